From an optimization exercise on the open Yosys and OpenROAD flow, aimed at small area and a short achievable clock period; shortcuts taken in it are not production practice.
RTL that was checked went through simulation tests only; none was proved equivalent to the original.
Order is by start time. A run may have started before the one above it ended, and the first run may already hold edits.
The series may have gaps, and a smaller design here may also do less where the tests do not look.
Function not checked in runs 3, 5, 6, 13, 18, 23 and 30: the RTL went through the layout flow alone.

==> flow/design.v <==
module t2c_maze_explorer (
    input clk,
    input rst_n,
    input left,
    mid,
    right,   
    output reg [2:0] move
);
  parameter IDLE = 3'b000;
  parameter START = 3'b001;
  parameter MOVE = 3'b010;
  parameter DECIDE = 3'b011;
  parameter STOP = 3'b000;
  parameter FORWARD = 3'b001;
  parameter LEFT = 3'b010;
  parameter RIGHT = 3'b011;
  parameter U_TURN = 3'b100;
  reg [2:0] state, next_state;
  reg [1:0] flag;
  reg [80:0] mark;   
  function mk;
    input [3:0] x, y;
    begin
      if (x < 9 && y < 9) mk = mark[x*9+y];
      else mk = 1'b1;
    end
  endfunction
  reg [1:0] dirn;   
  reg [3:0] x_pos, y_pos, prev_x, prev_y;
  reg signed [3:0] dir_x[3:0], dir_y[3:0];
  reg [1:0] ways_blocked, ways;
  reg block;
  reg flag2;
  always @(posedge clk or negedge rst_n) begin
    if (!rst_n) begin
      state <= IDLE;
      mark <= 81'd0;   
      mark[4*9+8] <= 1;
      move <= STOP;
      dirn <= 2'b00;
      x_pos <= 4;
      y_pos <= 8;
      prev_x <= 4;
      prev_y <= 8;
      flag <= 0;
      flag2 <= 0;
    end else begin
      flag  <= flag + 1;
      state <= next_state;
      if (state == START) begin
        move <= STOP;
      end else if (state == DECIDE) begin
        prev_x <= x_pos;
        prev_y <= y_pos;
        if (mk(prev_x, prev_y) && block) begin
          if (x_pos < 9 && y_pos < 9) mark[x_pos*9+y_pos] <= 1;
        end
        flag <= 0;
        if (x_pos == 4 && y_pos == 0) begin
          if (!flag2) begin
            flag2 <= 1;
            if ((!left + !mid + !right == 1)) begin
              x_pos <= x_pos + dir_x[3];
              y_pos <= y_pos + dir_y[3];
              dirn  <= (dirn + 2) % 4;
              move  <= U_TURN;
            end else if (!left && dirn != 1 && !mk(x_pos+dir_x[0], y_pos+dir_y[0])) begin
              x_pos <= x_pos + dir_x[0];
              y_pos <= y_pos + dir_y[0];
              dirn  <= (dirn + 3) % 4;
              move  <= LEFT;
            end else if ( !mid && dirn != 0 && !mk(x_pos+dir_x[1], y_pos+dir_y[1])) begin
              x_pos <= x_pos + dir_x[1];
              y_pos <= y_pos + dir_y[1];
              move  <= FORWARD;
            end else if ( !right && dirn != 3 && !mk(x_pos+dir_x[2], y_pos+dir_y[2])) begin
              x_pos <= x_pos + dir_x[2];
              y_pos <= y_pos + dir_y[2];
              dirn  <= (dirn + 1) % 4;
              move  <= RIGHT;
            end
          end else if (!left && (x_pos + dir_x[0] == 4) && (y_pos + dir_y[0] == -1)) begin
            x_pos <= x_pos + dir_x[0];
            y_pos <= y_pos + dir_y[0];
            dirn  <= (dirn + 3) % 4;
            move  <= LEFT;
          end else if (!mid && (x_pos + dir_x[1] == 4) && (y_pos + dir_y[1] == -1)) begin
            x_pos <= x_pos + dir_x[1];
            y_pos <= y_pos + dir_y[1];
            move  <= FORWARD;
          end else if (!right && (x_pos + dir_x[2] == 4) && (y_pos + dir_y[2] == -1)) begin
            x_pos <= x_pos + dir_x[2];
            y_pos <= y_pos + dir_y[2];
            dirn  <= (dirn + 1) % 4;
            move  <= RIGHT;
          end else if (!left && !mk(x_pos+dir_x[0], y_pos+dir_y[0])) begin
            x_pos <= x_pos + dir_x[0];
            y_pos <= y_pos + dir_y[0];
            dirn  <= (dirn + 3) % 4;
            move  <= LEFT;
          end else if (!mid && !mk(x_pos+dir_x[1], y_pos+dir_y[1])) begin
            x_pos <= x_pos + dir_x[1];
            y_pos <= y_pos + dir_y[1];
            move  <= FORWARD;
          end else if (!right && !mk(x_pos+dir_x[2], y_pos+dir_y[2])) begin
            x_pos <= x_pos + dir_x[2];
            y_pos <= y_pos + dir_y[2];
            dirn  <= (dirn + 1) % 4;
            move  <= RIGHT;
          end
        end else if (!left && !mk(x_pos+dir_x[0], y_pos+dir_y[0])) begin
          x_pos <= x_pos + dir_x[0];
          y_pos <= y_pos + dir_y[0];
          dirn  <= (dirn + 3) % 4;
          move  <= LEFT;
        end else if (!mid && !mk(x_pos+dir_x[1], y_pos+dir_y[1])) begin
          x_pos <= x_pos + dir_x[1];
          y_pos <= y_pos + dir_y[1];
          move  <= FORWARD;
        end else if (!right && !mk(x_pos+dir_x[2], y_pos+dir_y[2])) begin
          x_pos <= x_pos + dir_x[2];
          y_pos <= y_pos + dir_y[2];
          dirn  <= (dirn + 1) % 4;
          move  <= RIGHT;
        end else begin
          x_pos <= x_pos + dir_x[3];
          y_pos <= y_pos + dir_y[3];
          if (x_pos < 9 && y_pos < 9) mark[x_pos*9+y_pos] <= 1;
          dirn <= (dirn + 2) % 4;
          move <= U_TURN;
        end
      end
    end
  end
  always @(*) begin
    case (dirn)
      2'b00: begin
        dir_x[0] = -1;
        dir_y[0] = 0;
        dir_x[1] = 0;
        dir_y[1] = -1;
        dir_x[2] = 1;
        dir_y[2] = 0;
        dir_x[3] = 0;
        dir_y[3] = 1;
      end
      2'b01: begin
        dir_x[0] = 0;
        dir_y[0] = -1;
        dir_x[1] = 1;
        dir_y[1] = 0;
        dir_x[2] = 0;
        dir_y[2] = 1;
        dir_x[3] = -1;
        dir_y[3] = 0;
      end
      2'b10: begin
        dir_x[0] = 1;
        dir_y[0] = 0;
        dir_x[1] = 0;
        dir_y[1] = 1;
        dir_x[2] = -1;
        dir_y[2] = 0;
        dir_x[3] = 0;
        dir_y[3] = -1;
      end
      2'b11: begin
        dir_x[0] = 0;
        dir_y[0] = 1;
        dir_x[1] = -1;
        dir_y[1] = 0;
        dir_x[2] = 0;
        dir_y[2] = -1;
        dir_x[3] = 1;
        dir_y[3] = 0;
      end
    endcase
    ways_blocked=(!left && mk(x_pos+dir_x[0], y_pos+dir_y[0])) +
    (!mid && mk(x_pos+dir_x[1], y_pos+dir_y[1])) + (!right && mk(x_pos+dir_x[2], y_pos+dir_y[2]));
    ways = !left + !mid + !right;
    block = (ways_blocked + 1 == ways);
    next_state = IDLE;
    case (state)
      IDLE: begin
        next_state = START;
      end
      START: begin
        if (flag == 2'b01) begin
          next_state = DECIDE;
        end else begin
          next_state = START;
        end
      end
      MOVE: begin
        next_state = DECIDE;
      end
      DECIDE: begin
        next_state = MOVE;
      end
    endcase
  end
endmodule
==> flow/run.sh <==
#!/bin/bash
# synth_recipe.tcl (not shown) runs the flow's synth.tcl, then flattens the netlist and writes it again
# the make line also repeats each setting of config.mk as NAME=value (left out here)
make -C /OpenROAD-flow-scripts/flow DESIGN_CONFIG=/design/flow/config.mk WORK_HOME=/design/flow/orfs CLKGATE_MAP_FILE= SYNTH_SCRIPT=/design/flow/synth_recipe.tcl finish
==> flow/config.mk <==
export PLATFORM = sky130hd
export DESIGN_NAME = t2c_maze_explorer
export DESIGN_NICKNAME = t2c_maze_explorer
export VERILOG_FILES = /design/flow/design.v
export SDC_FILE = /design/flow/constraint.sdc
export NUM_CORES = 4
export LEC_CHECK = 0
export CAP_MARGIN = 20
export CORE_MARGIN = 2
export CORE_UTILIZATION = 40
export SLEW_MARGIN = 20
==> flow/constraint.sdc <==
create_clock -name core_clock -period 9.0 [get_ports {clk}]
set_input_delay 1.8000 -clock core_clock [delete_from_list [all_inputs] [get_ports {clk}]]
set_output_delay 1.8000 -clock core_clock [all_outputs]
set_load 0.01 [all_outputs]
==> run_results.csv, run 1 <==
group,metric,value,unit
cts,clkTransAtPathRegs,0.09,ns
global_route,grt_first_pass_wirelength,51300,um
cts,cts_hold_buf,0,
cells_and_area,design_area,0.0111,sq mm
place,routabilityCongestion,0.943,
yosys,synth_top_area_share,24.2,%
critical_path,worstPathArrival,8.73,ns
yosys,synth_edf_count,0,
floorplanning,initial_utilization,40.5,%
critical_path,r2r_slack,0.56,ns
cells_and_area,diodes,0,
cells_and_area,fin_nets,1105,
yosys,synth_common_cells,"dfrtp_1, ha_1, mux4_2",
place,hpwl,24500,um
cts,clock-sinks,107,
detailed_routing,drt_iter0_drc,937,
yosys,ys_ff_latch,107,
yosys,yosysWarnings,3,
detailed_routing,drt_first_pass_iters,5,
detailed_routing,drc,0,
place,dp_cells,1316,
cts,h-tree-depth,3,
global_route,gr-usage-met1,33.7,%
yosys,yosys.area.top_type,"dfrtp_1",
floorplanning,die-area,0.0276,sq mm
global_route,antenna_found_initial,0,
detailed_routing,ant_nets,0,
sta,period_needed,8.44,ns
critical_path,crit_required,9.29,ns
sta,relSlewSlack,23.5,%
cts,clk-insertion-delay-late,0.37,ns
detailed_routing,routed_wl,32300,um
critical_path,critPathMaxFanout,11,
sta,fin_crit_sh,93.7,%
floorplanning,coreArea,0.0260,sq mm
sta,hold_violations,0,
critical_path,max_stage_delay,0.77,ns
global_route,use_met2,37.3,%
sta,whs,0.428,ns
critical_path,crit_type,"reg2reg",
global_route,grt_start_max_net_pins,73,
cts,cts_buffers,9,
yosys,netlist_top_cells_area,"dfrtp_1, mux4_2, ha_1, a21o_1, fa_1",
sta,slew_viol_final,0,
global_route,grt_pass1_vias,8548,
cts,cts_setup_buffers,0,
sta,finalClockSkew,0.0151,ns
min_path,hold_class,"reg2reg",
cts,cts_tree,"built",
global_route,grt_use_met3,4.41,%
critical_path,critPathSlowestCell,"or4_1",
critical_path,critical-path-top-delay-family,"adder cells",
sta,tightest_slew,1.15,ns
floorplanning,fp.dieW,166,um
sta,setup_viol,0,
cts,cts_buffer_depth,2,
sta,rsz0062_at_grt,"no",
cells_and_area,fin_cells,1332,
critical_path,critPathCaptureType,"register",
sta,fin_tns_setup,0,ns
global_route,track_usage,23.8,%
yosys,synth_seq_area_share,25.5,%
cells_and_area,area_growth,5.81,%
yosys,synth_flop_cell,"dfrtp_1",
yosys,syn-num-nets,1118,
cells_and_area,num-fill-cells,2522,
detailed_routing,wl_per_cell,24.2,um
yosys,async_flop_share,100,%
yosys,netlist_area,0.0105,sq mm
critical_path,crit_path_start_kind,"register",
yosys,synthCells,1005,
outcome,status,"complete, no violations",
floorplanning,rows,59,
floorplanning,io-pin-count,8,
place,place_area,0.0108,sq mm
cts,cts_root_buffer,"clkbuf_16",
yosys,ys_types,83,
sta,fmax,0.119,GHz
cells_and_area,drive_above_1_share,14.8,%
yosys,synth.most_common_cell,"dfrtp_1",
place,port_buffers,7,
critical_path,cpMostUsedCell,"ha_1",
yosys,syn_avg_cell_area,10.5,sq um
detailed_routing,vias_per_cell,6.41,
floorplanning,die_h,166,um
global_route,overflow,0,
cts,cts_resized,0,
run,drv_cap,0,
critical_path,critPathBufInv,4,
detailed_routing,dr_total_vias,8534,
global_route,top_usage_layer,"met2",
-- stage by stage --
stage                     util (%)  setup slack (ns)
after detailed placement      41.7             0.422
after global routing          42.9            0.0181
after floorplan                  -              2.18
after global placement        41.7             0.604
final                         42.9             0.563
after CTS                     42.9             0.345
-- cells by family (layout without fill, tap and decap cells) --
family / Yosys count / in the layout / synth area share [%]
AOI/OAI and AO/OA: 272 / 272 / 18.5
DFF: 107 / 107 / 25.5
adders and majority gates: 108 / 108 / 14.0
and+or+nand+nor: 244 / 244 / 12.0
buffers and inverters: 110 / 102 / 5.08
muxes: 118 / 118 / 21.1
xor gates and xnor gates: 46 / 46 / 3.97
-- final timing paths --
path / start / to / cells after the start
min in group asynchronous: rst_n / mark[40] / 1
setup reg to reg: dirn[1] / mark[26] / 30
hold reg to reg: flag[0] / flag[0] / 1
setup / recovery: dirn[1] / mark[26] / 30
max in group asynchronous: rst_n / prev_y[2] / 2
hold / removal: flag[0] / flag[0] / 1
-- worst register-to-register path: cells and delay by family (launching register included) --
kind | cells | cell delay, ns
AOI/OAI and AO/OA | 8 | 1.69
xor gates and xnor gates | 3 | 1.23
adders and majority gates | 8 | 2.43
buffers and inverters | 4 | 0.61
DFF | 1 | 0.47
muxes | 2 | 0.46
and+or+nand+nor | 5 | 1.46
-- per-layer routing --
layer	up-vias	part of all wire [%]
li1	3818	-
met1	4272	44
met2	385	46
met3	59	7.8
met4	0	2.6
met5	-	0
-- state kept, by name (all words and copies together), names as in the netlist --
register / count
x_pos: 4
dirn: 2
prev_y: 4
flag2: 1
prev_x: 4
move: 3
flag: 2
mark: 81
y_pos: 4
state: 2
-- layout make-up --
class,instances,area (sq um),share of cell area (%)
clock buffers,10,239,2.14
clock inverters,6,62.6,0.561
inverters,65,244,2.19
multi-input cells,788,7320,65.7
flip-flops and latches,107,2680,24.1
well taps,335,419,3.76
repair buffers,21,173,1.55
-- layout by cell type (no fill, tap or decap), drive strengths merged, types with 7 or more instances in the layout --
| master | count |
|---|---|
| a31oi | 12 |
| mux2i | 29 |
| a21oi | 42 |
| a211oi | 8 |
| nor3 | 12 |
| or3 | 7 |
| xor2 | 24 |
| o31ai | 7 |
| buf | 15 |
| nand4 | 10 |
| xnor2 | 22 |
| mux2 | 8 |
| a21o | 55 |
| fa | 16 |
| nand3 | 53 |
| clkbuf | 10 |
| ha | 92 |
| nor2 | 40 |
| mux4 | 81 |
| o21bai | 38 |
| o21ai | 36 |
| a22oi | 8 |
| nand2 | 59 |
| inv | 68 |
| nor2b | 16 |
| dfrtp | 102 |
| and3 | 11 |
Power of run 1 is not shown: default switching activity piles up to over one toggle a cycle in this logic, so the estimate is an artifact.
==> inputs of run 2 (changes only) <==
==> flow/design.v (replaced) <==
module t2c_maze_explorer (
    input clk,
    input rst_n,
    input left,
    mid,
    right,   
    output reg [2:0] move
);
  localparam STOP = 3'b000;
  localparam FORWARD = 3'b001;
  localparam LEFT = 3'b010;
  localparam RIGHT = 3'b011;
  localparam U_TURN = 3'b100;
  reg [1:0] st;         
  reg [3:0] x_pos, y_pos;
  reg [1:0] dirn;       
  reg flag2;
  reg cm;               
  reg pm;               
  reg mL, mF, mR, mB;   
  wire [80:0] mark;     
  wire idle = (st == 2'b00);
  wire decide = (st == 2'b10);
  wire [8:0] xh, yh;    
  genvar gi, gj;
  generate
    for (gi = 0; gi < 9; gi = gi + 1) begin : g_dec
      assign xh[gi] = (x_pos == gi);
      assign yh[gi] = (y_pos == gi);
    end
  endgenerate
  wire [8:0] col_y;     
  wire [8:0] row_x;     
  generate
    for (gi = 0; gi < 9; gi = gi + 1) begin : g_pl
      wire [8:0] a, b;
      for (gj = 0; gj < 9; gj = gj + 1) begin : g_t
        assign a[gj] = mark[gi*9+gj] & yh[gj];
        assign b[gj] = mark[gj*9+gi] & xh[gj];
      end
      assign col_y[gi] = |a;
      assign row_x[gi] = |b;
    end
  endgenerate
  wire x_out = ~|xh;
  wire y_out = ~|yh;
  wire mE = y_out | (|(col_y[8:1] & xh[7:0])) | (x_pos >= 4'd8 && x_pos != 4'd15) |
            (x_pos == 4'd15 && col_y[0]);
  wire mW = y_out | (|(col_y[7:0] & xh[8:1])) | (x_pos == 4'd0) | (x_pos >= 4'd10) |
            (x_pos == 4'd9 && col_y[8]);
  wire mS = x_out | (|(row_x[8:1] & yh[7:0])) | (y_pos >= 4'd8 && y_pos != 4'd15) |
            (y_pos == 4'd15 && row_x[0]);
  wire mN = x_out | (|(row_x[7:0] & yh[8:1])) | (y_pos == 4'd0) | (y_pos >= 4'd10) |
            (y_pos == 4'd9 && row_x[8]);
  wire [3:0] nb = {mW, mS, mE, mN};
  always @(posedge clk) begin
    mF <= nb[dirn];
    mR <= nb[dirn+2'd1];
    mB <= nb[dirn+2'd2];
    mL <= nb[dirn+2'd3];
  end
  wire fL = ~left & ~mL;
  wire fF = ~mid & ~mF;
  wire fR = ~right & ~mR;
  wire nofree = ~fL & ~fF & ~fR;
  wire block = (fL ^ fF ^ fR) & ~(fL & fF & fR);
  wire ways1 = (~left ^ ~mid ^ ~right) & ~(~left & ~mid & ~right);
  wire at40 = (x_pos == 4'd4) && (y_pos == 4'd0);
  reg go;               
  reg [1:0] turn;       
  always @(*) begin
    go = 1'b1;
    turn = 2'd2;
    if (at40 && !flag2) begin
      if (ways1) turn = 2'd2;
      else if (fL && dirn != 2'd1) turn = 2'd3;
      else if (fF && dirn != 2'd0) turn = 2'd0;
      else if (fR && dirn != 2'd3) turn = 2'd1;
      else go = 1'b0;
    end else begin
      if (fL) turn = 2'd3;
      else if (fF) turn = 2'd0;
      else if (fR) turn = 2'd1;
      else if (at40) go = 1'b0;
    end
  end
  wire we = (pm & block) | (nofree & ~at40);
  wire [1:0] nd = dirn + turn;
  wire [2:0] mv = (turn == 2'd0) ? FORWARD : (turn == 2'd1) ? RIGHT :
                  (turn == 2'd2) ? U_TURN : LEFT;
  always @(posedge clk or negedge rst_n) begin
    if (!rst_n) begin
      st <= 2'b00;
      move <= STOP;
      dirn <= 2'd0;
      x_pos <= 4'd4;
      y_pos <= 4'd8;
      flag2 <= 1'b0;
      cm <= 1'b1;
      pm <= 1'b1;
    end else begin
      st <= {st[1] | st[0], ~st[0]};
      if (decide) begin
        pm <= cm | we;
        if (at40) flag2 <= 1'b1;
        if (go) begin
          move <= mv;
          dirn <= nd;
          cm <= (turn == 2'd2) ? mB : 1'b0;
          case (nd)
            2'd0: y_pos <= y_pos - 4'd1;
            2'd1: x_pos <= x_pos + 4'd1;
            2'd2: y_pos <= y_pos + 4'd1;
            2'd3: x_pos <= x_pos - 4'd1;
          endcase
        end
      end
    end
  end
  wire [8:0] wr = xh & {9{we & decide}};
  generate
    for (gi = 0; gi < 9; gi = gi + 1) begin : g_wi
      for (gj = 0; gj < 9; gj = gj + 1) begin : g_wj
        if (gi == 4 && gj == 8) begin : g_start
          assign mark[gi*9+gj] = 1'b1;
        end else begin : g_cell
          reg m;
          always @(posedge clk) m <= (m & ~idle) | (wr[gi] & yh[gj]);
          assign mark[gi*9+gj] = m;
        end
      end
    end
  endgenerate
endmodule
==> run_results.csv, run 2 <==
group,metric,value,unit
yosys,synth_edf_count,0,
detailed_routing,drt_first_pass_iters,8,
place,port_buffers,7,
cts,clock-sinks,102,
sta,setup_viol,0,
yosys,syn-num-nets,688,
detailed_routing,drc,0,
critical_path,critPathSlowestCell,"clkdlybuf4s50_1",
cts,cts_buffers,9,
detailed_routing,wl_per_cell,23.1,um
sta,fin_tns_setup,0,ns
floorplanning,fp.dieW,121,um
cells_and_area,num-fill-cells,1379,
min_path,min-delay-start,"mB",
cells_and_area,fin_nets,667,
sta,rsz0062_at_grt,"no",
global_route,grt_pass1_vias,5038,
critical_path,critical-path-top-delay-family,"simple AND/OR/NAND/NOR gates",
min_path,hold_class,"reg2reg",
detailed_routing,drt_iter0_drc,573,
global_route,grt_start_max_net_pins,75,
cts,clk-insertion-delay-late,0.36,ns
floorplanning,coreArea,0.0133,sq mm
cts,cts_setup_buffers,0,
run,drv_cap,0,
yosys,synth_flop_cell,"dfxtp_1",
global_route,track_usage,26.6,%
sta,finalClockSkew,0.0126,ns
yosys,ys_types,67,
place,hpwl,13100,um
cells_and_area,layout_common_cells,"nand2_1, o21ai_0, dfxtp_1",
critical_path,path_depth,11,
sta,period_needed,4.65,ns
yosys,synth_top_area_share,30.5,%
cells_and_area,drive_above_1_share,6.47,%
critical_path,worst-r2r-cell-count,13,
yosys,synth_seq_area_share,38.8,%
cells_and_area,diodes,0,
cts,cts_buffer_depth,2,
yosys,netlist_area,0.00551,sq mm
place,routabilityCongestion,0.987,
detailed_routing,ant_nets,0,
cts,cts_root_buffer,"clkbuf_16",
yosys,syn_avg_cell_area,8.27,sq um
cts,cts_tree,"built",
cells_and_area,layout_commonest_cell,"nand2_1",
cells_and_area,reg.largest.list,"g_wi.g_wj.g_cell.m: 80 flops, x_pos: 4 flops, y_pos: 4 flops",
yosys,synthCells,666,
critical_path,crit_path_start_kind,"input pin",
critical_path,worstPathArrival,4.92,ns
yosys,async_flop_share,17.6,%
yosys,synth_common_cells,"nand2_1, o21ai_0, dfxtp_1",
cells_and_area,final_util,44.5,%
floorplanning,die_h,121,um
yosys,ys_ff_latch,102,
cells_and_area,top_register,"g_wi.g_wj.g_cell.m",
critical_path,path_cells,"clkdlybuf4s50_1 > or2_2 > o31ai_1 > nand2_1 > a21boi_0 > ha_1 > xnor2_1 > xnor2_2 > or4_1 > a211oi_2 > xnor2_1",
sta,tightest_slew,1.08,ns
detailed_routing,routed_wl,19000,um
sta,hold_violations,0,
global_route,grt_first_pass_wirelength,29300,um
cts,cts_resized,0,
critical_path,worstReg2RegStart,"y_pos[1]",
cells_and_area,area_growth,7.86,%
detailed_routing,vias_per_cell,6.48,
yosys,netlist_top_cells_area,"dfxtp_1, o21ai_0, nand2_1, dfrtp_1, a22oi_1",
critical_path,critPathBufInv,1,
critical_path,max_stage_delay,0.52,ns
floorplanning,initial_utilization,41.3,%
critical_path,crit_required,9.27,ns
min_path,whs_path_depth,2,
critical_path,cp-startpoint,"right",
outcome,status,"complete, no violations",
critical_path,critPathCaptureType,"register",
cells_and_area,regArea,0.00214,sq mm
sta,relSlewSlack,28.0,%
cts,clkTransAtPathRegs,0.06,ns
global_route,overflow,0,
detailed_routing,dr_total_vias,5343,
sta,slew_viol_final,0,
yosys,yosys.area.top_type,"dfxtp_1",
global_route,antenna_found_initial,0,
cts,h-tree-depth,3,
sta,fin_crit_sh,51.6,%
yosys,yosysWarnings,1,
cts,cts_hold_buf,0,
floorplanning,io-pin-count,8,
critical_path,cpMostUsedCell,"xnor2_1",
sta,fmax,0.215,GHz
yosys,synth.most_common_cell,"nand2_1",
critical_path,critPathMaxFanout,9,
cells_and_area,largest_reg_flops,80,
floorplanning,rows,42,
floorplanning,die-area,0.0147,sq mm
critical_path,crit_type,"in2reg",
cells_and_area,multi_input_area,0.00309,sq mm
## run 2: changes by cell type after synthesis, sizes merged, moves of 23 or more
cell	before	now
nand2	59	108
o21bai	38	1
mux4	81	0
a21o	55	1
xor2	24	1
a21oi	42	17
dfrtp	102	14
nand3	53	16
inv	64	27
dfxtp	0	84
ha	92	17
o21ai	36	91
## run 2: path summary, 6_finish.rpt
| kind | to | slack [ns] |
|---|---|---|
| worst max-delay path | x_pos[3] | 4.35 |
| worst min register to register | cm | 0.43 |
| worst min-delay path | cm | 0.43 |
| worst max register to register | x_pos[3] | 4.95 |
| min in group asynchronous | dirn[1] | 1.95 |
| max in group asynchronous | dirn[0] | 6.52 |
## run 2: stage by stage
step | instances | area, sq um | hold slack, ns | setup slack (ns)
finish | 825 | 5940 | 0.426 | 4.35
floorplan | 666 | 5510 | 0.375 | 4.96
global route | 825 | 5940 | 0.454 | 4.13
CTS | 825 | 5940 | 0.424 | 4.31
detailed placement | 810 | 5670 | 0.407 | 3.96
global placement | 810 | 5670 | 0.391 | 3.93
## run 2: metal layers
metal	vias up	share of wire, %	GRT usage [%]
li1	2405	-	-
met1	2560	42	34.2
met2	307	46	41.8
met3	71	8.1	6.30
met4	0	4.5	12.7
met5	-	0	0
## run 2: worst register-to-register path, delay by kind of cell (launching register included)
| kind | cells | cell delay [ns] |
|---|---|---|
| xor gates and xnor gates | 3 | 0.51 |
| AOI/OAI and AO/OA | 3 | 0.89 |
| buffers and inverters | 2 | 0.42 |
| and+or+nand+nor | 3 | 1.27 |
| adders and majority gates | 2 | 0.43 |
| DFF | 1 | 0.46 |
## run 2: cell type report
cell class / count / area share (%)
flip-flops and latches: 102 / 36.0
inverters: 27 / 1.71
repair buffers: 14 / 2.06
clock inverters: 4 / 0.485
multi-input cells: 491 / 52.0
clock buffers: 11 / 4.09
well taps: 176 / 3.71
## run 2: cells by family (layout without fill, tap and decap cells)
kind of cell,count (synthesis),in the layout,synth area share [%]
simple gates,204,204,17.1
buf+inv,73,56,5.27
compound gates,235,235,28.4
xor+xnor,10,10,1.73
fa+ha+maj,17,17,3.86
flops,102,102,38.8
mux,25,25,4.77
Power of run 2 is not shown: the default activity estimate is doubtful for this run.
==> inputs of run 3 (changes only) <==
--- a/flow/design.v
+++ b/flow/design.v
@@ -8,7 +8,2 @@
 );
-  localparam STOP = 3'b000;
-  localparam FORWARD = 3'b001;
-  localparam LEFT = 3'b010;
-  localparam RIGHT = 3'b011;
-  localparam U_TURN = 3'b100;
   reg [1:0] st;         
@@ -18,7 +13,8 @@
   reg cm;               
+  reg bm;               
   reg pm;               
-  reg mL, mF, mR, mB;   
+  reg mL, mF, mR;       
   wire [80:0] mark;     
-  wire idle = (st == 2'b00);
-  wire decide = (st == 2'b10);
+  wire idle = ~st[1] & ~st[0];
+  wire decide = st[1] & ~st[0];
   wire [8:0] xh, yh;    
@@ -58,3 +54,2 @@
     mR <= nb[dirn+2'd1];
-    mB <= nb[dirn+2'd2];
     mL <= nb[dirn+2'd3];
@@ -64,28 +59,22 @@
   wire fR = ~right & ~mR;
-  wire nofree = ~fL & ~fF & ~fR;
+  wire nof = ~fL & ~fF & ~fR;
   wire block = (fL ^ fF ^ fR) & ~(fL & fF & fR);
-  wire ways1 = (~left ^ ~mid ^ ~right) & ~(~left & ~mid & ~right);
+  wire ways1 = ~(left ^ mid ^ right) & (left | mid | right);   
   wire at40 = (x_pos == 4'd4) && (y_pos == 4'd0);
-  reg go;               
-  reg [1:0] turn;       
-  always @(*) begin
-    go = 1'b1;
-    turn = 2'd2;
-    if (at40 && !flag2) begin
-      if (ways1) turn = 2'd2;
-      else if (fL && dirn != 2'd1) turn = 2'd3;
-      else if (fF && dirn != 2'd0) turn = 2'd0;
-      else if (fR && dirn != 2'd3) turn = 2'd1;
-      else go = 1'b0;
-    end else begin
-      if (fL) turn = 2'd3;
-      else if (fF) turn = 2'd0;
-      else if (fR) turn = 2'd1;
-      else if (at40) go = 1'b0;
-    end
-  end
-  wire we = (pm & block) | (nofree & ~at40);
-  wire [1:0] nd = dirn + turn;
-  wire [2:0] mv = (turn == 2'd0) ? FORWARD : (turn == 2'd1) ? RIGHT :
-                  (turn == 2'd2) ? U_TURN : LEFT;
+  wire uf = at40 & ~flag2 & ways1;    
+  wire sL = ~uf & fL;
+  wire sF = ~uf & ~fL & fF;
+  wire sR = ~uf & ~fL & ~fF & fR;
+  wire sU = uf | (nof & ~at40);
+  wire go = sL | sF | sR | sU;
+  wire we = (pm & block) | (nof & ~at40);
+  wire [3:0] xp = x_pos + 4'd1, xm = x_pos - 4'd1;
+  wire [3:0] yp = y_pos + 4'd1, ym = y_pos - 4'd1;
+  wire [1:0] dL = dirn + 2'd3, dR = dirn + 2'd1, dU = dirn + 2'd2;
+  wire [7:0] nxt[0:3];
+  assign nxt[0] = {x_pos, ym};
+  assign nxt[1] = {xp, y_pos};
+  assign nxt[2] = {x_pos, yp};
+  assign nxt[3] = {xm, y_pos};
+  wire [7:0] pL = nxt[dL], pF = nxt[dirn], pR = nxt[dR], pU = nxt[dU];
   always @(posedge clk or negedge rst_n) begin
@@ -93,3 +82,3 @@
       st <= 2'b00;
-      move <= STOP;
+      move <= 3'd0;
       dirn <= 2'd0;
@@ -99,2 +88,3 @@
       cm <= 1'b1;
+      bm <= 1'b1;
       pm <= 1'b1;
@@ -106,11 +96,7 @@
         if (go) begin
-          move <= mv;
-          dirn <= nd;
-          cm <= (turn == 2'd2) ? mB : 1'b0;
-          case (nd)
-            2'd0: y_pos <= y_pos - 4'd1;
-            2'd1: x_pos <= x_pos + 4'd1;
-            2'd2: y_pos <= y_pos + 4'd1;
-            2'd3: x_pos <= x_pos - 4'd1;
-          endcase
+          move <= {sU, sL | sR, sF | sR};
+          dirn <= ({2{sL}} & dL) | ({2{sF}} & dirn) | ({2{sR}} & dR) | ({2{sU}} & dU);
+          {x_pos, y_pos} <= ({8{sL}} & pL) | ({8{sF}} & pF) | ({8{sR}} & pR) | ({8{sU}} & pU);
+          bm <= cm | we;
+          cm <= sU & bm;
         end
@@ -119,3 +105,5 @@
   end
-  wire [8:0] wr = xh & {9{we & decide}};
+  wire [8:0] wa = xh & {9{decide & pm}};
+  wire [8:0] wb = xh & {9{decide & ~at40}};
+  wire [8:0] wr = (wa & {9{block}}) | (wb & {9{nof}});
   generate
==> run_results.csv, run 3 <==
group,metric,value,unit
cts,cts_hold_buf,0,
critical_path,crit_path_start_kind,"input pin",
sta,fin_tns_setup,0,ns
critical_path,worstPathArrival,4.91,ns
global_route,antenna_found_initial,0,
sta,tightest_slew,0.975,ns
cells_and_area,area_growth,6.26,%
detailed_routing,drt_iter0_drc,967,
detailed_routing,drt_first_pass_iters,10,
cells_and_area,layout_common_cells,"nand2_1, o21ai_0, dfxtp_1",
sta,hold_violations,0,
floorplanning,fp.dieW,132,um
cts,cts_root_buffer,"clkbuf_16",
critical_path,critPathMaxFanout,12,
cts,cts_resized,0,
yosys,yosysWarnings,1,
cts,h-tree-depth,3,
yosys,synth_common_cells,"nand2_1, o21ai_0, dfxtp_1",
sta,finalClockSkew,0.0130,ns
yosys,synth_seq_area_share,32.8,%
detailed_routing,routed_wl,23600,um
cts,clock-sinks,102,
global_route,grt_pass1_vias,6321,
yosys,syn_avg_cell_area,7.69,sq um
global_route,grt_start_max_net_pins,79,
floorplanning,initial_utilization,41.0,%
global_route,overflow,0,
yosys,netlist_area,0.00654,sq mm
sta,fin_crit_sh,51.9,%
cts,clkTransAtPathRegs,0.07,ns
yosys,synth_flop_cell,"dfxtp_1",
outcome,status,"complete, no violations",
cells_and_area,layout_commonest_cell,"nand2_1",
sta,fmax,0.214,GHz
floorplanning,die-area,0.0174,sq mm
detailed_routing,wl_per_cell,23.0,um
sta,rsz0062_at_grt,"no",
yosys,synth_edf_count,0,
critical_path,critPathCaptureType,"register",
cells_and_area,num-fill-cells,1654,
cts,cts_tree,"built",
place,port_buffers,7,
sta,period_needed,4.67,ns
detailed_routing,drc,0,
critical_path,crit_required,9.24,ns
sta,relSlewSlack,35.0,%
cts,cts_buffer_depth,2,
cells_and_area,largest_reg_flops,80,
sta,setup_viol,0,
sta,slew_viol_final,0,
cts,cts_buffers,9,
yosys,synth_top_area_share,25.4,%
min_path,hold_class,"reg2reg",
cts,clk-insertion-delay-late,0.37,ns
yosys,netlist_top_cells_area,"dfxtp_1, o21ai_0, nand2_1, a22oi_1, dfrtp_1",
yosys,synth.most_common_cell,"nand2_1",
cts,cts_setup_buffers,0,
floorplanning,rows,46,
place,hpwl,15600,um
global_route,grt_first_pass_wirelength,36800,um
floorplanning,die_h,132,um
floorplanning,io-pin-count,8,
critical_path,crit_type,"in2reg",
place,routabilityCongestion,0.934,
yosys,ys_ff_latch,102,
yosys,async_flop_share,18.6,%
global_route,track_usage,26.5,%
run,drv_cap,0,
cells_and_area,reg.largest.list,"g_wi.g_wj.g_cell.m: 80 flops, x_pos: 4 flops, y_pos: 4 flops",
cells_and_area,fin_nets,827,
detailed_routing,ant_nets,0,
cells_and_area,top_register,"g_wi.g_wj.g_cell.m",
yosys,syn-num-nets,875,
yosys,synthCells,850,
detailed_routing,dr_total_vias,6880,
cells_and_area,diodes,0,
floorplanning,coreArea,0.0159,sq mm
yosys,ys_types,68,
cells_and_area,drive_above_1_share,5.95,%
yosys,yosys.area.top_type,"dfxtp_1",
detailed_routing,vias_per_cell,6.73,
run 3: cell count changes after synthesis, sizes merged, moves of 8 or more:
cell and delta:
a211oi +9, buf +23, nand2 +11, nand3 +9, nor2 +10, mux2 -8
a22oi +21, clkbuf +10, o21ai +17, a21oi +37, nor3 +19, a221oi +14
run 3: worst max-delay path: stages:
cell and delay (ns):
clkdlybuf4s50_1 0.48, inv_1 0.05, ha_1 0.29, or3_1 0.42, a2111oi_4 0.40, or3_1 0.55, inv_1 0.14, a21oi_1 0.26
o31ai_1 0.14, a221o_1 0.38
run 3: final timing paths:
| path | depth (start not counted) | slack [ns] | from | end |
|---|---|---|---|---|
| max in group asynchronous | 2 | 6.76 | rst_n | bm |
| worst min register to register | 2 | 0.47 | move[1] | move[1] |
| worst max register to register | 10 | 5.20 | y_pos[0] | x_pos[0] |
| worst min-delay path | 2 | 0.47 | move[1] | move[1] |
| worst max-delay path | 10 | 4.33 | left | x_pos[0] |
| min in group asynchronous | 1 | 1.72 | rst_n | x_pos[3] |
run 3: final cells by class:
cell class / instances / area [sq um] / area share, %
repair buffers: 20 / 175 / 2.52
inverters: 28 / 105 / 1.51
well taps: 216 / 270 / 3.89
clock inverters: 7 / 91.3 / 1.32
clock buffers: 9 / 225 / 3.24
multi-input cells: 641 / 3930 / 56.6
flip-flops and latches: 102 / 2140 / 30.9
run 3: cell families after synthesis:
group / after synthesis / share of synthesized area, %
AOI/OAI and AO/OA: 338 / 34.3
xor gates and xnor gates: 3 / 0.402
muxes: 16 / 2.49
DFF: 102 / 32.8
and+or+nand+nor: 264 / 19.1
adders and majority gates: 20 / 3.83
buffers and inverters: 107 / 7.03
run 3: per-stage QoR:
| step | utilization, % | hold slack [ns] | setup slack (ns) | instances | area (sq um) |
|---|---|---|---|---|---|
| detailed placement | 41.5 | 0.462 | 4.01 | 1006 | 6610 |
| floorplan | - | 0.432 | 5.14 | 850 | 6540 |
| finish | 43.6 | 0.473 | 4.33 | 1023 | 6940 |
| CTS | 43.5 | 0.475 | 4.39 | 1022 | 6930 |
| global placement | 41.5 | 0.457 | 4.09 | 1006 | 6610 |
| global route | 43.6 | 0.505 | 4.18 | 1023 | 6940 |
run 3: metal layers:
layer,vias to the layer above,track usage (%),wire length (um)
met5,-,0,0
met4,0,12.2,837
met3,73,4.73,2040
met2,418,41.4,10800
met1,3297,35.6,9910
li1,3092,-,-
Power of run 3 is not shown: the default activity estimate is doubtful for this run.
==> inputs of run 4 (changes only) <==
==> flow/design.v: back to that of run 2 <==
--- a/flow/config.mk
+++ b/flow/config.mk
@@ -10,2 +10,3 @@
 export CORE_UTILIZATION = 40
+export SETUP_SLACK_MARGIN = 5
 export SLEW_MARGIN = 20
==> run_results.csv, run 4 <==
group,metric,value,unit
yosys,netlist_area,0.00551,sq mm
critical_path,worstReg2RegStart,"y_pos[0]",
critical_path,crit_type,"in2reg",
sta,period_needed,3.92,ns
cts,cts_root_buffer,"clkbuf_16",
cells_and_area,fin_nets,672,
sta,fmax,0.255,GHz
cells_and_area,largest_reg_flops,80,
yosys,syn_avg_cell_area,8.27,sq um
yosys,netlist_top_cells_area,"dfxtp_1, o21ai_0, nand2_1, dfrtp_1, a22oi_1",
sta,rsz0062_at_grt,"yes",
cells_and_area,layout_commonest_cell,"nand2_1",
cells_and_area,num-fill-cells,1349,
cells_and_area,diodes,0,
cts,cts_buffers,9,
sta,relSlewSlack,31.4,%
global_route,antenna_found_initial,0,
detailed_routing,drt_first_pass_iters,5,
cts,clock-sinks,102,
place,routabilityCongestion,0.967,
critical_path,r2r_slack,5.27,ns
yosys,synth_edf_count,0,
sta,slew_viol_final,0,
cells_and_area,top_register,"g_wi.g_wj.g_cell.m",
detailed_routing,routed_wl,18900,um
critical_path,crit_path_start_kind,"input pin",
yosys,synth_common_cells,"nand2_1, o21ai_0, dfxtp_1",
cts,h-tree-depth,3,
critical_path,rr_endpoint,"x_pos[3]",
global_route,grt_start_max_net_pins,41,
yosys,synthCells,666,
cells_and_area,reg.largest.list,"g_wi.g_wj.g_cell.m: 80 flops, x_pos: 4 flops, y_pos: 4 flops",
detailed_routing,dr_total_vias,5332,
detailed_routing,wl_per_cell,22.8,um
yosys,synth_top_area_share,30.5,%
cts,clkTransAtPathRegs,0.07,ns
cts,cts_buffer_depth,2,
detailed_routing,vias_per_cell,6.42,
floorplanning,die_h,121,um
yosys,yosys.area.top_type,"dfxtp_1",
yosys,synth_flop_cell,"dfxtp_1",
sta,hold_violations,0,
floorplanning,die-area,0.0147,sq mm
place,hpwl,12900,um
global_route,grt_first_pass_wirelength,29200,um
min_path,hold_class,"reg2reg",
critical_path,crit_required,9.27,ns
min_path,hold_end,"cm",
min_path,min-delay-start,"mB",
yosys,syn-num-nets,688,
detailed_routing,drt_iter0_drc,722,
sta,fin_tns_setup,0,ns
run,drv_cap,0,
cells_and_area,area_growth,12.0,%
floorplanning,initial_utilization,41.3,%
yosys,synth.most_common_cell,"nand2_1",
cells_and_area,layout_common_cells,"nand2_1, dfxtp_1, o21ai_0",
global_route,overflow,0,
critical_path,critPathMaxFanout,9,
yosys,ys_types,67,
global_route,track_usage,26.2,%
detailed_routing,drc,0,
cells_and_area,drive_above_1_share,10.7,%
floorplanning,coreArea,0.0133,sq mm
sta,fin_crit_sh,43.5,%
sta,setup_viol,0,
min_path,whs_path_depth,2,
outcome,status,"complete, no violations",
global_route,grt_pass1_vias,5071,
floorplanning,rows,42,
yosys,async_flop_share,17.6,%
floorplanning,fp.dieW,121,um
critical_path,worst-r2r-cell-count,12,
sta,finalClockSkew,0.0109,ns
yosys,synth_seq_area_share,38.8,%
sta,tightest_slew,1.00,ns
critical_path,worstPathArrival,4.19,ns
detailed_routing,ant_nets,0,
yosys,yosysWarnings,1,
yosys,ys_ff_latch,102,
cts,clk-insertion-delay-late,0.36,ns
critical_path,critPathCaptureType,"register",
place,port_buffers,7,
floorplanning,io-pin-count,8,
cts,cts_tree,"built",
==> run 4: cell count changes after synthesis, sizes merged, moves of 10 or more <==
cell and change:
buf -23, a221oi -14, a22oi -21, nor3 -19, nor2 -10, clkbuf -10, o21ai -17, nand2 -11
a21oi -37
==> run 4: cell families (layout without fill, tap and decap cells) <==
kind of cell | after synthesis | in the layout | share of synthesized area, %
XOR/XNOR | 10 | 10 | 1.73
flip-flops | 102 | 102 | 38.8
AO/OA/AOI/OAI | 235 | 235 | 28.4
adder cells (fa/ha/maj) | 17 | 17 | 3.86
AND/OR/NAND/NOR | 204 | 204 | 17.1
buffers and inverters | 73 | 61 | 5.27
multiplexers | 25 | 25 | 4.77
==> run 4: timing repair <==
action,in CTS,in global routing
pin swaps,6,4
setup endpoints to repair,86,74
hold buffers,0,0
resized for setup,21,37
setup buffers,4,2
==> run 4: stage by stage <==
| step | utilization [%] | worst slack (ns) | instances | hold WS, ns | area [sq um] |
|---|---|---|---|---|---|
| floorplan | - | 5.03 | 666 | 0.375 | 5520 |
| global placement | 42.4 | 4.13 | 808 | 0.389 | 5670 |
| detailed placement | 42.6 | 4.08 | 809 | 0.412 | 5690 |
| CTS | 45.6 | 5.00 | 828 | 0.424 | 6080 |
| global route | 46.2 | 4.94 | 830 | 0.466 | 6160 |
| finish | 46.2 | 5.08 | 830 | 0.420 | 6160 |
==> run 4: area by class of cell <==
class	count	area (sq um)	area share (%)
Clock buffer	10	229	3.71
Clock inverter	5	56.3	0.913
Inverter	27	101	1.64
Multi-Input combinational cell	491	3230	52.4
Sequential cell	102	2140	34.7
Tap cell	176	220	3.57
Timing Repair Buffer	19	188	3.04
==> run 4: critical path, cell delays in order <==
cell and delay [ns]:
clkdlybuf4s15_1 0.21, or2_1 0.30, ha_1 0.34, nor4_2 0.29, a21oi_1 0.07, nor2b_1 0.17
a31oi_1 0.11, nor2_4 0.27, buf_4 0.19, nand3_2 0.18, o21ai_0 0.26
==> run 4: per-layer routing <==
metal  track usage [%]  part of all wire (%)  up-vias
li1                  -                     -     2419
met1              34.5                    41     2570
met2              41.7                    45      285
met3              5.12                   9.6       58
met4              11.8                   4.1        0
met5                 0                     0        -
==> run 4: how the worst max path moves through the flow <==
stage / startpoint / endpoint / slack [ns] / cells after the start
finish: left / g_wi[3].g_wj[7].g_cell.m / 5.08 / 11
global route: left / g_wi[3].g_wj[7].g_cell.m / 4.94 / 11
CTS: right / x_pos[3] / 5.00 / 11
detailed placement: right / x_pos[3] / 4.08 / 11
global placement: mid / g_wi[3].g_wj[6].g_cell.m / 4.13 / 10
floorplan: left / x_pos[3] / 5.03 / 12
Power of run 4 is not shown: the default activity estimate is doubtful for this run.
==> inputs of run 5 (changes only) <==
==> flow/design.v (replaced) <==
module t2c_maze_explorer (
    input clk,
    input rst_n,
    input left,
    mid,
    right,   
    output reg [2:0] move
);
  reg [1:0] st;         
  reg [3:0] x_pos, y_pos;
  reg [1:0] dirn;       
  reg flag2;
  reg cm;               
  reg bm;               
  reg pm;               
  reg mL, mF, mR;       
  wire [80:0] mark;     
  wire idle = ~st[1] & ~st[0];
  wire decide = st[1] & ~st[0];
  wire [15:0] xa, ya;   
  genvar gi, gj;
  generate
    for (gi = 0; gi < 16; gi = gi + 1) begin : g_dec
      assign xa[gi] = (x_pos == gi);
      assign ya[gi] = (y_pos == gi);
    end
  endgenerate
  wire [8:0] xh = xa[8:0], yh = ya[8:0];
  wire [8:0] col_y;     
  wire [8:0] row_x;     
  generate
    for (gi = 0; gi < 9; gi = gi + 1) begin : g_pl
      wire [8:0] a, b;
      for (gj = 0; gj < 9; gj = gj + 1) begin : g_t
        assign a[gj] = mark[gi*9+gj] & yh[gj];
        assign b[gj] = mark[gj*9+gi] & xh[gj];
      end
      assign col_y[gi] = |a;
      assign row_x[gi] = |b;
    end
  endgenerate
  wire x_out = |xa[15:9];
  wire y_out = |ya[15:9];
  wire mE = y_out | (|(col_y[8:1] & xa[7:0])) | (|xa[14:8]) | (xa[15] & col_y[0]);
  wire mW = y_out | (|(col_y[8:0] & xa[9:1])) | xa[0] | (|xa[15:10]);
  wire mS = x_out | (|(row_x[8:1] & ya[7:0])) | (|ya[14:8]) | (ya[15] & row_x[0]);
  wire mN = x_out | (|(row_x[8:0] & ya[9:1])) | ya[0] | (|ya[15:10]);
  always @(posedge clk) begin
    case (dirn)
      2'd0: {mL, mF, mR} <= {mW, mN, mE};
      2'd1: {mL, mF, mR} <= {mN, mE, mS};
      2'd2: {mL, mF, mR} <= {mE, mS, mW};
      default: {mL, mF, mR} <= {mS, mW, mN};
    endcase
  end
  wire fL = ~left & ~mL;
  wire fF = ~mid & ~mF;
  wire fR = ~right & ~mR;
  wire nof = ~fL & ~fF & ~fR;
  wire block = (fL ^ fF ^ fR) & ~(fL & fF & fR);
  wire ways1 = ~(left ^ mid ^ right) & (left | mid | right);   
  wire at40 = xa[4] & ya[0];
  wire uf = at40 & ~flag2 & ways1;    
  wire sL = ~uf & fL;
  wire sF = ~uf & ~fL & fF;
  wire sR = ~uf & ~fL & ~fF & fR;
  wire sU = uf | (nof & ~at40);
  wire go = sL | sF | sR | sU;
  wire we = (pm & block) | (nof & ~at40);
  wire [1:0] turn = {sU | sL, sR | sL};
  wire [1:0] nd = {dirn[1] ^ turn[1] ^ (dirn[0] & turn[0]), dirn[0] ^ turn[0]};
  wire [3:0] xp = {x_pos[3] ^ (&x_pos[2:0]), x_pos[2] ^ (&x_pos[1:0]), x_pos[1] ^ x_pos[0], ~x_pos[0]};
  wire [3:0] xm = {x_pos[3] ^ ~(|x_pos[2:0]), x_pos[2] ^ ~(|x_pos[1:0]), x_pos[1] ^ ~x_pos[0], ~x_pos[0]};
  wire [3:0] yp = {y_pos[3] ^ (&y_pos[2:0]), y_pos[2] ^ (&y_pos[1:0]), y_pos[1] ^ y_pos[0], ~y_pos[0]};
  wire [3:0] ym = {y_pos[3] ^ ~(|y_pos[2:0]), y_pos[2] ^ ~(|y_pos[1:0]), y_pos[1] ^ ~y_pos[0], ~y_pos[0]};
  always @(posedge clk or negedge rst_n) begin
    if (!rst_n) begin
      st <= 2'b00;
      move <= 3'd0;
      dirn <= 2'd0;
      x_pos <= 4'd4;
      y_pos <= 4'd8;
      flag2 <= 1'b0;
      cm <= 1'b1;
      bm <= 1'b1;
      pm <= 1'b1;
    end else begin
      st <= {st[1] | st[0], ~st[0]};
      if (decide) begin
        pm <= cm | we;
        if (at40) flag2 <= 1'b1;
        if (go) begin
          move <= {sU, sL | sR, sF | sR};
          dirn <= nd;
          bm <= cm | we;
          cm <= sU & bm;
          case (nd)
            2'd0: y_pos <= ym;
            2'd1: x_pos <= xp;
            2'd2: y_pos <= yp;
            default: x_pos <= xm;
          endcase
        end
      end
    end
  end
  wire [8:0] wr = xh & {9{decide & we}};
  generate
    for (gi = 0; gi < 9; gi = gi + 1) begin : g_wi
      for (gj = 0; gj < 9; gj = gj + 1) begin : g_wj
        if (gi == 4 && gj == 8) begin : g_start
          assign mark[gi*9+gj] = 1'b1;
        end else begin : g_cell
          reg m_n;   
          always @(posedge clk) m_n <= (m_n | idle) & ~(wr[gi] & yh[gj]);
          assign mark[gi*9+gj] = ~m_n;
        end
      end
    end
  endgenerate
endmodule
==> flow/flow/run.sh (new file) <==
#!/bin/bash
# Own layout flow: the standard flow, except that the synthesised netlist
# comes from the same synthesis script with a different ABC mapping script
# (flow/area.abc) and without the adder-cell mapping.  Registers (names and
# cell types) are those of the standard synthesis; this is checked below.
set -euo pipefail
W=$PWD
F=$W/flow
R=$W/orfs/results/$FLOW_PLATFORM/t2c_maze_explorer/base

bash standard.sh synth > $W/log_std_synth.txt 2>&1
cp $R/1_2_yosys.v $W/std_1_2_yosys.v

# 2. own synthesis in a separate ORFS work folder
MY_ABC_SCRIPT=$F/area.abc make -C $FLOW_HOME DESIGN_CONFIG=$W/config.mk WORK_HOME=$W/own \
  CLKGATE_MAP_FILE= SYNTH_SCRIPT=$F/mysynth.tcl synth > $W/log_own_synth.txt 2>&1
OWN=$W/own/results/$FLOW_PLATFORM/t2c_maze_explorer/base/1_2_yosys.v

regs() { grep -E '^ *sky130_fd_sc_hd__(df|ed|sd)[a-z]*_[0-9]+ ' "$1" | awk '{print $1, $2}' | sed 's/_[0-9]* / /' | sort; }
regs $R/1_2_yosys.v > $W/regs_std.txt
regs $OWN > $W/regs_own.txt
if cmp -s $W/regs_std.txt $W/regs_own.txt; then
  cp $OWN $R/1_2_yosys.v
  echo "own synthesis used" > $W/log_synth_choice.txt
else
  echo "register mismatch; keeping the standard synthesis" > $W/log_synth_choice.txt
fi

# 3. the rest of the standard flow on that netlist
bash standard.sh > $W/log_flow.txt 2>&1
==> flow/flow/area.abc (new file) <==
strash; dch -f; amap; topo
==> flow/flow/mysynth.tcl (new file) <==
proc synth {args} { yosys synth -nofsm -noshare {*}$args }
set ::env(ADDER_MAP_FILE) ""
proc abc {args} {
  set i [lsearch -exact $args -script]
  if {$i >= 0} {
    if {[info exists ::env(MY_ABC_SCRIPT)] && $::env(MY_ABC_SCRIPT) ne ""} {
      set args [lreplace $args $i [expr {$i+1}] -script $::env(MY_ABC_SCRIPT)]
    } else {
      set args [lreplace $args $i [expr {$i+1}]]
    }
  }
  if {[info exists ::env(MY_ABC_NOD)]} {
    set j [lsearch -exact $args -D]
    if {$j >= 0} { set args [lreplace $args $j [expr {$j+1}]] }
  }
  puts "my abc: $args"
  yosys abc {*}$args
}
source $::env(SCRIPTS_DIR)/synth.tcl
# left out here: clear keep_hierarchy, flatten, clean up, hide names made inside functions, write 1_2_yosys.v
==> flow/standard.sh (new file) <==
#!/bin/bash
# synth_recipe.tcl (not shown) runs the flow's synth.tcl, then flattens the netlist and writes it again
# the make line also repeats each setting of config.mk as NAME=value (left out here)
make -C /OpenROAD-flow-scripts/flow DESIGN_CONFIG=/design/flow/config.mk WORK_HOME=/design/flow/orfs CLKGATE_MAP_FILE= SYNTH_SCRIPT=/design/flow/synth_recipe.tcl "${@:-finish}"
removed: flow/run.sh
==> run_results.csv, run 5 <==
group,metric,value,unit
cts,cts_buffer_depth,2,
critical_path,worstPathArrival,4.08,ns
detailed_routing,drt_first_pass_iters,5,
detailed_routing,wl_met2,6270,um
run,drv_cap,0,
detailed_routing,highest_layer,"met4",
cells_and_area,drive_above_1_share,13.1,%
cts,clock-sinks,102,
critical_path,max_stage_delay,0.61,ns
cts,cts_buffers,9,
floorplanning,fp.dieW,111,um
sta,setup_viol,0,
place,routabilityCongestion,0.909,
yosys,syn-num-nets,516,
min_path,min-delay-start,"bm",
floorplanning,rows,38,
cts,clkTransAtPathRegs,0.07,ns
cells_and_area,layout_common_cells,"o22a_1, dfxtp_1, nor2_1",
min_path,hold_class,"reg2reg",
critical_path,cp-startpoint,"y_pos[3]",
detailed_routing,vias_per_cell,6.36,
global_route,antenna_found_initial,0,
critical_path,critical-path-top-delay-family,"simple AND/OR/NAND/NOR gates",
yosys,netlist_area,0.00455,sq mm
yosys,syn_avg_cell_area,8.91,sq um
sta,whs,0.456,ns
place,port_buffers,7,
cts,cts_tree,"built",
global_route,grt_first_pass_wirelength,21700,um
cts,cts_hold_buf,0,
detailed_routing,drt-met1-wl,6260,um
floorplanning,coreArea,0.0110,sq mm
critical_path,path_cells,"clkinv_1 > nand4_1 > buf_4 > o22a_1 > o221ai_1 > nor4_1 > o22ai_1 > nor4_1 > o21ai_0 > nor4_2 > o22ai_1 > a31oi_1 > o21ai_0",
detailed_routing,ant_nets,0,
critical_path,critPathSlowestCell,"nor4_1",
cells_and_area,reg.largest.list,"g_wi.g_wj.g_cell.m_n: 80 flops, x_pos: 4 flops, y_pos: 4 flops",
cts,cts_root_buffer,"clkbuf_16",
sta,slew_viol_final,0,
sta,fmax,0.259,GHz
yosys,synthCells,511,
critical_path,worstReg2RegStart,"y_pos[3]",
floorplanning,initial_utilization,41.4,%
detailed_routing,dr_total_vias,4389,
global_route,grt_pass1_vias,3930,
outcome,status,"complete, no violations",
critical_path,crit_required,9.22,ns
critical_path,crit_type,"reg2reg",
sta,fin_crit_sh,42.8,%
floorplanning,die_h,111,um
cells_and_area,layout_commonest_cell,"o22a_1",
critical_path,critPathBufInv,2,
global_route,track_usage,22.5,%
floorplanning,io-pin-count,8,
cts,h-tree-depth,3,
cells_and_area,fin_nets,550,
cells_and_area,top_register,"g_wi.g_wj.g_cell.m_n",
cells_and_area,area_growth,18.1,%
global_route,overflow,0,
cts,clk-insertion-delay-late,0.36,ns
sta,hold_violations,0,
detailed_routing,drt_iter0_drc,400,
critical_path,critPathMaxFanout,20,
sta,fin_tns_setup,0,ns
global_route,grt_start_max_net_pins,82,
place,hpwl,9390,um
sta,period_needed,3.86,ns
critical_path,crit_path_start_kind,"register",
sta,rsz0062_at_grt,"yes",
cells_and_area,diodes,0,
floorplanning,die-area,0.0122,sq mm
detailed_routing,wl_per_cell,20.2,um
sta,tightest_slew,0.882,ns
cells_and_area,largest_reg_flops,80,
yosys,yosysWarnings,1,
critical_path,critPathCaptureType,"register",
detailed_routing,wl_met3,851,um
sta,finalClockSkew,0.0107,ns
sta,relSlewSlack,41.2,%
detailed_routing,drc,0,
detailed_routing,routed_wl,13900,um
run 5: final timing paths:
check,to,slack [ns],cells past startpoint
worst min register to register,bm,0.46,2
max in group asynchronous,move[1],6.56,1
worst max register to register,mR,5.14,13
worst max-delay path,mR,5.14,13
worst min-delay path,bm,0.46,2
min in group asynchronous,move[2],1.92,1
run 5: metal layers:
layer,vias up,global-route usage (%)
met3,36,5.41
met1,2122,30.5
li1,2078,-
met2,153,34.2
met4,0,9.75
met5,-,0
run 5: metrics by stage:
| step | cells | util, % | area, sq um | setup WS (ns) |
|---|---|---|---|---|
| 2_1_floorplan | 511 | - | 4620 | 4.99 |
| 3_3_place_gp | 664 | 44.7 | 4910 | 4.10 |
| 3_5_place_dp | 664 | 44.7 | 4910 | 3.99 |
| 4_1_cts | 685 | 48.1 | 5280 | 4.92 |
| 5_1_grt | 690 | 49.0 | 5380 | 4.97 |
| 6_report | 690 | 49.0 | 5380 | 5.14 |
run 5: worst register-to-register path, cell delays in order, from the launching register on:
cell	delay [ns]
dfstp_2	0.58
clkinv_1	0.33
nand4_1	0.18
buf_4	0.30
o22a_1	0.17
o221ai_1	0.11
nor4_1	0.61
o22ai_1	0.16
nor4_1	0.28
o21ai_0	0.17
nor4_2	0.43
o22ai_1	0.14
a31oi_1	0.15
o21ai_0	0.11
run 5: final cells by class:
type	instances	area [sq um]
fill	1020	5610
multi-input combinational	371	2410
sequential	102	2140
clock buffer	13	262
timing repair buffer	23	185
tap	140	175
inverter	38	171
clock inverter	3	25.0
run 5: what timing repair did:
action	in CTS	in global routing
pin swaps	1	5
setup buffers	5	5
endpoints found under the setup margin	87	75
gates resized for setup	23	21
Power of run 5 is not shown: the default activity estimate is doubtful for this run.
==> inputs of run 6 (changes only) <==
--- a/flow/flow/run.sh
+++ b/flow/flow/run.sh
@@ -29,2 +29,3 @@
 # 3. the rest of the standard flow on that netlist
+export SETUP_SLACK_MARGIN=6.5
 bash standard.sh > $W/log_flow.txt 2>&1
--- a/flow/config.mk
+++ b/flow/config.mk
@@ -10,3 +10,2 @@
 export CORE_UTILIZATION = 40
-export SETUP_SLACK_MARGIN = 5
 export SLEW_MARGIN = 20
==> run_results.csv, run 6 <==
group,metric,value,unit
cells_and_area,multi_input_area,0.00306,sq mm
floorplanning,die_h,111,um
critical_path,crit_required,9.24,ns
cells_and_area,top_register,"g_wi.g_wj.g_cell.m_n",
critical_path,cpMostUsedCell,"buf_6",
cells_and_area,num-fill-cells,865,
detailed_routing,routed_wl,19000,um
floorplanning,initial_utilization,41.4,%
sta,hold_violations,0,
global_route,track_usage,28.5,%
critical_path,worstPathArrival,4.11,ns
global_route,grt_first_pass_wirelength,27400,um
detailed_routing,wl_per_cell,24.1,um
yosys,syn-num-nets,516,
detailed_routing,drt_iter0_drc,515,
critical_path,critPathSlowestCell,"nor3_2",
outcome,status,"complete, no violations",
cts,cts_root_buffer,"clkbuf_16",
critical_path,critPathMaxFanout,3,
cts,h-tree-depth,3,
critical_path,path_cells,"buf_12 > inv_8 > nand2_4 > o21ai_4 > xor2_1 > o21ai_1 > nor3_2 > clkinv_2 > o21ai_4 > nor3_4 > a21oi_4 > buf_6 > nor2_4 > a21oi_4 > buf_6 > nor2_4 > buf_6 > o22ai_2 > nor2_1 > a21oi_1 > o22ai_1",
cells_and_area,fin_nets,649,
critical_path,path_depth,21,
critical_path,worst-r2r-cell-count,21,
cells_and_area,reg.largest.list,"g_wi.g_wj.g_cell.m_n: 80 flops, x_pos: 4 flops, y_pos: 4 flops",
global_route,grt_pass1_vias,4905,
floorplanning,coreArea,0.0110,sq mm
cts,cts_buffer_depth,2,
floorplanning,rows,38,
place,port_buffers,7,
yosys,syn_avg_cell_area,8.91,sq um
cts,clkTransAtPathRegs,0.07,ns
cells_and_area,layout_common_cells,"o22a_1, dfxtp_1, buf_4",
sta,setup_viol,0,
floorplanning,io-pin-count,8,
cts,cts_hold_buf,0,
cells_and_area,area_growth,52.0,%
detailed_routing,ant_nets,0,
yosys,synthCells,511,
critical_path,max_stage_delay,0.23,ns
detailed_routing,dr_total_vias,5315,
min_path,hold_class,"reg2reg",
run,drv_cap,0,
sta,period_needed,3.87,ns
min_path,whs_path_depth,2,
global_route,grt_start_max_net_pins,82,
cts,clock-sinks,102,
yosys,netlist_area,0.00455,sq mm
cells_and_area,layout_commonest_cell,"o22a_1",
cts,cts_tree,"built",
global_route,antenna_found_initial,0,
sta,relSlewSlack,38.0,%
sta,rsz0062_at_grt,"yes",
sta,finalClockSkew,0.00645,ns
cts,clk-insertion-delay-late,0.36,ns
global_route,overflow,0,
critical_path,crit_type,"in2reg",
cells_and_area,regArea,0.00215,sq mm
cells_and_area,diodes,0,
detailed_routing,vias_per_cell,6.74,
detailed_routing,drt_first_pass_iters,5,
floorplanning,die-area,0.0122,sq mm
sta,fin_crit_sh,43.0,%
critical_path,r2r_slack,5.34,ns
cts,cts_buffers,9,
sta,fmax,0.258,GHz
cells_and_area,largest_reg_flops,80,
critical_path,crit_path_start_kind,"input pin",
critical_path,critPathBufInv,6,
yosys,yosysWarnings,1,
critical_path,critical-path-top-delay-family,"compound AO/OA/AOI/OAI gates",
detailed_routing,drc,0,
sta,whs,0.461,ns
floorplanning,fp.dieW,111,um
sta,slew_viol_final,0,
place,hpwl,9600,um
critical_path,critPathCaptureType,"register",
sta,tightest_slew,0.930,ns
sta,fin_tns_setup,0,ns
cells_and_area,final_util,63.0,%
cells_and_area,drive_above_1_share,40.8,%
place,routabilityCongestion,0.891,
-- run 6: final cells by class --
cell class | count | area share (%)
multi-input cells | 381 | 44.2
repair buffers | 112 | 14.4
clock buffers | 10 | 3.45
clock inverters | 6 | 1.10
well taps | 140 | 2.53
flip-flops and latches | 102 | 31.0
inverters | 38 | 3.26
-- run 6: final timing paths --
kind | to | from
worst max-delay path | y_pos[1] | mid
worst min register to register | bm | bm
min in group asynchronous | y_pos[1] | rst_n
worst max register to register | y_pos[1] | x_pos[0]
worst min-delay path | bm | bm
max in group asynchronous | x_pos[3] | rst_n
-- run 6: worst register-to-register path, cell delays in order, from the launching register on --
cell and delay, ns:
dfrtp_1 0.43, nor2_1 0.30, clkinv_1 0.30, nor3_4 0.36, inv_4 0.14, nor2_2 0.19
clkinv_1 0.12, nor3_2 0.19, clkinv_2 0.14, o21ai_4 0.10, nor3_4 0.07, a21oi_4 0.12
buf_6 0.14, nor2_4 0.05, a21oi_4 0.17, buf_6 0.14, nor2_4 0.04, buf_6 0.11
o22ai_2 0.15, nor2_1 0.06, a21oi_1 0.16, o22ai_1 0.08
-- run 6: per-stage QoR --
stage / setup slack (ns) / instance area, sq um / cells
finish: 5.13 / 6920 / 789
global placement: 4.20 / 5070 / 664
floorplan: 5.14 / 4770 / 511
CTS: 5.40 / 6380 / 752
global route: 4.95 / 6920 / 789
detailed placement: 4.09 / 5070 / 664
-- run 6: metal layers --
metal	GRT usage, %	up-vias	routed length [um]
li1	-	2303	-
met4	13.2	0	1090
met3	8.15	97	1770
met2	45.6	330	8820
met1	35.7	2585	7360
met5	0	-	0
-- run 6: timing repair --
item,in CTS,in global routing
pin swaps,39,27
hold endpoints to repair,0,0
buffers inserted,62,34
gates resized for setup,132,59
endpoints found under the setup margin,117,102
cloned,10,3
Power of run 6 is not shown: the default activity estimate is doubtful for this run.
==> inputs of run 7 (changes only) <==
==> flow/design.v (replaced) <==
module t2c_late (
    input left, mid, right,    
    input mL, mF, mR,          
    input [3:0] dh,            
    input decide,              
    input at40,                
    input sp,                  
    input pm, cm, bm,          
    input [2:0] move,
    input [1:0] dirn, dL, dR, dU,        
    input [3:0] x, xp, xm, y, yp, ym,    
    input [8:0] xh,                      
    output [2:0] move_d,
    output [1:0] dirn_d,
    output [3:0] x_d, y_d,
    output pm_d, bm_d, cm_d,
    output [8:0] wr                      
);
  wire fL = ~left & ~mL;
  wire fF = ~mid & ~mF;
  wire fR = ~right & ~mR;
  wire nof = ~(fL | fF | fR);
  wire block = (fL & ~fF & ~fR) | (~fL & fF & ~fR) | (~fL & ~fF & fR);
  wire uf = sp & ((left & mid & ~right) | (left & ~mid & right) | (~left & mid & right));
  wire sL = decide & ~uf & fL;
  wire sF = decide & ~uf & ~fL & fF;
  wire sR = decide & ~uf & ~fL & ~fF & fR;
  wire sU = decide & (uf | (nof & ~at40));
  wire hold = ~(sL | sF | sR | sU);
  wire selN = dh[0] & sF | dh[1] & sL | dh[2] & sU | dh[3] & sR;
  wire selE = dh[0] & sR | dh[1] & sF | dh[2] & sL | dh[3] & sU;
  wire selS = dh[0] & sU | dh[1] & sR | dh[2] & sF | dh[3] & sL;
  wire selW = dh[0] & sL | dh[1] & sU | dh[2] & sR | dh[3] & sF;
  wire holdx = ~(selE | selW);
  wire holdy = ~(selN | selS);
  wire wm = decide & (pm & block | nof & ~at40);    
  assign move_d = ({3{sL}} & 3'd2) | ({3{sF}} & 3'd1) | ({3{sR}} & 3'd3) | ({3{sU}} & 3'd4) |
                  ({3{hold}} & move);
  assign dirn_d = ({2{sL}} & dL) | ({2{sF}} & dirn) | ({2{sR}} & dR) | ({2{sU}} & dU) |
                  ({2{hold}} & dirn);
  assign x_d = ({4{selE}} & xp) | ({4{selW}} & xm) | ({4{holdx}} & x);
  assign y_d = ({4{selS}} & yp) | ({4{selN}} & ym) | ({4{holdy}} & y);
  assign pm_d = decide ? (cm | wm) : pm;
  assign bm_d = hold ? bm : (cm | wm);
  assign cm_d = hold ? cm : (sU & bm);
  assign wr = xh & {9{wm}};
endmodule
module t2c_maze_explorer (
    input clk,
    input rst_n,
    input left,
    mid,
    right,   
    output reg [2:0] move
);
  reg [1:0] st;         
  reg [3:0] x_pos, y_pos;
  reg [1:0] dirn;       
  reg flag2;
  reg cm;               
  reg bm;               
  reg pm;               
  reg mN, mE, mS, mW;   
  wire [80:0] mark;     
  wire idle = ~st[1] & ~st[0];
  wire decide = st[1] & ~st[0];
  wire [15:0] xa, ya;   
  genvar gi, gj;
  generate
    for (gi = 0; gi < 16; gi = gi + 1) begin : g_dec
      assign xa[gi] = (x_pos == gi);
      assign ya[gi] = (y_pos == gi);
    end
  endgenerate
  wire [8:0] xh = xa[8:0], yh = ya[8:0];
  wire [8:0] col_y;     
  wire [8:0] row_x;     
  generate
    for (gi = 0; gi < 9; gi = gi + 1) begin : g_pl
      wire [8:0] a, b;
      for (gj = 0; gj < 9; gj = gj + 1) begin : g_t
        assign a[gj] = mark[gi*9+gj] & yh[gj];
        assign b[gj] = mark[gj*9+gi] & xh[gj];
      end
      assign col_y[gi] = |a;
      assign row_x[gi] = |b;
    end
  endgenerate
  wire x_out = |xa[15:9];
  wire y_out = |ya[15:9];
  always @(posedge clk) begin
    mE <= y_out | (|(col_y[8:1] & xa[7:0])) | (|xa[14:8]) | (xa[15] & col_y[0]);
    mW <= y_out | (|(col_y[8:0] & xa[9:1])) | xa[0] | (|xa[15:10]);
    mS <= x_out | (|(row_x[8:1] & ya[7:0])) | (|ya[14:8]) | (ya[15] & row_x[0]);
    mN <= x_out | (|(row_x[8:0] & ya[9:1])) | ya[0] | (|ya[15:10]);
  end
  wire [3:0] dh = {dirn == 2'd3, dirn == 2'd2, dirn == 2'd1, dirn == 2'd0};
  wire mL = dh[0] & mW | dh[1] & mN | dh[2] & mE | dh[3] & mS;
  wire mF = dh[0] & mN | dh[1] & mE | dh[2] & mS | dh[3] & mW;
  wire mR = dh[0] & mE | dh[1] & mS | dh[2] & mW | dh[3] & mN;
  wire at40 = xa[4] & ya[0];
  wire sp = at40 & ~flag2;
  wire [3:0] xp = {x_pos[3] ^ (&x_pos[2:0]), x_pos[2] ^ (&x_pos[1:0]), x_pos[1] ^ x_pos[0], ~x_pos[0]};
  wire [3:0] xm = {x_pos[3] ^ ~(|x_pos[2:0]), x_pos[2] ^ ~(|x_pos[1:0]), x_pos[1] ^ ~x_pos[0], ~x_pos[0]};
  wire [3:0] yp = {y_pos[3] ^ (&y_pos[2:0]), y_pos[2] ^ (&y_pos[1:0]), y_pos[1] ^ y_pos[0], ~y_pos[0]};
  wire [3:0] ym = {y_pos[3] ^ ~(|y_pos[2:0]), y_pos[2] ^ ~(|y_pos[1:0]), y_pos[1] ^ ~y_pos[0], ~y_pos[0]};
  wire [1:0] dL = {dirn[1] ^ ~dirn[0], ~dirn[0]};
  wire [1:0] dR = {dirn[1] ^ dirn[0], ~dirn[0]};
  wire [1:0] dU = {~dirn[1], dirn[0]};
  wire [2:0] move_d;
  wire [1:0] dirn_d;
  wire [3:0] x_d, y_d;
  wire pm_d, bm_d, cm_d;
  wire [8:0] wr;
  t2c_late u_late (
      .left(left), .mid(mid), .right(right), .mL(mL), .mF(mF), .mR(mR), .dh(dh),
      .decide(decide), .at40(at40), .sp(sp), .pm(pm), .cm(cm), .bm(bm), .move(move),
      .dirn(dirn), .dL(dL), .dR(dR), .dU(dU), .x(x_pos), .xp(xp), .xm(xm),
      .y(y_pos), .yp(yp), .ym(ym), .xh(xh),
      .move_d(move_d), .dirn_d(dirn_d), .x_d(x_d), .y_d(y_d),
      .pm_d(pm_d), .bm_d(bm_d), .cm_d(cm_d), .wr(wr));
  always @(posedge clk or negedge rst_n) begin
    if (!rst_n) begin
      st <= 2'b00;
      move <= 3'd0;
      dirn <= 2'd0;
      x_pos <= 4'd4;
      y_pos <= 4'd8;
      flag2 <= 1'b0;
      cm <= 1'b1;
      bm <= 1'b1;
      pm <= 1'b1;
    end else begin
      st <= {st[1] | st[0], ~st[0]};
      if (decide && at40) flag2 <= 1'b1;
      move <= move_d;
      dirn <= dirn_d;
      x_pos <= x_d;
      y_pos <= y_d;
      pm <= pm_d;
      bm <= bm_d;
      cm <= cm_d;
    end
  end
  generate
    for (gi = 0; gi < 9; gi = gi + 1) begin : g_wi
      for (gj = 0; gj < 9; gj = gj + 1) begin : g_wj
        if (gi == 4 && gj == 8) begin : g_start
          assign mark[gi*9+gj] = 1'b1;
        end else begin : g_cell
          reg m_n;   
          always @(posedge clk) m_n <= (m_n | idle) & ~(wr[gi] & yh[gj]);
          assign mark[gi*9+gj] = ~m_n;
        end
      end
    end
  endgenerate
endmodule
--- a/flow/flow/run.sh
+++ b/flow/flow/run.sh
@@ -2,5 +2,6 @@
 # Own layout flow: the standard flow, except that the synthesised netlist
-# comes from the same synthesis script with a different ABC mapping script
-# (flow/area.abc) and without the adder-cell mapping.  Registers (names and
-# cell types) are those of the standard synthesis; this is checked below.
+# comes from the same synthesis script with different ABC mapping (see
+# flow/mysynth.tcl and flow/settings.sh) and without the adder-cell mapping.
+# Registers (names and cell types) are those of the standard synthesis; this
+# is checked below, and the standard netlist is used if they differ.
 set -euo pipefail
@@ -9,2 +10,3 @@
 R=$W/orfs/results/$FLOW_PLATFORM/t2c_maze_explorer/base
+source $F/settings.sh
 
@@ -14,3 +16,3 @@
 # 2. own synthesis in a separate ORFS work folder
-MY_ABC_SCRIPT=$F/area.abc make -C $FLOW_HOME DESIGN_CONFIG=$W/config.mk WORK_HOME=$W/own \
+make -C $FLOW_HOME DESIGN_CONFIG=$W/config.mk WORK_HOME=$W/own \
   CLKGATE_MAP_FILE= SYNTH_SCRIPT=$F/mysynth.tcl synth > $W/log_own_synth.txt 2>&1
@@ -29,3 +31,3 @@
 # 3. the rest of the standard flow on that netlist
-export SETUP_SLACK_MARGIN=6.5
+export SETUP_SLACK_MARGIN=$FLOW_SETUP_MARGIN
 bash standard.sh > $W/log_flow.txt 2>&1
--- a/flow/flow/mysynth.tcl
+++ b/flow/flow/mysynth.tcl
@@ -11,5 +11,39 @@
   }
-  if {[info exists ::env(MY_ABC_NOD)]} {
-    set j [lsearch -exact $args -D]
-    if {$j >= 0} { set args [lreplace $args $j [expr {$j+1}]] }
+  set j [lsearch -exact $args -D]
+  if {$j >= 0} { set args [lreplace $args $j [expr {$j+1}]] }
+  if {[info exists ::env(MY_ABC_D)] && $::env(MY_ABC_D) ne ""} {
+    lappend args -D $::env(MY_ABC_D)
+  }
+  if {[info exists ::env(MY_LATE_D)] && $::env(MY_LATE_D) ne ""} {
+    # speed-map the logic cone of the sensor inputs first (up to the flip-flops)
+    set stop {}
+    foreach c [split [string trim [tee -q -s result.string select -list-mod =A:liberty_cell]] "\n"] {
+      if {[regexp {__(df|ed|sd)} $c]} { lappend stop $c }
+    }
+    yosys select -set late {*}$::env(MY_LATE_FROM) %co*:-[join $stop ,]
+    set sargs $args
+    set k [lsearch -exact $sargs -script]
+    if {$k >= 0} { set sargs [lreplace $sargs $k [expr {$k+1}]] }
+    if {[info exists ::env(MY_LATE_SCRIPT)] && $::env(MY_LATE_SCRIPT) ne ""} { lappend sargs -script $::env(MY_LATE_SCRIPT) }
+    set k [lsearch -exact $sargs -D]
+    if {$k >= 0} { set sargs [lreplace $sargs $k [expr {$k+1}]] }
+    lappend sargs -D $::env(MY_LATE_D)
+    puts "my late abc: $sargs"
+    yosys abc {*}$sargs @late
+    yosys select -clear
+  }
+  if {[info exists ::env(MY_KEEP)]} {
+    set kargs $args
+    set k [lsearch -exact $kargs -script]
+    if {$k >= 0} { set kargs [lreplace $kargs $k [expr {$k+1}]] }
+    set k [lsearch -exact $kargs -D]
+    if {$k >= 0} { set kargs [lreplace $kargs $k [expr {$k+1}]] }
+    if {[info exists ::env(MY_KEEP_SCRIPT)] && $::env(MY_KEEP_SCRIPT) ne ""} { lappend kargs -script $::env(MY_KEEP_SCRIPT) }
+    lappend kargs -D $::env(MY_KEEP_D)
+    foreach m $::env(MY_KEEP) {
+      puts "my keep abc ($m): $kargs"
+      yosys abc {*}$kargs $m
+    }
+    yosys abc {*}$args $::env(DESIGN_NAME)
+    return
   }
@@ -18,2 +52,10 @@
 }
+# modules named in MY_KEEP keep their own hierarchy until after ABC, which maps
+# them on their own with yosys's default (delay-driven) script and -D MY_KEEP_D
+proc hierarchy {args} {
+  yosys hierarchy {*}$args
+  if {[info exists ::env(MY_KEEP)]} {
+    foreach m $::env(MY_KEEP) { yosys setattr -mod -set keep_hierarchy 1 $m }
+  }
+}
 source $::env(SCRIPTS_DIR)/synth.tcl
==> flow/flow/settings.sh (new file) <==
# settings for flow/run.sh
export MY_ABC_SCRIPT=$F/area.abc   # ABC script for the design
export MY_KEEP=t2c_late            # module mapped on its own, delay-driven
export MY_KEEP_D=300               # its ABC delay target (ps)
export FLOW_SETUP_MARGIN=6.0       # repair_timing setup margin (ns)
--- a/flow/config.mk
+++ b/flow/config.mk
@@ -9,3 +9,3 @@
 export CORE_MARGIN = 2
-export CORE_UTILIZATION = 40
+export CORE_UTILIZATION = 55
 export SLEW_MARGIN = 20
==> run_results.csv, run 7 <==
group,metric,value,unit
yosys,netlist_top_cells_area,"dfxtp_1, o32a_2, dfrtp_1, o22ai_1, ha_1",
global_route,overflow,0,
cells_and_area,layout_commonest_cell,"dfxtp_1",
cts,cts_buffers,9,
floorplanning,io-pin-count,8,
sta,whs,0.480,ns
cells_and_area,num-fill-cells,679,
cells_and_area,area_growth,30.5,%
sta,fmax,0.312,GHz
cells_and_area,drive_above_1_share,31.6,%
cells_and_area,top_register,"g_wi.g_wj.g_cell.m_n",
critical_path,crit_required,9.30,ns
sta,hold_violations,0,
yosys,synth_common_cells,"dfxtp_1, o32a_2, clkbuf_1",
cells_and_area,largest_reg_flops,80,
yosys,yosysWarnings,1,
floorplanning,coreArea,0.0104,sq mm
yosys,synth_edf_count,0,
cts,cts_buffer_depth,2,
sta,period_needed,3.21,ns
critical_path,critPathMaxFanout,6,
cells_and_area,design_area,0.00768,sq mm
run,drv_cap,0,
critical_path,crit_type,"in2reg",
detailed_routing,vias_per_cell,7.69,
critical_path,critPathSlowestCell,"a31oi_4",
cts,clk-insertion-delay-late,0.42,ns
place,routabilityCongestion,1.01,
cells_and_area,final_util,74.1,%
cells_and_area,fin_nets,671,
yosys,netlist_area,0.00589,sq mm
detailed_routing,ant_nets,0,
critical_path,path_cells,"buf_12 > xnor2_4 > a211oi_4 > buf_6 > a211oi_4 > a32oi_2 > a31oi_4 > o21bai_1 > mux2_4",
global_route,grt_first_pass_wirelength,35000,um
place,port_buffers,7,
critical_path,critPathCaptureType,"register",
yosys,async_flop_share,18.4,%
yosys,synth.most_common_cell,"dfxtp_1",
sta,setup_viol,0,
min_path,hold_class,"reg2reg",
detailed_routing,drt_first_pass_iters,8,
sta,slew_viol_final,0,
cts,clkTransAtPathRegs,0.10,ns
detailed_routing,wl_per_cell,29.5,um
sta,relSlewSlack,35.1,%
cells_and_area,diodes,0,
floorplanning,die_h,107,um
global_route,grt_pass1_vias,5913,
floorplanning,initial_utilization,56.8,%
critical_path,cpMostUsedCell,"a211oi_4",
cells_and_area,reg.largest.list,"g_wi.g_wj.g_cell.m_n: 80 flops, x_pos: 4 flops, y_pos: 4 flops",
cts,cts_tree,"built",
global_route,grt_start_max_net_pins,81,
floorplanning,fp.dieW,107,um
yosys,ys_ff_latch,103,
detailed_routing,routed_wl,23300,um
yosys,synthCells,622,
global_route,antenna_found_initial,1,
yosys,syn-num-nets,643,
cts,h-tree-depth,3,
critical_path,max_stage_delay,0.35,ns
critical_path,worstPathArrival,3.51,ns
detailed_routing,drc,0,
detailed_routing,drt_iter0_drc,1026,
sta,finalClockSkew,0.0141,ns
place,hpwl,13500,um
sta,fin_tns_setup,0,ns
yosys,yosys.area.top_type,"dfxtp_1",
cells_and_area,layout_common_cells,"dfxtp_1, o32a_4, buf_4",
cts,clock-sinks,103,
yosys,synth_flop_cell,"dfxtp_1",
yosys,syn_avg_cell_area,9.47,sq um
floorplanning,rows,37,
sta,fin_crit_sh,35.6,%
sta,tightest_slew,0.970,ns
sta,rsz0062_at_grt,"yes",
cts,cts_root_buffer,"clkbuf_8",
critical_path,crit_path_start_kind,"input pin",
outcome,status,"complete, no violations",
yosys,synth_top_area_share,28.6,%
detailed_routing,dr_total_vias,6085,
place,place_area,0.00653,sq mm
yosys,ys_types,79,
yosys,synth_seq_area_share,36.7,%
floorplanning,die-area,0.0115,sq mm
global_route,track_usage,40.4,%
[run 7: cell count changes in the layout (fill, tap and decap cells not counted), sizes merged, moves of 15 or more]
cell / delta
buf: -41
o22ai: -35
clkinv: -28
o32a: +75
o22a: -77
nand2: +19
nor2: -41
nand2b: +15
ha: +16
[run 7: final timing paths]
path | slack (ns) | endpoint | cells after the start | start
worst max register to register | 5.87 | mW | 7 | y_pos[3]
worst max-delay path | 5.79 | y_pos[1] | 9 | mid
min in group asynchronous | 1.90 | x_pos[0] | 1 | rst_n
worst min register to register | 0.48 | move[1] | 2 | move[1]
worst min-delay path | 0.48 | move[1] | 2 | move[1]
max in group asynchronous | 6.49 | y_pos[1] | 1 | rst_n
[run 7: stage by stage]
step	worst slack [ns]	std cells
2_1_floorplan	5.66	622
3_3_place_gp	4.46	712
3_5_place_dp	4.38	712
4_1_cts	5.79	774
5_1_grt	5.71	791
6_report	5.79	791
[run 7: repair_timing]
action / 4_1_cts / 5_1_grt
hold buffers: 0 / 0
cloned: 6 / 1
setup buffers: 40 / 15
pin swaps: 38 / 9
resized for setup: 69 / 9
endpoints found under the setup margin: 103 / 93
[run 7: cell families (layout without fill, tap and decap cells)]
kind of cell    after synthesis  in the layout  synth area share (%)
compound gates              251            251                  35.6
xor+xnor                      5              5                 0.744
fa+ha+maj                    16             16                  3.40
buf+inv                      84            114                  7.35
flops                       103            103                  36.7
mux                          10             10                  1.78
simple gates                153            156                  14.4
[run 7: layout make-up]
class,instances,area (sq um),share of cell area [%]
Clock buffer,11,153,1.99
Clock inverter,5,45.0,0.586
Timing Repair Buffer,73,820,10.7
Multi-Input combinational cell,438,4230,55.0
Tap cell,136,170,2.21
Inverter,25,101,1.32
Sequential cell,103,2170,28.2
[run 7: worst max-delay path: cells and delay by family]
family	cells	cell delay [ns]
AO/OA/AOI/OAI	5	0.99
multiplexers	1	0.27
buffers and inverters	2	0.25
XOR/XNOR	1	0.17
[run 7: layer usage]
metal  routed length, um  share of wire [%]  GRT usage (%)  up-vias
met1                8750                 38           52.6     2960
li1                    -                  -              -     2522
met2               10500                 45           60.4      472
met5                   0                  0              0        -
met4                1220                5.2           19.7        0
met3                2800                 12           13.2      131
Power of run 7 is not shown: the default activity estimate is doubtful for this run.
==> inputs of run 8 (changes only) <==
==> flow/flow/settings.sh (replaced) <==
# settings for flow/run.sh
export MY_ABC_SCRIPT=$F/area.abc   # ABC script for the design
export FLOW_SETUP_MARGIN=6.0       # repair_timing setup margin (ns)
==> run_results.csv, run 8 <==
group,metric,value,unit
outcome,status,"complete, no violations",
sta,fin_tns_setup,0,ns
cells_and_area,reg.largest.list,"g_wi.g_wj.g_cell.m_n: 80 flops, x_pos: 4 flops, y_pos: 4 flops",
cts,h-tree-depth,3,
sta,fmax,0.300,GHz
cts,cts_tree,"built",
sta,slew_viol_final,0,
floorplanning,die-area,0.00910,sq mm
sta,period_needed,3.34,ns
cts,clkTransAtPathRegs,0.11,ns
yosys,netlist_area,0.00459,sq mm
place,hpwl,9320,um
floorplanning,coreArea,0.00818,sq mm
sta,fin_crit_sh,37.1,%
cts,cts_root_buffer,"clkbuf_8",
detailed_routing,drt_iter0_drc,418,
global_route,overflow,0,
detailed_routing,wl_per_cell,23.1,um
cells_and_area,top_register,"g_wi.g_wj.g_cell.m_n",
cts,cts_buffer_depth,2,
cells_and_area,area_growth,27.8,%
detailed_routing,drt_first_pass_iters,5,
critical_path,crit_path_start_kind,"input pin",
cells_and_area,largest_reg_flops,80,
critical_path,critPathCaptureType,"register",
critical_path,worstPathArrival,3.64,ns
sta,rsz0062_at_grt,"yes",
floorplanning,die_h,95.4,um
cts,clk-insertion-delay-late,0.38,ns
sta,setup_viol,0,
cells_and_area,fin_nets,580,
cells_and_area,final_util,71.8,%
global_route,grt_pass1_vias,4288,
floorplanning,rows,33,
yosys,yosysWarnings,1,
yosys,syn_avg_cell_area,9.12,sq um
global_route,track_usage,33.2,%
floorplanning,initial_utilization,56.2,%
sta,hold_violations,0,
run,drv_cap,0,
cells_and_area,diodes,0,
sta,relSlewSlack,39.9,%
yosys,syn-num-nets,509,
global_route,grt_first_pass_wirelength,22900,um
detailed_routing,vias_per_cell,7.03,
detailed_routing,ant_nets,0,
cells_and_area,drive_above_1_share,24.8,%
floorplanning,io-pin-count,8,
detailed_routing,dr_total_vias,4816,
cts,cts_hold_buf,0,
critical_path,crit_type,"in2reg",
min_path,hold_class,"reg2reg",
global_route,grt_start_max_net_pins,82,
sta,finalClockSkew,0.0155,ns
cts,cts_buffers,9,
detailed_routing,routed_wl,15800,um
floorplanning,fp.dieW,95.4,um
place,port_buffers,7,
critical_path,critPathMaxFanout,4,
yosys,synthCells,504,
detailed_routing,drc,0,
cells_and_area,layout_common_cells,"o22ai_1, dfxtp_1, o22a_1",
sta,tightest_slew,0.899,ns
global_route,antenna_found_initial,0,
cts,clock-sinks,103,
critical_path,crit_required,9.30,ns
place,routabilityCongestion,0.927,
[run 8: cell count changes in the layout (fill, tap and decap cells not counted), sizes merged, moves of 18 or more]
cell	previous run	this run
nor4	3	23
o22a	7	80
o32a	75	0
clkinv	3	34
o22ai	35	88
nand2	37	18
buf	68	50
[run 8: cell type report]
| class | count | area (sq um) |
|---|---|---|
| clock buffers | 10 | 128 |
| fillers | 595 | 2300 |
| repair buffers | 54 | 482 |
| flip-flops and latches | 103 | 2160 |
| inverters | 42 | 200 |
| clock inverters | 6 | 62.6 |
| multi-input cells | 365 | 2700 |
| well taps | 105 | 131 |
[run 8: routing by layer]
metal / vias up / GRT usage, % / wire, um
met5: - / 0 / 0
met4: 0 / 16.0 / 533
met3: 52 / 6.64 / 1190
met2: 257 / 54.2 / 7680
met1: 2323 / 42.2 / 6430
li1: 2184 / - / -
[run 8: final timing paths]
kind / startpoint / end / slack, ns / cells after the start
max: right / y_pos[3] / 5.66 / 12
min in group asynchronous: rst_n / st[1] / 1.92 / 1
max in group asynchronous: rst_n / y_pos[2] / 6.48 / 1
min: bm / bm / 0.49 / 2
min reg2reg: bm / bm / 0.49 / 2
max reg2reg: x_pos[3] / mN / 5.73 / 10
[run 8: through the flow]
stage          cells  hold slack (ns)  cell area [sq um]  setup slack, ns
3_5_place_dp     619            0.476               4930             4.32
2_1_floorplan    504            0.454               4700             5.47
5_1_grt          685            0.520               5870             5.58
3_3_place_gp     619            0.472               4930             4.39
4_1_cts          661            0.490               5490             5.61
6_report         685            0.486               5870             5.66
[run 8: worst max-delay path: stages]
cell and delay, ns:
buf_6 0.10, o21a_1 0.18, a21oi_2 0.14, nor3_2 0.07
or3_4 0.35, nor3_4 0.25, inv_4 0.08, o22ai_2 0.15
a31oi_1 0.08, o21ai_2 0.15, o21ai_0 0.16, o211ai_1 0.12
[run 8: repair_timing]
item | in CTS | in global routing
endpoints found under the setup margin | 102 | 99
setup buffers | 22 | 20
gates cloned | 4 | 3
pin swaps | 23 | 21
gates resized for setup | 65 | 45
Power of run 8 is not shown: the default activity estimate is doubtful for this run.
==> inputs of run 9 (changes only) <==
--- a/flow/design.v
+++ b/flow/design.v
@@ -8,10 +8,11 @@
     input pm, cm, bm,          
-    input [2:0] move,
     input [1:0] dirn, dL, dR, dU,        
-    input [3:0] x, xp, xm, y, yp, ym,    
+    input [3:0] xp, xm, yp, ym,          
     input [8:0] xh,                      
-    output [2:0] move_d,
-    output [1:0] dirn_d,
-    output [3:0] x_d, y_d,
-    output pm_d, bm_d, cm_d,
+    output go,                           
+    output [2:0] move_n,
+    output [1:0] dirn_n,
+    output ex, ey,                       
+    output [3:0] x_n, y_n,
+    output pm_n, bm_n, cm_n,
     output [8:0] wr                      
@@ -36,11 +37,12 @@
   wire wm = decide & (pm & block | nof & ~at40);    
-  assign move_d = ({3{sL}} & 3'd2) | ({3{sF}} & 3'd1) | ({3{sR}} & 3'd3) | ({3{sU}} & 3'd4) |
-                  ({3{hold}} & move);
-  assign dirn_d = ({2{sL}} & dL) | ({2{sF}} & dirn) | ({2{sR}} & dR) | ({2{sU}} & dU) |
-                  ({2{hold}} & dirn);
-  assign x_d = ({4{selE}} & xp) | ({4{selW}} & xm) | ({4{holdx}} & x);
-  assign y_d = ({4{selS}} & yp) | ({4{selN}} & ym) | ({4{holdy}} & y);
-  assign pm_d = decide ? (cm | wm) : pm;
-  assign bm_d = hold ? bm : (cm | wm);
-  assign cm_d = hold ? cm : (sU & bm);
+  assign go = ~hold;
+  assign move_n = ({3{sL}} & 3'd2) | ({3{sF}} & 3'd1) | ({3{sR}} & 3'd3) | ({3{sU}} & 3'd4);
+  assign dirn_n = ({2{sL}} & dL) | ({2{sF}} & dirn) | ({2{sR}} & dR) | ({2{sU}} & dU);
+  assign ex = ~holdx;
+  assign ey = ~holdy;
+  assign x_n = ({4{selE}} & xp) | ({4{selW}} & xm);
+  assign y_n = ({4{selS}} & yp) | ({4{selN}} & ym);
+  assign pm_n = cm | wm;
+  assign bm_n = cm | wm;
+  assign cm_n = sU & bm;
   assign wr = xh & {9{wm}};
@@ -109,6 +111,7 @@
   wire [1:0] dU = {~dirn[1], dirn[0]};
-  wire [2:0] move_d;
-  wire [1:0] dirn_d;
-  wire [3:0] x_d, y_d;
-  wire pm_d, bm_d, cm_d;
+  wire go, ex, ey;
+  wire [2:0] move_n;
+  wire [1:0] dirn_n;
+  wire [3:0] x_n, y_n;
+  wire pm_n, bm_n, cm_n;
   wire [8:0] wr;
@@ -116,7 +119,6 @@
       .left(left), .mid(mid), .right(right), .mL(mL), .mF(mF), .mR(mR), .dh(dh),
-      .decide(decide), .at40(at40), .sp(sp), .pm(pm), .cm(cm), .bm(bm), .move(move),
-      .dirn(dirn), .dL(dL), .dR(dR), .dU(dU), .x(x_pos), .xp(xp), .xm(xm),
-      .y(y_pos), .yp(yp), .ym(ym), .xh(xh),
-      .move_d(move_d), .dirn_d(dirn_d), .x_d(x_d), .y_d(y_d),
-      .pm_d(pm_d), .bm_d(bm_d), .cm_d(cm_d), .wr(wr));
+      .decide(decide), .at40(at40), .sp(sp), .pm(pm), .cm(cm), .bm(bm),
+      .dirn(dirn), .dL(dL), .dR(dR), .dU(dU), .xp(xp), .xm(xm), .yp(yp), .ym(ym), .xh(xh),
+      .go(go), .move_n(move_n), .dirn_n(dirn_n), .ex(ex), .ey(ey), .x_n(x_n), .y_n(y_n),
+      .pm_n(pm_n), .bm_n(bm_n), .cm_n(cm_n), .wr(wr));
   always @(posedge clk or negedge rst_n) begin
@@ -135,9 +137,11 @@
       if (decide && at40) flag2 <= 1'b1;
-      move <= move_d;
-      dirn <= dirn_d;
-      x_pos <= x_d;
-      y_pos <= y_d;
-      pm <= pm_d;
-      bm <= bm_d;
-      cm <= cm_d;
+      if (decide) pm <= pm_n;
+      if (go) begin
+        move <= move_n;
+        dirn <= dirn_n;
+        bm <= bm_n;
+        cm <= cm_n;
+      end
+      if (ex) x_pos <= x_n;
+      if (ey) y_pos <= y_n;
     end
--- a/flow/flow/mysynth.tcl
+++ b/flow/flow/mysynth.tcl
@@ -1,2 +1,12 @@
-proc synth {args} { yosys synth -nofsm -noshare {*}$args }
+proc synth {args} {
+
+  yosys synth -nofsm -noshare {*}$args
+  if {[lsearch -exact $args fine:] >= 0 && [info exists ::env(MY_LATE_OUTS)] && $::env(MY_LATE_OUTS) ne ""} {
+    # mark the cells between the wires MY_LATE_INS and MY_LATE_OUTS
+    yosys select -set lo {*}$::env(MY_LATE_OUTS) %ci*
+    yosys select -set li {*}$::env(MY_LATE_INS) %ci*
+    yosys setattr -set my_late 1 @lo @li %d
+    yosys select -clear
+  }
+}
 set ::env(ADDER_MAP_FILE) ""
@@ -22,3 +32,8 @@
     }
-    yosys select -set late {*}$::env(MY_LATE_FROM) %co*:-[join $stop ,]
+    if {[info exists ::env(MY_LATE_OUTS)] && $::env(MY_LATE_OUTS) ne ""} {
+      yosys select -set late a:my_late
+    } else {
+      yosys select -set late {*}$::env(MY_LATE_FROM) %co*:-[join $stop ,]
+    }
+    yosys tee -o $::env(REPORTS_DIR)/late_stat.txt stat @late
     set sargs $args
==> run_results.csv, run 9 <==
group,metric,value,unit
critical_path,rr_endpoint,"dirn[0]",
critical_path,critPathMaxFanout,5,
critical_path,crit_required,9.25,ns
sta,fin_tns_setup,0,ns
cells_and_area,design_area,0.00620,sq mm
detailed_routing,drt_iter0_drc,565,
detailed_routing,drc,0,
place,routabilityCongestion,0.907,
floorplanning,fp.dieW,95.9,um
critical_path,crit_path_start_kind,"input pin",
floorplanning,rows,33,
critical_path,worst-r2r-cell-count,15,
floorplanning,die-area,0.00919,sq mm
global_route,track_usage,32.5,%
cells_and_area,drive_above_1_share,29.5,%
cts,clk-insertion-delay-late,0.38,ns
detailed_routing,ant_nets,0,
cells_and_area,diodes,0,
critical_path,critical-path-top-delay-family,"simple AND/OR/NAND/NOR gates",
run,drv_cap,0,
cells_and_area,layout_common_cells,"dfxtp_1, o22a_1, nor2_1",
detailed_routing,dr_total_vias,5139,
floorplanning,coreArea,0.00822,sq mm
cts,cts_buffer_depth,2,
sta,fin_crit_sh,38.4,%
outcome,status,"complete, no violations",
sta,hold_violations,0,
cells_and_area,layout_commonest_cell,"dfxtp_1",
global_route,antenna_found_initial,0,
cells_and_area,top_register,"g_wi.g_wj.g_cell.m_n",
sta,tightest_slew,0.877,ns
cells_and_area,fin_nets,624,
place,hpwl,9500,um
detailed_routing,routed_wl,16600,um
critical_path,path_depth,14,
cts,cts_buffers,9,
cts,h-tree-depth,3,
sta,slew_viol_final,0,
detailed_routing,drt_first_pass_iters,6,
critical_path,critPathBufInv,4,
global_route,grt_pass1_vias,4535,
critical_path,r2r_slack,5.65,ns
yosys,syn_avg_cell_area,8.66,sq um
sta,finalClockSkew,0.0122,ns
cts,cts_tree,"built",
detailed_routing,vias_per_cell,7.05,
cells_and_area,largest_reg_flops,80,
critical_path,critPathSlowestCell,"nor4_2",
yosys,netlist_area,0.00464,sq mm
sta,relSlewSlack,41.3,%
floorplanning,io-pin-count,8,
critical_path,max_stage_delay,0.31,ns
critical_path,path_cells,"buf_6 > buf_6 > nor2_2 > o21a_1 > nor4_2 > or2_4 > nor2_4 > inv_4 > nor2_4 > nor3_2 > o21ai_2 > nor2_4 > buf_6 > o21ai_1",
sta,fmax,0.289,GHz
critical_path,worstPathArrival,3.71,ns
sta,setup_viol,0,
cells_and_area,reg.largest.list,"g_wi.g_wj.g_cell.m_n: 80 flops, x_pos: 4 flops, y_pos: 4 flops",
cells_and_area,area_growth,33.6,%
global_route,overflow,0,
critical_path,crit_type,"in2reg",
global_route,grt_first_pass_wirelength,22900,um
critical_path,critPathCaptureType,"register",
critical_path,cp-endpoint,"dirn[0]",
critical_path,cp-startpoint,"mid",
cts,clock-sinks,103,
yosys,synthCells,536,
sta,period_needed,3.46,ns
floorplanning,initial_utilization,56.5,%
place,place_area,0.00495,sq mm
critical_path,worstReg2RegStart,"x_pos[2]",
floorplanning,die_h,95.9,um
place,port_buffers,7,
min_path,hold_class,"reg2reg",
global_route,grt_start_max_net_pins,82,
cts,cts_root_buffer,"clkbuf_8",
yosys,syn-num-nets,541,
detailed_routing,wl_per_cell,22.8,um
sta,rsz0062_at_grt,"yes",
yosys,yosysWarnings,1,
cts,clkTransAtPathRegs,0.10,ns
## run 9: final cells by class
class / instances / area [sq um]
Multi-Input combinational cell: 398 / 2930
Sequential cell: 103 / 2170
Fill cell: 599 / 2010
Timing Repair Buffer: 65 / 562
Inverter: 41 / 221
Tap cell: 105 / 131
Clock buffer: 10 / 128
Clock inverter: 6 / 58.8
Timing Repair inverter: 1 / 5.00
## run 9: worst min path at each step
stage               startpoint  end  cells after the start
finish                      cm   cm                      2
detailed placement          bm   cm                      2
floorplan                   bm   cm                      2
global placement            bm   cm                      2
CTS                         bm   cm                      2
global route                cm   cm                      2
## run 9: through the flow
stage | std cells | hold WS (ns) | util [%] | worst slack [ns]
finish | 729 | 0.504 | 75.5 | 5.54
global route | 729 | 0.529 | 75.5 | 5.45
CTS | 693 | 0.480 | 67.6 | 5.63
detailed placement | 654 | 0.468 | 60.3 | 4.49
global placement | 654 | 0.469 | 60.3 | 4.63
floorplan | 536 | 0.448 | - | 5.52
## run 9: what timing repair did
item	CTS	global route
gates resized for setup	77	95
setup endpoints to repair	103	100
cloned	1	7
hold buffers	0	0
pin swaps	20	28
buffers inserted	22	29
## run 9: routing by layer
metal  up-vias  global-route usage, %  part of all wire (%)
li1       2258                      -                     -
met1      2477                   40.8                    40
met2       333                   53.0                    46
met3        71                   6.66                   9.1
met4         0                   16.3                   4.6
met5         -                      0                     0
## run 9: worst min-delay path, cell delays in order (launching register included)
cell and delay [ns]:
dfstp_2 0.40, nand2_1 0.06, o21ai_1 0.06
Power of run 9 is not shown: the default activity estimate is doubtful for this run.
==> inputs of run 10 (changes only) <==
==> flow/flow/settings.sh (replaced) <==
# settings for flow/run.sh
export MY_ABC_SCRIPT=$F/area.abc   # ABC script for the design
export MY_KEEP=t2c_late            # module mapped on its own, delay-driven
export MY_KEEP_D=300               # its ABC delay target (ps)
export FLOW_SETUP_MARGIN=6.0       # repair_timing setup margin (ns)
export BUFFER_PORTS_ARGS="-buffer_cell sky130_fd_sc_hd__buf_2"   # port buffers
--- a/flow/config.mk
+++ b/flow/config.mk
@@ -9,3 +9,3 @@
 export CORE_MARGIN = 2
-export CORE_UTILIZATION = 55
+export CORE_UTILIZATION = 70
 export SLEW_MARGIN = 20
==> run_results.csv, run 10 <==
group,metric,value,unit
cells_and_area,num-fill-cells,258,
cts,cts_root_buffer,"clkbuf_8",
floorplanning,coreArea,0.00676,sq mm
run,drv_cap,0,
critical_path,max_stage_delay,0.59,ns
global_route,antenna_found_initial,1,
sta,relSlewSlack,42.5,%
floorplanning,fp.dieW,87.4,um
yosys,netlist_area,0.00487,sq mm
critical_path,critPathCaptureType,"register",
detailed_routing,drc,0,
yosys,synthCells,558,
cts,clock-sinks,103,
floorplanning,initial_utilization,72.1,%
global_route,grt_pass1_vias,4942,
cells_and_area,reg.largest.list,"g_wi.g_wj.g_cell.m_n: 80 flops, x_pos: 4 flops, y_pos: 4 flops",
cts,clkTransAtPathRegs,0.09,ns
cts,cts_tree,"built",
sta,period_needed,3.36,ns
critical_path,crit_path_start_kind,"register",
cts,cts_buffers,9,
critical_path,critPathMaxFanout,11,
global_route,grt_start_max_net_pins,82,
critical_path,worstPathArrival,3.56,ns
cells_and_area,top_register,"g_wi.g_wj.g_cell.m_n",
detailed_routing,ant_nets,0,
place,port_buffers,7,
floorplanning,rows,30,
sta,setup_viol,0,
global_route,track_usage,43.8,%
place,hpwl,10400,um
critical_path,crit_type,"reg2reg",
cells_and_area,layout_commonest_cell,"dfxtp_1",
global_route,overflow,0,
critical_path,path_cells,"clkinv_1 > nand2_1 > nor2_1 > inv_2 > o22ai_1 > nor4_2 > o22ai_1 > nor4_2 > clkinv_1 > a2111oi_1 > o21ai_0",
cts,cts_buffer_depth,2,
yosys,yosysWarnings,1,
min_path,hold_class,"reg2reg",
sta,fmax,0.298,GHz
floorplanning,die_h,87.4,um
sta,fin_tns_setup,0,ns
detailed_routing,wl_per_cell,29.5,um
cells_and_area,fin_nets,617,
sta,tightest_slew,0.863,ns
floorplanning,io-pin-count,8,
detailed_routing,drt_first_pass_iters,24,
yosys,syn_avg_cell_area,8.73,sq um
outcome,status,"complete, no violations",
cells_and_area,largest_reg_flops,80,
critical_path,crit_required,9.20,ns
cts,h-tree-depth,3,
detailed_routing,routed_wl,20600,um
yosys,syn-num-nets,563,
cells_and_area,layout_common_cells,"dfxtp_1, o22a_1, o22ai_1",
cts,clk-insertion-delay-late,0.37,ns
sta,slew_viol_final,0,
floorplanning,die-area,0.00764,sq mm
sta,rsz0062_at_grt,"yes",
sta,fin_crit_sh,37.3,%
place,routabilityCongestion,0.995,
sta,hold_violations,0,
detailed_routing,dr_total_vias,5904,
detailed_routing,vias_per_cell,8.47,
cells_and_area,drive_above_1_share,26.6,%
critical_path,critPathSlowestCell,"dfstp_2",
global_route,grt_first_pass_wirelength,25700,um
sta,finalClockSkew,0.0177,ns
cts,cts_hold_buf,0,
detailed_routing,drt_iter0_drc,1579,
cells_and_area,area_growth,26.0,%
==> run 10: layout make-up <==
class / instances / area (sq um) / area share, %
Timing Repair Buffer: 42 / 375 / 6.12
Sequential cell: 103 / 2170 / 35.3
Antenna cell: 1 / 2.50 / 0.0408
Multi-Input combinational cell: 404 / 3050 / 49.7
Clock inverter: 5 / 57.6 / 0.938
Clock buffer: 10 / 128 / 2.08
Inverter: 51 / 251 / 4.10
Tap cell: 80 / 100 / 1.63
Timing Repair inverter: 1 / 5.00 / 0.0815
==> run 10: repair_timing <==
item	4_1_cts	5_1_grt
pin swaps	12	14
gates cloned	1	3
setup endpoints to repair	99	99
buffers inserted	11	18
gates resized for setup	51	87
==> run 10: worst paths after layout <==
path                       slack, ns     start  endpoint  cells past startpoint
setup / recovery                5.64  x_pos[2]        mN                     11
hold reg to reg                 0.52     st[0]     st[0]                      1
min in group asynchronous       1.37     rst_n  y_pos[1]                      1
max in group asynchronous       7.26     rst_n  x_pos[2]                      1
hold / removal                  0.52     st[0]     st[0]                      1
setup reg to reg                5.64  x_pos[2]        mN                     11
==> run 10: through the flow <==
step                setup slack, ns  instance area (sq um)  instances  hold WS [ns]  util, %
finish                         5.64                   6140        697         0.522     90.8
global route                   5.25                   6140        697         0.537     90.8
CTS                            5.91                   5620        675         0.498     83.1
detailed placement             5.11                   5150        648         0.472     76.2
global placement               5.24                   5150        648         0.468     76.2
floorplan                      5.83                   4990        558         0.444        -
==> run 10: per-layer routing <==
layer  part of all wire (%)  track usage, %
met5                      0               0
met4                     11            20.3
met1                     32            54.1
met2                     41            70.0
met3                     16            13.3
==> run 10: worst max-delay path, delay by kind of cell (launching register included) <==
family	cells	cell delay (ns)
AO/OA/AOI/OAI	4	0.94
flip-flops	1	0.59
AND/OR/NAND/NOR	4	1.10
buffers and inverters	3	0.56
Power of run 10 is not shown: the default activity estimate is doubtful for this run.
==> inputs of run 11 (changes only) <==
==> flow/flow/settings.sh (replaced) <==
# settings for flow/run.sh
export MY_ABC_SCRIPT=$F/area.abc   # ABC script for the design
export MY_KEEP=t2c_late            # module mapped on its own, delay-driven
export MY_KEEP_D=300               # its ABC delay target (ps)
export FLOW_SETUP_MARGIN=5.5       # repair_timing setup margin (ns)
--- a/flow/config.mk
+++ b/flow/config.mk
@@ -9,3 +9,3 @@
 export CORE_MARGIN = 2
-export CORE_UTILIZATION = 70
+export CORE_UTILIZATION = 55
 export SLEW_MARGIN = 20
==> run_results.csv, run 11 <==
group,metric,value,unit
outcome,status,"complete, no violations",
critical_path,crit_path_start_kind,"register",
cts,clock-sinks,103,
place,routabilityCongestion,0.955,
critical_path,worstPathArrival,3.67,ns
cts,cts_hold_buf,0,
yosys,syn-num-nets,563,
yosys,netlist_area,0.00487,sq mm
cells_and_area,fin_nets,590,
cells_and_area,layout_commonest_cell,"dfxtp_1",
critical_path,crit_type,"reg2reg",
cells_and_area,area_growth,12.9,%
global_route,overflow,0,
floorplanning,die-area,0.00963,sq mm
cts,cts_root_buffer,"clkbuf_8",
sta,hold_violations,0,
sta,fin_crit_sh,38.3,%
detailed_routing,wl_per_cell,20.9,um
cells_and_area,layout_common_cells,"dfxtp_1, o22a_1, nor2_1",
place,preCtsSetupSlack,4.81,ns
cts,clkTransAtPathRegs,0.10,ns
place,port_buffers,7,
cts,cts_buffers,9,
cts,cts_buffer_depth,2,
cells_and_area,largest_reg_flops,80,
detailed_routing,ant_nets,0,
place,dp_cells,675,
critical_path,critPathMaxFanout,11,
critical_path,cp-endpoint,"mN",
cells_and_area,diodes,0,
global_route,antenna_found_initial,0,
sta,fmax,0.290,GHz
cts,h-tree-depth,3,
min_path,hold_class,"reg2reg",
floorplanning,coreArea,0.00864,sq mm
global_route,track_usage,30.6,%
place,hpwl,9940,um
cells_and_area,reg.largest.list,"g_wi.g_wj.g_cell.m_n: 80 flops, x_pos: 4 flops, y_pos: 4 flops",
floorplanning,io-pin-count,8,
detailed_routing,drt_iter0_drc,456,
sta,tightest_slew,0.896,ns
sta,finalClockSkew,0.0212,ns
floorplanning,die_h,98.1,um
cells_and_area,num-fill-cells,777,
sta,setup_viol,0,
sta,relSlewSlack,40.1,%
critical_path,critPathCaptureType,"register",
detailed_routing,vias_per_cell,6.87,
critical_path,worst-r2r-cell-count,12,
cts,clk-insertion-delay-late,0.38,ns
yosys,synthCells,558,
sta,fin_tns_setup,0,ns
yosys,syn_avg_cell_area,8.73,sq um
global_route,grt_pass1_vias,4452,
critical_path,cp-startpoint,"x_pos[3]",
sta,whs,0.505,ns
global_route,grt_start_max_net_pins,82,
yosys,yosysWarnings,1,
cts,cts_tree,"built",
sta,period_needed,3.45,ns
floorplanning,initial_utilization,56.4,%
global_route,grt_first_pass_wirelength,23600,um
floorplanning,fp.dieW,98.1,um
critical_path,worstReg2RegStart,"x_pos[3]",
critical_path,crit_required,9.22,ns
cells_and_area,fin_cells,698,
detailed_routing,dr_total_vias,4795,
critical_path,r2r_slack,5.55,ns
sta,rsz0062_at_grt,"yes",
sta,fin_ws,5.55,ns
detailed_routing,drc,0,
detailed_routing,routed_wl,14600,um
sta,slew_viol_final,0,
cells_and_area,top_register,"g_wi.g_wj.g_cell.m_n",
cells_and_area,drive_above_1_share,12.0,%
floorplanning,rows,34,
critical_path,rr_endpoint,"mN",
run,drv_cap,0,
detailed_routing,drt_first_pass_iters,5,
run 11: layout make-up:
type,instances,area [sq um],area share (%)
repair buffers,19,160,2.91
clock inverters,6,60.1,1.09
multi-input cells,401,2660,48.3
flip-flops and latches,103,2160,39.3
well taps,108,135,2.46
clock buffers,10,128,2.32
inverters,51,198,3.59
run 11: layer usage:
layer  wire (um)  share of wire (%)  track usage (%)
met5           0                  0                0
met4         360                2.5             10.3
met3        1080                7.4             6.08
met2        6810                 47             47.7
met1        6350                 44             42.8
run 11: worst min path at each step:
stage                  from      end  slack [ns]  cells past startpoint
global placement      flag2    flag2        0.48                      1
detailed placement    flag2    flag2        0.47                      1
global route        move[1]  move[1]        0.53                      1
floorplan             st[0]    st[0]        0.44                      1
CTS                   flag2    flag2        0.50                      1
finish                flag2    flag2        0.51                      1
run 11: through the flow:
step	instance area, sq um	util, %
2_1_floorplan	4870	-
3_3_place_gp	5100	59.0
3_5_place_dp	5100	59.0
4_1_cts	5380	62.3
5_1_grt	5500	63.7
6_report	5500	63.7
run 11: repair_timing:
action / 4_1_cts / 5_1_grt
resized for setup: 22 / 21
buffers inserted: 3 / 4
pin swaps: 5 / 1
setup endpoints to repair: 88 / 80
run 11: critical path, stage by stage, from the launching register on:
cell	delay [ns]
dfrtp_1	0.47
clkinv_1	0.30
nand2_1	0.19
nor2_1	0.11
clkinv_1	0.22
o22a_1	0.18
o221ai_1	0.19
nor4_1	0.42
o22ai_1	0.13
nor4_1	0.34
clkinv_1	0.13
a2111oi_1	0.45
o21ai_0	0.18
Power of run 11 is not shown: the default activity estimate is doubtful for this run.
==> inputs of run 12 (changes only) <==
--- a/flow/flow/settings.sh
+++ b/flow/flow/settings.sh
@@ -4,2 +4,2 @@
 export MY_KEEP_D=300               # its ABC delay target (ps)
-export FLOW_SETUP_MARGIN=5.5       # repair_timing setup margin (ns)
+export FLOW_SETUP_MARGIN=6.5       # repair_timing setup margin (ns)
==> run_results.csv, run 12 <==
group,metric,value,unit
cells_and_area,fin_nets,658,
min_path,hold_class,"reg2reg",
cells_and_area,top_register,"g_wi.g_wj.g_cell.m_n",
cells_and_area,reg.largest.list,"g_wi.g_wj.g_cell.m_n: 80 flops, x_pos: 4 flops, y_pos: 4 flops",
sta,fin_tns_setup,0,ns
place,routabilityCongestion,0.962,
sta,rsz0062_at_grt,"yes",
critical_path,worstPathArrival,3.35,ns
sta,tightest_slew,0.870,ns
min_path,hold_end,"g_wi[0].g_wj[2].g_cell.m_n",
sta,finalClockSkew,0.0165,ns
cts,cts_hold_buf,0,
detailed_routing,routed_wl,17300,um
critical_path,crit_path_start_kind,"input pin",
critical_path,r2r_slack,6.06,ns
detailed_routing,drc,0,
place,hpwl,10200,um
global_route,grt_first_pass_wirelength,26000,um
global_route,grt_start_max_net_pins,82,
cells_and_area,drive_above_1_share,36.6,%
sta,setup_viol,0,
min_path,whs_path_depth,1,
floorplanning,io-pin-count,8,
yosys,syn-num-nets,563,
floorplanning,die_h,98.1,um
place,dp_cells,677,
detailed_routing,vias_per_cell,6.97,
cells_and_area,layout_commonest_cell,"dfxtp_1",
critical_path,crit_required,9.31,ns
floorplanning,initial_utilization,56.4,%
critical_path,critPathCaptureType,"register",
floorplanning,coreArea,0.00864,sq mm
cts,h-tree-depth,3,
cts,cts_buffers,9,
global_route,antenna_found_initial,0,
global_route,grt_pass1_vias,4985,
yosys,synthCells,558,
detailed_routing,ant_nets,0,
yosys,netlist_area,0.00487,sq mm
cts,cts_tree,"built",
critical_path,rr_endpoint,"x_pos[2]",
cts,cts_buffer_depth,2,
detailed_routing,dr_total_vias,5336,
detailed_routing,wl_per_cell,22.5,um
yosys,syn_avg_cell_area,8.73,sq um
global_route,track_usage,33.7,%
cells_and_area,area_growth,36.8,%
global_route,overflow,0,
cells_and_area,largest_reg_flops,80,
place,preCtsSetupSlack,4.67,ns
cells_and_area,diodes,0,
critical_path,crit_type,"in2reg",
floorplanning,die-area,0.00963,sq mm
cts,cts_root_buffer,"clkbuf_8",
critical_path,worstReg2RegStart,"x_pos[1]",
yosys,yosysWarnings,1,
floorplanning,rows,34,
sta,relSlewSlack,41.9,%
sta,hold_violations,0,
sta,fin_ws,5.95,ns
outcome,status,"complete, no violations",
cells_and_area,fin_cells,766,
sta,fin_crit_sh,33.9,%
place,port_buffers,7,
cts,clock-sinks,103,
sta,period_needed,3.05,ns
sta,fmax,0.328,GHz
critical_path,worst-r2r-cell-count,16,
cells_and_area,num-fill-cells,619,
cts,clkTransAtPathRegs,0.11,ns
floorplanning,fp.dieW,98.1,um
critical_path,critPathMaxFanout,8,
detailed_routing,drt_iter0_drc,581,
min_path,min-delay-start,"g_wi[0].g_wj[2].g_cell.m_n",
run,drv_cap,0,
sta,slew_viol_final,0,
cts,clk-insertion-delay-late,0.37,ns
cells_and_area,layout_common_cells,"dfxtp_1, o22a_1, o22ai_1",
detailed_routing,drt_first_pass_iters,5,
-- run 12: changes by cell type in the layout (fill, tap and decap cells not counted), sizes merged --
cell | before | now
buf | 12 | 80
inv | 11 | 22
clkinv | 45 | 35
clkdlybuf4s50 | 4 | 0
clkinvlp | 1 | 5
dlygate4sd2 | 2 | 0
nand2 | 24 | 25
-- run 12: cell type report --
class / count / area [sq um] / area share [%]
sequential: 103 / 2170 / 32.5
tap: 108 / 135 / 2.03
timing repair inverter: 5 / 21.3 / 0.319
clock inverter: 6 / 43.8 / 0.657
multi-input combinational: 402 / 3160 / 47.4
clock buffer: 10 / 128 / 1.91
inverter: 51 / 280 / 4.20
timing repair buffer: 81 / 727 / 10.9
-- run 12: metal layers --
metal,wire (um),global-route usage [%]
met3,1620,6.16
met1,6550,42.7
met2,8030,53.8
met5,0,0
met4,1060,19.9
-- run 12: stage by stage --
stage          hold WS [ns]  area [sq um]  util (%)
2_1_floorplan         0.444          5000         -
3_3_place_gp          0.460          5230      60.6
3_5_place_dp          0.476          5230      60.6
4_1_cts               0.501          6110      70.7
5_1_grt               0.535          6670      77.2
6_report              0.520          6670      77.2
-- run 12: worst max-delay path, stage by stage --
cell and delay, ns:
buf_12 0.12, and3_4 0.20, o31a_4 0.32, buf_4 0.15, nand3_2 0.08, o2111ai_4 0.11, or2_1 0.27, inv_4 0.12
nor2_1 0.06, a21oi_1 0.14
-- run 12: timing repair --
item,4_1_cts,5_1_grt
resized for setup,136,92
setup endpoints to repair,104,117
buffers inserted,40,27
pin swaps,30,73
cloned,4,2
-- run 12: worst max-delay path by stage --
stage,startpoint,endpoint,depth (start not counted),slack (ns)
global route,mid,y_pos[0],10,5.90
global placement,mid,x_pos[0],9,4.81
floorplan,mid,x_pos[2],8,5.83
detailed placement,mid,x_pos[1],9,4.67
finish,mid,x_pos[2],10,5.95
CTS,mid,y_pos[3],10,5.95
Power of run 12 is not shown: the default activity estimate is doubtful for this run.
==> inputs of run 13 (changes only) <==
--- a/flow/design.v
+++ b/flow/design.v
@@ -11,7 +11,8 @@
     input [8:0] xh,                      
+    input [2:0] move,
+    input [3:0] x, y,                    
     output go,                           
-    output [2:0] move_n,
-    output [1:0] dirn_n,
-    output ex, ey,                       
-    output [3:0] x_n, y_n,
+    output [2:0] move_d,                 
+    output [1:0] dirn_d,
+    output [3:0] x_d, y_d,
     output pm_n, bm_n, cm_n,
@@ -38,8 +39,8 @@
   assign go = ~hold;
-  assign move_n = ({3{sL}} & 3'd2) | ({3{sF}} & 3'd1) | ({3{sR}} & 3'd3) | ({3{sU}} & 3'd4);
-  assign dirn_n = ({2{sL}} & dL) | ({2{sF}} & dirn) | ({2{sR}} & dR) | ({2{sU}} & dU);
-  assign ex = ~holdx;
-  assign ey = ~holdy;
-  assign x_n = ({4{selE}} & xp) | ({4{selW}} & xm);
-  assign y_n = ({4{selS}} & yp) | ({4{selN}} & ym);
+  assign move_d = ({3{sL}} & 3'd2) | ({3{sF}} & 3'd1) | ({3{sR}} & 3'd3) | ({3{sU}} & 3'd4) |
+                  ({3{hold}} & move);
+  assign dirn_d = ({2{sL}} & dL) | ({2{sF}} & dirn) | ({2{sR}} & dR) | ({2{sU}} & dU) |
+                  ({2{hold}} & dirn);
+  assign x_d = ({4{selE}} & xp) | ({4{selW}} & xm) | ({4{holdx}} & x);
+  assign y_d = ({4{selS}} & yp) | ({4{selN}} & ym) | ({4{holdy}} & y);
   assign pm_n = cm | wm;
@@ -111,6 +112,6 @@
   wire [1:0] dU = {~dirn[1], dirn[0]};
-  wire go, ex, ey;
-  wire [2:0] move_n;
-  wire [1:0] dirn_n;
-  wire [3:0] x_n, y_n;
+  wire go;
+  wire [2:0] move_d;
+  wire [1:0] dirn_d;
+  wire [3:0] x_d, y_d;
   wire pm_n, bm_n, cm_n;
@@ -121,3 +122,4 @@
       .dirn(dirn), .dL(dL), .dR(dR), .dU(dU), .xp(xp), .xm(xm), .yp(yp), .ym(ym), .xh(xh),
-      .go(go), .move_n(move_n), .dirn_n(dirn_n), .ex(ex), .ey(ey), .x_n(x_n), .y_n(y_n),
+      .move(move), .x(x_pos), .y(y_pos),
+      .go(go), .move_d(move_d), .dirn_d(dirn_d), .x_d(x_d), .y_d(y_d),
       .pm_n(pm_n), .bm_n(bm_n), .cm_n(cm_n), .wr(wr));
@@ -139,4 +141,2 @@
       if (go) begin
-        move <= move_n;
-        dirn <= dirn_n;
         bm <= bm_n;
@@ -144,4 +144,6 @@
       end
-      if (ex) x_pos <= x_n;
-      if (ey) y_pos <= y_n;
+      move <= move_d;
+      dirn <= dirn_d;
+      x_pos <= x_d;
+      y_pos <= y_d;
     end
--- a/flow/flow/settings.sh
+++ b/flow/flow/settings.sh
@@ -4,2 +4,2 @@
 export MY_KEEP_D=300               # its ABC delay target (ps)
-export FLOW_SETUP_MARGIN=6.5       # repair_timing setup margin (ns)
+export FLOW_SETUP_MARGIN=6.0       # repair_timing setup margin (ns)
==> run_results.csv, run 13 <==
group,metric,value,unit
cts,clkTransAtPathRegs,0.11,ns
sta,hold_violations,0,
detailed_routing,ant_nets,0,
global_route,grt_start_max_net_pins,82,
floorplanning,die-area,0.00986,sq mm
sta,tightest_slew,0.929,ns
cts,cts_buffer_depth,2,
yosys,syn-num-nets,565,
detailed_routing,wl_per_cell,22.8,um
critical_path,critical-path-top-delay-family,"simple AND/OR/NAND/NOR gates",
detailed_routing,drt_iter0_drc,608,
cells_and_area,layout_common_cells,"dfxtp_1, o22a_1, nor2_1",
cells_and_area,area_growth,29.4,%
critical_path,worst-r2r-cell-count,14,
sta,setup_viol,0,
critical_path,path_cells,"buf_12 > and3_4 > o31ai_4 > buf_6 > buf_16 > nor3_4 > or4_4 > o311ai_4",
cells_and_area,diodes,0,
detailed_routing,drc,0,
cells_and_area,top_register,"g_wi.g_wj.g_cell.m_n",
cts,cts_buffers,9,
detailed_routing,routed_wl,17000,um
floorplanning,initial_utilization,57.0,%
cells_and_area,largest_reg_flops,80,
global_route,antenna_found_initial,0,
sta,whs,0.487,ns
cts,cts_hold_buf,0,
cts,cts_tree,"built",
global_route,track_usage,33.6,%
critical_path,path_depth,8,
cells_and_area,fin_nets,638,
critical_path,critPathBufInv,3,
detailed_routing,dr_total_vias,5210,
yosys,netlist_area,0.00499,sq mm
critical_path,critPathMaxFanout,5,
sta,finalClockSkew,0.0108,ns
min_path,hold_class,"reg2reg",
place,hpwl,10500,um
cts,clk-insertion-delay-late,0.38,ns
cts,clock-sinks,103,
sta,rsz0062_at_grt,"yes",
cts,h-tree-depth,3,
floorplanning,coreArea,0.00876,sq mm
floorplanning,die_h,99.3,um
yosys,yosysWarnings,1,
yosys,syn_avg_cell_area,8.92,sq um
critical_path,crit_type,"in2reg",
critical_path,crit_required,9.27,ns
place,preCtsSetupSlack,4.40,ns
global_route,grt_pass1_vias,4798,
sta,fin_tns_setup,0,ns
sta,slew_viol_final,0,
sta,relSlewSlack,37.9,%
floorplanning,io-pin-count,8,
min_path,whs_path_depth,1,
cts,cts_root_buffer,"clkbuf_8",
critical_path,max_stage_delay,0.59,ns
cells_and_area,reg.largest.list,"g_wi.g_wj.g_cell.m_n: 80 flops, x_pos: 4 flops, y_pos: 4 flops",
run,drv_cap,0,
critical_path,critPathSlowestCell,"or4_4",
critical_path,crit_path_start_kind,"input pin",
detailed_routing,vias_per_cell,6.98,
global_route,grt_first_pass_wirelength,26100,um
sta,period_needed,3.28,ns
cells_and_area,drive_above_1_share,29.9,%
detailed_routing,drt_first_pass_iters,5,
place,port_buffers,7,
sta,fin_crit_sh,36.4,%
sta,fin_ws,5.72,ns
floorplanning,rows,34,
floorplanning,fp.dieW,99.3,um
cells_and_area,layout_commonest_cell,"dfxtp_1",
place,routabilityCongestion,0.978,
sta,fmax,0.305,GHz
cells_and_area,design_area,0.00646,sq mm
outcome,status,"complete, no violations",
global_route,overflow,0,
yosys,synthCells,560,
place,place_area,0.00541,sq mm
critical_path,worstPathArrival,3.55,ns
critical_path,critPathCaptureType,"register",
[run 13: worst paths after layout]
check                         start        to  slack [ns]
hold / removal              move[2]   move[2]        0.49
max in group asynchronous     rst_n  y_pos[1]        6.44
min in group asynchronous     rst_n  y_pos[0]        1.94
setup reg to reg           y_pos[2]  y_pos[0]        5.80
setup / recovery               left  y_pos[0]        5.72
hold reg to reg             move[2]   move[2]        0.49
[run 13: area by class of cell]
| cell class | count | area, sq um |
|---|---|---|
| tap | 108 | 135 |
| fill | 635 | 2300 |
| clock buffer | 10 | 128 |
| timing repair buffer | 61 | 557 |
| multi-input combinational | 398 | 3110 |
| inverter | 59 | 289 |
| clock inverter | 6 | 65.1 |
| sequential | 103 | 2170 |
| timing repair inverter | 1 | 7.51 |
[run 13: timing repair]
item                       in CTS  in global routing
gates cloned                    4                  2
gates resized for setup        66                 43
setup endpoints to repair     102                 81
pin swaps                      22                 27
setup buffers                  23                 27
[run 13: layer usage]
layer | share of wire [%] | GRT usage [%] | vias to the layer above
li1 | - | - | 2376
met5 | 0 | 0 | -
met1 | 41 | 44.5 | 2487
met3 | 7.7 | 4.85 | 56
met4 | 3.5 | 13.9 | 0
met2 | 48 | 55.1 | 291
[run 13: through the flow]
step / utilization [%] / std cells
2_1_floorplan: - / 560
3_3_place_gp: 61.7 / 674
3_5_place_dp: 61.7 / 674
4_1_cts: 69.0 / 717
5_1_grt: 73.7 / 746
6_report: 73.7 / 746
Power of run 13 is not shown: the default activity estimate is doubtful for this run.
==> inputs of run 14 (changes only) <==
--- a/flow/design.v
+++ b/flow/design.v
@@ -11,8 +11,7 @@
     input [8:0] xh,                      
-    input [2:0] move,
-    input [3:0] x, y,                    
     output go,                           
-    output [2:0] move_d,                 
-    output [1:0] dirn_d,
-    output [3:0] x_d, y_d,
+    output [2:0] move_n,
+    output [1:0] dirn_n,
+    output ex, ey,                       
+    output [3:0] x_n, y_n,
     output pm_n, bm_n, cm_n,
@@ -39,8 +38,8 @@
   assign go = ~hold;
-  assign move_d = ({3{sL}} & 3'd2) | ({3{sF}} & 3'd1) | ({3{sR}} & 3'd3) | ({3{sU}} & 3'd4) |
-                  ({3{hold}} & move);
-  assign dirn_d = ({2{sL}} & dL) | ({2{sF}} & dirn) | ({2{sR}} & dR) | ({2{sU}} & dU) |
-                  ({2{hold}} & dirn);
-  assign x_d = ({4{selE}} & xp) | ({4{selW}} & xm) | ({4{holdx}} & x);
-  assign y_d = ({4{selS}} & yp) | ({4{selN}} & ym) | ({4{holdy}} & y);
+  assign move_n = ({3{sL}} & 3'd2) | ({3{sF}} & 3'd1) | ({3{sR}} & 3'd3) | ({3{sU}} & 3'd4);
+  assign dirn_n = ({2{sL}} & dL) | ({2{sF}} & dirn) | ({2{sR}} & dR) | ({2{sU}} & dU);
+  assign ex = ~holdx;
+  assign ey = ~holdy;
+  assign x_n = ({4{selE}} & xp) | ({4{selW}} & xm);
+  assign y_n = ({4{selS}} & yp) | ({4{selN}} & ym);
   assign pm_n = cm | wm;
@@ -112,6 +111,6 @@
   wire [1:0] dU = {~dirn[1], dirn[0]};
-  wire go;
-  wire [2:0] move_d;
-  wire [1:0] dirn_d;
-  wire [3:0] x_d, y_d;
+  wire go, ex, ey;
+  wire [2:0] move_n;
+  wire [1:0] dirn_n;
+  wire [3:0] x_n, y_n;
   wire pm_n, bm_n, cm_n;
@@ -122,4 +121,3 @@
       .dirn(dirn), .dL(dL), .dR(dR), .dU(dU), .xp(xp), .xm(xm), .yp(yp), .ym(ym), .xh(xh),
-      .move(move), .x(x_pos), .y(y_pos),
-      .go(go), .move_d(move_d), .dirn_d(dirn_d), .x_d(x_d), .y_d(y_d),
+      .go(go), .move_n(move_n), .dirn_n(dirn_n), .ex(ex), .ey(ey), .x_n(x_n), .y_n(y_n),
       .pm_n(pm_n), .bm_n(bm_n), .cm_n(cm_n), .wr(wr));
@@ -141,2 +139,4 @@
       if (go) begin
+        move <= move_n;
+        dirn <= dirn_n;
         bm <= bm_n;
@@ -144,6 +144,4 @@
       end
-      move <= move_d;
-      dirn <= dirn_d;
-      x_pos <= x_d;
-      y_pos <= y_d;
+      if (ex) x_pos <= x_n;
+      if (ey) y_pos <= y_n;
     end
==> run_results.csv, run 14 <==
group,metric,value,unit
yosys,synthCells,558,
detailed_routing,drt_first_pass_iters,5,
place,routabilityCongestion,0.961,
sta,fin_crit_sh,34.0,%
cells_and_area,largest_reg_flops,80,
floorplanning,io-pin-count,8,
cts,cts_buffers,9,
global_route,grt_first_pass_wirelength,24500,um
place,dp_cells,678,
critical_path,crit_required,9.30,ns
cells_and_area,layout_commonest_cell,"dfxtp_1",
global_route,track_usage,32.1,%
detailed_routing,wl_per_cell,22.0,um
cells_and_area,reg.largest.list,"g_wi.g_wj.g_cell.m_n: 80 flops, x_pos: 4 flops, y_pos: 4 flops",
cts,h-tree-depth,3,
floorplanning,die_h,98.1,um
min_path,hold_class,"reg2reg",
cts,clock-sinks,103,
cells_and_area,fin_nets,622,
detailed_routing,drt_iter0_drc,605,
critical_path,crit_type,"in2reg",
detailed_routing,highest_layer,"met4",
cts,cts_tree,"built",
detailed_routing,dr_total_vias,5108,
floorplanning,fp.dieW,98.1,um
yosys,syn_avg_cell_area,8.73,sq um
cells_and_area,area_growth,26.1,%
place,place_area,0.00523,sq mm
cts,cts_root_buffer,"clkbuf_8",
yosys,yosysWarnings,1,
cts,cts_buffer_depth,2,
place,port_buffers,7,
sta,tightest_slew,0.849,ns
run,drv_cap,0,
critical_path,worstPathArrival,3.36,ns
global_route,grt_pass1_vias,4722,
cells_and_area,fin_cells,730,
cts,clk-insertion-delay-late,0.38,ns
cells_and_area,drive_above_1_share,26.7,%
floorplanning,die-area,0.00963,sq mm
sta,hold_violations,0,
cts,cts_hold_buf,0,
critical_path,critPathCaptureType,"register",
place,hpwl,9980,um
cells_and_area,layout_common_cells,"dfxtp_1, o22a_1, nor2_1, o22ai_1, buf_4",
global_route,antenna_found_initial,0,
detailed_routing,wl_met2,7530,um
sta,rsz0062_at_grt,"yes",
detailed_routing,routed_wl,16100,um
global_route,grt_start_max_net_pins,82,
detailed_routing,wl_met3,1430,um
yosys,syn-num-nets,563,
cells_and_area,diodes,0,
sta,period_needed,3.06,ns
cells_and_area,top_register,"g_wi.g_wj.g_cell.m_n",
detailed_routing,vias_per_cell,7.00,
floorplanning,coreArea,0.00864,sq mm
global_route,overflow,0,
cts,clkTransAtPathRegs,0.10,ns
sta,slew_viol_final,0,
outcome,status,"complete, no violations",
critical_path,crit_path_start_kind,"input pin",
sta,relSlewSlack,43.2,%
sta,setup_viol,0,
detailed_routing,drt-met1-wl,6450,um
floorplanning,initial_utilization,56.4,%
sta,finalClockSkew,0.0130,ns
yosys,netlist_area,0.00487,sq mm
detailed_routing,drc,0,
critical_path,critPathMaxFanout,4,
floorplanning,rows,34,
cells_and_area,design_area,0.00614,sq mm
sta,fmax,0.327,GHz
detailed_routing,ant_nets,0,
sta,fin_tns_setup,0,ns
-- run 14: changes by cell type in the layout (fill, tap and decap cells not counted), moves of 9 or more --
cell,previous run,this run
a21oi_1,11,30
buf_4,46,33
and2_4,12,0
o41ai_1,12,0
inv_1,15,4
o22ai_1,57,67
a21oi_2,11,2
-- run 14: repair_timing --
| action | in CTS | in global routing |
|---|---|---|
| resized for setup | 71 | 78 |
| pin swaps | 10 | 25 |
| setup buffers | 12 | 21 |
| endpoints found under the setup margin | 102 | 75 |
| gates cloned | 1 | 2 |
| hold endpoints to repair | 0 | 0 |
-- run 14: final timing paths --
kind                               from        to  slack, ns  depth (start not counted)
worst max-delay path              right  y_pos[0]       5.94                         11
worst min-delay path              flag2     flag2       0.50                          1
worst max register to register  dirn[1]  y_pos[0]       6.07                         13
worst min register to register    flag2     flag2       0.50                          1
max in group asynchronous         rst_n  y_pos[1]       6.52                          1
min in group asynchronous         rst_n     st[0]       1.89                          1
-- run 14: final cells by class --
cell class | instances | area, sq um
sequential | 103 | 2170
inverter | 51 | 235
multi-input combinational | 403 | 2990
clock inverter | 6 | 50.0
clock buffer | 10 | 138
timing repair buffer | 48 | 424
timing repair inverter | 1 | 5.00
tap | 108 | 135
fill | 673 | 2490
-- run 14: metrics by stage --
step                      hold WS, ns  utilization (%)  worst slack [ns]
after floorplan                 0.444                -              5.83
after global placement          0.463             60.6              4.82
after detailed placement        0.470             60.6              4.71
after CTS                       0.497             66.0              5.97
after global routing            0.512             71.1              5.87
final                           0.496             71.1              5.94
-- run 14: metal layers --
metal | vias up | track usage, %
li1 | 2294 | -
met1 | 2445 | 42.5
met2 | 301 | 51.4
met3 | 68 | 5.51
met4 | 0 | 15.0
met5 | - | 0
-- run 14: critical path, cell delays in order --
cell	delay, ns
buf_8	0.09
buf_6	0.10
nor2_4	0.04
nor4b_4	0.40
a21oi_4	0.11
buf_6	0.16
o2111ai_4	0.24
buf_6	0.14
a22o_1	0.14
nor2_2	0.04
a21oi_1	0.10
Power of run 14 is not shown: the default activity estimate is doubtful for this run.
==> inputs of run 15 (changes only) <==
--- a/flow/flow/settings.sh
+++ b/flow/flow/settings.sh
@@ -5 +5,2 @@
 export FLOW_SETUP_MARGIN=6.0       # repair_timing setup margin (ns)
+export BUFFER_PORTS_ARGS="-buffer_cell sky130_fd_sc_hd__buf_2"   # port buffers
--- a/flow/config.mk
+++ b/flow/config.mk
@@ -9,3 +9,3 @@
 export CORE_MARGIN = 2
-export CORE_UTILIZATION = 55
+export CORE_UTILIZATION = 60
 export SLEW_MARGIN = 20
==> run_results.csv, run 15 <==
group,metric,value,unit
cts,cts_buffer_depth,2,
global_route,antenna_found_initial,0,
global_route,grt_pass1_vias,4738,
place,routabilityCongestion,0.986,
floorplanning,die-area,0.00886,sq mm
cells_and_area,layout_commonest_cell,"dfxtp_1",
floorplanning,initial_utilization,62.4,%
cells_and_area,fin_nets,617,
detailed_routing,ant_nets,0,
global_route,track_usage,35.5,%
critical_path,crit_required,9.31,ns
sta,finalClockSkew,0.0101,ns
detailed_routing,drt_iter0_drc,612,
yosys,netlist_area,0.00487,sq mm
detailed_routing,vias_per_cell,7.35,
floorplanning,io-pin-count,8,
global_route,grt_first_pass_wirelength,24300,um
critical_path,worstPathArrival,3.52,ns
floorplanning,rows,32,
detailed_routing,routed_wl,16500,um
detailed_routing,dr_total_vias,5282,
detailed_routing,drt_first_pass_iters,13,
cts,clock-sinks,103,
floorplanning,coreArea,0.00781,sq mm
place,dp_cells,670,
sta,fmax,0.311,GHz
cells_and_area,area_growth,25.0,%
critical_path,crit_type,"in2reg",
sta,fin_tns_setup,0,ns
sta,hold_violations,0,
outcome,status,"complete, no violations",
cts,cts_buffers,9,
critical_path,critPathMaxFanout,8,
sta,setup_viol,0,
yosys,syn-num-nets,563,
sta,tightest_slew,0.848,ns
cells_and_area,regArea,0.00217,sq mm
detailed_routing,wl_per_cell,23.0,um
cells_and_area,diodes,0,
cells_and_area,top_register,"g_wi.g_wj.g_cell.m_n",
cells_and_area,drive_above_1_share,25.8,%
cts,cts_tree,"built",
cts,clk-insertion-delay-late,0.38,ns
cells_and_area,num-fill-cells,557,
cells_and_area,reg.largest.list,"g_wi.g_wj.g_cell.m_n: 80 flops, x_pos: 4 flops, y_pos: 4 flops",
cts,h-tree-depth,3,
sta,period_needed,3.21,ns
floorplanning,die_h,94.1,um
place,port_buffers,7,
sta,relSlewSlack,43.5,%
cts,cts_root_buffer,"clkbuf_8",
critical_path,critPathCaptureType,"register",
cells_and_area,fin_cells,719,
global_route,overflow,0,
global_route,grt_start_max_net_pins,82,
cts,clkTransAtPathRegs,0.11,ns
cells_and_area,layout_common_cells,"dfxtp_1, o22a_1, o22ai_1",
yosys,yosysWarnings,1,
yosys,synthCells,558,
cells_and_area,largest_reg_flops,80,
yosys,syn_avg_cell_area,8.73,sq um
run,drv_cap,0,
sta,slew_viol_final,0,
detailed_routing,drc,0,
place,hpwl,10200,um
critical_path,crit_path_start_kind,"input pin",
cells_and_area,multi_input_area,0.00296,sq mm
sta,fin_crit_sh,35.7,%
cts,cts_hold_buf,0,
floorplanning,fp.dieW,94.1,um
sta,rsz0062_at_grt,"yes",
min_path,hold_class,"reg2reg",
[run 15: changes by cell type in the layout (fill, tap and decap cells not counted), moves of 3 or more]
cell | before | now
clkinv_1 | 22 | 25
dlygate4sd2_1 | 3 | 0
inv_8 | 1 | 4
a21oi_2 | 2 | 5
buf_2 | 0 | 5
buf_4 | 33 | 28
[run 15: area by class of cell]
class	instances	area share, %
clock inverters	7	1.60
multi-input cells	402	48.5
well taps	102	2.10
repair buffers	43	6.14
clock buffers	9	2.03
flip-flops and latches	103	35.6
inverters	51	3.80
repair inverters	2	0.205
[run 15: repair_timing]
action | in CTS | in global routing
pin swaps | 14 | 17
buffers inserted | 17 | 13
endpoints found under the setup margin | 99 | 86
gates cloned | 0 | 3
resized for setup | 49 | 75
[run 15: worst paths after layout]
| kind | startpoint | to | slack [ns] | depth (start not counted) |
|---|---|---|---|---|
| max | mid | y_pos[1] | 5.79 | 11 |
| min | move[2] | move[2] | 0.51 | 1 |
| max reg2reg | y_pos[1] | y_pos[1] | 5.87 | 15 |
| min reg2reg | move[2] | move[2] | 0.51 | 1 |
| max in group asynchronous | rst_n | bm | 7.32 | 1 |
| min in group asynchronous | rst_n | y_pos[0] | 1.35 | 1 |
[run 15: worst max-delay path, cell delays in order]
cell and delay (ns):
buf_12 0.11, o22ai_4 0.24, nor4b_4 0.08, buf_4 0.15
a21oi_4 0.25, buf_6 0.15, o2111ai_4 0.15, or2_1 0.29
inv_4 0.11, nor2_1 0.05, a21oi_1 0.11
[run 15: stage by stage]
stage	worst slack (ns)	hold slack [ns]	util (%)	area, sq um
after detailed placement	5.03	0.479	66.3	5170
after CTS	5.89	0.504	73.1	5700
after floorplan	5.83	0.444	-	4990
after global placement	5.27	0.468	66.3	5170
final	5.79	0.511	78.0	6090
after global routing	5.67	0.533	78.0	6090
[run 15: routing by layer]
layer | global-route usage (%) | wire length [um] | up-vias
li1 | - | - | 2276
met3 | 10.8 | 1830 | 109
met4 | 18.4 | 1010 | 0
met1 | 45.8 | 6280 | 2487
met2 | 53.7 | 7410 | 410
met5 | 0 | 0 | -
Power of run 15 is not shown: the default activity estimate is doubtful for this run.
==> inputs of run 16 (changes only) <==
--- a/flow/design.v
+++ b/flow/design.v
@@ -127,2 +127,9 @@
       move <= 3'd0;
+    end else begin
+      st <= {st[1] | st[0], ~st[0]};
+      if (go) move <= move_n;
+    end
+  end
+  always @(posedge clk) begin
+    if (idle) begin
       dirn <= 2'd0;
@@ -135,3 +142,2 @@
     end else begin
-      st <= {st[1] | st[0], ~st[0]};
       if (decide && at40) flag2 <= 1'b1;
@@ -139,3 +145,2 @@
       if (go) begin
-        move <= move_n;
         dirn <= dirn_n;
--- a/flow/flow/settings.sh
+++ b/flow/flow/settings.sh
@@ -5,2 +5 @@
 export FLOW_SETUP_MARGIN=6.0       # repair_timing setup margin (ns)
-export BUFFER_PORTS_ARGS="-buffer_cell sky130_fd_sc_hd__buf_2"   # port buffers
--- a/flow/config.mk
+++ b/flow/config.mk
@@ -9,3 +9,3 @@
 export CORE_MARGIN = 2
-export CORE_UTILIZATION = 60
+export CORE_UTILIZATION = 50
 export SLEW_MARGIN = 20
==> run_results.csv, run 16 <==
group,metric,value,unit
outcome,status,"complete, no violations",
place,routabilityCongestion,0.936,
global_route,grt_first_pass_wirelength,25200,um
cts,cts_tree,"built",
min_path,hold_class,"reg2reg",
sta,relSlewSlack,38.9,%
sta,fmax,0.329,GHz
critical_path,crit_required,9.30,ns
cells_and_area,area_growth,26.6,%
detailed_routing,ant_nets,0,
critical_path,worstPathArrival,3.34,ns
global_route,overflow,0,
sta,slew_viol_final,0,
cells_and_area,final_util,65.5,%
floorplanning,initial_utilization,51.7,%
cts,cts_buffers,9,
cts,cts_buffer_depth,2,
cts,cts_root_buffer,"clkbuf_8",
cells_and_area,drive_above_1_share,23.7,%
cts,clk-insertion-delay-late,0.38,ns
yosys,syn-num-nets,558,
floorplanning,coreArea,0.00928,sq mm
sta,rsz0062_at_grt,"yes",
critical_path,critPathCaptureType,"register",
critical_path,critPathMaxFanout,6,
sta,fin_crit_sh,33.7,%
detailed_routing,routed_wl,16300,um
sta,period_needed,3.04,ns
cells_and_area,reg.largest.list,"g_wi.g_wj.g_cell.m_n: 80 flops, x_pos: 4 flops, y_pos: 4 flops",
detailed_routing,drt_first_pass_iters,8,
floorplanning,die_h,102,um
global_route,grt_start_max_net_pins,85,
floorplanning,rows,35,
detailed_routing,drc,0,
detailed_routing,drt_iter0_drc,549,
cells_and_area,fin_nets,603,
cells_and_area,layout_common_cells,"dfxtp_1, o22a_1, o22ai_1",
cells_and_area,largest_reg_flops,80,
detailed_routing,dr_total_vias,5015,
cts,clock-sinks,103,
run,drv_cap,0,
cells_and_area,top_register,"g_wi.g_wj.g_cell.m_n",
floorplanning,die-area,0.0104,sq mm
sta,tightest_slew,0.917,ns
critical_path,crit_type,"in2reg",
place,hpwl,10200,um
critical_path,crit_path_start_kind,"input pin",
floorplanning,io-pin-count,8,
yosys,yosysWarnings,1,
cts,clkTransAtPathRegs,0.10,ns
detailed_routing,vias_per_cell,6.85,
yosys,syn_avg_cell_area,8.68,sq um
sta,hold_violations,0,
global_route,track_usage,31.8,%
cells_and_area,diodes,0,
sta,finalClockSkew,0.0137,ns
global_route,antenna_found_initial,0,
critical_path,r2r_slack,6.05,ns
yosys,netlist_area,0.00480,sq mm
cells_and_area,layout_commonest_cell,"dfxtp_1",
yosys,synthCells,553,
critical_path,worst-r2r-cell-count,12,
sta,fin_tns_setup,0,ns
min_path,whs_path_depth,2,
floorplanning,fp.dieW,102,um
global_route,grt_pass1_vias,4659,
sta,setup_viol,0,
place,port_buffers,7,
cts,h-tree-depth,3,
cells_and_area,num-fill-cells,786,
detailed_routing,wl_per_cell,22.2,um
-- run 16: final timing paths --
check                        start  endpoint
setup reg to reg           dirn[1]  x_pos[3]
hold reg to reg                 cm        cm
max in group asynchronous    rst_n     st[0]
min in group asynchronous    rst_n     st[1]
setup / recovery               mid  x_pos[3]
hold / removal                  cm        cm
-- run 16: layout make-up --
type,instances,area (sq um),share of cell area (%)
well taps,129,161,2.65
inverters,48,238,3.91
flip-flops and latches,103,2090,34.4
clock buffers,13,170,2.80
repair buffers,32,337,5.54
multi-input cells,404,3040,49.9
clock inverters,3,46.3,0.761
-- run 16: metrics by stage --
| stage | worst slack, ns | std cells | hold slack (ns) | area (sq um) |
|---|---|---|---|---|
| 6_report | 5.96 | 732 | 0.500 | 6080 |
| 5_1_grt | 5.89 | 732 | 0.522 | 6080 |
| 4_1_cts | 5.96 | 722 | 0.498 | 5780 |
| 3_5_place_dp | 4.73 | 690 | 0.471 | 5170 |
| 3_3_place_gp | 4.89 | 690 | 0.447 | 5170 |
| 2_1_floorplan | 5.76 | 553 | 0.432 | 4940 |
-- run 16: timing repair --
action / in CTS / in global routing
resized for setup: 75 / 55
setup endpoints to repair: 101 / 83
buffers inserted: 11 / 10
cloned: 5 / 0
pin swaps: 13 / 18
hold buffers: 0 / 0
-- run 16: worst max-delay path, cell delays in order --
cell       delay (ns)
buf_12           0.12
o22ai_4          0.25
nor4b_4          0.10
a21oi_4          0.14
buf_12           0.15
o2111ai_4        0.17
or2_4            0.30
inv_8            0.09
o21ai_2          0.06
a21oi_2          0.15
-- run 16: layer usage --
metal,up-vias,part of all wire (%),GRT usage (%)
met1,2471,41,42.7
met4,0,2.4,12.6
met3,44,9.0,6.29
met2,229,47,50.5
met5,-,0,2.40
li1,2271,-,-
Power of run 16 is not shown: the default activity estimate is doubtful for this run.
==> inputs of run 17 (changes only) <==
--- a/flow/config.mk
+++ b/flow/config.mk
@@ -9,3 +9,3 @@
 export CORE_MARGIN = 2
-export CORE_UTILIZATION = 50
+export CORE_UTILIZATION = 55
 export SLEW_MARGIN = 20
==> run_results.csv, run 17 <==
group,metric,value,unit
sta,period_needed,3.09,ns
cells_and_area,largest_reg_flops,80,
global_route,grt_start_max_net_pins,85,
detailed_routing,drc,0,
cells_and_area,fin_nets,591,
yosys,syn-num-nets,558,
critical_path,critPathMaxFanout,9,
cells_and_area,num-fill-cells,708,
floorplanning,die_h,97.4,um
global_route,overflow,0,
detailed_routing,drt_first_pass_iters,6,
global_route,grt_pass1_vias,4427,
cts,clock-sinks,103,
cts,cts_buffers,9,
global_route,top_usage_layer,"met2",
critical_path,crit_required,9.32,ns
cts,cts_buffer_depth,2,
sta,fin_crit_sh,34.4,%
sta,rsz0062_at_grt,"yes",
floorplanning,die-area,0.00949,sq mm
detailed_routing,dr_total_vias,4929,
cells_and_area,layout_commonest_cell,"dfxtp_1",
global_route,use_met2,50.2,%
global_route,antenna_found_initial,0,
cells_and_area,area_growth,22.9,%
detailed_routing,routed_wl,15600,um
floorplanning,coreArea,0.00859,sq mm
detailed_routing,wl_per_cell,22.3,um
cells_and_area,top_register,"g_wi.g_wj.g_cell.m_n",
cells_and_area,regArea,0.00209,sq mm
run,drv_cap,0,
global_route,grt_first_pass_wirelength,23900,um
yosys,yosysWarnings,1,
cts,cts_root_buffer,"clkbuf_8",
critical_path,critPathCaptureType,"register",
global_route,grt_use_met3,6.33,%
cells_and_area,multi_input_area,0.00302,sq mm
sta,fin_tns_setup,0,ns
yosys,netlist_area,0.00480,sq mm
cts,cts_tree,"built",
sta,relSlewSlack,40.0,%
detailed_routing,drt_iter0_drc,561,
sta,setup_viol,0,
cells_and_area,reg.largest.list,"g_wi.g_wj.g_cell.m_n: 80 flops, x_pos: 4 flops, y_pos: 4 flops",
cells_and_area,layout_common_cells,"dfxtp_1, o22a_1, o22ai_1",
cts,cts_hold_buf,0,
yosys,syn_avg_cell_area,8.68,sq um
outcome,status,"complete, no violations",
min_path,min-delay-start,"cm",
cells_and_area,diodes,0,
sta,finalClockSkew,0.0153,ns
floorplanning,initial_utilization,55.9,%
cts,clkTransAtPathRegs,0.12,ns
yosys,synthCells,553,
place,routabilityCongestion,0.926,
global_route,gr-usage-met1,44.3,%
cells_and_area,drive_above_1_share,20.8,%
detailed_routing,ant_nets,0,
min_path,hold_class,"reg2reg",
cts,clk-insertion-delay-late,0.38,ns
global_route,track_usage,31.5,%
sta,fmax,0.323,GHz
sta,hold_violations,0,
floorplanning,io-pin-count,8,
critical_path,worstPathArrival,3.41,ns
floorplanning,fp.dieW,97.4,um
critical_path,worstReg2RegStart,"x_pos[3]",
sta,tightest_slew,0.901,ns
floorplanning,rows,34,
sta,slew_viol_final,0,
detailed_routing,vias_per_cell,7.05,
cts,h-tree-depth,3,
critical_path,crit_type,"in2reg",
place,hpwl,9990,um
place,port_buffers,7,
critical_path,crit_path_start_kind,"input pin",
critical_path,cp-startpoint,"mid",
## run 17: per-stage QoR
step                      cell area, sq um  hold WS, ns  std cells  utilization, %  setup WS (ns)
after CTS                             5610        0.477        693            65.3           5.96
after floorplan                       4940        0.432        553               -           5.76
after global routing                  5900        0.518        699            68.7           5.85
after global placement                5140        0.445        668            59.8           4.87
final                                 5900        0.480        699            68.7           5.91
after detailed placement              5140        0.448        668            59.8           4.74
## run 17: path summary, 6_finish.rpt
check | end | slack [ns] | depth (start not counted)
worst max-delay path | g_wi[7].g_wj[3].g_cell.m_n | 5.91 | 8
worst min-delay path | cm | 0.48 | 2
worst max register to register | mN | 6.02 | 11
worst min register to register | cm | 0.48 | 2
max in group asynchronous | move[1] | 7.13 | 1
min in group asynchronous | st[0] | 1.64 | 1
## run 17: critical path, cell delays in order
cell and delay, ns:
buf_12 0.12, o41ai_1 0.53, a21oi_1 0.15, a31oi_4 0.27
buf_12 0.20, nor2b_4 0.07, inv_4 0.11, o22a_1 0.15
## run 17: layout make-up
class                   instances  area share, %
repair buffers                 22           3.80
multi-input cells             402           51.1
clock buffers                  10           2.16
clock inverters                 6           1.08
well taps                     108           2.29
flip-flops and latches        103           35.4
inverters                      48           4.13
## run 17: per-layer routing
metal / vias up / part of all wire, %
met1: 2359 / 43
li1: 2256 / -
met2: 250 / 46
met3: 64 / 7.7
met4: 0 / 3.4
met5: - / 0
## run 17: what timing repair did
action	CTS	global route
pin swaps	14	11
setup buffers	6	6
endpoints found under the setup margin	101	88
gates resized for setup	67	57
gates cloned	3	0
Power of run 17 is not shown: the default activity estimate is doubtful for this run.
==> inputs of run 18 (changes only) <==
--- a/flow/design.v
+++ b/flow/design.v
@@ -10,3 +10,4 @@
     input [3:0] xp, xm, yp, ym,          
-    input [8:0] xh,                      
+    input [8:0] wra,                     
+    input [8:0] wrb,                     
     output go,                           
@@ -17,3 +18,3 @@
     output pm_n, bm_n, cm_n,
-    output [8:0] wr                      
+    output [8:0] wr_n                    
 );
@@ -47,3 +48,3 @@
   assign cm_n = sU & bm;
-  assign wr = xh & {9{wm}};
+  assign wr_n = ~((wra & {9{block}}) | (wrb & {9{nof}}));
 endmodule
@@ -116,3 +117,5 @@
   wire pm_n, bm_n, cm_n;
-  wire [8:0] wr;
+  wire [8:0] wr_n;
+  wire [8:0] wra = xh & {9{decide & pm}};
+  wire [8:0] wrb = xh & {9{decide & ~at40}};
   t2c_late u_late (
@@ -120,5 +123,5 @@
       .decide(decide), .at40(at40), .sp(sp), .pm(pm), .cm(cm), .bm(bm),
-      .dirn(dirn), .dL(dL), .dR(dR), .dU(dU), .xp(xp), .xm(xm), .yp(yp), .ym(ym), .xh(xh),
+      .dirn(dirn), .dL(dL), .dR(dR), .dU(dU), .xp(xp), .xm(xm), .yp(yp), .ym(ym), .wra(wra), .wrb(wrb),
       .go(go), .move_n(move_n), .dirn_n(dirn_n), .ex(ex), .ey(ey), .x_n(x_n), .y_n(y_n),
-      .pm_n(pm_n), .bm_n(bm_n), .cm_n(cm_n), .wr(wr));
+      .pm_n(pm_n), .bm_n(bm_n), .cm_n(cm_n), .wr_n(wr_n));
   always @(posedge clk or negedge rst_n) begin
@@ -160,3 +163,3 @@
           reg m_n;   
-          always @(posedge clk) m_n <= (m_n | idle) & ~(wr[gi] & yh[gj]);
+          always @(posedge clk) m_n <= (m_n | idle) & (wr_n[gi] | ~yh[gj]);
           assign mark[gi*9+gj] = ~m_n;
==> run_results.csv, run 18 <==
group,metric,value,unit
global_route,grt_first_pass_wirelength,25500,um
place,port_buffers,7,
cells_and_area,top_register,"g_wi.g_wj.g_cell.m_n",
detailed_routing,dr_total_vias,5297,
outcome,status,"complete, no violations",
global_route,overflow,0,
sta,setup_viol,0,
yosys,syn_avg_cell_area,8.90,sq um
critical_path,crit_required,9.31,ns
critical_path,path_cells,"buf_12 > and3_4 > o31a_4 > nand2_4 > o2111ai_4 > or2_4 > inv_4 > o21ai_0 > a21oi_1",
floorplanning,fp.dieW,97.7,um
sta,rsz0062_at_grt,"yes",
detailed_routing,drt_first_pass_iters,7,
critical_path,worst-r2r-cell-count,13,
critical_path,critPathMaxFanout,6,
floorplanning,rows,34,
cells_and_area,layout_common_cells,"o22a_1, dfxtp_1, nor2_1",
sta,period_needed,3.04,ns
floorplanning,io-pin-count,8,
critical_path,critical-path-top-delay-family,"compound AO/OA/AOI/OAI gates",
sta,fin_tns_setup,0,ns
detailed_routing,vias_per_cell,7.29,
detailed_routing,drc,0,
critical_path,worstPathArrival,3.35,ns
cells_and_area,largest_reg_flops,80,
cells_and_area,drive_above_1_share,26.0,%
sta,fmax,0.329,GHz
floorplanning,coreArea,0.00864,sq mm
cts,clock-sinks,103,
place,place_area,0.00523,sq mm
detailed_routing,drt_iter0_drc,538,
floorplanning,die_h,97.7,um
cts,cts_root_buffer,"clkbuf_8",
detailed_routing,ant_nets,0,
sta,fin_crit_sh,33.7,%
detailed_routing,routed_wl,16700,um
global_route,grt_pass1_vias,4832,
cells_and_area,reg.largest.list,"g_wi.g_wj.g_cell.m_n: 80 flops, x_pos: 4 flops, y_pos: 4 flops",
global_route,antenna_found_initial,0,
floorplanning,die-area,0.00955,sq mm
critical_path,path_depth,9,
run,drv_cap,0,
sta,tightest_slew,0.929,ns
cts,clk-insertion-delay-late,0.39,ns
cells_and_area,area_growth,27.9,%
cts,clkTransAtPathRegs,0.10,ns
critical_path,critPathBufInv,2,
cts,cts_hold_buf,0,
cells_and_area,diodes,0,
sta,relSlewSlack,38.0,%
cts,cts_buffer_depth,2,
yosys,netlist_area,0.00483,sq mm
critical_path,critPathSlowestCell,"o31a_4",
sta,hold_violations,0,
critical_path,crit_path_start_kind,"input pin",
detailed_routing,wl_per_cell,22.9,um
cts,cts_buffers,9,
place,hpwl,10000,um
sta,finalClockSkew,0.0164,ns
floorplanning,initial_utilization,56.0,%
min_path,whs_path_depth,2,
yosys,synthCells,543,
cells_and_area,design_area,0.00618,sq mm
yosys,yosysWarnings,1,
critical_path,max_stage_delay,0.34,ns
cells_and_area,fin_nets,619,
critical_path,critPathCaptureType,"register",
global_route,track_usage,33.6,%
yosys,syn-num-nets,548,
global_route,grt_start_max_net_pins,85,
place,routabilityCongestion,0.940,
critical_path,crit_type,"in2reg",
sta,slew_viol_final,0,
min_path,hold_class,"reg2reg",
cts,h-tree-depth,3,
cts,cts_tree,"built",
==> run 18: final timing paths <==
path	start	to	slack (ns)
min	bm	bm	0.48
max reg2reg	x_pos[0]	x_pos[3]	6.03
max in group asynchronous	rst_n	st[0]	7.16
max	mid	x_pos[3]	5.96
min in group asynchronous	rst_n	move[1]	1.64
min reg2reg	bm	bm	0.48
==> run 18: metrics by stage <==
step / hold WS [ns] / cells / utilization (%) / setup WS [ns]
floorplan: 0.433 / 543 / - / 5.75
global route: 0.494 / 727 / 71.6 / 5.86
CTS: 0.478 / 718 / 68.6 / 5.95
detailed placement: 0.453 / 659 / 60.5 / 4.52
global placement: 0.442 / 659 / 60.5 / 4.66
finish: 0.479 / 727 / 71.6 / 5.96
==> run 18: layer usage <==
metal / track usage (%) / routed length (um) / up-vias
met4: 16.9 / 759 / 0
met2: 52.8 / 7690 / 327
met3: 7.66 / 1570 / 84
met1: 43.7 / 6660 / 2529
li1: - / - / 2357
met5: 0 / 0 / -
==> run 18: area by class of cell <==
class / instances / area [sq um]
Inverter: 30 / 151
Clock inverter: 6 / 62.6
Fill cell: 679 / 2450
Multi-Input combinational cell: 410 / 3110
Timing Repair inverter: 1 / 5.00
Sequential cell: 103 / 2090
Tap cell: 108 / 135
Timing Repair Buffer: 59 / 505
Clock buffer: 10 / 128
==> run 18: worst reg2reg max path, stage by stage, from the launching register on <==
cell	delay [ns]
dfxtp_1	0.37
nor2_1	0.34
nand3_4	0.28
nor2_4	0.22
clkinv_1	0.12
nor2_2	0.17
o21ai_4	0.12
o31a_4	0.40
nand2_4	0.11
o2111ai_4	0.16
or2_4	0.31
inv_4	0.09
o21ai_0	0.08
a21oi_1	0.14
==> run 18: timing repair <==
action,4_1_cts,5_1_grt
setup buffers,40,8
resized for setup,63,49
endpoints found under the setup margin,101,97
pin swaps,25,17
gates cloned,3,1
Power of run 18 is not shown: the default activity estimate is doubtful for this run.
==> inputs of run 19 (changes only) <==
--- a/flow/design.v
+++ b/flow/design.v
@@ -10,4 +10,3 @@
     input [3:0] xp, xm, yp, ym,          
-    input [8:0] wra,                     
-    input [8:0] wrb,                     
+    input [8:0] xh,                      
     output go,                           
@@ -18,3 +17,3 @@
     output pm_n, bm_n, cm_n,
-    output [8:0] wr_n                    
+    output [8:0] wr                      
 );
@@ -48,3 +47,3 @@
   assign cm_n = sU & bm;
-  assign wr_n = ~((wra & {9{block}}) | (wrb & {9{nof}}));
+  assign wr = xh & {9{wm}};
 endmodule
@@ -117,5 +116,3 @@
   wire pm_n, bm_n, cm_n;
-  wire [8:0] wr_n;
-  wire [8:0] wra = xh & {9{decide & pm}};
-  wire [8:0] wrb = xh & {9{decide & ~at40}};
+  wire [8:0] wr;
   t2c_late u_late (
@@ -123,5 +120,5 @@
       .decide(decide), .at40(at40), .sp(sp), .pm(pm), .cm(cm), .bm(bm),
-      .dirn(dirn), .dL(dL), .dR(dR), .dU(dU), .xp(xp), .xm(xm), .yp(yp), .ym(ym), .wra(wra), .wrb(wrb),
+      .dirn(dirn), .dL(dL), .dR(dR), .dU(dU), .xp(xp), .xm(xm), .yp(yp), .ym(ym), .xh(xh),
       .go(go), .move_n(move_n), .dirn_n(dirn_n), .ex(ex), .ey(ey), .x_n(x_n), .y_n(y_n),
-      .pm_n(pm_n), .bm_n(bm_n), .cm_n(cm_n), .wr_n(wr_n));
+      .pm_n(pm_n), .bm_n(bm_n), .cm_n(cm_n), .wr(wr));
   always @(posedge clk or negedge rst_n) begin
@@ -163,3 +160,3 @@
           reg m_n;   
-          always @(posedge clk) m_n <= (m_n | idle) & (wr_n[gi] | ~yh[gj]);
+          always @(posedge clk) m_n <= (m_n | idle) & ~(wr[gi] & yh[gj]);
           assign mark[gi*9+gj] = ~m_n;
--- a/flow/flow/settings.sh
+++ b/flow/flow/settings.sh
@@ -4,2 +4,2 @@
 export MY_KEEP_D=300               # its ABC delay target (ps)
-export FLOW_SETUP_MARGIN=6.0       # repair_timing setup margin (ns)
+export FLOW_SETUP_MARGIN=6.2       # repair_timing setup margin (ns)
==> run_results.csv, run 19 <==
group,metric,value,unit
place,hpwl,10200,um
cts,cts_tree,"built",
cells_and_area,regArea,0.00209,sq mm
sta,rsz0062_at_grt,"yes",
critical_path,crit_required,9.26,ns
cts,cts_buffers,9,
yosys,synthCells,553,
floorplanning,fp.dieW,97.4,um
cells_and_area,num-fill-cells,633,
cells_and_area,diodes,0,
global_route,track_usage,35.5,%
cells_and_area,top_register,"g_wi.g_wj.g_cell.m_n",
floorplanning,die_h,97.4,um
outcome,status,"complete, no violations",
global_route,overflow,0,
floorplanning,io-pin-count,8,
cells_and_area,largest_reg_flops,80,
yosys,netlist_area,0.00480,sq mm
detailed_routing,routed_wl,17400,um
cells_and_area,reg.largest.list,"g_wi.g_wj.g_cell.m_n: 80 flops, x_pos: 4 flops, y_pos: 4 flops",
detailed_routing,ant_nets,0,
cells_and_area,layout_commonest_cell,"dfxtp_1",
sta,tightest_slew,0.916,ns
min_path,hold_class,"reg2reg",
cts,clock-sinks,103,
sta,fmax,0.319,GHz
cts,clk-insertion-delay-late,0.38,ns
place,routabilityCongestion,0.908,
run,drv_cap,0,
place,port_buffers,7,
sta,setup_viol,0,
floorplanning,die-area,0.00949,sq mm
sta,period_needed,3.14,ns
cells_and_area,layout_common_cells,"dfxtp_1, o22a_1, o22ai_1",
sta,fin_crit_sh,34.9,%
detailed_routing,drt_iter0_drc,529,
cells_and_area,multi_input_area,0.00315,sq mm
sta,slew_viol_final,0,
floorplanning,initial_utilization,55.9,%
detailed_routing,drc,0,
detailed_routing,wl_per_cell,23.8,um
cells_and_area,drive_above_1_share,30.5,%
detailed_routing,dr_total_vias,5318,
detailed_routing,vias_per_cell,7.28,
cts,h-tree-depth,3,
floorplanning,rows,34,
critical_path,crit_type,"in2reg",
cts,cts_hold_buf,0,
sta,finalClockSkew,0.0124,ns
cts,cts_buffer_depth,2,
detailed_routing,drt_first_pass_iters,5,
sta,relSlewSlack,39.0,%
critical_path,critPathCaptureType,"register",
yosys,syn_avg_cell_area,8.68,sq um
cts,cts_root_buffer,"clkbuf_8",
global_route,grt_start_max_net_pins,85,
global_route,antenna_found_initial,0,
cells_and_area,area_growth,32.1,%
floorplanning,coreArea,0.00859,sq mm
yosys,yosysWarnings,1,
sta,fin_tns_setup,0,ns
yosys,syn-num-nets,558,
sta,hold_violations,0,
cells_and_area,fin_nets,622,
critical_path,worstPathArrival,3.40,ns
global_route,grt_pass1_vias,5067,
critical_path,crit_path_start_kind,"input pin",
cts,clkTransAtPathRegs,0.10,ns
global_route,grt_first_pass_wirelength,26900,um
critical_path,critPathMaxFanout,6,
[run 19: changes by cell type in the layout (fill, tap and decap cells not counted), sizes merged, moves of 4 or more]
cell,change
nor2,-4
clkinv,+15
a22oi,-9
nor2b,+9
nand2,-5
a21oi,+16
o22a,-16
buf,-7
nor3,+4
[run 19: metal layers]
metal	part of all wire (%)	track usage, %	routed length (um)
met1	39	46.8	6850
met2	48	56.1	8290
met3	9.2	8.78	1600
met4	3.7	14.4	637
met5	0	0	0
[run 19: critical path: stages]
cell,delay (ns)
buf_12,0.12
and3_4,0.21
o31a_4,0.35
nand3_2,0.12
o2111ai_4,0.17
or2_4,0.31
a21oi_1,0.21
o21ai_1,0.10
[run 19: layout make-up]
type	instances	area share (%)
Clock inverter	6	1.01
Timing Repair Buffer	50	7.68
Clock buffer	10	2.01
Timing Repair inverter	1	0.0987
Inverter	48	4.40
Tap cell	108	2.13
Sequential cell	103	33.0
Multi-Input combinational cell	404	49.6
[run 19: worst paths after layout]
path,start,endpoint,slack (ns),depth (start not counted)
max in group asynchronous,rst_n,move[2],7.17,1
hold / removal,cm,cm,0.51,2
min in group asynchronous,rst_n,st[1],1.64,1
hold reg to reg,cm,cm,0.51,2
setup reg to reg,y_pos[0],x_pos[2],6.02,13
setup / recovery,left,x_pos[2],5.86,8
[run 19: metrics by stage]
step | setup slack (ns) | instances | hold WS, ns | area [sq um] | util [%]
global placement | 4.87 | 668 | 0.455 | 5140 | 59.8
floorplan | 5.76 | 553 | 0.432 | 4940 | -
detailed placement | 4.67 | 668 | 0.459 | 5140 | 59.8
CTS | 6.00 | 719 | 0.504 | 6040 | 70.3
finish | 5.86 | 730 | 0.506 | 6340 | 73.8
global route | 5.81 | 730 | 0.536 | 6340 | 73.8
[run 19: repair_timing]
action	4_1_cts	5_1_grt
endpoints found under the hold margin	0	0
pin swaps	37	23
cloned	7	0
resized for setup	134	55
setup buffers	28	11
setup endpoints to repair	103	101
Power of run 19 is not shown: the default activity estimate is doubtful for this run.
==> inputs of run 20 (changes only) <==
--- a/flow/flow/settings.sh
+++ b/flow/flow/settings.sh
@@ -4,2 +4,2 @@
 export MY_KEEP_D=300               # its ABC delay target (ps)
-export FLOW_SETUP_MARGIN=6.2       # repair_timing setup margin (ns)
+export FLOW_SETUP_MARGIN=5.8       # repair_timing setup margin (ns)
==> run_results.csv, run 20 <==
group,metric,value,unit
outcome,status,"complete, no violations",
cts,clk-insertion-delay-late,0.37,ns
floorplanning,die_h,97.4,um
sta,rsz0062_at_grt,"yes",
cts,cts_buffers,9,
sta,fin_crit_sh,35.3,%
detailed_routing,drc,0,
run,drv_cap,0,
detailed_routing,ant_nets,0,
global_route,grt_pass1_vias,4569,
floorplanning,fp.dieW,97.4,um
place,hpwl,9910,um
critical_path,rr_endpoint,"mW",
cells_and_area,layout_commonest_cell,"dfxtp_1",
place,port_buffers,7,
detailed_routing,drt_iter0_drc,516,
cts,h-tree-depth,3,
detailed_routing,dr_total_vias,4854,
floorplanning,coreArea,0.00859,sq mm
min_path,whs_path_depth,2,
sta,relSlewSlack,39.7,%
min_path,min-delay-start,"cm",
sta,fmax,0.315,GHz
yosys,syn-num-nets,558,
cells_and_area,fin_nets,595,
sta,slew_viol_final,0,
detailed_routing,drt_first_pass_iters,7,
floorplanning,io-pin-count,8,
place,place_area,0.00509,sq mm
cts,cts_tree,"built",
cells_and_area,largest_reg_flops,80,
cells_and_area,top_register,"g_wi.g_wj.g_cell.m_n",
sta,setup_viol,0,
global_route,overflow,0,
yosys,synthCells,553,
global_route,grt_start_max_net_pins,85,
global_route,antenna_found_initial,0,
critical_path,worstPathArrival,3.43,ns
critical_path,critPathMaxFanout,7,
cells_and_area,reg.largest.list,"g_wi.g_wj.g_cell.m_n: 80 flops, x_pos: 4 flops, y_pos: 4 flops",
sta,tightest_slew,0.904,ns
critical_path,worst-r2r-cell-count,8,
cells_and_area,drive_above_1_share,16.5,%
detailed_routing,vias_per_cell,6.90,
yosys,syn_avg_cell_area,8.68,sq um
min_path,hold_class,"reg2reg",
min_path,hold_end,"cm",
cts,clock-sinks,103,
yosys,netlist_area,0.00480,sq mm
floorplanning,initial_utilization,55.9,%
critical_path,r2r_slack,5.90,ns
sta,period_needed,3.18,ns
sta,fin_tns_setup,0,ns
cts,clkTransAtPathRegs,0.10,ns
sta,hold_violations,0,
sta,finalClockSkew,0.0153,ns
global_route,track_usage,30.7,%
critical_path,crit_required,9.25,ns
cells_and_area,area_growth,18.4,%
cts,cts_root_buffer,"clkbuf_8",
place,routabilityCongestion,0.955,
yosys,yosysWarnings,1,
cells_and_area,layout_common_cells,"dfxtp_1, o22a_1, o22ai_1",
critical_path,worstReg2RegStart,"y_pos[2]",
detailed_routing,wl_per_cell,21.5,um
cells_and_area,diodes,0,
cells_and_area,design_area,0.00568,sq mm
critical_path,crit_type,"in2reg",
floorplanning,die-area,0.00949,sq mm
cts,cts_hold_buf,0,
critical_path,critPathCaptureType,"register",
global_route,grt_first_pass_wirelength,23600,um
detailed_routing,routed_wl,15100,um
cts,cts_buffer_depth,2,
critical_path,crit_path_start_kind,"input pin",
floorplanning,rows,34,
## run 20: final cells by class
class                           count  area (sq um)
Inverter                           48           199
Clock inverter                      6          97.6
Tap cell                          108           135
Clock buffer                       10           138
Multi-Input combinational cell    401          2800
Timing Repair Buffer               27           226
Fill cell                         710          2910
Sequential cell                   103          2090
## run 20: how the worst max path moves through the flow
stage                         from  cells past startpoint  endpoint  slack (ns)
after floorplan               left                      8  y_pos[3]        5.75
after global placement         mid                      9  x_pos[3]        4.88
after detailed placement       mid                      9  x_pos[3]        4.77
after CTS                 y_pos[3]                      8        mW        5.81
after global routing      y_pos[0]                     10        mW        5.72
final                         left                      9  x_pos[1]        5.82
## run 20: what timing repair did
action                     in CTS  in global routing
cloned                          0                  2
buffers inserted                6                 10
pin swaps                       7                  8
setup endpoints to repair      97                 75
gates resized for setup        49                 25
## run 20: critical path, cell delays in order
cell       delay [ns]
clkbuf_4         0.16
and3_4           0.21
o311a_4          0.41
nand2_1          0.13
o2111ai_4        0.12
buf_4            0.16
a22o_1           0.23
o21ai_1          0.15
a21oi_1          0.06
## run 20: per-layer routing
layer / vias up / track usage [%] / routed length (um)
met1: 2308 / 41.9 / 6460
met5: - / 0 / 0
met4: 0 / 10.9 / 577
li1: 2251 / - / -
met3: 57 / 6.62 / 1190
met2: 238 / 48.4 / 6920
## run 20: through the flow
stage	utilization (%)	setup WS, ns	cells	hold WS [ns]
floorplan	-	5.75	553	0.432
global placement	59.3	4.88	669	0.445
detailed placement	59.3	4.77	669	0.449
CTS	64.1	5.81	691	0.472
global route	66.1	5.72	703	0.508
finish	66.1	5.82	703	0.467
Power of run 20 is not shown: the default activity estimate is doubtful for this run.
==> inputs of run 21 (changes only) <==
--- a/flow/flow/settings.sh
+++ b/flow/flow/settings.sh
@@ -4,2 +4,2 @@
 export MY_KEEP_D=300               # its ABC delay target (ps)
-export FLOW_SETUP_MARGIN=5.8       # repair_timing setup margin (ns)
+export FLOW_SETUP_MARGIN=5.6       # repair_timing setup margin (ns)
==> run_results.csv, run 21 <==
group,metric,value,unit
outcome,status,"complete, no violations",
cts,cts_tree,"built",
yosys,syn_avg_cell_area,8.68,sq um
floorplanning,fp.dieW,97.4,um
place,place_area,0.00500,sq mm
cells_and_area,design_area,0.00551,sq mm
critical_path,worstReg2RegStart,"y_pos[3]",
detailed_routing,ant_nets,0,
floorplanning,die-area,0.00949,sq mm
floorplanning,rows,34,
sta,fin_tns_setup,0,ns
critical_path,max_stage_delay,0.58,ns
min_path,hold_class,"reg2reg",
floorplanning,initial_utilization,55.9,%
detailed_routing,drt_iter0_drc,435,
cells_and_area,drive_above_1_share,12.1,%
detailed_routing,drc,0,
global_route,antenna_found_initial,0,
place,hpwl,9840,um
place,routabilityCongestion,1.00,
yosys,netlist_area,0.00480,sq mm
critical_path,critPathCaptureType,"register",
critical_path,critPathSlowestCell,"clkinv_1",
sta,tightest_slew,0.904,ns
sta,finalClockSkew,0.0103,ns
detailed_routing,routed_wl,15600,um
global_route,grt_pass1_vias,4421,
floorplanning,io-pin-count,8,
critical_path,worst-r2r-cell-count,9,
cts,cts_buffers,9,
cts,cts_buffer_depth,2,
cts,cts_hold_buf,0,
detailed_routing,drt_first_pass_iters,6,
global_route,overflow,0,
floorplanning,coreArea,0.00859,sq mm
detailed_routing,wl_per_cell,22.1,um
yosys,yosysWarnings,1,
critical_path,crit_path_start_kind,"register",
sta,rsz0062_at_grt,"no",
sta,hold_violations,0,
sta,period_needed,3.38,ns
place,dp_cells,667,
cts,clkTransAtPathRegs,0.10,ns
sta,slew_viol_final,0,
critical_path,critPathMaxFanout,21,
cells_and_area,layout_common_cells,"dfxtp_1, o22a_1, nor2_1",
cells_and_area,layout_commonest_cell,"dfxtp_1",
cells_and_area,reg.largest.list,"g_wi.g_wj.g_cell.m_n: 80 flops, x_pos: 4 flops, y_pos: 4 flops",
global_route,grt_start_max_net_pins,85,
sta,whs,0.494,ns
min_path,min-delay-start,"flag2",
critical_path,crit_required,9.24,ns
critical_path,path_cells,"clkinv_1 > nand2_4 > o22a_1 > o221ai_1 > nor4_1 > o22ai_1 > nor4_1 > nor4b_1 > o21ai_0",
min_path,hold_end,"flag2",
cts,clock-sinks,103,
sta,setup_viol,0,
min_path,whs_path_depth,2,
cells_and_area,largest_reg_flops,80,
sta,fmax,0.295,GHz
place,port_buffers,7,
cells_and_area,top_register,"g_wi.g_wj.g_cell.m_n",
yosys,syn-num-nets,558,
cts,cts_root_buffer,"clkbuf_8",
detailed_routing,vias_per_cell,7.10,
floorplanning,die_h,97.4,um
global_route,grt_first_pass_wirelength,23200,um
run,drv_cap,0,
cts,h-tree-depth,3,
yosys,synthCells,553,
cells_and_area,fin_nets,596,
detailed_routing,dr_total_vias,4998,
critical_path,worstPathArrival,3.63,ns
cells_and_area,area_growth,14.7,%
cts,clk-insertion-delay-late,0.38,ns
global_route,track_usage,30.3,%
critical_path,rr_endpoint,"mW",
sta,fin_crit_sh,37.6,%
critical_path,r2r_slack,5.62,ns
sta,relSlewSlack,39.7,%
critical_path,crit_type,"reg2reg",
cells_and_area,diodes,0,
critical_path,cpMostUsedCell,"nor4_1",
cells_and_area,fin_cells,704,
run 21: layout make-up:
type                       count  area, sq um
clock inverter                 6         86.3
fill                         775         3090
clock buffer                  10          128
sequential                   103         2090
tap                          108          135
inverter                      48          193
multi-input combinational    403         2670
timing repair buffer          26          210
run 21: worst max path at each step:
| stage | start | depth (start not counted) | to |
|---|---|---|---|
| finish | y_pos[3] | 9 | mW |
| global route | y_pos[3] | 9 | mW |
| CTS | mid | 10 | x_pos[2] |
| detailed placement | left | 9 | cm |
| global placement | left | 7 | g_wi[2].g_wj[6].g_cell.m_n |
| floorplan | left | 9 | y_pos[0] |
run 21: critical path: cells and delay by family (launching register included):
family,cells,cell delay (ns)
compound gates,4,0.67
buf+inv,1,0.58
flops,1,0.48
simple gates,4,1.52
run 21: metal layers:
metal  track usage [%]  vias up  part of all wire [%]
met1              41.8     2409                    42
met2              48.2      277                    47
met5                 0        -                     0
li1                  -     2256                     -
met4              10.6        0                   3.3
met3              5.40       56                   8.3
run 21: timing repair:
item	in CTS	in global routing
gates resized for setup	26	19
pin swaps	7	5
hold endpoints to repair	0	0
gates cloned	0	4
endpoints found under the setup margin	83	73
buffers inserted	8	9
run 21: stage by stage:
step,utilization [%],setup WS (ns)
3_3_place_gp,58.2,4.84
4_1_cts,62.3,5.61
3_5_place_dp,58.2,4.82
6_report,64.1,5.62
5_1_grt,64.1,5.57
2_1_floorplan,-,5.74
Power of run 21 is not shown: the default activity estimate is doubtful for this run.
==> inputs of run 22 (changes only) <==
--- a/flow/flow/settings.sh
+++ b/flow/flow/settings.sh
@@ -4,2 +4,2 @@
 export MY_KEEP_D=300               # its ABC delay target (ps)
-export FLOW_SETUP_MARGIN=5.6       # repair_timing setup margin (ns)
+export FLOW_SETUP_MARGIN=5.8       # repair_timing setup margin (ns)
--- a/flow/config.mk
+++ b/flow/config.mk
@@ -10,2 +10,3 @@
 export CORE_UTILIZATION = 55
+export CTS_BUF_LIST = sky130_fd_sc_hd__clkbuf_4 sky130_fd_sc_hd__clkbuf_8
 export SLEW_MARGIN = 20
==> run_results.csv, run 22 <==
group,metric,value,unit
detailed_routing,drc,0,
cells_and_area,layout_common_cells,"dfxtp_1, o22a_1, o22ai_1",
cells_and_area,fin_nets,595,
cells_and_area,regArea,0.00209,sq mm
detailed_routing,vias_per_cell,6.90,
cells_and_area,reg.largest.list,"g_wi.g_wj.g_cell.m_n: 80 flops, x_pos: 4 flops, y_pos: 4 flops",
critical_path,r2r_slack,5.90,ns
yosys,syn-num-nets,558,
floorplanning,io-pin-count,8,
floorplanning,fp.dieW,97.4,um
cts,clk-insertion-delay-late,0.37,ns
place,routabilityCongestion,0.955,
critical_path,cp-startpoint,"left",
cells_and_area,top_register,"g_wi.g_wj.g_cell.m_n",
cts,h-tree-depth,3,
sta,fin_crit_sh,35.3,%
sta,slew_viol_final,0,
cells_and_area,largest_reg_flops,80,
global_route,track_usage,30.7,%
critical_path,cp-endpoint,"x_pos[1]",
critical_path,worstPathArrival,3.43,ns
sta,rsz0062_at_grt,"yes",
yosys,synthCells,553,
cells_and_area,diodes,0,
place,port_buffers,7,
yosys,yosysWarnings,1,
floorplanning,die-area,0.00949,sq mm
floorplanning,rows,34,
yosys,netlist_area,0.00480,sq mm
detailed_routing,ant_nets,0,
cells_and_area,drive_above_1_share,16.5,%
detailed_routing,routed_wl,15100,um
critical_path,crit_type,"in2reg",
critical_path,critPathCaptureType,"register",
sta,fin_tns_setup,0,ns
detailed_routing,dr_total_vias,4854,
cells_and_area,area_growth,18.4,%
detailed_routing,wl_per_cell,21.5,um
detailed_routing,drt_iter0_drc,516,
global_route,overflow,0,
cts,cts_buffers,9,
sta,finalClockSkew,0.0153,ns
global_route,use_met2,48.4,%
critical_path,rr_endpoint,"mW",
floorplanning,coreArea,0.00859,sq mm
global_route,grt_use_met3,6.62,%
sta,fmax,0.315,GHz
place,hpwl,9910,um
sta,relSlewSlack,39.7,%
global_route,top_usage_layer,"met2",
critical_path,worstReg2RegStart,"y_pos[2]",
run,drv_cap,0,
global_route,antenna_found_initial,0,
sta,period_needed,3.18,ns
cells_and_area,num-fill-cells,710,
cts,clkTransAtPathRegs,0.10,ns
cts,cts_root_buffer,"clkbuf_8",
critical_path,crit_path_start_kind,"input pin",
detailed_routing,drt_first_pass_iters,7,
cells_and_area,layout_commonest_cell,"dfxtp_1",
global_route,grt_start_max_net_pins,85,
cts,clock-sinks,103,
global_route,grt_pass1_vias,4569,
min_path,hold_class,"reg2reg",
cts,cts_tree,"built",
sta,tightest_slew,0.904,ns
min_path,min-delay-start,"cm",
cells_and_area,multi_input_area,0.00280,sq mm
floorplanning,initial_utilization,55.9,%
critical_path,critPathMaxFanout,7,
floorplanning,die_h,97.4,um
cts,cts_hold_buf,0,
critical_path,worst-r2r-cell-count,8,
yosys,syn_avg_cell_area,8.68,sq um
sta,fin_ws,5.82,ns
sta,hold_violations,0,
critical_path,crit_required,9.25,ns
place,preCtsSetupSlack,4.77,ns
global_route,grt_first_pass_wirelength,23600,um
outcome,status,"complete, no violations",
sta,setup_viol,0,
global_route,gr-usage-met1,41.9,%
cts,cts_buffer_depth,2,
run 22: cell types whose count changed in the layout (fill, tap and decap cells not counted), sizes merged:
cell      delta
buf          +3
clkbuf       -2
nand4        -2
bufinv       +1
clkinv       -1
clkinvlp     +1
inv          -1
run 22: area by class of cell:
class                      instances  area share (%)
clock buffer                      10            2.42
clock inverter                     6            1.72
inverter                          48            3.50
multi-input combinational        401            49.3
sequential                       103            36.7
tap                              108            2.38
timing repair buffer              27            3.99
run 22: repair_timing:
item	CTS	global route
pin swaps	7	8
endpoints found under the setup margin	97	75
buffers inserted	6	10
gates resized for setup	49	25
cloned	0	2
endpoints found under the hold margin	0	0
run 22: metal layers:
metal	share of wire, %	up-vias
li1	-	2251
met1	43	2308
met2	46	238
met3	7.9	57
met4	3.8	0
met5	0	-
run 22: critical path, stage by stage:
cell and delay [ns]:
clkbuf_4 0.16, and3_4 0.21, o311a_4 0.41, nand2_1 0.13, o2111ai_4 0.12, buf_4 0.16
a22o_1 0.23, o21ai_1 0.15, a21oi_1 0.06
run 22: worst min-delay path by stage:
stage	slack (ns)	endpoint	cells past startpoint
2_1_floorplan	0.43	cm	2
3_3_place_gp	0.45	cm	2
3_5_place_dp	0.45	cm	2
4_1_cts	0.47	cm	2
5_1_grt	0.51	bm	2
6_report	0.47	cm	2
run 22: metrics by stage:
stage          util [%]  instances  hold WS, ns  cell area (sq um)
6_report           66.1        703        0.467               5680
5_1_grt            66.1        703        0.508               5680
4_1_cts            64.1        691        0.472               5510
3_5_place_dp       59.3        669        0.449               5090
3_3_place_gp       59.3        669        0.445               5090
2_1_floorplan         -        553        0.432               4880
Power of run 22 is not shown: the default activity estimate is doubtful for this run.
==> inputs of run 23 (changes only) <==
--- a/flow/design.v
+++ b/flow/design.v
@@ -10,3 +10,4 @@
     input [3:0] xp, xm, yp, ym,          
-    input [8:0] xh,                      
+    input [8:0] wra,                     
+    input [8:0] wrb,                     
     output go,                           
@@ -17,3 +18,3 @@
     output pm_n, bm_n, cm_n,
-    output [8:0] wr                      
+    output [8:0] wr_n                    
 );
@@ -47,3 +48,3 @@
   assign cm_n = sU & bm;
-  assign wr = xh & {9{wm}};
+  assign wr_n = ~((wra & {9{block}}) | (wrb & {9{nof}}));
 endmodule
@@ -116,3 +117,5 @@
   wire pm_n, bm_n, cm_n;
-  wire [8:0] wr;
+  wire [8:0] wr_n;
+  wire [8:0] wra = xh & {9{decide & pm}};
+  wire [8:0] wrb = xh & {9{decide & ~at40}};
   t2c_late u_late (
@@ -120,5 +123,5 @@
       .decide(decide), .at40(at40), .sp(sp), .pm(pm), .cm(cm), .bm(bm),
-      .dirn(dirn), .dL(dL), .dR(dR), .dU(dU), .xp(xp), .xm(xm), .yp(yp), .ym(ym), .xh(xh),
+      .dirn(dirn), .dL(dL), .dR(dR), .dU(dU), .xp(xp), .xm(xm), .yp(yp), .ym(ym), .wra(wra), .wrb(wrb),
       .go(go), .move_n(move_n), .dirn_n(dirn_n), .ex(ex), .ey(ey), .x_n(x_n), .y_n(y_n),
-      .pm_n(pm_n), .bm_n(bm_n), .cm_n(cm_n), .wr(wr));
+      .pm_n(pm_n), .bm_n(bm_n), .cm_n(cm_n), .wr_n(wr_n));
   always @(posedge clk or negedge rst_n) begin
@@ -160,3 +163,3 @@
           reg m_n;   
-          always @(posedge clk) m_n <= (m_n | idle) & ~(wr[gi] & yh[gj]);
+          always @(posedge clk) m_n <= (m_n | idle) & (wr_n[gi] | ~yh[gj]);
           assign mark[gi*9+gj] = ~m_n;
--- a/flow/config.mk
+++ b/flow/config.mk
@@ -10,3 +10,2 @@
 export CORE_UTILIZATION = 55
-export CTS_BUF_LIST = sky130_fd_sc_hd__clkbuf_4 sky130_fd_sc_hd__clkbuf_8
 export SLEW_MARGIN = 20
==> run_results.csv, run 23 <==
group,metric,value,unit
sta,finalClockSkew,0.0124,ns
cells_and_area,diodes,0,
floorplanning,initial_utilization,56.0,%
sta,hold_violations,0,
cts,clock-sinks,103,
run,drv_cap,0,
cells_and_area,layout_common_cells,"dfxtp_1, o22a_1, nor2_1",
global_route,track_usage,32.5,%
critical_path,critPathSlowestCell,"o311a_4",
cells_and_area,drive_above_1_share,20.0,%
place,routabilityCongestion,0.939,
floorplanning,fp.dieW,97.7,um
sta,period_needed,3.13,ns
sta,setup_viol,0,
detailed_routing,drt_first_pass_iters,6,
cts,cts_tree,"built",
yosys,synthCells,543,
critical_path,critPathMaxFanout,6,
floorplanning,io-pin-count,8,
detailed_routing,drt_iter0_drc,538,
global_route,grt_start_max_net_pins,85,
sta,tightest_slew,0.914,ns
cts,cts_buffer_depth,2,
cts,h-tree-depth,3,
cells_and_area,area_growth,20.7,%
sta,fmax,0.320,GHz
yosys,syn-num-nets,548,
cells_and_area,multi_input_area,0.00300,sq mm
critical_path,r2r_slack,5.94,ns
critical_path,critPathCaptureType,"register",
critical_path,crit_path_start_kind,"input pin",
floorplanning,die-area,0.00955,sq mm
floorplanning,die_h,97.7,um
cts,clkTransAtPathRegs,0.10,ns
cts,clk-insertion-delay-late,0.38,ns
global_route,antenna_found_initial,0,
cells_and_area,reg.largest.list,"g_wi.g_wj.g_cell.m_n: 80 flops, x_pos: 4 flops, y_pos: 4 flops",
yosys,netlist_area,0.00483,sq mm
place,hpwl,10000,um
cells_and_area,layout_commonest_cell,"dfxtp_1",
global_route,grt_pass1_vias,4663,
cts,cts_buffers,9,
detailed_routing,vias_per_cell,7.19,
cells_and_area,top_register,"g_wi.g_wj.g_cell.m_n",
detailed_routing,drc,0,
cells_and_area,regArea,0.00209,sq mm
global_route,grt_first_pass_wirelength,24800,um
sta,fin_tns_setup,0,ns
sta,relSlewSlack,39.1,%
critical_path,crit_required,9.27,ns
cts,cts_root_buffer,"clkbuf_8",
detailed_routing,wl_per_cell,22.4,um
cells_and_area,fin_nets,596,
min_path,hold_class,"reg2reg",
global_route,overflow,0,
cells_and_area,largest_reg_flops,80,
cells_and_area,num-fill-cells,708,
sta,fin_crit_sh,34.7,%
critical_path,worstPathArrival,3.39,ns
critical_path,path_cells,"buf_2 > a21oi_4 > o311a_4 > nand2_1 > o2111ai_4 > a22o_2 > a21oi_1 > o21ai_1",
yosys,yosysWarnings,1,
detailed_routing,dr_total_vias,5054,
detailed_routing,ant_nets,0,
yosys,syn_avg_cell_area,8.90,sq um
floorplanning,rows,34,
place,port_buffers,7,
critical_path,crit_type,"in2reg",
floorplanning,coreArea,0.00864,sq mm
sta,rsz0062_at_grt,"yes",
outcome,status,"complete, no violations",
sta,slew_viol_final,0,
critical_path,max_stage_delay,0.43,ns
detailed_routing,routed_wl,15800,um
[run 23: timing repair]
item	in CTS	in global routing
gates cloned	3	1
pin swaps	8	11
setup buffers	8	17
gates resized for setup	34	34
hold buffers	0	0
setup endpoints to repair	98	78
[run 23: metal layers]
metal  up-vias  share of wire (%)  wire length, um  GRT usage (%)
met5         -                  0                0              0
met2       267                 47             7390           52.3
met1      2429                 40             6370           42.3
met3        60                8.8             1390           7.23
met4         0                3.8              604           13.9
li1       2298                  -                -              -
[run 23: path summary, 6_finish.rpt]
kind,start,end,cells after the start
hold reg to reg,bm,bm,2
min in group asynchronous,rst_n,st[1],1
setup reg to reg,y_pos[0],x_pos[2],14
setup / recovery,left,x_pos[2],8
hold / removal,bm,bm,2
max in group asynchronous,rst_n,st[0],1
[run 23: area by class of cell]
| type | instances | area share [%] |
|---|---|---|
| multi-input combinational | 410 | 51.4 |
| sequential | 103 | 35.8 |
| timing repair buffer | 36 | 4.93 |
| tap | 108 | 2.32 |
| inverter | 30 | 2.27 |
| clock buffer | 9 | 2.12 |
| clock inverter | 6 | 1.07 |
| timing repair inverter | 1 | 0.0858 |
[run 23: per-stage QoR]
step | instances | hold WS, ns | instance area, sq um | setup WS, ns | util, %
floorplan | 543 | 0.433 | 4990 | 5.75 | -
global placement | 659 | 0.443 | 5200 | 4.72 | 60.2
detailed placement | 659 | 0.456 | 5200 | 4.60 | 60.2
CTS | 685 | 0.480 | 5570 | 5.80 | 64.5
global route | 703 | 0.520 | 5830 | 5.74 | 67.5
finish | 703 | 0.485 | 5830 | 5.87 | 67.5
[run 23: worst max-delay path, delay by kind of cell]
kind	cells	cell delay, ns
simple gates	1	0.13
buf+inv	1	0.22
compound gates	6	1.24
Power of run 23 is not shown: the default activity estimate is doubtful for this run.
==> inputs of run 24 (changes only) <==
--- a/flow/design.v
+++ b/flow/design.v
@@ -10,4 +10,3 @@
     input [3:0] xp, xm, yp, ym,          
-    input [8:0] wra,                     
-    input [8:0] wrb,                     
+    input [8:0] xh,                      
     output go,                           
@@ -18,3 +17,3 @@
     output pm_n, bm_n, cm_n,
-    output [8:0] wr_n                    
+    output [8:0] wr                      
 );
@@ -48,3 +47,3 @@
   assign cm_n = sU & bm;
-  assign wr_n = ~((wra & {9{block}}) | (wrb & {9{nof}}));
+  assign wr = xh & {9{wm}};
 endmodule
@@ -117,5 +116,3 @@
   wire pm_n, bm_n, cm_n;
-  wire [8:0] wr_n;
-  wire [8:0] wra = xh & {9{decide & pm}};
-  wire [8:0] wrb = xh & {9{decide & ~at40}};
+  wire [8:0] wr;
   t2c_late u_late (
@@ -123,5 +120,5 @@
       .decide(decide), .at40(at40), .sp(sp), .pm(pm), .cm(cm), .bm(bm),
-      .dirn(dirn), .dL(dL), .dR(dR), .dU(dU), .xp(xp), .xm(xm), .yp(yp), .ym(ym), .wra(wra), .wrb(wrb),
+      .dirn(dirn), .dL(dL), .dR(dR), .dU(dU), .xp(xp), .xm(xm), .yp(yp), .ym(ym), .xh(xh),
       .go(go), .move_n(move_n), .dirn_n(dirn_n), .ex(ex), .ey(ey), .x_n(x_n), .y_n(y_n),
-      .pm_n(pm_n), .bm_n(bm_n), .cm_n(cm_n), .wr_n(wr_n));
+      .pm_n(pm_n), .bm_n(bm_n), .cm_n(cm_n), .wr(wr));
   always @(posedge clk or negedge rst_n) begin
@@ -163,3 +160,3 @@
           reg m_n;   
-          always @(posedge clk) m_n <= (m_n | idle) & (wr_n[gi] | ~yh[gj]);
+          always @(posedge clk) m_n <= (m_n | idle) & ~(wr[gi] & yh[gj]);
           assign mark[gi*9+gj] = ~m_n;
--- a/flow/config.mk
+++ b/flow/config.mk
@@ -7,5 +7,5 @@
 export LEC_CHECK = 0
-export CAP_MARGIN = 20
+export CAP_MARGIN = 0
 export CORE_MARGIN = 2
 export CORE_UTILIZATION = 55
-export SLEW_MARGIN = 20
+export SLEW_MARGIN = 0
==> run_results.csv, run 24 <==
group,metric,value,unit
sta,hold_violations,0,
global_route,grt_first_pass_wirelength,23600,um
critical_path,critPathMaxFanout,7,
cells_and_area,regArea,0.00209,sq mm
detailed_routing,dr_total_vias,4854,
sta,fmax,0.315,GHz
sta,period_needed,3.18,ns
cts,cts_buffers,9,
yosys,syn_avg_cell_area,8.68,sq um
yosys,netlist_area,0.00480,sq mm
detailed_routing,drc,0,
floorplanning,coreArea,0.00859,sq mm
place,routabilityCongestion,0.955,
min_path,hold_class,"reg2reg",
cts,cts_buffer_depth,2,
cts,cts_root_buffer,"clkbuf_8",
critical_path,worstPathArrival,3.43,ns
sta,tightest_slew,0.904,ns
place,hpwl,9910,um
sta,relSlewSlack,39.7,%
cells_and_area,num-fill-cells,710,
place,port_buffers,7,
detailed_routing,ant_nets,0,
critical_path,crit_required,9.25,ns
critical_path,crit_path_start_kind,"input pin",
floorplanning,die-area,0.00949,sq mm
cts,clk-insertion-delay-late,0.37,ns
cells_and_area,fin_nets,595,
cells_and_area,diodes,0,
floorplanning,die_h,97.4,um
cells_and_area,area_growth,18.4,%
global_route,grt_pass1_vias,4569,
yosys,syn-num-nets,558,
cts,clkTransAtPathRegs,0.10,ns
global_route,overflow,0,
sta,fin_crit_sh,35.3,%
sta,finalClockSkew,0.0153,ns
cells_and_area,top_register,"g_wi.g_wj.g_cell.m_n",
cells_and_area,reg.largest.list,"g_wi.g_wj.g_cell.m_n: 80 flops, x_pos: 4 flops, y_pos: 4 flops",
cells_and_area,multi_input_area,0.00280,sq mm
cells_and_area,largest_reg_flops,80,
outcome,status,"complete, no violations",
sta,setup_viol,0,
cells_and_area,layout_commonest_cell,"dfxtp_1",
critical_path,critPathCaptureType,"register",
detailed_routing,vias_per_cell,6.90,
run,drv_cap,0,
cells_and_area,final_util,66.1,%
critical_path,crit_type,"in2reg",
sta,rsz0062_at_grt,"yes",
cts,h-tree-depth,3,
cts,cts_tree,"built",
global_route,track_usage,30.7,%
floorplanning,fp.dieW,97.4,um
detailed_routing,drt_iter0_drc,516,
detailed_routing,routed_wl,15100,um
global_route,grt_start_max_net_pins,85,
cells_and_area,layout_common_cells,"dfxtp_1, o22a_1, o22ai_1",
sta,slew_viol_final,0,
global_route,antenna_found_initial,0,
detailed_routing,wl_per_cell,21.5,um
detailed_routing,drt_first_pass_iters,7,
sta,fin_tns_setup,0,ns
yosys,synthCells,553,
floorplanning,rows,34,
floorplanning,initial_utilization,55.9,%
cts,clock-sinks,103,
floorplanning,io-pin-count,8,
cells_and_area,drive_above_1_share,16.5,%
yosys,yosysWarnings,1,
==> run 24: what timing repair did <==
action                     4_1_cts  5_1_grt
buffers inserted                 6       10
gates cloned                     0        2
pin swaps                        7        8
setup endpoints to repair       97       75
hold buffers                     0        0
resized for setup               49       25
==> run 24: through the flow <==
| stage | worst slack (ns) | hold slack [ns] | instance area, sq um | cells |
|---|---|---|---|---|
| after floorplan | 5.75 | 0.432 | 4880 | 553 |
| after global placement | 4.88 | 0.445 | 5090 | 669 |
| after global routing | 5.72 | 0.508 | 5680 | 703 |
| after detailed placement | 4.77 | 0.449 | 5090 | 669 |
| after CTS | 5.81 | 0.472 | 5510 | 691 |
| final | 5.82 | 0.467 | 5680 | 703 |
==> run 24: worst max-delay path, cell delays in order <==
cell       delay (ns)
clkbuf_4         0.16
and3_4           0.21
o311a_4          0.41
nand2_1          0.13
o2111ai_4        0.12
buf_4            0.16
a22o_1           0.23
o21ai_1          0.15
a21oi_1          0.06
==> run 24: layer usage <==
layer / global-route usage [%] / vias to the layer above / share of wire (%) / wire, um
met5: 0 / - / 0 / 0
met1: 41.9 / 2308 / 43 / 6460
met3: 6.62 / 57 / 7.9 / 1190
met4: 10.9 / 0 / 3.8 / 577
met2: 48.4 / 238 / 46 / 6920
li1: - / 2251 / - / -
==> run 24: final timing paths <==
path                                from        to  cells after the start  slack (ns)
min in group asynchronous          rst_n     st[0]                      1        1.65
worst min-delay path                  cm        cm                      2        0.47
worst max register to register  y_pos[2]        mW                      8        5.90
worst min register to register        cm        cm                      2        0.47
max in group asynchronous          rst_n   move[1]                      1        7.15
worst max-delay path                left  x_pos[1]                      9        5.82
==> run 24: final cells by class <==
| class | instances | share of cell area, % |
|---|---|---|
| Tap cell | 108 | 2.38 |
| Sequential cell | 103 | 36.7 |
| Timing Repair Buffer | 27 | 3.99 |
| Multi-Input combinational cell | 401 | 49.3 |
| Clock buffer | 10 | 2.42 |
| Clock inverter | 6 | 1.72 |
| Inverter | 48 | 3.50 |
Power of run 24 is not shown: the default activity estimate is doubtful for this run.
==> inputs of run 25 (changes only) <==
--- a/flow/config.mk
+++ b/flow/config.mk
@@ -7,5 +7,6 @@
 export LEC_CHECK = 0
-export CAP_MARGIN = 0
+export CAP_MARGIN = 20
 export CORE_MARGIN = 2
 export CORE_UTILIZATION = 55
-export SLEW_MARGIN = 0
+export GPL_TIMING_DRIVEN = 0
+export SLEW_MARGIN = 20
==> run_results.csv, run 25 <==
group,metric,value,unit
outcome,status,"complete, no violations",
floorplanning,io-pin-count,8,
cells_and_area,diodes,0,
global_route,overflow,0,
detailed_routing,drt_iter0_drc,499,
run,drv_cap,0,
critical_path,cp-startpoint,"y_pos[0]",
sta,setup_viol,0,
cells_and_area,num-fill-cells,695,
yosys,netlist_area,0.00480,sq mm
sta,finalClockSkew,0.0161,ns
critical_path,path_depth,10,
sta,fin_crit_sh,35.7,%
critical_path,crit_type,"reg2reg",
critical_path,path_cells,"clkinvlp_4 > nand4_1 > buf_4 > buf_4 > o221ai_1 > nor3_1 > o22ai_1 > nor4_1 > nor4b_1 > o21ai_0",
critical_path,critPathCaptureType,"register",
critical_path,cpMostUsedCell,"buf_4",
place,port_buffers,7,
critical_path,worstReg2RegStart,"y_pos[0]",
critical_path,crit_path_start_kind,"register",
yosys,syn-num-nets,558,
detailed_routing,dr_total_vias,4937,
yosys,yosysWarnings,1,
cts,cts_buffer_depth,2,
cts,cts_root_buffer,"clkbuf_8",
detailed_routing,wl_per_cell,21.8,um
cts,clock-sinks,103,
floorplanning,coreArea,0.00859,sq mm
cells_and_area,area_growth,20.5,%
detailed_routing,routed_wl,15500,um
place,routabilityCongestion,0.907,
sta,fin_tns_setup,0,ns
sta,tightest_slew,0.813,ns
cells_and_area,largest_reg_flops,80,
critical_path,r2r_slack,5.79,ns
cells_and_area,drive_above_1_share,16.9,%
sta,slew_viol_final,0,
critical_path,worst-r2r-cell-count,10,
global_route,grt_first_pass_wirelength,24600,um
min_path,hold_class,"reg2reg",
cts,clkTransAtPathRegs,0.12,ns
sta,hold_violations,0,
sta,period_needed,3.21,ns
cts,cts_buffers,9,
critical_path,critPathMaxFanout,9,
detailed_routing,vias_per_cell,6.95,
cells_and_area,fin_nets,602,
cts,cts_tree,"built",
min_path,whs_path_depth,2,
place,hpwl,10000,um
floorplanning,die-area,0.00949,sq mm
critical_path,rr_endpoint,"mW",
cells_and_area,reg.largest.list,"g_wi.g_wj.g_cell.m_n: 80 flops, x_pos: 4 flops, y_pos: 4 flops",
critical_path,cp-endpoint,"mW",
detailed_routing,ant_nets,0,
floorplanning,die_h,97.4,um
cells_and_area,top_register,"g_wi.g_wj.g_cell.m_n",
critical_path,max_stage_delay,0.65,ns
critical_path,critPathSlowestCell,"dfxtp_1",
sta,relSlewSlack,45.7,%
cells_and_area,layout_commonest_cell,"dfxtp_1",
critical_path,crit_required,9.26,ns
global_route,grt_pass1_vias,4611,
cts,clk-insertion-delay-late,0.38,ns
critical_path,worstPathArrival,3.47,ns
floorplanning,fp.dieW,97.4,um
yosys,syn_avg_cell_area,8.68,sq um
floorplanning,initial_utilization,55.9,%
sta,fmax,0.311,GHz
critical_path,critical-path-top-delay-family,"simple AND/OR/NAND/NOR gates",
cells_and_area,final_util,67.3,%
cells_and_area,layout_common_cells,"dfxtp_1, o22a_1, o22ai_1",
global_route,grt_start_max_net_pins,35,
global_route,track_usage,32.4,%
detailed_routing,drc,0,
cts,h-tree-depth,3,
floorplanning,rows,34,
global_route,antenna_found_initial,0,
yosys,synthCells,553,
critical_path,critPathBufInv,3,
min_path,min-delay-start,"cm",
detailed_routing,drt_first_pass_iters,7,
sta,rsz0062_at_grt,"yes",
## run 25: worst min-delay path by stage
stage | to | slack [ns]
CTS | cm | 0.49
finish | cm | 0.48
global placement | flag2 | 0.45
floorplan | cm | 0.43
detailed placement | cm | 0.46
global route | pm | 0.53
## run 25: metal layers
metal	share of wire [%]	track usage, %	up-vias	wire length [um]
li1	-	-	2278	-
met1	42	41.9	2384	6470
met2	48	54.1	222	7440
met3	6.6	5.97	53	1030
met4	3.6	12.3	0	553
met5	0	0	-	0
## run 25: per-stage QoR
| step | cell area (sq um) | std cells | hold slack, ns | setup WS [ns] |
|---|---|---|---|---|
| after floorplan | 4880 | 553 | 0.432 | 5.75 |
| after global placement | 5090 | 668 | 0.453 | 4.49 |
| after detailed placement | 5140 | 670 | 0.460 | 4.79 |
| after CTS | 5530 | 699 | 0.488 | 5.80 |
| after global routing | 5790 | 710 | 0.533 | 5.77 |
| final | 5790 | 710 | 0.485 | 5.79 |
## run 25: cell type report
type                    instances  area, sq um  share of cell area, %
repair buffers                 29          305                   5.28
clock inverters                 6         65.1                   1.12
plain buffers                   3         26.3                  0.454
flip-flops and latches        103         2090                   36.1
inverters                      48          214                   3.70
multi-input cells             403         2830                   48.8
well taps                     108          135                   2.34
clock buffers                  10          128                   2.21
## run 25: what timing repair did
item                                    in CTS  in global routing
pin swaps                                    9                  9
gates resized for setup                     45                 44
endpoints found under the setup margin      98                 79
hold buffers                                 0                  0
setup buffers                                9                 11
cloned                                       4                  0
## run 25: worst min-delay path, delay by kind of cell, from the launching register on
kind | cells | cell delay (ns)
compound gates | 1 | 0.06
simple gates | 1 | 0.06
flops | 1 | 0.34
Power of run 25 is not shown: the default activity estimate is doubtful for this run.
==> inputs of run 26 (changes only) <==
--- a/flow/flow/settings.sh
+++ b/flow/flow/settings.sh
@@ -4,2 +4,2 @@
 export MY_KEEP_D=300               # its ABC delay target (ps)
-export FLOW_SETUP_MARGIN=5.8       # repair_timing setup margin (ns)
+export FLOW_SETUP_MARGIN=5.9       # repair_timing setup margin (ns)
--- a/flow/config.mk
+++ b/flow/config.mk
@@ -10,3 +10,2 @@
 export CORE_UTILIZATION = 55
-export GPL_TIMING_DRIVEN = 0
 export SLEW_MARGIN = 20
==> run_results.csv, run 26 <==
group,metric,value,unit
critical_path,crit_required,9.26,ns
sta,relSlewSlack,37.6,%
critical_path,crit_type,"in2reg",
floorplanning,die-area,0.00949,sq mm
detailed_routing,wl_per_cell,23.2,um
global_route,grt_first_pass_wirelength,24800,um
sta,fin_crit_sh,35.4,%
detailed_routing,drt_first_pass_iters,5,
yosys,synthCells,553,
floorplanning,coreArea,0.00859,sq mm
yosys,netlist_area,0.00480,sq mm
sta,tightest_slew,0.936,ns
yosys,syn-num-nets,558,
cts,cts_root_buffer,"clkbuf_8",
critical_path,critPathMaxFanout,6,
yosys,syn_avg_cell_area,8.68,sq um
sta,period_needed,3.19,ns
cells_and_area,layout_common_cells,"dfxtp_1, o22a_1, o22ai_1",
sta,setup_viol,0,
critical_path,worstReg2RegStart,"dirn[0]",
critical_path,r2r_slack,5.93,ns
cts,clkTransAtPathRegs,0.10,ns
critical_path,rr_endpoint,"y_pos[1]",
floorplanning,initial_utilization,55.9,%
cts,cts_tree,"built",
sta,hold_violations,0,
floorplanning,io-pin-count,8,
cts,clk-insertion-delay-late,0.37,ns
cells_and_area,top_register,"g_wi.g_wj.g_cell.m_n",
run,drv_cap,0,
floorplanning,fp.dieW,97.4,um
global_route,antenna_found_initial,0,
sta,whs,0.476,ns
global_route,overflow,0,
sta,slew_viol_final,0,
global_route,track_usage,32.8,%
global_route,grt_start_max_net_pins,85,
sta,fmax,0.314,GHz
detailed_routing,vias_per_cell,7.14,
critical_path,cp-startpoint,"mid",
outcome,status,"complete, no violations",
global_route,grt_pass1_vias,4633,
min_path,hold_end,"cm",
place,dp_cells,668,
critical_path,worst-r2r-cell-count,13,
floorplanning,rows,34,
critical_path,critPathCaptureType,"register",
critical_path,path_cells,"buf_12 > o41ai_1 > a21oi_2 > a31oi_4 > nand2b_1 > o22ai_1 > nand2_1",
detailed_routing,drc,0,
min_path,hold_class,"reg2reg",
global_route,use_met2,51.7,%
detailed_routing,dr_total_vias,5085,
critical_path,critical-path-top-delay-family,"compound AO/OA/AOI/OAI gates",
cells_and_area,largest_reg_flops,80,
cells_and_area,drive_above_1_share,21.2,%
cells_and_area,fin_cells,712,
detailed_routing,routed_wl,16500,um
detailed_routing,ant_nets,0,
cells_and_area,regArea,0.00209,sq mm
min_path,min-delay-start,"cm",
cells_and_area,fin_nets,604,
cts,cts_hold_buf,0,
critical_path,max_stage_delay,0.58,ns
min_path,whs_path_depth,2,
cts,cts_buffer_depth,2,
cells_and_area,layout_commonest_cell,"dfxtp_1",
cells_and_area,num-fill-cells,687,
cells_and_area,multi_input_area,0.00298,sq mm
critical_path,critPathSlowestCell,"o41ai_1",
sta,finalClockSkew,0.0103,ns
global_route,gr-usage-met1,43.8,%
place,hpwl,9820,um
yosys,yosysWarnings,1,
global_route,grt_use_met3,7.34,%
cells_and_area,reg.largest.list,"g_wi.g_wj.g_cell.m_n: 80 flops, x_pos: 4 flops, y_pos: 4 flops",
floorplanning,die_h,97.4,um
critical_path,critPathBufInv,1,
place,routabilityCongestion,0.970,
sta,rsz0062_at_grt,"yes",
global_route,top_usage_layer,"met2",
cts,cts_buffers,9,
critical_path,crit_path_start_kind,"input pin",
critical_path,worstPathArrival,3.45,ns
cts,h-tree-depth,3,
cells_and_area,diodes,0,
cts,clock-sinks,103,
cells_and_area,area_growth,24.0,%
sta,fin_tns_setup,0,ns
place,port_buffers,7,
detailed_routing,drt_iter0_drc,505,
## run 26: worst register-to-register path, cell delays in order (launching register included)
cell and delay (ns):
dfxtp_1 0.50, clkinv_1 0.29, nor2_4 0.29, a222oi_1 0.16, nand2_1 0.25, o22ai_4 0.15, nor4b_4 0.35, a21oi_4 0.07
buf_12 0.16, o2111ai_4 0.26, or2_4 0.20, inv_4 0.06, o21ai_2 0.17, a21oi_2 0.05
## run 26: area by class of cell
type,instances,share of cell area [%]
clock inverter,6,1.03
multi-input combinational,404,50.0
sequential,103,35.1
inverter,48,3.78
clock buffer,10,2.14
timing repair buffer,33,5.67
tap,108,2.27
## run 26: worst max path at each step
| stage | to | slack, ns | cells after the start |
|---|---|---|---|
| floorplan | y_pos[3] | 5.75 | 8 |
| global placement | x_pos[0] | 4.88 | 9 |
| detailed placement | x_pos[0] | 4.75 | 9 |
| CTS | g_wi[8].g_wj[7].g_cell.m_n | 5.91 | 7 |
| global route | mN | 5.77 | 11 |
| finish | bm | 5.81 | 7 |
## run 26: repair_timing
| action | CTS | global route |
|---|---|---|
| buffers inserted | 8 | 15 |
| gates cloned | 4 | 1 |
| pin swaps | 10 | 24 |
| endpoints found under the setup margin | 98 | 81 |
| endpoints found under the hold margin | 0 | 0 |
| gates resized for setup | 58 | 63 |
## run 26: per-stage QoR
stage                     util (%)  instance area (sq um)  worst slack, ns
after floorplan                  -                   4900             5.75
after global placement        59.4                   5100             4.88
after detailed placement      59.4                   5100             4.75
after CTS                     64.6                   5550             5.91
after global routing          69.3                   5950             5.77
final                         69.3                   5950             5.81
## run 26: metal layers
metal | vias up | routed length, um | share of wire [%]
met3 | 84 | 1370 | 8.3
met5 | - | 0 | 0
met4 | 0 | 862 | 5.2
li1 | 2272 | - | -
met2 | 294 | 7570 | 46
met1 | 2435 | 6720 | 41
Power of run 26 is not shown: the default activity estimate is doubtful for this run.
==> inputs of run 27 (changes only) <==
--- a/flow/flow/settings.sh
+++ b/flow/flow/settings.sh
@@ -4,2 +4,2 @@
 export MY_KEEP_D=300               # its ABC delay target (ps)
-export FLOW_SETUP_MARGIN=5.9       # repair_timing setup margin (ns)
+export FLOW_SETUP_MARGIN=5.8       # repair_timing setup margin (ns)
--- a/flow/config.mk
+++ b/flow/config.mk
@@ -9,3 +9,3 @@
 export CORE_MARGIN = 2
-export CORE_UTILIZATION = 55
+export CORE_UTILIZATION = 45
 export SLEW_MARGIN = 20
==> run_results.csv, run 27 <==
group,metric,value,unit
critical_path,critPathMaxFanout,6,
detailed_routing,vias_per_cell,6.80,
critical_path,critical-path-top-delay-family,"simple AND/OR/NAND/NOR gates",
detailed_routing,dr_total_vias,4970,
cells_and_area,drive_above_1_share,17.6,%
detailed_routing,ant_nets,0,
floorplanning,rows,37,
detailed_routing,routed_wl,16200,um
critical_path,critPathCaptureType,"register",
place,routabilityCongestion,0.920,
sta,fin_tns_setup,0,ns
cells_and_area,area_growth,19.5,%
yosys,yosysWarnings,1,
sta,hold_violations,0,
cts,cts_buffer_depth,2,
global_route,grt_pass1_vias,4589,
floorplanning,initial_utilization,46.5,%
sta,fmax,0.320,GHz
cells_and_area,fin_nets,595,
global_route,grt_start_max_net_pins,85,
cts,cts_buffers,9,
critical_path,critPathSlowestCell,"o2111ai_4",
outcome,status,"complete, no violations",
sta,period_needed,3.13,ns
sta,slew_viol_final,0,
global_route,overflow,0,
min_path,hold_class,"reg2reg",
place,place_area,0.00514,sq mm
cts,clock-sinks,103,
floorplanning,fp.dieW,107,um
floorplanning,die_h,107,um
cells_and_area,layout_commonest_cell,"dfxtp_1",
floorplanning,die-area,0.0115,sq mm
cts,clkTransAtPathRegs,0.09,ns
cells_and_area,layout_common_cells,"dfxtp_1, o22a_1, nor2_1, o22ai_1, a21oi_1",
cts,h-tree-depth,3,
critical_path,critPathBufInv,3,
critical_path,max_stage_delay,0.24,ns
global_route,antenna_found_initial,0,
yosys,synthCells,553,
sta,fin_crit_sh,34.7,%
detailed_routing,drt_first_pass_iters,8,
sta,relSlewSlack,37.5,%
sta,finalClockSkew,0.0149,ns
cts,cts_root_buffer,"clkbuf_8",
global_route,grt_first_pass_wirelength,25200,um
floorplanning,coreArea,0.0103,sq mm
cells_and_area,reg.largest.list,"g_wi.g_wj.g_cell.m_n: 80 flops, x_pos: 4 flops, y_pos: 4 flops",
sta,rsz0062_at_grt,"yes",
run,drv_cap,0,
cts,clk-insertion-delay-late,0.39,ns
place,preCtsSetupSlack,4.77,ns
yosys,netlist_area,0.00480,sq mm
sta,setup_viol,0,
place,port_buffers,7,
global_route,track_usage,28.2,%
critical_path,crit_required,9.27,ns
critical_path,path_cells,"clkbuf_4 > and3_4 > nor3_4 > a21oi_2 > buf_4 > o2111ai_4 > or2_4 > clkinv_2 > o21ai_0 > a21oi_1",
place,hpwl,10300,um
sta,tightest_slew,0.938,ns
sta,fin_ws,5.87,ns
yosys,syn-num-nets,558,
cells_and_area,design_area,0.00574,sq mm
critical_path,crit_type,"in2reg",
critical_path,crit_path_start_kind,"input pin",
cells_and_area,top_register,"g_wi.g_wj.g_cell.m_n",
detailed_routing,wl_per_cell,22.2,um
cells_and_area,diodes,0,
yosys,syn_avg_cell_area,8.68,sq um
detailed_routing,drt_iter0_drc,457,
cts,cts_tree,"built",
critical_path,worstPathArrival,3.40,ns
floorplanning,io-pin-count,8,
cells_and_area,largest_reg_flops,80,
detailed_routing,drc,0,
## run 27: final cells by class
cell class,count,area (sq um)
timing repair buffer,25,208
clock buffer,11,141
sequential,103,2090
fill,965,4590
multi-input combinational,403,2870
clock inverter,5,46.3
inverter,48,211
tap,136,170
## run 27: worst paths after layout
| check | to | from | slack [ns] | depth (start not counted) |
|---|---|---|---|---|
| setup / recovery | x_pos[3] | left | 5.87 | 10 |
| hold / removal | cm | cm | 0.48 | 2 |
| setup reg to reg | mN | x_pos[3] | 5.96 | 13 |
| hold reg to reg | cm | cm | 0.48 | 2 |
| max in group asynchronous | st[1] | rst_n | 7.15 | 1 |
| min in group asynchronous | move[2] | rst_n | 1.63 | 1 |
## run 27: worst register-to-register path, cell delays in order (launching register included)
cell and delay, ns:
dfxtp_1 0.36, clkinv_1 0.23, nand2_1 0.20, nor2_1 0.11, clkinvlp_4 0.12, buf_4 0.18
o22ai_1 0.10, nor2_1 0.14, o21ai_0 0.14, nor3_1 0.29, o22ai_1 0.12, nor4_1 0.42
nor4b_1 0.37, o21ai_0 0.14
## run 27: per-layer routing
layer  up-vias  GRT usage, %  part of all wire, %
met1      2403          37.2                   42
met4         0          11.8                  3.7
met5         -             0                    0
met2       249          44.7                   46
met3        59          6.05                  8.6
li1       2259             -                    -
## run 27: repair_timing
item                                    CTS  global route
gates resized for setup                  42            40
endpoints found under the setup margin   98            81
hold buffers                              0             0
gates cloned                              3             1
pin swaps                                 8             5
setup buffers                             6             7
## run 27: stage by stage
stage	instances	hold slack, ns	util [%]
final	731	0.484	55.6
after global routing	731	0.520	55.6
after CTS	723	0.479	53.1
after detailed placement	698	0.452	49.8
after global placement	698	0.447	49.8
after floorplan	553	0.432	-
Power of run 27 is not shown: the default activity estimate is doubtful for this run.
==> inputs of run 28 (changes only) <==
--- a/flow/flow/settings.sh
+++ b/flow/flow/settings.sh
@@ -1 +1,2 @@
+# settings for flow/run.sh
 # settings for flow/run.sh
--- a/flow/config.mk
+++ b/flow/config.mk
@@ -9,3 +9,3 @@
 export CORE_MARGIN = 2
-export CORE_UTILIZATION = 45
+export CORE_UTILIZATION = 40
 export SLEW_MARGIN = 20
==> run_results.csv, run 28 <==
group,metric,value,unit
run,drv_cap,0,
yosys,netlist_area,0.00480,sq mm
sta,relSlewSlack,38.3,%
cts,h-tree-depth,3,
detailed_routing,drc,0,
cts,cts_buffers,9,
floorplanning,die-area,0.0129,sq mm
global_route,antenna_found_initial,0,
sta,finalClockSkew,0.00685,ns
cts,cts_tree,"built",
detailed_routing,drt_iter0_drc,593,
cells_and_area,drive_above_1_share,17.5,%
cts,clk-insertion-delay-late,0.35,ns
place,routabilityCongestion,0.897,
cts,cts_root_buffer,"clkbuf_16",
floorplanning,coreArea,0.0119,sq mm
cells_and_area,fin_nets,590,
detailed_routing,drt_first_pass_iters,7,
yosys,syn-num-nets,558,
detailed_routing,dr_total_vias,4872,
critical_path,crit_path_start_kind,"input pin",
global_route,grt_first_pass_wirelength,23200,um
floorplanning,fp.dieW,114,um
global_route,grt_start_max_net_pins,85,
sta,slew_viol_final,0,
floorplanning,io-pin-count,8,
yosys,yosysWarnings,1,
global_route,track_usage,22.8,%
sta,period_needed,3.16,ns
place,preCtsSetupSlack,4.79,ns
cells_and_area,diodes,0,
min_path,hold_class,"reg2reg",
sta,rsz0062_at_grt,"yes",
sta,fin_crit_sh,35.1,%
floorplanning,rows,40,
cells_and_area,num-fill-cells,1096,
floorplanning,die_h,114,um
cells_and_area,final_util,49.0,%
detailed_routing,vias_per_cell,6.61,
detailed_routing,routed_wl,15300,um
cells_and_area,largest_reg_flops,80,
cells_and_area,layout_commonest_cell,"dfxtp_1",
sta,setup_viol,0,
detailed_routing,ant_nets,0,
critical_path,worstReg2RegStart,"y_pos[3]",
global_route,grt_pass1_vias,4426,
sta,hold_violations,0,
critical_path,worstPathArrival,3.39,ns
critical_path,crit_required,9.24,ns
place,hpwl,9890,um
min_path,min-delay-start,"cm",
yosys,syn_avg_cell_area,8.68,sq um
cts,clkTransAtPathRegs,0.07,ns
cells_and_area,area_growth,21.0,%
cts,cts_hold_buf,0,
critical_path,cp-startpoint,"left",
critical_path,critPathMaxFanout,6,
floorplanning,initial_utilization,40.5,%
global_route,overflow,0,
cells_and_area,reg.largest.list,"g_wi.g_wj.g_cell.m_n: 80 flops, x_pos: 4 flops, y_pos: 4 flops",
cts,cts_buffer_depth,2,
sta,tightest_slew,0.925,ns
sta,fin_tns_setup,0,ns
critical_path,critPathCaptureType,"register",
outcome,status,"complete, no violations",
cts,clock-sinks,103,
cells_and_area,layout_common_cells,"dfxtp_1, o22a_1, o22ai_1",
critical_path,crit_type,"in2reg",
yosys,synthCells,553,
sta,fmax,0.317,GHz
place,port_buffers,7,
sta,fin_ws,5.84,ns
detailed_routing,wl_per_cell,20.7,um
cells_and_area,top_register,"g_wi.g_wj.g_cell.m_n",
[run 28: cell count changes in the layout (fill, tap and decap cells not counted), moves of 3 or more]
cell and change:
clkbuf_8 -9, clkbuf_16 +9, dfxtp_1 +3, buf_4 -4, clkinvlp_4 -3, inv_2 +3
dfxtp_2 -3
[run 28: final cells by class]
cell class / count / area, sq um / share of cell area (%)
Timing Repair Buffer: 21 / 188 / 3.23
Clock buffer: 11 / 243 / 4.18
Clock inverter: 5 / 38.8 / 0.668
Inverter: 48 / 205 / 3.53
Multi-Input combinational cell: 402 / 2860 / 49.3
Tap cell: 147 / 184 / 3.17
Sequential cell: 103 / 2090 / 35.9
[run 28: worst paths after layout]
path	endpoint	slack, ns	cells after the start
worst min-delay path	cm	0.50	2
max in group asynchronous	st[0]	7.13	1
worst max-delay path	y_pos[1]	5.84	10
worst max register to register	mW	5.93	10
min in group asynchronous	move[2]	1.68	1
worst min register to register	cm	0.50	2
[run 28: critical path, stage by stage]
cell       delay (ns)
buf_4            0.16
o22ai_4          0.11
nor4b_4          0.41
a21oi_4          0.07
buf_12           0.16
o2111ai_4        0.26
or2_4            0.20
inv_4            0.05
o21ai_1          0.12
a21oi_1          0.06
[run 28: stage by stage]
| stage | hold WS [ns] | cells | cell area (sq um) |
|---|---|---|---|
| 2_1_floorplan | 0.432 | 553 | 4880 |
| 3_3_place_gp | 0.448 | 708 | 5140 |
| 3_5_place_dp | 0.473 | 708 | 5140 |
| 4_1_cts | 0.490 | 729 | 5630 |
| 5_1_grt | 0.512 | 737 | 5810 |
| 6_report | 0.501 | 737 | 5810 |
[run 28: what timing repair did]
| item | CTS | global route |
|---|---|---|
| resized for setup | 56 | 36 |
| setup endpoints to repair | 97 | 63 |
| cloned | 1 | 2 |
| pin swaps | 6 | 14 |
| buffers inserted | 4 | 6 |
[run 28: routing by layer]
metal / track usage, % / vias up / wire (um)
met5: 0 / - / 0
met4: 6.50 / 0 / 345
met3: 5.84 / 41 / 1050
met2: 36.0 / 215 / 7230
met1: 30.9 / 2378 / 6640
li1: - / 2238 / -
Power of run 28 is not shown: the default activity estimate is doubtful for this run.
==> inputs of run 29 (changes only) <==
--- a/flow/config.mk
+++ b/flow/config.mk
@@ -9,3 +9,3 @@
 export CORE_MARGIN = 2
-export CORE_UTILIZATION = 40
+export CORE_UTILIZATION = 50
 export SLEW_MARGIN = 20
==> run_results.csv, run 29 <==
group,metric,value,unit
min_path,min-delay-start,"cm",
cts,cts_buffer_depth,2,
cells_and_area,fin_nets,590,
sta,tightest_slew,0.913,ns
critical_path,critPathCaptureType,"register",
sta,period_needed,3.12,ns
cells_and_area,drive_above_1_share,16.6,%
yosys,syn_avg_cell_area,8.68,sq um
floorplanning,coreArea,0.00928,sq mm
cells_and_area,layout_common_cells,"dfxtp_1, o22a_1, o22ai_1",
cells_and_area,fin_cells,719,
outcome,status,"complete, no violations",
cts,h-tree-depth,3,
cells_and_area,largest_reg_flops,80,
floorplanning,rows,35,
cells_and_area,area_growth,17.2,%
global_route,overflow,0,
detailed_routing,dr_total_vias,4887,
floorplanning,die-area,0.0104,sq mm
detailed_routing,vias_per_cell,6.80,
yosys,netlist_area,0.00480,sq mm
global_route,antenna_found_initial,0,
detailed_routing,routed_wl,15800,um
run,drv_cap,0,
cells_and_area,design_area,0.00563,sq mm
detailed_routing,drt_iter0_drc,441,
cells_and_area,top_register,"g_wi.g_wj.g_cell.m_n",
place,routabilityCongestion,0.987,
yosys,syn-num-nets,558,
sta,relSlewSlack,39.2,%
detailed_routing,drc,0,
global_route,grt_pass1_vias,4347,
sta,slew_viol_final,0,
cts,cts_tree,"built",
cts,clkTransAtPathRegs,0.10,ns
critical_path,worstReg2RegStart,"x_pos[3]",
detailed_routing,drt_first_pass_iters,6,
yosys,synthCells,553,
cts,clk-insertion-delay-late,0.38,ns
sta,fmax,0.320,GHz
floorplanning,io-pin-count,8,
critical_path,crit_type,"in2reg",
yosys,yosysWarnings,1,
sta,setup_viol,0,
floorplanning,die_h,102,um
place,dp_cells,689,
global_route,grt_start_max_net_pins,85,
place,place_area,0.00511,sq mm
sta,rsz0062_at_grt,"yes",
place,port_buffers,7,
cts,cts_buffers,9,
critical_path,worstPathArrival,3.39,ns
floorplanning,initial_utilization,51.7,%
global_route,track_usage,30.8,%
cells_and_area,reg.largest.list,"g_wi.g_wj.g_cell.m_n: 80 flops, x_pos: 4 flops, y_pos: 4 flops",
critical_path,crit_required,9.27,ns
sta,hold_violations,0,
sta,finalClockSkew,0.0131,ns
min_path,hold_class,"reg2reg",
cells_and_area,layout_commonest_cell,"dfxtp_1",
place,hpwl,10200,um
sta,fin_tns_setup,0,ns
detailed_routing,wl_per_cell,22.0,um
critical_path,critPathMaxFanout,10,
cells_and_area,diodes,0,
cts,cts_hold_buf,0,
critical_path,cp-startpoint,"left",
cts,cts_root_buffer,"clkbuf_8",
floorplanning,fp.dieW,102,um
global_route,grt_first_pass_wirelength,24500,um
sta,fin_crit_sh,34.7,%
detailed_routing,ant_nets,0,
critical_path,crit_path_start_kind,"input pin",
cts,clock-sinks,103,
## run 29: final cells by class
| class | count | area [sq um] |
|---|---|---|
| clock buffer | 9 | 124 |
| clock inverter | 7 | 66.3 |
| fill | 849 | 3660 |
| inverter | 48 | 208 |
| multi-input combinational | 402 | 2810 |
| sequential | 103 | 2090 |
| tap | 129 | 161 |
| timing repair buffer | 21 | 169 |
## run 29: what timing repair did
item / CTS / global route
setup buffers: 7 / 4
resized for setup: 47 / 35
endpoints found under the setup margin: 98 / 72
gates cloned: 3 / 0
pin swaps: 9 / 6
## run 29: path summary, 6_finish.rpt
check                                             end  slack [ns]  cells past startpoint
min in group asynchronous                       st[0]        1.65                      1
setup reg to reg                                   mN        5.91                     11
hold reg to reg                                    cm        0.49                      2
max in group asynchronous                       st[1]        7.14                      1
hold / removal                                     cm        0.49                      2
setup / recovery           g_wi[4].g_wj[1].g_cell.m_n        5.88                      7
## run 29: per-stage QoR
step / hold WS, ns / utilization, % / setup WS [ns]
finish: 0.487 / 60.6 / 5.88
detailed placement: 0.455 / 55.1 / 4.76
global route: 0.525 / 60.6 / 5.78
floorplan: 0.432 / - / 5.75
global placement: 0.447 / 55.1 / 4.85
CTS: 0.481 / 59.5 / 5.80
## run 29: worst max-delay path: stages
cell and delay, ns:
buf_4 0.15, o22ai_4 0.11, nor4b_4 0.42, a31oi_4 0.16, nor2b_1 0.34, clkinv_2 0.20, o22a_1 0.21
## run 29: layer usage
layer	share of wire [%]	global-route usage [%]	vias up
met1	43	43.1	2354
met3	7.6	6.02	50
li1	-	-	2243
met2	46	47.5	240
met4	3.4	11.3	0
met5	0	0	-
Power of run 29 is not shown: the default activity estimate is doubtful for this run.
==> inputs of run 30 (changes only) <==
--- a/flow/design.v
+++ b/flow/design.v
@@ -10,3 +10,4 @@
     input [3:0] xp, xm, yp, ym,          
-    input [8:0] xh,                      
+    input [8:0] wra,                     
+    input [8:0] wrb,                     
     output go,                           
@@ -17,3 +18,3 @@
     output pm_n, bm_n, cm_n,
-    output [8:0] wr                      
+    output [8:0] wr_n                    
 );
@@ -47,3 +48,3 @@
   assign cm_n = sU & bm;
-  assign wr = xh & {9{wm}};
+  assign wr_n = ~((wra & {9{block}}) | (wrb & {9{nof}}));
 endmodule
@@ -116,3 +117,5 @@
   wire pm_n, bm_n, cm_n;
-  wire [8:0] wr;
+  wire [8:0] wr_n;
+  wire [8:0] wra = xh & {9{decide & pm}};
+  wire [8:0] wrb = xh & {9{decide & ~at40}};
   t2c_late u_late (
@@ -120,5 +123,5 @@
       .decide(decide), .at40(at40), .sp(sp), .pm(pm), .cm(cm), .bm(bm),
-      .dirn(dirn), .dL(dL), .dR(dR), .dU(dU), .xp(xp), .xm(xm), .yp(yp), .ym(ym), .xh(xh),
+      .dirn(dirn), .dL(dL), .dR(dR), .dU(dU), .xp(xp), .xm(xm), .yp(yp), .ym(ym), .wra(wra), .wrb(wrb),
       .go(go), .move_n(move_n), .dirn_n(dirn_n), .ex(ex), .ey(ey), .x_n(x_n), .y_n(y_n),
-      .pm_n(pm_n), .bm_n(bm_n), .cm_n(cm_n), .wr(wr));
+      .pm_n(pm_n), .bm_n(bm_n), .cm_n(cm_n), .wr_n(wr_n));
   always @(posedge clk or negedge rst_n) begin
@@ -160,3 +163,3 @@
           reg m_n;   
-          always @(posedge clk) m_n <= (m_n | idle) & ~(wr[gi] & yh[gj]);
+          always @(posedge clk) m_n <= (m_n | idle) & (wr_n[gi] | ~yh[gj]);
           assign mark[gi*9+gj] = ~m_n;
==> run_results.csv, run 30 <==
group,metric,value,unit
detailed_routing,wl_per_cell,20.9,um
detailed_routing,dr_total_vias,4934,
global_route,grt_first_pass_wirelength,23700,um
global_route,overflow,0,
yosys,yosysWarnings,1,
place,hpwl,10200,um
cts,clk-insertion-delay-late,0.37,ns
place,routabilityCongestion,0.933,
cts,cts_root_buffer,"clkbuf_8",
floorplanning,die_h,102,um
cts,cts_buffers,9,
place,port_buffers,7,
detailed_routing,routed_wl,15100,um
yosys,syn-num-nets,548,
cts,cts_hold_buf,0,
floorplanning,initial_utilization,51.8,%
cells_and_area,diodes,0,
detailed_routing,drt_iter0_drc,393,
detailed_routing,ant_nets,0,
cells_and_area,area_growth,20.2,%
sta,period_needed,3.13,ns
cells_and_area,largest_reg_flops,80,
floorplanning,fp.dieW,102,um
critical_path,critPathMaxFanout,12,
critical_path,cp-startpoint,"x_pos[3]",
run,drv_cap,0,
critical_path,worstPathArrival,3.38,ns
min_path,min-delay-start,"bm",
sta,rsz0062_at_grt,"no",
global_route,use_met2,47.2,%
critical_path,crit_type,"reg2reg",
global_route,track_usage,29.4,%
detailed_routing,drc,0,
global_route,grt_use_met3,6.43,%
cells_and_area,layout_commonest_cell,"dfxtp_1",
sta,hold_violations,0,
global_route,antenna_found_initial,0,
floorplanning,io-pin-count,8,
outcome,status,"complete, no violations",
cts,h-tree-depth,3,
cts,clock-sinks,103,
floorplanning,coreArea,0.00933,sq mm
floorplanning,rows,35,
sta,relSlewSlack,40.8,%
detailed_routing,vias_per_cell,6.81,
cts,clkTransAtPathRegs,0.10,ns
yosys,syn_avg_cell_area,8.90,sq um
sta,slew_viol_final,0,
sta,fin_tns_setup,0,ns
global_route,grt_pass1_vias,4483,
sta,tightest_slew,0.887,ns
sta,finalClockSkew,0.0117,ns
global_route,gr-usage-met1,39.2,%
sta,fin_crit_sh,34.8,%
cts,cts_tree,"built",
min_path,hold_class,"reg2reg",
global_route,grt_start_max_net_pins,85,
critical_path,crit_path_start_kind,"register",
sta,setup_viol,0,
yosys,netlist_area,0.00483,sq mm
cells_and_area,drive_above_1_share,19.3,%
critical_path,worstReg2RegStart,"x_pos[3]",
cells_and_area,top_register,"g_wi.g_wj.g_cell.m_n",
floorplanning,die-area,0.0105,sq mm
detailed_routing,drt_first_pass_iters,7,
cts,cts_buffer_depth,2,
critical_path,critPathCaptureType,"register",
yosys,synthCells,543,
global_route,top_usage_layer,"met2",
critical_path,crit_required,9.25,ns
sta,fmax,0.319,GHz
cells_and_area,layout_common_cells,"dfxtp_1, o22a_1, nor2_1",
cells_and_area,reg.largest.list,"g_wi.g_wj.g_cell.m_n: 80 flops, x_pos: 4 flops, y_pos: 4 flops",
cells_and_area,fin_nets,596,
[run 30: metrics by stage]
| step | setup WS, ns | utilization [%] | area [sq um] | hold WS (ns) | cells |
|---|---|---|---|---|---|
| floorplan | 5.75 | - | 4990 | 0.433 | 543 |
| global placement | 4.71 | 56.2 | 5240 | 0.444 | 682 |
| detailed placement | 4.59 | 56.2 | 5240 | 0.460 | 682 |
| CTS | 5.77 | 59.2 | 5530 | 0.483 | 702 |
| global route | 5.80 | 62.3 | 5810 | 0.518 | 725 |
| finish | 5.87 | 62.3 | 5810 | 0.485 | 725 |
[run 30: path summary, 6_finish.rpt]
check                          end  slack (ns)  cells past startpoint
min                             bm        0.49                      2
min reg2reg                     bm        0.49                      2
max reg2reg                     mS        5.87                     12
min in group asynchronous  move[0]        1.64                      1
max in group asynchronous    st[0]        7.17                      1
max                             mS        5.87                     12
[run 30: critical path, stage by stage (launching register included)]
cell and delay (ns):
dfxtp_1 0.45, clkinvlp_4 0.28, buf_4 0.21, nand4_1 0.08, buf_4 0.15, buf_4 0.15, o22ai_1 0.08, nor2_1 0.09
o21ai_0 0.12, nor3_1 0.33, a21oi_1 0.16, or4_1 0.49, or4_1 0.43
[run 30: cell type report]
class	instances	area (sq um)
clock buffer	11	141
multi-input combinational	407	2920
clock inverter	5	40.0
fill	830	3520
inverter	30	131
timing repair inverter	1	5.00
sequential	103	2090
timing repair buffer	39	322
tap	129	161
[run 30: routing by layer]
| metal | up-vias | wire (um) |
|---|---|---|
| met5 | - | 0 |
| met4 | 0 | 408 |
| met3 | 42 | 1140 |
| met2 | 217 | 6970 |
| met1 | 2371 | 6600 |
| li1 | 2304 | - |
[run 30: what timing repair did]
| item | CTS | global route |
|---|---|---|
| endpoints found under the setup margin | 98 | 98 |
| buffers inserted | 4 | 22 |
| gates cloned | 0 | 1 |
| pin swaps | 3 | 10 |
| hold endpoints to repair | 0 | 0 |
| gates resized for setup | 30 | 40 |
Power of run 30 is not shown: the default activity estimate is doubtful for this run.
==> inputs of run 31 (changes only) <==
--- a/flow/design.v
+++ b/flow/design.v
@@ -10,4 +10,3 @@
     input [3:0] xp, xm, yp, ym,          
-    input [8:0] wra,                     
-    input [8:0] wrb,                     
+    input [8:0] xh,                      
     output go,                           
@@ -18,3 +17,3 @@
     output pm_n, bm_n, cm_n,
-    output [8:0] wr_n                    
+    output [8:0] wr                      
 );
@@ -48,3 +47,3 @@
   assign cm_n = sU & bm;
-  assign wr_n = ~((wra & {9{block}}) | (wrb & {9{nof}}));
+  assign wr = xh & {9{wm}};
 endmodule
@@ -117,5 +116,3 @@
   wire pm_n, bm_n, cm_n;
-  wire [8:0] wr_n;
-  wire [8:0] wra = xh & {9{decide & pm}};
-  wire [8:0] wrb = xh & {9{decide & ~at40}};
+  wire [8:0] wr;
   t2c_late u_late (
@@ -123,5 +120,5 @@
       .decide(decide), .at40(at40), .sp(sp), .pm(pm), .cm(cm), .bm(bm),
-      .dirn(dirn), .dL(dL), .dR(dR), .dU(dU), .xp(xp), .xm(xm), .yp(yp), .ym(ym), .wra(wra), .wrb(wrb),
+      .dirn(dirn), .dL(dL), .dR(dR), .dU(dU), .xp(xp), .xm(xm), .yp(yp), .ym(ym), .xh(xh),
       .go(go), .move_n(move_n), .dirn_n(dirn_n), .ex(ex), .ey(ey), .x_n(x_n), .y_n(y_n),
-      .pm_n(pm_n), .bm_n(bm_n), .cm_n(cm_n), .wr_n(wr_n));
+      .pm_n(pm_n), .bm_n(bm_n), .cm_n(cm_n), .wr(wr));
   always @(posedge clk or negedge rst_n) begin
@@ -163,3 +160,3 @@
           reg m_n;   
-          always @(posedge clk) m_n <= (m_n | idle) & (wr_n[gi] | ~yh[gj]);
+          always @(posedge clk) m_n <= (m_n | idle) & ~(wr[gi] & yh[gj]);
           assign mark[gi*9+gj] = ~m_n;
--- a/flow/flow/settings.sh
+++ b/flow/flow/settings.sh
@@ -5,2 +5,2 @@
 export MY_KEEP_D=300               # its ABC delay target (ps)
-export FLOW_SETUP_MARGIN=5.8       # repair_timing setup margin (ns)
+export FLOW_SETUP_MARGIN=5.7       # repair_timing setup margin (ns)
==> run_results.csv, run 31 <==
group,metric,value,unit
detailed_routing,drt_iter0_drc,404,
yosys,syn-num-nets,558,
place,port_buffers,7,
min_path,hold_class,"reg2reg",
cells_and_area,layout_common_cells,"dfxtp_1, o22a_1, nor2_1",
global_route,use_met2,48.5,%
global_route,overflow,0,
cts,h-tree-depth,3,
yosys,yosysWarnings,1,
sta,fin_tns_setup,0,ns
sta,tightest_slew,0.897,ns
critical_path,crit_required,9.26,ns
critical_path,path_cells,"clkdlybuf4s15_2 > and3_4 > o31a_2 > nand3_1 > o2111ai_2 > buf_4 > a22o_1 > a21oi_1 > o21ai_0",
place,routabilityCongestion,0.946,
sta,period_needed,3.24,ns
critical_path,critPathCaptureType,"register",
cts,cts_tree,"built",
global_route,antenna_found_initial,0,
sta,fin_crit_sh,36.0,%
detailed_routing,wl_per_cell,21.8,um
cts,cts_root_buffer,"clkbuf_8",
floorplanning,initial_utilization,51.7,%
global_route,grt_start_max_net_pins,85,
cells_and_area,top_register,"g_wi.g_wj.g_cell.m_n",
cells_and_area,reg.largest.list,"g_wi.g_wj.g_cell.m_n: 80 flops, x_pos: 4 flops, y_pos: 4 flops",
sta,finalClockSkew,0.0126,ns
sta,slew_viol_final,0,
yosys,netlist_area,0.00480,sq mm
cts,cts_buffers,9,
cells_and_area,largest_reg_flops,80,
detailed_routing,drc,0,
sta,hold_violations,0,
cts,cts_buffer_depth,2,
cts,clock-sinks,103,
global_route,grt_pass1_vias,4389,
floorplanning,die-area,0.0104,sq mm
critical_path,critPathSlowestCell,"o31a_2",
critical_path,critPathMaxFanout,5,
global_route,top_usage_layer,"met2",
cts,clk-insertion-delay-late,0.38,ns
detailed_routing,drt_first_pass_iters,6,
critical_path,worstPathArrival,3.50,ns
floorplanning,rows,35,
cells_and_area,drive_above_1_share,14.4,%
cts,cts_hold_buf,0,
run,drv_cap,0,
floorplanning,fp.dieW,102,um
global_route,gr-usage-met1,39.9,%
global_route,grt_first_pass_wirelength,23800,um
cells_and_area,fin_nets,592,
detailed_routing,routed_wl,15700,um
yosys,syn_avg_cell_area,8.68,sq um
floorplanning,io-pin-count,8,
critical_path,max_stage_delay,0.40,ns
cts,clkTransAtPathRegs,0.10,ns
critical_path,crit_path_start_kind,"input pin",
sta,fmax,0.309,GHz
yosys,synthCells,553,
critical_path,crit_type,"in2reg",
floorplanning,coreArea,0.00928,sq mm
sta,relSlewSlack,40.2,%
floorplanning,die_h,102,um
detailed_routing,ant_nets,0,
detailed_routing,vias_per_cell,6.79,
outcome,status,"complete, no violations",
place,hpwl,10100,um
cells_and_area,diodes,0,
sta,rsz0062_at_grt,"no",
cells_and_area,area_growth,16.6,%
global_route,track_usage,30.0,%
cells_and_area,layout_commonest_cell,"dfxtp_1",
sta,setup_viol,0,
global_route,grt_use_met3,7.52,%
detailed_routing,dr_total_vias,4894,
## run 31: worst paths after layout
| kind | depth (start not counted) | slack (ns) | from | to |
|---|---|---|---|---|
| worst max-delay path | 9 | 5.76 | right | x_pos[2] |
| worst min-delay path | 1 | 0.50 | move[0] | move[0] |
| worst max register to register | 10 | 5.89 | y_pos[2] | mW |
| worst min register to register | 1 | 0.50 | move[0] | move[0] |
| max in group asynchronous | 1 | 7.11 | rst_n | st[1] |
| min in group asynchronous | 1 | 1.66 | rst_n | move[0] |
## run 31: critical path: cells and delay by family
kind | cells | cell delay, ns
buf+inv | 2 | 0.43
simple gates | 2 | 0.33
compound gates | 5 | 0.93
## run 31: final cells by class
cell class / count / area (sq um)
Clock buffer: 9 / 124
Clock inverter: 7 / 65.1
Fill cell: 865 / 3690
Inverter: 48 / 199
Multi-Input combinational cell: 403 / 2780
Sequential cell: 103 / 2090
Tap cell: 129 / 161
Timing Repair Buffer: 22 / 186
## run 31: per-layer routing
metal | vias up | share of wire [%]
met5 | - | 0
met4 | 0 | 3.3
met3 | 54 | 7.6
met2 | 230 | 47
met1 | 2359 | 42
li1 | 2251 | -
## run 31: stage by stage
step | cells | cell area, sq um | hold WS [ns] | utilization, % | setup WS, ns
after CTS | 712 | 5410 | 0.489 | 58.3 | 5.70
after floorplan | 553 | 4800 | 0.432 | - | 5.74
after global placement | 690 | 5040 | 0.456 | 54.3 | 4.85
after detailed placement | 690 | 5040 | 0.464 | 54.3 | 4.81
after global routing | 721 | 5600 | 0.521 | 60.3 | 5.66
final | 721 | 5600 | 0.505 | 60.3 | 5.76
## run 31: what timing repair did
action | 4_1_cts | 5_1_grt
hold endpoints to repair | 0 | 0
cloned | 2 | 2
gates resized for setup | 36 | 33
pin swaps | 5 | 4
setup endpoints to repair | 97 | 37
setup buffers | 4 | 7
Power of run 31 is not shown: the default activity estimate is doubtful for this run.
==> inputs of run 32 (changes only) <==
--- a/flow/flow/settings.sh
+++ b/flow/flow/settings.sh
@@ -5,2 +5,2 @@
 export MY_KEEP_D=300               # its ABC delay target (ps)
-export FLOW_SETUP_MARGIN=5.7       # repair_timing setup margin (ns)
+export FLOW_SETUP_MARGIN=5.8       # repair_timing setup margin (ns)
--- a/flow/config.mk
+++ b/flow/config.mk
@@ -10,2 +10,3 @@
 export CORE_UTILIZATION = 50
+export PLACE_DENSITY = 0.75
 export SLEW_MARGIN = 20
==> run_results.csv, run 32 <==
group,metric,value,unit
outcome,status,"complete, no violations",
cts,cts_buffer_depth,2,
cts,clkTransAtPathRegs,0.11,ns
critical_path,path_cells,"buf_2 > o22ai_4 > or2_1 > a31oi_4 > nor2b_1 > clkinv_2 > o22a_1",
detailed_routing,drt_iter0_drc,591,
global_route,grt_start_max_net_pins,85,
yosys,synthCells,553,
sta,fin_tns_setup,0,ns
floorplanning,io-pin-count,8,
cells_and_area,layout_commonest_cell,"dfxtp_1",
cts,cts_buffers,9,
critical_path,worstPathArrival,3.45,ns
critical_path,worst-r2r-cell-count,9,
critical_path,critPathMaxFanout,10,
critical_path,path_depth,7,
critical_path,crit_type,"in2reg",
sta,finalClockSkew,0.0106,ns
yosys,syn-num-nets,558,
yosys,yosysWarnings,1,
floorplanning,coreArea,0.00928,sq mm
critical_path,worstReg2RegStart,"y_pos[0]",
sta,fin_crit_sh,35.1,%
cells_and_area,design_area,0.00563,sq mm
cts,cts_tree,"built",
cells_and_area,diodes,0,
cts,clock-sinks,103,
critical_path,critPathCaptureType,"register",
sta,tightest_slew,0.891,ns
critical_path,cp-startpoint,"mid",
sta,relSlewSlack,40.6,%
floorplanning,fp.dieW,102,um
detailed_routing,ant_nets,0,
global_route,grt_first_pass_wirelength,22400,um
place,port_buffers,7,
global_route,grt_pass1_vias,4440,
detailed_routing,drc,0,
floorplanning,initial_utilization,51.7,%
run,drv_cap,0,
cells_and_area,drive_above_1_share,16.2,%
cells_and_area,reg.largest.list,"g_wi.g_wj.g_cell.m_n: 80 flops, x_pos: 4 flops, y_pos: 4 flops",
cells_and_area,area_growth,17.3,%
sta,hold_violations,0,
floorplanning,die_h,102,um
place,routabilityCongestion,0.918,
critical_path,max_stage_delay,0.36,ns
cts,clk-insertion-delay-late,0.39,ns
sta,rsz0062_at_grt,"yes",
critical_path,crit_path_start_kind,"input pin",
floorplanning,rows,35,
detailed_routing,dr_total_vias,4910,
place,place_area,0.00511,sq mm
place,hpwl,9540,um
cells_and_area,layout_common_cells,"dfxtp_1, o22a_1, o22ai_1",
sta,slew_viol_final,0,
detailed_routing,vias_per_cell,6.80,
critical_path,critPathSlowestCell,"nor2b_1",
critical_path,r2r_slack,5.88,ns
sta,period_needed,3.16,ns
global_route,overflow,0,
critical_path,rr_endpoint,"mW",
detailed_routing,wl_per_cell,20.5,um
global_route,track_usage,27.7,%
detailed_routing,drt_first_pass_iters,6,
critical_path,crit_required,9.29,ns
cells_and_area,fin_nets,593,
yosys,syn_avg_cell_area,8.68,sq um
detailed_routing,routed_wl,14800,um
critical_path,critPathBufInv,2,
min_path,hold_class,"reg2reg",
cts,h-tree-depth,3,
cts,cts_root_buffer,"clkbuf_8",
cells_and_area,largest_reg_flops,80,
sta,setup_viol,0,
floorplanning,die-area,0.0104,sq mm
critical_path,cp-endpoint,"g_wi[0].g_wj[3].g_cell.m_n",
global_route,antenna_found_initial,0,
critical_path,critical-path-top-delay-family,"compound AO/OA/AOI/OAI gates",
sta,fmax,0.316,GHz
yosys,netlist_area,0.00480,sq mm
cells_and_area,top_register,"g_wi.g_wj.g_cell.m_n",
run 32: cell count changes in the layout (fill, tap and decap cells not counted), moves of 2 or more:
cell,before,now
buf_4,14,16
clkinv_1,32,28
inv_8,1,3
nand2_1,22,20
nand2_2,1,3
nand3_1,2,0
nand3_2,7,9
nor2_1,66,63
nor2_2,2,4
o21ai_0,24,20
o21ai_1,2,6
run 32: timing repair:
action                                  CTS  global route
pin swaps                                 6             4
hold buffers                              0             0
gates cloned                              1             2
buffers inserted                          8             6
hold endpoints to repair                  0             0
endpoints found under the setup margin   96            40
resized for setup                        36            33
run 32: per-stage QoR:
stage               util [%]  std cells  setup WS [ns]  hold slack, ns
finish                  60.7        722           5.84           0.502
global route            60.7        722           5.75           0.533
CTS                     58.6        713           5.76           0.489
detailed placement      55.0        688           4.75           0.464
global placement        55.0        688           4.87           0.449
floorplan                  -        553           5.75           0.432
run 32: how the worst min path moves through the flow:
stage / start / end / cells after the start / slack (ns)
6_report: bm / bm / 2 / 0.50
5_1_grt: bm / bm / 2 / 0.53
4_1_cts: flag2 / flag2 / 2 / 0.49
3_5_place_dp: flag2 / flag2 / 2 / 0.46
3_3_place_gp: cm / cm / 2 / 0.45
2_1_floorplan: cm / cm / 2 / 0.43
run 32: area by class of cell:
| class | count | area [sq um] |
|---|---|---|
| sequential | 103 | 2090 |
| multi-input combinational | 402 | 2810 |
| fill | 830 | 3650 |
| clock inverter | 6 | 58.8 |
| inverter | 48 | 204 |
| tap | 129 | 161 |
| clock buffer | 10 | 128 |
| timing repair buffer | 24 | 186 |
run 32: per-layer routing:
layer	part of all wire [%]	up-vias	GRT usage, %
met5	0	-	0
met4	2.3	0	8.72
met3	9.8	33	6.02
met2	47	268	46.4
met1	41	2369	35.9
li1	-	2240	-
run 32: tightest hold or removal path, cell delays in order (launching register included):
cell and delay (ns):
dfxtp_1 0.34, o22ai_1 0.08, nand2_1 0.06
Power of run 32 is not shown: the default activity estimate is doubtful for this run.
==> inputs of run 33 (changes only) <==
--- a/flow/config.mk
+++ b/flow/config.mk
@@ -9,4 +9,3 @@
 export CORE_MARGIN = 2
-export CORE_UTILIZATION = 50
-export PLACE_DENSITY = 0.75
+export CORE_UTILIZATION = 52
 export SLEW_MARGIN = 20
==> run_results.csv, run 33 <==
group,metric,value,unit
floorplanning,initial_utilization,52.7,%
cells_and_area,top_register,"g_wi.g_wj.g_cell.m_n",
sta,fin_crit_sh,34.3,%
cells_and_area,final_util,62.4,%
critical_path,worst-r2r-cell-count,10,
detailed_routing,wl_per_cell,21.8,um
detailed_routing,drt_first_pass_iters,5,
critical_path,path_depth,7,
yosys,syn-num-nets,558,
cells_and_area,layout_commonest_cell,"dfxtp_1",
global_route,grt_pass1_vias,4661,
sta,rsz0062_at_grt,"yes",
detailed_routing,highest_layer,"met4",
place,preCtsSetupSlack,4.78,ns
critical_path,path_cells,"clkbuf_4 > o22ai_4 > or2_1 > a31oi_4 > nor2b_2 > clkinv_2 > o22a_1",
min_path,min-delay-start,"pm",
critical_path,critical-path-top-delay-family,"compound AO/OA/AOI/OAI gates",
critical_path,critPathMaxFanout,10,
floorplanning,coreArea,0.00911,sq mm
critical_path,rr_endpoint,"mW",
critical_path,crit_required,9.27,ns
cells_and_area,fin_cells,706,
yosys,synthCells,553,
critical_path,worstPathArrival,3.36,ns
floorplanning,io-pin-count,8,
global_route,overflow,0,
critical_path,crit_type,"in2reg",
cts,h-tree-depth,3,
cts,clkTransAtPathRegs,0.11,ns
global_route,grt_start_max_net_pins,85,
critical_path,critPathCaptureType,"register",
sta,fmax,0.324,GHz
critical_path,critPathSlowestCell,"nor2b_2",
sta,slew_viol_final,0,
cts,clk-insertion-delay-late,0.38,ns
cells_and_area,drive_above_1_share,17.8,%
global_route,grt_first_pass_wirelength,24500,um
sta,hold_violations,0,
sta,fin_tns_setup,0,ns
min_path,hold_class,"reg2reg",
detailed_routing,drt_iter0_drc,448,
sta,tightest_slew,0.930,ns
sta,setup_viol,0,
detailed_routing,routed_wl,15400,um
yosys,yosysWarnings,1,
cells_and_area,area_growth,18.3,%
critical_path,critPathBufInv,2,
cts,clock-sinks,103,
floorplanning,die_h,100,um
critical_path,crit_path_start_kind,"input pin",
critical_path,r2r_slack,5.97,ns
cells_and_area,fin_nets,595,
place,port_buffers,7,
sta,finalClockSkew,0.0185,ns
critical_path,cp-startpoint,"mid",
run,drv_cap,0,
detailed_routing,drc,0,
detailed_routing,dr_total_vias,4967,
detailed_routing,wl_met2,7120,um
global_route,track_usage,31.2,%
sta,fin_ws,5.91,ns
outcome,status,"complete, no violations",
cts,cts_tree,"built",
detailed_routing,vias_per_cell,7.04,
sta,relSlewSlack,38.0,%
cells_and_area,diodes,0,
cells_and_area,layout_common_cells,"dfxtp_1, o22a_1, o22ai_1",
place,hpwl,10200,um
floorplanning,die-area,0.0100,sq mm
cells_and_area,reg.largest.list,"g_wi.g_wj.g_cell.m_n: 80 flops, x_pos: 4 flops, y_pos: 4 flops",
sta,period_needed,3.09,ns
place,dp_cells,671,
cells_and_area,largest_reg_flops,80,
detailed_routing,wl_met3,981,um
floorplanning,rows,35,
critical_path,max_stage_delay,0.28,ns
detailed_routing,ant_nets,0,
cts,cts_root_buffer,"clkbuf_8",
critical_path,worstReg2RegStart,"y_pos[1]",
cts,cts_buffer_depth,2,
yosys,netlist_area,0.00480,sq mm
critical_path,cp-endpoint,"g_wi[2].g_wj[3].g_cell.m_n",
yosys,syn_avg_cell_area,8.68,sq um
detailed_routing,drt-met1-wl,6460,um
cts,cts_buffers,9,
global_route,antenna_found_initial,0,
place,routabilityCongestion,0.947,
floorplanning,fp.dieW,100,um
==> run 33: metrics by stage <==
step / cell area (sq um) / hold WS (ns)
floorplan: 4880 / 0.432
global placement: 5090 / 0.448
detailed placement: 5090 / 0.465
CTS: 5580 / 0.487
global route: 5680 / 0.528
finish: 5680 / 0.502
==> run 33: final cells by class <==
cell class                      count  area (sq um)
Timing Repair Buffer               25           221
Fill cell                         782          3430
Clock inverter                      7          70.1
Clock buffer                        9           124
Inverter                           48           203
Tap cell                          111           139
Multi-Input combinational cell    403          2840
Sequential cell                   103          2090
==> run 33: routing by layer <==
metal  global-route usage [%]  up-vias
li1                         -     2255
met1                     40.3     2410
met2                     50.7      233
met3                     5.15       69
met4                     15.6        0
met5                        0        -
==> run 33: worst min-delay path by stage <==
stage          endpoint  slack (ns)  cells past startpoint
6_report             pm        0.50                      1
5_1_grt           flag2        0.53                      2
4_1_cts           flag2        0.49                      2
3_5_place_dp      flag2        0.47                      2
3_3_place_gp         cm        0.45                      2
2_1_floorplan        cm        0.43                      2
==> run 33: timing repair <==
| action | in CTS | in global routing |
|---|---|---|
| gates resized for setup | 46 | 34 |
| endpoints found under the setup margin | 97 | 71 |
| gates cloned | 4 | 0 |
| buffers inserted | 15 | 0 |
| hold buffers | 0 | 0 |
| pin swaps | 11 | 3 |
Power of run 33 is not shown: the default activity estimate is doubtful for this run.

-- separate check: timing with driven ports --
Ports are ideal in the flow. The routed layouts listed here were re-timed in OpenROAD.
Step 1 (the two cells are an assumption about what drives the block):
set clk [get_ports {clk}]
set_driving_cell -lib_cell sky130_fd_sc_hd__clkbuf_16 $clk
set_driving_cell -lib_cell sky130_fd_sc_hd__buf_2 [delete_from_list [all_inputs] $clk]
Step 2 adds t to the input delays and takes it off the output delays; t is the mean of the earliest and latest rising clock arrival at the registers after step 1. Input paths then give back, and output paths get back, about the clock's delay inside the block.
Three values: ideal ports, drivers, drivers and shift; two values: the first two.
run | shift t [ns] | setup WS [ns] | hold WS [ns] | worst setup path at the end
run 1 | 0.406 | 0.563 / 0.563 / 0.563 | 0.428 / 0.428 / 0.428 | register to register
run 2 | 0.394 | 4.352 / 4.369 / 3.975 | 0.426 / 0.426 / 0.426 | input to register
run 3 | 0.407 | 4.329 / 4.352 / 3.945 | 0.473 / 0.473 / 0.473 | input to register
run 4 | 0.399 | 5.081 / 5.097 / 4.698 | 0.420 / 0.420 / 0.420 | input to register
run 5 | 0.395 | 5.144 / 5.144 / 4.816 | 0.456 / 0.456 / 0.456 | input to register
run 6 | 0.397 | 5.130 / 5.107 / 4.710 | 0.461 / 0.461 / 0.461 | input to register
run 7 | 0.456 | 5.795 / 5.786 / 5.330 | 0.480 / 0.480 / 0.480 | input to register
run 8 | 0.406 | 5.663 / 5.659 / 5.252 | 0.486 / 0.486 / 0.486 | input to register
run 9 | 0.413 | 5.544 / 5.536 / 5.123 | 0.504 / 0.504 / 0.504 | input to register
run 10 | 0.402 | 5.640 / 5.640 / 5.348 | 0.522 / 0.522 / 0.522 | input to register
run 11 | 0.403 | 5.549 / 5.549 / 5.207 | 0.505 / 0.505 / 0.505 | input to register
run 12 | 0.396 | 5.951 / 5.934 / 5.538 | 0.520 / 0.520 / 0.520 | input to register
run 13 | 0.407 | 5.724 / 5.709 / 5.302 | 0.487 / 0.487 / 0.487 | input to register
run 14 | 0.408 | 5.943 / 5.923 / 5.515 | 0.496 / 0.496 / 0.496 | input to register
run 15 | 0.406 | 5.788 / 5.773 / 5.367 | 0.511 / 0.511 / 0.511 | input to register
run 16 | 0.413 | 5.965 / 5.934 / 5.521 | 0.500 / 0.500 / 0.500 | input to register
run 17 | 0.409 | 5.908 / 5.897 / 5.488 | 0.480 / 0.480 / 0.480 | input to register
run 18 | 0.415 | 5.963 / 5.947 / 5.532 | 0.479 / 0.479 / 0.479 | input to register
run 19 | 0.412 | 5.862 / 5.845 / 5.433 | 0.506 / 0.506 / 0.506 | input to register
run 20 | 0.393 | 5.821 / 5.832 / 5.439 | 0.467 / 0.467 / 0.467 | input to register
run 21 | 0.407 | 5.615 / 5.615 / 5.344 | 0.494 / 0.494 / 0.494 | input to register
run 22 | 0.393 | 5.821 / 5.832 / 5.439 | 0.467 / 0.467 / 0.467 | input to register
run 23 | 0.409 | 5.874 / 5.878 / 5.469 | 0.485 / 0.485 / 0.485 | input to register
run 24 | 0.393 | 5.821 / 5.832 / 5.439 | 0.467 / 0.467 / 0.467 | input to register
run 25 | 0.405 | 5.789 / 5.783 / 5.378 | 0.485 / 0.485 / 0.485 | input to register
run 26 | 0.404 | 5.813 / 5.794 / 5.389 | 0.476 / 0.476 / 0.476 | input to register
run 27 | 0.422 | 5.873 / 5.856 / 5.466 | 0.484 / 0.484 / 0.484 | input to register
run 28 | 0.386 | 5.845 / 5.856 / 5.471 | 0.501 / 0.501 / 0.501 | input to register
run 29 | 0.406 | 5.878 / 5.878 / 5.472 | 0.487 / 0.487 / 0.487 | input to register
run 30 | 0.403 | 5.866 / 5.866 / 5.482 | 0.485 / 0.485 / 0.485 | input to register
run 31 | 0.409 | 5.764 / 5.779 / 5.370 | 0.505 / 0.505 / 0.505 | input to register
run 32 | 0.419 | 5.837 / 5.850 / 5.431 | 0.502 / 0.502 / 0.502 | input to register
run 33 | 0.406 | 5.914 / 5.900 / 5.520 | 0.502 / 0.502 / 0.502 | input to register
After both steps setup and hold are still met in every run listed. The setup slack of run 7, which loses most, moves by -0.009 ns with the drivers and by -0.465 ns with both steps.
